Source: an optimization exercise on an open RTL-to-GDS flow (aim: a short achievable clock period and few clock cycles). Production flows keep margins and buffers that such runs may drop. Where RTL was checked, it was by simulation tests only, not by an equivalence proof against the original. Runs are listed by start time; runs that overlapped did not see each other's results, and the first one shown may already differ from the original design. Some runs may be left out. An edit can pass the tests and still lose a function that they never use. Function not checked in runs 2 to 4: the RTL went through the layout flow alone. No activity file was given, so power comes from the tool's default toggle rates.

--- config.mk ---
export PLATFORM = sky130hd
export DESIGN_NAME = cpu
export DESIGN_NICKNAME = cpu
export VERILOG_FILES = /design/flow/design.v
export SDC_FILE = /design/flow/constraint.sdc
export NUM_CORES = 8
export LEC_CHECK = 0
export CAP_MARGIN = 20
export CORE_MARGIN = 2
export CORE_UTILIZATION = 40
export SETUP_SLACK_MARGIN = 2
export SLEW_MARGIN = 20
--- constraint.sdc ---
create_clock -name core_clock -period 10.5 [get_ports {clk}]
set_input_delay 2.1000 -clock core_clock [delete_from_list [all_inputs] [get_ports {clk}]]
set_output_delay 2.1000 -clock core_clock [all_outputs]
set_load 0.01 [all_outputs]
--- design.v ---
module unit_adder(
    input logic a, b, cin, 
    output logic g, p, s, cout
); 
assign g = a & b;     
assign p = a ^ b;     
assign s = p ^ cin;   
assign cout = g | (p & cin); 
endmodule 
module gp_block(
    input logic g_l, g_h, p_l, p_h, cin,  
    output logic g_hl, p_hl,  
    output logic cin_h, cin_l  
);
assign g_hl = g_h | (g_l & p_h); 
assign p_hl = p_h & p_l; 
assign cin_h = g_l  | (p_l & (cin_l)); 
assign cin_l = cin; 
endmodule
module cla(
    input logic[31:0] A, B, 
    input logic Cin, 
    output logic[31:0] S
);
logic[1:0] gp_1[31:0];  
logic[1:0] gp_2[15:0];  
logic[1:0] gp_3[7:0];
logic[1:0] gp_4[3:0];
logic[1:0] gp_5[1:0]; 
logic cin_1 [31:0];  
logic cin_2 [15:0];  
logic cin_3 [8:0];
logic cin_4 [3:0];
logic cin_5 [1:0];  
genvar k; 
generate 
    for(k = 0; k < 32; k += 1) begin
        unit_adder L1(.a(A[k]), .b(B[k]), .cin(cin_1[k]), .s(S[k]), .g(gp_1[k][1]), .p(gp_1[k][0])); 
    end
endgenerate
generate 
    for(k = 0; k < 16; k += 1) begin
        gp_block L2(.g_l(gp_1[k*2][1]), .g_h(gp_1[k*2 + 1][1]), .p_l(gp_1[k*2][0]), .p_h(gp_1[k*2 + 1][0]), .cin(cin_2[k]), 
                    .cin_l(cin_1[k * 2]), .cin_h(cin_1[k*2 + 1]),
                    .g_hl(gp_2[k][1]), .p_hl(gp_2[k][0])); 
    end
endgenerate 
generate 
    for(k = 0; k < 8; k += 1) begin
        gp_block L3(.g_l(gp_2[k*2][1]), .g_h(gp_2[k*2 + 1][1]), .p_l(gp_2[k*2][0]), .p_h(gp_2[k*2 + 1][0]), .cin(cin_3[k]), 
                    .cin_l(cin_2[k * 2]), .cin_h(cin_2[k*2 + 1]),
                    .g_hl(gp_3[k][1]), .p_hl(gp_3[k][0])); 
    end
endgenerate 
generate 
    for(k = 0; k < 4; k += 1) begin
        gp_block L4(.g_l(gp_3[k*2][1]), .g_h(gp_3[k*2 + 1][1]), .p_l(gp_3[k*2][0]), .p_h(gp_3[k*2 + 1][0]), .cin(cin_4[k]), 
                    .cin_l(cin_3[k * 2]), .cin_h(cin_3[k*2 + 1]),
                    .g_hl(gp_4[k][1]), .p_hl(gp_4[k][0])); 
    end
endgenerate 
generate 
    for(k = 0; k < 2; k += 1) begin
        gp_block L5(.g_l(gp_4[k*2][1]), .g_h(gp_4[k*2 + 1][1]), .p_l(gp_4[k*2][0]), .p_h(gp_4[k*2 + 1][0]), .cin(cin_5[k]), 
                    .cin_l(cin_4[k * 2]), .cin_h(cin_4[k*2 + 1]),
                    .g_hl(gp_5[k][1]), .p_hl(gp_5[k][0])); 
    end
endgenerate 
gp_block L6(.g_l(gp_5[0][1]), .g_h(gp_5[1][1]), .p_l(gp_5[0][0]), .p_h(gp_5[1][0]),
            .cin(Cin), .cin_l(cin_5[0]), .cin_h(cin_5[1])); 
endmodule
module arith(
    input logic[31:0] A, B, 
    input logic AFN,
    output logic[31:0] S,
    output logic z, v, n   
);
logic[31:0] B_in;  
assign B_in = B ^ {32{AFN}}; 
cla ADDER(.A(A), .B(B_in), .Cin(AFN), .S(S)); 
assign z = (S == 32'd0) ? 1'b1 : 1'b0; 
assign n = S[31] == 1'b1 ? 1'b1 : 1'b0; 
assign v = (A[31] & B_in[31] & ~S[31]) | (~A[31] & ~B_in[31] & S[31]);
endmodule 
module bool_func(
    input logic [31:0] A, B,     
    input logic [3:0] BFN,
    output logic[31:0] Y
);
always_comb begin
    for(integer i = 0; i < 32; i += 1) 
        Y[i] = BFN[{B[i], A[i]}]; 
end
endmodule
module cmp (
    input logic z, v, n, 
    input logic[1:0] CFN,
    output logic[31:0] Y
);
assign Y = CFN == 2'b01 ? {{31{1'b0}}, z} : 
           (CFN == 2'b10 ? {{31{1'b0}}, n ^ v} : 
            {{31{1'b0}}, z | (n ^ v) }
           ); 
endmodule 
module shifter(
    input logic[31:0] A, 
    input logic[4:0] B,
    input logic [1:0] SFN,
    output logic[31:0] Y
); 
logic[31:0] A_0, A_1, A_2, A_3, A_4;  
logic [31:0] A_in;  
logic extend_bit; 
assign extend_bit = SFN[1] ? A[31] : 1'b0; 
always_comb begin: A_IN_LOGIC
    if(~SFN[0])
        A_in = A; 
    else begin
        for(integer i = 0; i < 32; i += 1) begin
            A_in[i] = A[31 - i]; 
        end
    end
end
assign A_0 = B[0] ? {A_in[30:0], extend_bit} : A_in; 
assign A_1 = B[1] ? {A_0[29:0], {2{extend_bit}}} : A_0; 
assign A_2 = B[2] ? {A_1[27:0], {4{extend_bit}}} : A_1; 
assign A_3 = B[3] ? {A_2[23:0], {8{extend_bit}}} : A_2; 
assign A_4 = B[4] ? {A_3[15:0], {16{extend_bit}}} : A_3; 
always_comb begin: Y_LOGIC
    if(~SFN[0])
        Y = A_4; 
    else begin
        for(integer i = 0; i < 32; i += 1) begin
            Y[i] = A_4[31 - i]; 
        end
    end
end 
endmodule 
module alu (
    input logic [31:0] A, B,
    input logic[5:0] FN,
    output logic[31:0] Y
);
logic[31:0] shift_o, bool_o, arith_o, cmp_o;  
logic n, z, v; 
logic[31:0] sub_outputs[3:0]; 
arith ARTH (.A(A), .B(B), .AFN(FN[0]), .z(z), .v(v), .n(n), .S(arith_o)); 
shifter SHIFT(.A(A), .B(B[4:0]), .SFN(FN[1:0]), .Y(shift_o)); 
bool_func BOOL(.A(A), .B(B), .BFN(FN[3:0]), .Y(bool_o));
cmp CMP(.CFN(FN[2:1]), .Y(cmp_o), .z(z), .v(v), .n(n)); 
always_comb begin
    Y = 32'd0; 
    case(FN[5:4])
        2'b11: Y = shift_o; 
        2'b10: Y = bool_o; 
        2'b01: Y = arith_o;
        2'b00: Y = cmp_o; 
    endcase 
end
endmodule
module le_reg(
    input logic clk, n_rst, 
    input logic[31:0] load_data, 
    input logic load_en, 
    output logic[31:0] data_out
);
always_ff @(posedge clk, negedge n_rst) begin
    if(~n_rst)
        data_out <= 'b0; 
    else if (load_en) 
        data_out <= load_data; 
end 
endmodule 
module register_file(
    input logic clk, n_rst,
    input logic[4:0] RA1, RA2, WA,
    input logic[31:0] WD,
    input logic WE,
    output logic[31:0] RD1, RD2
);
logic[31:0] WA_dec; 
logic[31:0] reg_outputs[31:0]; 
genvar i; 
generate 
    for(i = 0; i < 31; i += 1)
        le_reg REGX(.clk(clk), .n_rst(n_rst), .load_en(WE & WA_dec[i]), .load_data(WD), .data_out(reg_outputs[i])); 
endgenerate 
always_comb begin: READING_REGISTERS
    RD1 = 'b0; 
    RD2 = 'b0; 
    if(RA1 != 5'd31)
        RD1 = reg_outputs[RA1]; 
    if(RA2 != 5'd31)
        RD2 = reg_outputs[RA2]; 
end
always_comb begin: WA_DECODER_LOGIC
    WA_dec = 'b0; 
    WA_dec[WA] = 1'b1; 
end
endmodule 
module control (
    input logic[5:0] op_code,
    input logic Z, 
    input logic RESET, IRQ, 
    output logic[5:0] ALUFN,
    output logic ASEL, BSEL,
    output logic MOE, MWR, 
    output logic[2:0] PCSEL, 
    output logic RA2SEL,
    output logic WASEL,
    output logic[1:0] WDSEL,
    output logic WERF
);
enum logic[5:0] {CMPEQ = 6'b000011, CMPLT = 6'b000101, CMPLE = 6'b000111,
                 ADD = 6'b010000, SUB = 6'b010001, SHL = 6'b110000,
                 SHR = 6'b110001, SRA = 6'b110011, AFN = 6'b101010, 
                 AND = 6'b101000, OR = 6'b101110, XOR = 6'b100110, XNOR = 6'b101001} ALU_OP; 
always_comb begin
    if(RESET) begin
        ASEL = 1'b0;
        BSEL = 1'b0;
        MOE = 1'b0; 
        MWR = 1'b0; 
        PCSEL = 3'b00; 
        RA2SEL = 1'b0; 
        WASEL = 1'b0; 
        WDSEL = 2'b00;
        WERF = 1'b0; 
        ALUFN = AFN; 
    end
    else if(IRQ) begin
        ASEL = 1'b0;
        BSEL = 1'b0;
        MOE = 1'b0; 
        MWR = 1'b0; 
        PCSEL = 3'b100; 
        RA2SEL = 1'b0; 
        WASEL = 1'b1; 
        WDSEL = 2'b00;
        WERF = 1'b1; 
        ALUFN = AFN; 
    end 
    else begin
        case(op_code)
            6'h0: begin
                ASEL = 1'b0;
                BSEL = 1'b0;
                MOE = 1'b0; 
                MWR = 1'b0; 
                PCSEL = 3'b00; 
                RA2SEL = 1'b0; 
                WASEL = 1'b0; 
                WDSEL = 2'b00;
                WERF = 1'b0; 
                ALUFN = AFN; 
            end 
            6'h20: begin
                ASEL = 1'b0;
                BSEL = 1'b0;
                MOE = 1'b0; 
                MWR = 1'b0; 
                PCSEL = 3'b00; 
                RA2SEL = 1'b0; 
                WASEL = 1'b0; 
                WDSEL = 2'b01;
                WERF = 1'b1; 
                ALUFN = ADD; 
            end
            6'h21: begin
                ASEL = 1'b0;
                BSEL = 1'b0;
                MOE = 1'b0; 
                MWR = 1'b0; 
                PCSEL = 3'b00; 
                RA2SEL = 1'b0; 
                WASEL = 1'b0; 
                WDSEL = 2'b01;
                WERF = 1'b1; 
                ALUFN = SUB; 
            end
            6'h28: begin
                ASEL = 1'b0;
                BSEL = 1'b0;
                MOE = 1'b0; 
                MWR = 1'b0; 
                PCSEL = 3'b00; 
                RA2SEL = 1'b0; 
                WASEL = 1'b0; 
                WDSEL = 2'b01;
                WERF = 1'b1; 
                ALUFN = AND; 
            end
            6'h24: begin
                ASEL = 1'b0;
                BSEL = 1'b0;
                MOE = 1'b0; 
                MWR = 1'b0; 
                PCSEL = 3'b00; 
                RA2SEL = 1'b0; 
                WASEL = 1'b0; 
                WDSEL = 2'b01;
                WERF = 1'b1; 
                ALUFN = CMPEQ; 
            end
            6'h26: begin
                ASEL = 1'b0;
                BSEL = 1'b0;
                MOE = 1'b0; 
                MWR = 1'b0; 
                PCSEL = 3'b00; 
                RA2SEL = 1'b0; 
                WASEL = 1'b0; 
                WDSEL = 2'b01;
                WERF = 1'b1; 
                ALUFN = CMPLE; 
            end
            6'h25: begin
                ASEL = 1'b0;
                BSEL = 1'b0;
                MOE = 1'b0; 
                MWR = 1'b0; 
                PCSEL = 3'b00; 
                RA2SEL = 1'b0; 
                WASEL = 1'b0; 
                WDSEL = 2'b01;
                WERF = 1'b1; 
                ALUFN = CMPLT; 
            end
            6'h29: begin
                ASEL = 1'b0;
                BSEL = 1'b0;
                MOE = 1'b0; 
                MWR = 1'b0; 
                PCSEL = 3'b00; 
                RA2SEL = 1'b0; 
                WASEL = 1'b0; 
                WDSEL = 2'b01;
                WERF = 1'b1; 
                ALUFN = OR; 
            end
            6'h2C: begin
                ASEL = 1'b0;
                BSEL = 1'b0;
                MOE = 1'b0; 
                MWR = 1'b0; 
                PCSEL = 3'b00; 
                RA2SEL = 1'b0; 
                WASEL = 1'b0; 
                WDSEL = 2'b01;
                WERF = 1'b1; 
                ALUFN = SHL; 
            end
            6'h2D: begin
                ASEL = 1'b0;
                BSEL = 1'b0;
                MOE = 1'b0; 
                MWR = 1'b0; 
                PCSEL = 3'b00; 
                RA2SEL = 1'b0; 
                WASEL = 1'b0; 
                WDSEL = 2'b01;
                WERF = 1'b1; 
                ALUFN = SHR; 
            end
            6'h2E: begin
                ASEL = 1'b0;
                BSEL = 1'b0;
                MOE = 1'b0; 
                MWR = 1'b0; 
                PCSEL = 3'b00; 
                RA2SEL = 1'b0; 
                WASEL = 1'b0; 
                WDSEL = 2'b01;
                WERF = 1'b1; 
                ALUFN = SRA; 
            end
            6'h2A: begin
                ASEL = 1'b0;
                BSEL = 1'b0;
                MOE = 1'b0; 
                MWR = 1'b0; 
                PCSEL = 3'b00; 
                RA2SEL = 1'b0; 
                WASEL = 1'b0; 
                WDSEL = 2'b01;
                WERF = 1'b1; 
                ALUFN = XOR; 
            end
            6'h2B: begin
                ASEL = 1'b0;
                BSEL = 1'b0;
                MOE = 1'b0; 
                MWR = 1'b0; 
                PCSEL = 3'b00; 
                RA2SEL = 1'b0; 
                WASEL = 1'b0; 
                WDSEL = 2'b01;
                WERF = 1'b1; 
                ALUFN = XNOR; 
            end
            6'h30: begin
                ASEL = 1'b0;
                BSEL = 1'b1;
                MOE = 1'b0; 
                MWR = 1'b0; 
                PCSEL = 3'b00; 
                RA2SEL = 1'b0; 
                WASEL = 1'b0; 
                WDSEL = 2'b01;
                WERF = 1'b1; 
                ALUFN = ADD; 
            end
            6'h31: begin
                ASEL = 1'b0;
                BSEL = 1'b1;
                MOE = 1'b0; 
                MWR = 1'b0; 
                PCSEL = 3'b00; 
                RA2SEL = 1'b0; 
                WASEL = 1'b0; 
                WDSEL = 2'b01;
                WERF = 1'b1; 
                ALUFN = SUB; 
            end
            6'h38: begin
                ASEL = 1'b0;
                BSEL = 1'b1;
                MOE = 1'b0; 
                MWR = 1'b0; 
                PCSEL = 3'b00; 
                RA2SEL = 1'b0; 
                WASEL = 1'b0; 
                WDSEL = 2'b01;
                WERF = 1'b1; 
                ALUFN = AND; 
            end
            6'h34: begin
                ASEL = 1'b0;
                BSEL = 1'b1;
                MOE = 1'b0; 
                MWR = 1'b0; 
                PCSEL = 3'b00; 
                RA2SEL = 1'b0; 
                WASEL = 1'b0; 
                WDSEL = 2'b01;
                WERF = 1'b1; 
                ALUFN = CMPEQ; 
            end
            6'h36: begin
            ASEL = 1'b0;
                BSEL = 1'b1;
                MOE = 1'b0; 
                MWR = 1'b0; 
                PCSEL = 3'b00; 
                RA2SEL = 1'b0; 
                WASEL = 1'b0; 
                WDSEL = 2'b01;
                WERF = 1'b1; 
                ALUFN = CMPLE; 
            end
            6'h35: begin
                ASEL = 1'b0;
                BSEL = 1'b1;
                MOE = 1'b0; 
                MWR = 1'b0; 
                PCSEL = 3'b00; 
                RA2SEL = 1'b0; 
                WASEL = 1'b0; 
                WDSEL = 2'b01;
                WERF = 1'b1; 
                ALUFN = CMPLT; 
            end
            6'h39: begin
                ASEL = 1'b0;
                BSEL = 1'b1;
                MOE = 1'b0; 
                MWR = 1'b0; 
                PCSEL = 3'b00; 
                RA2SEL = 1'b0; 
                WASEL = 1'b0; 
                WDSEL = 2'b01;
                WERF = 1'b1; 
                ALUFN = OR; 
            end
            6'h3C: begin
                ASEL = 1'b0;
                BSEL = 1'b1;
                MOE = 1'b0; 
                MWR = 1'b0; 
                PCSEL = 3'b00; 
                RA2SEL = 1'b0; 
                WASEL = 1'b0; 
                WDSEL = 2'b01;
                WERF = 1'b1; 
                ALUFN = SHL; 
            end
            6'h3D: begin
                ASEL = 1'b0;
                BSEL = 1'b1;
                MOE = 1'b0; 
                MWR = 1'b0; 
                PCSEL = 3'b00; 
                RA2SEL = 1'b0; 
                WASEL = 1'b0; 
                WDSEL = 2'b01;
                WERF = 1'b1; 
                ALUFN = SHR; 
            end
            6'h3E: begin
                ASEL = 1'b0;
                BSEL = 1'b1;
                MOE = 1'b0; 
                MWR = 1'b0; 
                PCSEL = 3'b00; 
                RA2SEL = 1'b0; 
                WASEL = 1'b0; 
                WDSEL = 2'b01;
                WERF = 1'b1; 
                ALUFN = SRA; 
            end
            6'h3A: begin
                ASEL = 1'b0;
                BSEL = 1'b1;
                MOE = 1'b0; 
                MWR = 1'b0; 
                PCSEL = 3'b00; 
                RA2SEL = 1'b0; 
                WASEL = 1'b0; 
                WDSEL = 2'b01;
                WERF = 1'b1; 
                ALUFN = XOR; 
            end
            6'h3B: begin
                ASEL = 1'b0;
                BSEL = 1'b1;
                MOE = 1'b0; 
                MWR = 1'b0; 
                PCSEL = 3'b00; 
                RA2SEL = 1'b0; 
                WASEL = 1'b0; 
                WDSEL = 2'b01;
                WERF = 1'b1; 
                ALUFN = XNOR; 
            end
            6'h18: begin
                ASEL = 1'b0;
                BSEL = 1'b1;
                MOE = 1'b1; 
                MWR = 1'b0; 
                PCSEL = 3'b00; 
                RA2SEL = 1'b0; 
                WASEL = 1'b0; 
                WDSEL = 2'b10;
                WERF = 1'b1; 
                ALUFN = ADD; 
            end
            6'h19: begin
                ASEL = 1'b0;
                BSEL = 1'b1;
                MOE = 1'b0; 
                MWR = 1'b1; 
                PCSEL = 3'b00; 
                RA2SEL = 1'b1; 
                WASEL = 1'b0; 
                WDSEL = 2'b00;
                WERF = 1'b0; 
                ALUFN = ADD; 
            end
            6'h1F: begin
                ASEL = 1'b1;
                BSEL = 1'b0;
                MOE = 1'b1; 
                MWR = 1'b0; 
                PCSEL = 3'b00; 
                RA2SEL = 1'b0; 
                WASEL = 1'b0; 
                WDSEL = 2'b10;
                WERF = 1'b1; 
                ALUFN = AFN; 
            end
            6'h1B: begin
                ASEL = 1'b0;
                BSEL = 1'b0;
                MOE = 1'b0; 
                MWR = 1'b0; 
                PCSEL = 3'b10; 
                RA2SEL = 1'b0; 
                WASEL = 1'b0; 
                WDSEL = 2'b00;
                WERF = 1'b1; 
                ALUFN = AFN; 
            end
            6'h1C: begin
                ASEL = 1'b0;
                BSEL = 1'b0;
                MOE = 1'b0; 
                MWR = 1'b0; 
                PCSEL = Z ? 3'b01: 3'b00; 
                RA2SEL = 1'b0; 
                WASEL = 1'b0; 
                WDSEL = 2'b00;
                WERF = 1'b1; 
                ALUFN = AFN; 
            end 
            6'h1D: begin
                ASEL = 1'b0;
                BSEL = 1'b0;
                MOE = 1'b0; 
                MWR = 1'b0; 
                PCSEL = Z ? 3'b0 : 3'b1; 
                RA2SEL = 1'b0; 
                WASEL = 1'b0; 
                WDSEL = 2'b00;
                WERF = 1'b1; 
                ALUFN = XNOR; 
            end
            default: begin
                ASEL = 1'b0;
                BSEL = 1'b0;
                MOE = 1'b0; 
                MWR = 1'b0; 
                PCSEL = 3'b11; 
                RA2SEL = 1'b0; 
                WASEL = 1'b1; 
                WDSEL = 2'b00;
                WERF = 1'b1; 
                ALUFN = AFN; 
            end 
        endcase 
    end
end 
endmodule
module IF(
    input logic clk, n_rst,
    input logic bt, jt, irq, stall, reset, RF_exp, 
    input logic[31:0] rd1, 
    input logic[31:0] id, 
    input logic[31:0] pc_offset,
    output logic[31:0] pc,
    output logic[31:0] id_RF, pc_RF
);
localparam BNE_XP = 32'h77df0000;
localparam NOP = 32'h83fff800; 
localparam Reset = 32'h80000000;  
localparam Illop = 32'h80000004;   
localparam XAdr  = 32'h80000008;  
logic[31:0] next_pc;
logic[31:0] next_id_RF;  
logic[31:0] pc_incr;
assign pc_incr = pc + 32'd4;
always_ff @(posedge clk, negedge n_rst) begin: REG_LOGIC_WITH_STALLS
    if(~n_rst) begin
        pc <= 'b0; 
        id_RF <= NOP; 
        pc_RF <= 'b0; 
    end
    else begin
        pc <= stall ? pc : next_pc;
        id_RF <= stall ? id_RF : next_id_RF; 
        pc_RF <= stall ? pc_RF : {pc[31], pc_incr[30:0]}; 
    end
end
always_comb begin: NEXT_PC_LOGIC
    next_pc = {pc[31], pc_incr[30:0]};  
    if(reset)
        next_pc = Reset; 
    else if(RF_exp)
        next_pc = Illop; 
    else if(jt) begin
        next_pc = {pc[31] & rd1[31], rd1[30:0]}; 
    end
    else if(bt) 
        next_pc = {pc[31], pc_offset[30:0]}; 
    else if(irq && ~pc[31])  
        next_pc = XAdr; 
end 
always_comb begin: ID_RF_LOGIC
    next_id_RF = id; 
    if(bt || jt || RF_exp) begin
        next_id_RF = NOP; 
    end
    else if(irq && ~pc[31]) begin  
        next_id_RF = BNE_XP; 
    end
end
endmodule 
module RF(
    input clk, n_rst, 
    input logic[31:0] pc_RF, id_RF, 
    input logic[31:0] y, 
    input logic[31:0] pc_MEM, id_MEM, y_MEM,
    input logic[31:0] pc_WB, id_WB, wd,
    input logic[31:0] rd1, rd2, 
    output logic[31:0] pc_ALU, id_ALU, 
    output logic stall, 
    output logic[31:0] a_ALU, b_ALU, d_ALU, 
    output logic[4:0] ra1, ra2,
    output logic bt, jt, RF_exp, 
    output logic[31:0] pc_offset,
    output logic[31:0] jt_addr
);
localparam BNE_XP = 32'h77df0000;
localparam NOP = 32'h83fff800; 
logic[31:0] next_id_ALU, next_a_ALU, next_b_ALU; 
logic[31:0] rd1_bypass, rd2_bypass; 
logic z, ASEL, BSEL, RA2SEL; 
logic[2:0] PCSEL; 
logic[5:0] op_code; 
logic[4:0] Ra, Rb, Rc; 
logic[15:0] C; 
logic[31:0] SXT_C ;  
control CRTL(
    .op_code (op_code),
    .Z(z),
    .RESET(1'b0),
    .IRQ(1'b0), 
    .ASEL(ASEL), .BSEL(BSEL), 
    .RA2SEL(RA2SEL), 
    .PCSEL(PCSEL)
);
assign Ra = id_RF[20:16];
assign op_code = id_RF[31:26];
assign Rb = id_RF[15:11];
assign Rc = id_RF[25:21]; 
assign C = id_RF[15:0]; 
assign SXT_C = {{16{C[15]}}, C}; 
assign z = ~(|rd1_bypass); 
assign jt_addr = rd1_bypass; 
assign pc_offset = pc_RF + (SXT_C << 2); 
assign jt = op_code == 6'h1B ? 1'b1 : 1'b0; 
assign bt = (op_code == 6'h1c && z) || (op_code == 6'h1d && ~z) ? 1'b1 : 1'b0; 
assign next_a_ALU = ASEL ? pc_offset : rd1_bypass; 
assign next_b_ALU = BSEL ? SXT_C : rd2_bypass; 
assign ra1 = Ra; 
assign ra2 = RA2SEL ? Rc : Rb; 
assign RF_exp = (PCSEL == 3'b011) ? 1'b1 : 1'b0; 
logic wr_ALU, wr_MEM, wr_WB; 
assign wr_ALU = id_ALU[31:26] != 6'h19 && id_ALU[31:26] != 6'h00; 
assign wr_MEM = id_MEM[31:26] != 6'h19 && id_MEM[31:26] != 6'h00; 
assign wr_WB = id_WB[31:26] != 6'h19 && id_WB[31:26] != 6'h00; 
always_ff @(posedge clk, negedge n_rst) begin: REG_LOGIC
    if(~n_rst) begin
        pc_ALU <= 'b0; 
        id_ALU <= NOP; 
        a_ALU <= 'b0; 
        b_ALU <= 'b0; 
        d_ALU <= 'b0; 
    end
    else begin
        pc_ALU <= pc_RF; 
        id_ALU <= next_id_ALU; 
        a_ALU <= next_a_ALU; 
        b_ALU <= next_b_ALU; 
        d_ALU <= rd2_bypass; 
    end 
end
always_comb begin: STALL_LOGIC 
    rd1_bypass = rd1; 
    rd2_bypass = rd2; 
    stall = 1'b0; 
    if(op_code != 6'd0) begin
        if(Ra == id_ALU[25:21] && Ra != 5'd31 && wr_ALU) begin
            if(id_ALU[31:26] == 6'h18 || id_ALU[31:26] == 6'h1f) begin
                stall = 1'b1; 
            end  
            else if(id_ALU[31:26] != 6'h19) begin  
                if(id_ALU[31:26] == 6'h1c || id_ALU[31:26] == 6'h1d || id_ALU[31:26] == 6'h1b)
                    rd1_bypass = pc_ALU; 
                else begin  
                    rd1_bypass = y; 
                end
            end
        end  
        else if(Ra == id_MEM[25:21] && Ra != 5'd31 && wr_MEM) begin 
            if(id_MEM[31:26] == 6'h18 || id_MEM[31:26] == 6'h1f) begin
                stall = 1'b1; 
            end  
            else if(id_MEM[31:26] != 6'h19) begin  
                if(id_MEM[31:26] == 6'h1c || id_MEM[31:26] == 6'h1d || id_MEM[31:26] == 6'h1b)
                    rd1_bypass = pc_MEM; 
                else begin  
                    rd1_bypass = y_MEM; 
                end
            end
        end  
        else if(Ra == id_WB[25:21] && Ra != 5'd31 && wr_WB) begin 
            if(id_WB[31:26] != 6'h19) begin  
                if(id_WB[31:26] == 6'h1c || id_WB[31:26] == 6'h1d || id_WB[31:26] == 6'h1b)
                    rd1_bypass = pc_WB; 
                else begin  
                    rd1_bypass = wd; 
                end
            end
        end
        if(op_code[5:4] == 2'b10) begin
            if(Rb == id_ALU[25:21] && Rb != 5'd31 && wr_ALU) begin
                if(id_ALU[31:26] == 6'h18 || id_ALU[31:26] == 6'h1f) begin
                    stall = 1'b1; 
                end  
                else if(id_ALU[31:26] != 6'h19) begin  
                    if(id_ALU[31:26] == 6'h1c || id_ALU[31:26] == 6'h1d || id_ALU[31:26] == 6'h1b)
                        rd2_bypass = pc_ALU; 
                    else begin  
                        rd2_bypass = y; 
                    end
                end
            end  
            else if(Rb == id_MEM[25:21] && Rb != 5'd31 && wr_MEM) begin 
                if(id_MEM[31:26] == 6'h18 || id_MEM[31:26] == 6'h1f) begin
                    stall = 1'b1; 
                end  
                else if(id_MEM[31:26] != 6'h19) begin  
                    if(id_MEM[31:26] == 6'h1c || id_MEM[31:26] == 6'h1d || id_MEM[31:26] == 6'h1b)
                        rd2_bypass = pc_MEM; 
                    else begin  
                        rd2_bypass = y_MEM; 
                    end
                end
            end  
            else if(Rb == id_WB[25:21] && Rb != 5'd31 && wr_WB) begin 
                if(id_WB[31:26] != 6'h19) begin  
                    if(id_WB[31:26] == 6'h1c || id_WB[31:26] == 6'h1d || id_WB[31:26] == 6'h1b)
                        rd2_bypass = pc_WB; 
                    else begin  
                        rd2_bypass = wd; 
                    end
                end
            end
        end
        if(op_code == 6'h19) begin
            if(Rc == id_ALU[25:21] && Rc != 5'd31 && wr_ALU) begin
                if(id_ALU[31:26] == 6'h18 || id_ALU[31:26] == 6'h1f) begin
                    stall = 1'b1; 
                end  
                else if(id_ALU[31:26] != 6'h19) begin  
                    if(id_ALU[31:26] == 6'h1c || id_ALU[31:26] == 6'h1d || id_ALU[31:26] == 6'h1b)
                        rd2_bypass = pc_ALU; 
                    else begin  
                        rd2_bypass = y; 
                    end
                end
            end  
            else if(Rc == id_MEM[25:21] && Rc != 5'd31 && wr_MEM) begin 
                if(id_MEM[31:26] == 6'h18 || id_MEM[31:26] == 6'h1f) begin
                    stall = 1'b1; 
                end  
                else if(id_MEM[31:26] != 6'h19) begin  
                    if(id_MEM[31:26] == 6'h1c || id_MEM[31:26] == 6'h1d || id_MEM[31:26] == 6'h1b)
                        rd2_bypass = pc_MEM; 
                    else begin  
                        rd2_bypass = y_MEM; 
                    end
                end
            end  
            else if(Rc == id_WB[25:21] && Rc != 5'd31 && wr_WB) begin 
                if(id_WB[31:26] != 6'h19) begin  
                    if(id_WB[31:26] == 6'h1c || id_WB[31:26] == 6'h1d || id_WB[31:26] == 6'h1b)
                        rd2_bypass = pc_WB; 
                    else begin  
                        rd2_bypass = wd; 
                    end
                end
            end
        end 
    end 
end
always_comb begin: ID_ALU_LOGIC
    next_id_ALU = id_RF; 
    if(stall)
        next_id_ALU = NOP; 
    else if(RF_exp)
        next_id_ALU = BNE_XP; 
end
endmodule
module ALU(
    input logic clk, n_rst, 
    input logic[31:0] id_ALU, pc_ALU, a_ALU, b_ALU, d_ALU,
    output logic[31:0] y, y_MEM, pc_MEM, id_MEM, d_MEM
); 
localparam NOP = 32'h83fff800; 
logic[5:0] ALUFN; 
always_ff @(posedge clk, negedge n_rst) begin
    if(~n_rst) begin
        pc_MEM <= 'b0; 
        id_MEM <= NOP; 
        y_MEM <= 'b0; 
        d_MEM <= 'b0; 
    end
    else begin
        y_MEM <= y; 
        pc_MEM <= pc_ALU; 
        id_MEM <= id_ALU; 
        d_MEM <= d_ALU; 
    end
end 
alu alu(
    .A(a_ALU),
    .B(b_ALU),
    .FN(ALUFN), 
    .Y(y)
); 
control CTRL(
    .op_code(id_ALU[31:26]),
    .Z(1'b0), 
    .RESET(1'b0),
    .IRQ(1'b0),
    .ALUFN(ALUFN)
); 
endmodule 
module MEM (
    input logic clk, n_rst, 
    input logic[31:0] pc_MEM, id_MEM, y_MEM, 
    output logic[31:0] pc_WB, id_WB, y_WB,
    output logic MWR
); 
localparam NOP = 32'h83fff800; 
always_ff @(posedge clk, negedge n_rst) begin
    if(~n_rst) begin
        pc_WB <= 'b0; 
        id_WB <= NOP; 
        y_WB <= 'b0; 
    end
    else begin
        pc_WB <= pc_MEM; 
        id_WB <= id_MEM; 
        y_WB <= y_MEM; 
    end
end
control CTRL(
    .op_code(id_MEM[31:26]), 
    .Z(1'b0), 
    .RESET(1'b0),
    .IRQ(1'b0),
    .MWR(MWR)
); 
endmodule 
module WB(
    input logic clk, n_rst, 
    input logic[31:0] pc_WB, id_WB, y_WB, MRD, 
    output logic[4:0] wa, 
    output logic[31:0] wd, 
    output logic WERF 
);
assign wa = id_WB[25:21]; 
logic[1:0] WDSEL; 
control CTRL(
    .op_code(id_WB[31:26]), 
    .Z(1'b0), 
    .RESET(1'b0),
    .IRQ(1'b0),
    .WERF(WERF), 
    .WDSEL(WDSEL)
);
always_comb begin
    case(WDSEL)
    2'b00: wd = pc_WB; 
    2'b01: wd = y_WB; 
    2'b10: wd = MRD; 
    default: wd = 'b0; 
    endcase
end
endmodule 
module cpu (
    input logic clk, n_rst,
    input logic RESET, IRQ,
    input logic[31:0] ID,  
    input logic[31:0] MRD,  
    output logic[31:0] IA,  
    output logic[31:0] MWD,  
    output logic[31:0] MA,
    output logic MWR, MOE
);
logic bt, jt, stall, RF_exp; 
logic[31:0] rd1, rd2; 
logic[31:0] pc_offset; 
logic[31:0] jt_addr;  
logic[31:0] id_RF, pc_RF; 
logic[31:0] y, pc_MEM, id_MEM, y_MEM, pc_WB, id_WB, wd, y_WB; 
logic[31:0] pc_ALU, id_ALU, a_ALU, b_ALU, d_ALU, d_MEM; 
logic[4:0] ra1, ra2, wa;
logic WERF; 
assign MOE = 1'b1; 
assign MA = y_MEM; 
assign MWD = d_MEM; 
IF INSTRUCTION_FETCH(
    .clk(clk), .n_rst(n_rst),
    .bt(bt), .jt(jt), .irq(IRQ), .stall(stall), .reset(RESET), .RF_exp(RF_exp), 
    .rd1(jt_addr), 
    .id(ID), 
    .pc_offset(pc_offset),
    .pc(IA),
    .id_RF(id_RF), .pc_RF(pc_RF)
);
RF REGISTER_FILE_STAGE(.*);
ALU ALU(.*); 
MEM MEMORY_STAGE(.*);
WB WRITE_BACK(.*);
register_file REG_FILE(
    .clk(clk), .n_rst(n_rst),
    .RA1(ra1), .RA2(ra2), .WA(wa),
    .WD(wd),
    .WE(WERF),
    .RD1(rd1), .RD2(rd2)
);
endmodule 
--- run.sh ---
#!/bin/bash
# synth_recipe.tcl (not shown) runs the flow's synth.tcl, then flattens the netlist and writes it again
# the make line also repeats each setting of config.mk as NAME=value (left out here)
make -C /OpenROAD-flow-scripts/flow DESIGN_CONFIG=/design/flow/config.mk WORK_HOME=/design/flow/orfs CLKGATE_MAP_FILE= SYNTH_SCRIPT=/design/flow/synth_recipe.tcl finish
==> results of run 1 <==
==> metrics by stage <==
stage	util [%]	instances
6_report	46.67	11674
5_1_grt	46.59	11610
4_1_cts	46.43	11594
3_5_place_dp	43.41	11286
3_3_place_gp	43.38	11284
2_1_floorplan	-	8970
==> sequential cells by signal (all words and copies together), names as in the netlist <==
signal                          count
ALU.d_MEM                          32
ALU.id_MEM                         11
ALU.pc_MEM                         32
ALU.y_MEM                          32
INSTRUCTION_FETCH.id_RF            32
INSTRUCTION_FETCH.pc               32
INSTRUCTION_FETCH.pc_RF            32
MEMORY_STAGE.id_WB                 11
MEMORY_STAGE.pc_WB                 32
MEMORY_STAGE.y_WB                  32
REGISTER_FILE_STAGE.a_ALU          32
REGISTER_FILE_STAGE.b_ALU          32
REGISTER_FILE_STAGE.d_ALU          32
REGISTER_FILE_STAGE.id_ALU         11
REGISTER_FILE_STAGE.pc_ALU         32
REG_FILE.genblk1.REGX.data_out    992
==> worst max-delay path: cells and delay by family (launching register included) <==
kind	cells	cell delay, ns
buf+inv	2	0.34
xor+xnor	2	0.38
mux	1	0.40
fa+ha+maj	2	0.68
flops	1	0.44
compound gates	22	4.58
simple gates	12	2.18
==> cell type report <==
class / instances / area [sq um]
Fill cell: 18638 / 103800
Antenna cell: 73 / 182.7
Timing Repair Buffer: 587 / 5114
Multi-Input combinational cell: 6707 / 41190
Clock buffer: 229 / 4653
Clock inverter: 68 / 963.4
Inverter: 59 / 221.5
Tap cell: 2542 / 3181
Sequential cell: 1409 / 35310
==> logic make-up (layout without fill, tap and decap cells) <==
group	after synthesis	after routing	synth area share, %
compound gates	3436	3436	28.54
simple gates	2870	2870	16.10
flops	1409	1409	45.15
buf+inv	854	943	4.316
mux	171	171	2.778
xor+xnor	148	148	1.658
fa+ha+maj	81	81	1.450
other cells	1	74	0.004796
==> layer usage <==
metal | track usage [%] | routed length, um | up-vias
met3 | 27.23 | 85320 | 2536
met4 | 33.15 | 44730 | 52
li1 | - | - | 33228
met5 | 4.371 | 1339 | -
met2 | 61.69 | 184200 | 8633
met1 | 61.67 | 183500 | 42460
==> worst min path at each step <==
stage                                                  startpoint                               end  slack, ns
after floorplan            REGISTER_FILE_STAGE.d_ALU[0]$_DFF_PN0_            ALU.d_MEM[0]$_DFF_PN0_       0.33
after global placement    REGISTER_FILE_STAGE.d_ALU[13]$_DFF_PN0_           ALU.d_MEM[13]$_DFF_PN0_       0.33
after detailed placement  REGISTER_FILE_STAGE.d_ALU[12]$_DFF_PN0_           ALU.d_MEM[12]$_DFF_PN0_       0.33
after CTS                 REGISTER_FILE_STAGE.d_ALU[18]$_DFF_PN0_           ALU.d_MEM[18]$_DFF_PN0_       0.35
after global routing      REGISTER_FILE_STAGE.d_ALU[18]$_DFF_PN0_           ALU.d_MEM[18]$_DFF_PN0_       0.35
final                                    ALU.pc_MEM[17]$_DFF_PN0_  MEMORY_STAGE.pc_WB[17]$_DFF_PN0_       0.35
==> cells in the final DEF (no fill, tap or decap), types with 35 or more instances in the layout <==
| master | instances |
|---|---|
| a211oi_1 | 76 |
| a21o_1 | 39 |
| a21oi_1 | 791 |
| a221oi_1 | 128 |
| a222oi_1 | 85 |
| a22o_1 | 161 |
| a22oi_1 | 602 |
| a31oi_1 | 58 |
| and2_1 | 38 |
| and3_1 | 51 |
| buf_4 | 394 |
| clkbuf_16 | 160 |
| clkbuf_8 | 39 |
| clkdlybuf4s50_1 | 163 |
| dfrtp_1 | 1369 |
| diode_2 | 73 |
| ha_1 | 65 |
| inv_1 | 58 |
| mux2_2 | 41 |
| mux2i_1 | 91 |
| nand2_1 | 1129 |
| nand2b_1 | 35 |
| nand3_1 | 141 |
| nand4_1 | 143 |
| nor2_1 | 878 |
| nor2_4 | 54 |
| nor2b_1 | 35 |
| nor3_1 | 128 |
| nor4_1 | 41 |
| o211ai_1 | 51 |
| o21ai_0 | 884 |
| o22ai_1 | 81 |
| or3_1 | 40 |
| xnor2_1 | 80 |
| xor2_1 | 64 |
==> repair_timing <==
| item | in CTS | in global routing |
|---|---|---|
| resized for setup | 39 | 30 |
| cloned | 2 | 0 |
| pin swaps | 17 | 13 |
| hold buffers | 0 | 0 |
| setup endpoints to repair | 65 | 65 |
| buffers inserted | 9 | 3 |
==> flow_metrics.py, run 1 <==
metrics = {
    "clock_tree": {
        "clock_path_buffers": 3,
        "cts_tree": "yes",
        "ctsRootBufferMaster": "clkbuf_16",
        "cts.htree.levels": 4,
        "cts_made_buffers": 159,
        "path_clk_slew_ns": 0.06,
        "clock_latency_ns": 0.89,
        "clock-sinks": 1409,
    },
    "floorplanning": {
        "coreArea_sq_um": 194600,
        "die_h_um": 446.1,
        "ioPinCount": 166,
        "start_util_pct": 40.18,
        "die_w_um": 446.1,
        "rows": 162,
        "die_area_sq_um": 199000,
    },
    "detailed_routing": {
        "drc_errors": 0,
        "wl_per_cell_um": 42.76,
        "vias_per_cell": 7.445,
        "antenna_left": 0,
        "drt_iter0_markers": 17619,
        "first_pass_iters": 12,
        "wirelength_mm": 499.1,
        "route.vias.total": 86909,
    },
    "critical_path": {
        "r2r_setup_slack_ns": 1.36,
        "reg2reg_depth": 41,
        "crit_type": "reg2reg",
        "r2r-end": "INSTRUCTION_FETCH.pc[10]$_DFFE_PN0N_",
        "end_kind": "register",
        "start_kind": "register",
        "cp_slowest_cell": "or4b_4",
        "crit_path_max_fanout": 11,
        "crit_start": "REGISTER_FILE_STAGE.id_ALU[27]$_DFF_PN0_",
        "cp_data_required_time_ns": 11.23,
        "crit_arrival_ns": 9.87,
        "cpPeakStageDelay_ns": 0.46,
        "crit_path_end": "INSTRUCTION_FETCH.pc[10]$_DFFE_PN0N_",
        "reg2reg_from": "REGISTER_FILE_STAGE.id_ALU[27]$_DFF_PN0_",
    },
    "job": {
        "cap_viol_max_count": 0,
    },
    "global_routing": {
        "grt_antenna_before_repair": 56,
        "grt_use_total_pct": 48.79,
        "grt_pass1_wl_mm": 670.6,
        "overflow": 0,
        "grt_max_degree": 158,
        "grt_pass1_vias": 78670,
    },
    "logic_synthesis": {
        "syn_area_sq_um": 78190,
        "synth_area_leader_cell": "dfrtp_1",
        "avgSynthCellArea_sq_um": 8.717,
        "yosysMostFrequentCell": "dfrtp_1",
        "synthArstFlopShare_pct": 100.0,
        "synth_cell_types": 112,
        "synth_warnings": 55,
        "yosysSeqAreaShare_pct": 45.15,
        "synthCells": 8970,
        "synth_top_area_share_pct": 44.00,
        "ys_ff_latch": 1409,
        "ys.flop_type": "dfrtp_1",
        "ys_top_cells_by_area": "dfrtp_1 44%, a22oi_1 5.8%, o21ai_0 5.7%, nand2_1 5.5%, a21oi_1 5.4%",
        "synth_common_cells": "1375 x dfrtp_1, 1142 x nand2_1, 941 x nor2_1",
        "synth_edf_count": 0,
    },
    "placement": {
        "place.gp.congestion": 1.051,
        "dpl-instance-area_sq_um": 84470,
        "pre_cts_ws_ns": 0.5941,
        "io_buffers": 164,
        "hpwl_mm": 334.7,
    },
    "timing": {
        "setup_viol": 0,
        "finalMaxSlewViolations": 0,
        "fin_crit_ns": 9.140,
        "final_hold_viol_count": 0,
        "finalCritPeriodShare_pct": 87.05,
        "max_slew_margin_pct": 4.251,
        "worstMarginPinSlew_ns": 1.431,
        "fin_ws_ns": 1.360,
        "timing.hold.ws_ns": 0.3460,
        "timing.setup.tns_ns": 0,
        "max_freq_mhz": 109.4,
        "rsz0062_at_grt": "yes",
        "finalClockSkew_ns": 0.08760,
    },
    "layout": {
        "nNetsFinal": 9072,
        "stdcell_area_sq_um": 90820,
        "drive_gt1_share_pct": 12.09,
        "area_delta_synth_final_pct": 16.15,
    },
    "outcome": {
        "outcome": "finished clean",
    },
    "worst_hold_path": {
        "hold_path.class": "reg2reg",
        "hold_depth": 0,
    },
}
Testbench counts, summed over its fixed seeds: cycles 91,595.
Power of run 1 is not shown: the default activity estimate is doubtful for this run.
==> inputs of run 2 (changes only) <==
==> design.v (replaced) <==
module cpu (
    input  logic        clk, n_rst,
    input  logic        RESET, IRQ,
    input  logic [31:0] ID,
    input  logic [31:0] MRD,
    output logic [31:0] IA,
    output logic [31:0] MWD,
    output logic [31:0] MA,
    output logic        MWR, MOE
);
assign MOE = 1'b1;
localparam int NB = 8;              
logic [31:0] pc_F;
logic [NB-1:0] btb_v;
logic [31:0]   btb_tag [NB];
logic [31:0]   btb_tgt [NB];
logic [1:0]    btb_cnt [NB];
logic [2:0]    btb_rr;
logic        valid_D;
logic [31:0] ir_D, pc_D, pc4_D, ptgt_D;
logic        ptk_D;
logic        valid_E;
logic [31:0] a_E, b_E, sd_E, pc_E, pc4_E, tgt_E, ptgt_E;
logic        ptk_E, tgtok_E;
logic [4:0]  rc_E;
logic        we_E, ld_E, st_E, beq_E, bne_E, jmp_E, ctl_E, ill_E;
logic        r_add_E, r_cmp_E, r_bool_E, r_sh_E, r_link_E;
logic        sub_E;
logic [1:0]  cfn_E;      
logic [1:0]  sfn_E;      
logic [1:0]  bfn_E;      
logic        fa_y_E, fa_l_E, fb_y_E, fb_l_E, fs_y_E, fs_l_E;
logic        we_M, ldf_M;
logic [4:0]  rc_M;
logic [31:0] y_M, sd_M;
logic        mwr_M;
logic        bupd_M, btk_M;
logic [31:0] bpc_M, btgt_M;
logic        we_W, ldf_W;
logic [4:0]  rc_W;
logic [31:0] y_W;
logic        we_X, ldf_X;
logic [4:0]  rc_X;
logic [31:0] y_X, ld_X;
logic [31:0] rf [31];
logic [30:0] rv;
logic irq_r, reset_r;
logic [NB-1:0] hit_M;
assign IA  = pc_F;
assign MA  = y_M;
assign MWD = sd_M;
assign MWR = mwr_M;
logic [31:0] a, b, sd;
assign a  = fa_y_E ? y_M : (fa_l_E ? ld_X : a_E);
assign b  = fb_y_E ? y_M : (fb_l_E ? ld_X : b_E);
assign sd = fs_y_E ? y_M : (fs_l_E ? ld_X : sd_E);
logic [31:0] sum, shl, shr, bres, shres, res;
logic        eq, lt, cmpb;
assign sum = a + (b ^ {32{sub_E}}) + {31'b0, sub_E};
assign eq  = (a == b);
assign lt  = (a[31] != b[31]) ? a[31] : (a[30:0] < b[30:0]);
always_comb begin
    case (cfn_E)
        2'b00:   cmpb = eq;
        2'b01:   cmpb = lt;
        default: cmpb = lt | eq;
    endcase
end
assign shl  = a << b[4:0];
logic [63:0] shr64;
assign shr64 = {{32{sfn_E[1] & a[31]}}, a} >> b[4:0];
assign shr  = shr64[31:0];
always_comb begin
    case (sfn_E)
        2'b00:   shres = shl;
        default: shres = shr;
    endcase
end
always_comb begin
    case (bfn_E)
        2'b00:   bres = a & b;
        2'b01:   bres = a | b;
        2'b10:   bres = a ^ b;
        default: bres = ~(a ^ b);
    endcase
end
logic irq_sel, irq_take, trap, exec_E;
assign irq_sel  = irq_r & ~pc4_E[31];
assign irq_take = valid_E & irq_sel & ~reset_r;
assign trap     = valid_E & ill_E & ~irq_sel & ~reset_r;
assign exec_E   = valid_E & ~irq_sel & ~reset_r & ~ill_E;
assign res = ({32{r_add_E  & ~irq_sel}} & sum)
           | ({32{r_cmp_E  & ~irq_sel}} & {31'b0, cmpb})
           | ({32{r_bool_E & ~irq_sel}} & bres)
           | ({32{r_sh_E   & ~irq_sel}} & shres)
           | ({32{r_link_E |  irq_sel}} & pc4_E);
logic        az, br_tk, jmp_ok, mis, redirect;
logic [31:0] jtgt, ctgt, rtgt;
assign az     = (a == 32'b0);
assign br_tk  = (beq_E & az) | (bne_E & ~az);
assign jtgt   = {pc4_E[31] & a[31], a[30:0]};
assign jmp_ok = (jtgt == ptgt_E);
always_comb begin
    if (ptk_E)
        mis = jmp_E ? ~jmp_ok : ~(br_tk & tgtok_E);
    else
        mis = jmp_E | br_tk;
end
assign ctgt = jmp_E ? jtgt : (br_tk ? tgt_E : pc4_E);
assign redirect = reset_r | irq_take | trap | (exec_E & mis);
always_comb begin
    if (reset_r)       rtgt = 32'h8000_0000;
    else if (irq_take) rtgt = 32'h8000_0008;
    else if (trap)     rtgt = 32'h8000_0004;
    else               rtgt = ctgt;
end
logic [5:0]  op;
logic [4:0]  rc, ra, rb, r2;
logic [31:0] sxt;
logic        is_alu, is_aluc, is_ld, is_st, is_jmp, is_beq, is_bne, is_ldr, is_nop, legal;
logic        use_a, use_2, use_lit, writes;
logic [4:0]  dst;
logic        we_d;
logic [3:0]  fn;
logic        alu_fn_ok;
assign op  = ir_D[31:26];
assign rc  = ir_D[25:21];
assign ra  = ir_D[20:16];
assign rb  = ir_D[15:11];
assign sxt = {{16{ir_D[15]}}, ir_D[15:0]};
assign fn  = op[3:0];
always_comb begin
    case (fn)
        4'h0, 4'h1, 4'h4, 4'h5, 4'h6, 4'h8, 4'h9, 4'hA, 4'hB, 4'hC, 4'hD, 4'hE: alu_fn_ok = 1'b1;
        default: alu_fn_ok = 1'b0;
    endcase
end
assign is_alu  = op[5] & alu_fn_ok;
assign is_aluc = is_alu & op[4];
assign is_ld   = (op == 6'h18);
assign is_st   = (op == 6'h19);
assign is_jmp  = (op == 6'h1B);
assign is_beq  = (op == 6'h1C);
assign is_bne  = (op == 6'h1D);
assign is_ldr  = (op == 6'h1F);
assign is_nop  = (op == 6'h00);
assign legal   = is_alu | is_ld | is_st | is_jmp | is_beq | is_bne | is_ldr | is_nop;
assign use_a   = is_alu | is_ld | is_st | is_jmp | is_beq | is_bne;
assign use_2   = (is_alu & ~op[4]) | is_st;
assign r2      = is_st ? rc : rb;
assign use_lit = is_aluc | is_ld | is_st;
assign writes  = is_alu | is_ld | is_ldr | is_jmp | is_beq | is_bne | ~legal;
assign dst     = legal ? rc : 5'd30;
assign we_d    = writes & (dst != 5'd31);
logic mE_a, mM_a, mW_a, mX_a, mE_2, mM_2, mW_2, mX_2;
assign mE_a = valid_E & we_E & (rc_E == ra);
assign mM_a = we_M & (rc_M == ra);
assign mW_a = we_W & (rc_W == ra);
assign mX_a = we_X & (rc_X == ra);
assign mE_2 = valid_E & we_E & (rc_E == r2);
assign mM_2 = we_M & (rc_M == r2);
assign mW_2 = we_W & (rc_W == r2);
assign mX_2 = we_X & (rc_X == r2);
logic stall;
assign stall = valid_D & (
      (use_a & ((mE_a & ld_E) | (~mE_a & mM_a & ldf_M)))
    | (use_2 & ((mE_2 & ld_E) | (~mE_2 & mM_2 & ldf_M))));
logic [31:0] rfa, rf2, va, v2, vb;
logic        rva, rv2;
assign rfa = (ra == 5'd31) ? 32'b0 : rf[ra];
assign rf2 = (r2 == 5'd31) ? 32'b0 : rf[r2];
assign rva = (ra != 5'd31) & rv[ra];
assign rv2 = (r2 != 5'd31) & rv[r2];
logic sM_a, sW_a, sXl_a, sXy_a, sR_a, sM_2, sW_2, sXl_2, sXy_2, sR_2;
assign sM_a  = use_a & ~mE_a & mM_a;
assign sW_a  = use_a & ~mE_a & ~mM_a & mW_a & ~ldf_W;
assign sXl_a = use_a & ~mE_a & ~mM_a & ~mW_a & mX_a & ldf_X;
assign sXy_a = use_a & ~mE_a & ~mM_a & ~mW_a & mX_a & ~ldf_X;
assign sR_a  = use_a & ~mE_a & ~mM_a & ~mW_a & ~mX_a & rva;
assign sM_2  = use_2 & ~mE_2 & mM_2;
assign sW_2  = use_2 & ~mE_2 & ~mM_2 & mW_2 & ~ldf_W;
assign sXl_2 = use_2 & ~mE_2 & ~mM_2 & ~mW_2 & mX_2 & ldf_X;
assign sXy_2 = use_2 & ~mE_2 & ~mM_2 & ~mW_2 & mX_2 & ~ldf_X;
assign sR_2  = use_2 & ~mE_2 & ~mM_2 & ~mW_2 & ~mX_2 & rv2;
assign va = ({32{sM_a}} & y_M) | ({32{sW_a}} & y_W) | ({32{sXl_a}} & ld_X)
          | ({32{sXy_a}} & y_X) | ({32{sR_a}} & rfa);
assign v2 = ({32{sM_2}} & y_M) | ({32{sW_2}} & y_W) | ({32{sXl_2}} & ld_X)
          | ({32{sXy_2}} & y_X) | ({32{sR_2}} & rf2);
logic [31:0] tsum, tgt_d;
assign tsum  = pc4_D + {sxt[29:0], 2'b00};
assign tgt_d = {pc4_D[31], tsum[30:0]};
assign vb    = is_ldr ? tsum : (use_lit ? sxt : v2);
logic [31:0] pc4_F, ptgt_F, npc;
logic        ptk_F;
logic [NB-1:0] hit_F;
assign pc4_F = {pc_F[31], pc_F[30:0] + 31'd4};
always_comb begin
    ptk_F  = 1'b0;
    ptgt_F = 32'b0;
    for (int i = 0; i < NB; i++) begin
        hit_F[i] = btb_v[i] & (btb_tag[i] == pc_F) & btb_cnt[i][1];
        ptk_F  = ptk_F | hit_F[i];
        ptgt_F = ptgt_F | ({32{hit_F[i]}} & btb_tgt[i]);
    end
end
always_comb begin
    if (redirect)   npc = rtgt;
    else if (stall) npc = pc_F;
    else if (ptk_F) npc = ptgt_F;
    else            npc = pc4_F;
end
always_ff @(posedge clk, negedge n_rst) begin
    if (~n_rst) begin
        pc_F    <= 32'b0;
        valid_D <= 1'b0;
        valid_E <= 1'b0;
        we_M    <= 1'b0;
        mwr_M   <= 1'b0;
        bupd_M  <= 1'b0;
        we_W    <= 1'b0;
        we_X    <= 1'b0;
        irq_r   <= 1'b0;
        reset_r <= 1'b0;
        rv      <= 31'b0;
        btb_v   <= '0;
        btb_rr  <= 3'b0;
    end else begin
        pc_F    <= npc;
        valid_D <= redirect ? 1'b0 : (stall ? valid_D : 1'b1);
        valid_E <= valid_D & ~stall & ~redirect;
        we_M    <= valid_E & ~reset_r & (irq_sel | we_E);
        mwr_M   <= exec_E & st_E;
        bupd_M  <= exec_E & ctl_E;
        we_W    <= we_M;
        we_X    <= we_W;
        irq_r   <= IRQ;
        reset_r <= RESET;
        if (we_X) rv[rc_X] <= 1'b1;
        if (bupd_M & ~(|hit_M) & btk_M) begin
            btb_v[btb_rr] <= 1'b1;
            btb_rr        <= btb_rr + 3'd1;
        end
    end
end
always_comb
    for (int i = 0; i < NB; i++) hit_M[i] = btb_v[i] & (btb_tag[i] == bpc_M);
always_ff @(posedge clk) begin
    for (int i = 0; i < NB; i++) begin
        if (bupd_M & hit_M[i]) begin
            if (btk_M) begin
                btb_tgt[i] <= btgt_M;
                if (btb_cnt[i] != 2'b11) btb_cnt[i] <= btb_cnt[i] + 2'd1;
            end else begin
                if (btb_cnt[i] != 2'b00) btb_cnt[i] <= btb_cnt[i] - 2'd1;
            end
        end else if (bupd_M & ~(|hit_M) & btk_M & (btb_rr == 3'(i))) begin
            btb_tag[i] <= bpc_M;
            btb_tgt[i] <= btgt_M;
            btb_cnt[i] <= 2'b10;
        end
    end
end
always_ff @(posedge clk) begin
    if (~stall) begin
        ir_D   <= ID;
        pc_D   <= pc_F;
        pc4_D  <= pc4_F;
        ptk_D  <= ptk_F;
        ptgt_D <= ptgt_F;
    end
    a_E     <= va;
    b_E     <= vb;
    sd_E    <= v2;
    pc_E    <= pc_D;
    pc4_E   <= pc4_D;
    tgt_E   <= tgt_d;
    ptgt_E  <= ptgt_D;
    ptk_E   <= ptk_D;
    tgtok_E <= (ptgt_D == tgt_d);
    rc_E    <= dst;
    we_E    <= we_d;
    ld_E    <= is_ld | is_ldr;
    st_E    <= is_st;
    beq_E   <= is_beq;
    bne_E   <= is_bne;
    jmp_E   <= is_jmp;
    ctl_E   <= is_beq | is_bne | is_jmp;
    ill_E   <= ~legal;
    r_add_E  <= (is_alu & (fn[3:1] == 3'b000)) | is_ld | is_st | is_ldr;
    r_cmp_E  <= is_alu & (fn[3:2] == 2'b01);
    r_bool_E <= is_alu & (fn[3:2] == 2'b10);
    r_sh_E   <= is_alu & (fn[3:2] == 2'b11);
    r_link_E <= is_jmp | is_beq | is_bne | ~legal;
    sub_E   <= is_alu & (fn[3:1] == 3'b000) & fn[0];
    cfn_E   <= (fn[1:0] == 2'b00) ? 2'b00 : ((fn[1:0] == 2'b01) ? 2'b01 : 2'b10);
    sfn_E   <= fn[1:0];
    bfn_E   <= fn[1:0];
    fa_y_E  <= use_a & mE_a;
    fa_l_E  <= use_a & ~mE_a & ~mM_a & mW_a & ldf_W;
    fb_y_E  <= use_2 & ~is_st & mE_2;
    fb_l_E  <= use_2 & ~is_st & ~mE_2 & ~mM_2 & mW_2 & ldf_W;
    fs_y_E  <= use_2 & is_st & mE_2;
    fs_l_E  <= use_2 & is_st & ~mE_2 & ~mM_2 & mW_2 & ldf_W;
    rc_M   <= irq_sel ? 5'd30 : rc_E;
    ldf_M  <= ld_E & ~irq_sel;
    y_M    <= res;
    sd_M   <= sd;
    btk_M  <= br_tk | jmp_E;
    bpc_M  <= pc_E;
    btgt_M <= ctgt;
    rc_W  <= rc_M;
    ldf_W <= ldf_M;
    y_W   <= y_M;
    rc_X  <= rc_W;
    ldf_X <= ldf_W;
    y_X   <= y_W;
    ld_X  <= MRD;
    if (we_X) rf[rc_X] <= ldf_X ? ld_X : y_X;
end
endmodule
--- a/config.mk
+++ b/config.mk
@@ -8,5 +8,5 @@
 export CAP_MARGIN = 20
 export CORE_MARGIN = 2
 export CORE_UTILIZATION = 40
-export SETUP_SLACK_MARGIN = 2
+export SETUP_SLACK_MARGIN = 5
 export SLEW_MARGIN = 20
==> flow_metrics.py, run 2 <==
metrics = {
    "pwr": {
        "clockPowerShare_pct": 42.0,
        "p_seq_share_pct": 48.5,
        "p_int_mw": 15.12,
        "p_total_mw": 20.26,
        "power.switching_mw": 5.143,
        "p_sw_share_pct": 25.38,
        "power.density_nw_per_um2": 165.8,
        "combinationalPowerShare_pct": 9.5,
        "p_leak_nw": 44.19,
        "max-vdd-ir-drop_uv": 165.3,
    },
    "layout": {
        "final_common_cell": "edfxtp_1",
        "regMostFlops": "rf",
        "largest_reg_flops": 992,
        "nNetsFinal": 9087,
        "largestRegisters": "rf: 992 flops, btb_tag: 256 flops, btb_tgt: 256 flops",
        "final_core_util_pct": 45.52,
        "drive_gt1_share_pct": 12.84,
        "layout_common_cells": "1646 x edfxtp_1, 1132 x nand2_1, 545 x xnor2_1",
        "area_delta_synth_final_pct": 12.93,
    },
    "timing": {
        "final_hold_viol_count": 0,
        "timing.setup.tns_ns": 0,
        "finalMaxSlewViolations": 0,
        "fin_ws_ns": 5.189,
        "timing.hold.ws_ns": 0.2628,
        "worstMarginPinSlew_ns": 1.321,
        "finalClockSkew_ns": 0.1155,
        "finalCritPeriodShare_pct": 50.59,
        "fin_crit_ns": 5.311,
        "max_slew_margin_pct": 11.28,
        "max_freq_mhz": 188.3,
        "setup_viol": 0,
        "rsz0062_at_grt": "no",
    },
    "clock_tree": {
        "cts_hold_buf": 0,
        "cts_tree": "yes",
        "clock-sinks": 2227,
        "clock_latency_ns": 0.94,
        "ctsRootBufferMaster": "clkbuf_16",
        "cts.htree.levels": 4,
        "cts_made_buffers": 235,
        "clock_path_buffers": 4,
        "path_clk_slew_ns": 0.06,
    },
    "detailed_routing": {
        "wl_met2_mm": 184.4,
        "met3_length_mm": 45.12,
        "drc_errors": 0,
        "route.vias.total": 80783,
        "antenna_left": 0,
        "drt_iter0_markers": 12155,
        "vias_per_cell": 6.398,
        "highest_layer": "met5",
        "wl_per_cell_um": 33.43,
        "m1WireLength_mm": 167.1,
        "first_pass_iters": 10,
        "wirelength_mm": 422.1,
    },
    "placement": {
        "pre_cts_ws_ns": 4.468,
        "hpwl_mm": 276.1,
        "place.gp.congestion": 1.014,
        "io_buffers": 164,
    },
    "floorplanning": {
        "start_util_pct": 40.31,
        "die_w_um": 524.1,
        "ioPinCount": 166,
        "rows": 190,
        "die_h_um": 524.1,
        "die_area_sq_um": 274600,
        "coreArea_sq_um": 268400,
    },
    "global_routing": {
        "grt_max_degree": 150,
        "grt_pass1_wl_mm": 586.1,
        "overflow": 0,
        "grt_use_total_pct": 29.86,
        "grt_pass1_vias": 77409,
        "grt_antenna_before_repair": 29,
    },
    "logic_synthesis": {
        "ys_top_cells_by_area": "edfxtp_1 46%, dfxtp_1 9.2%, mux4_2 6.2%, xnor2_1 4.4%, nand2_1 3.9%",
        "avgSynthCellArea_sq_um": 12.26,
        "ys.flop_type": "edfxtp_1",
        "synth_top_area_share_pct": 45.69,
        "syn_area_sq_um": 108200,
        "synth_area_leader_cell": "edfxtp_1",
        "synth_cell_types": 108,
        "ys_ff_latch": 2227,
        "synthArstFlopShare_pct": 3.727,
        "synthCells": 8824,
        "yosysSeqAreaShare_pct": 56.82,
        "synth_warnings": 4,
        "synth_common_cells": "1646 x edfxtp_1, 1138 x nand2_1, 545 x xnor2_1",
        "synth_edf_count": 1646,
        "yosysMostFrequentCell": "edfxtp_1",
    },
    "worst_hold_path": {
        "hold_path.class": "reg2reg",
    },
    "critical_path": {
        "end_kind": "register",
        "crit_arrival_ns": 6.09,
        "path_common_cell": "buf_4",
        "crit_chain": "buf_4, mux2_1, mux2i_2, nand4_1, nor4_1, nand2_1, mux2i_4, buf_4, mux2i_1, o21ai_0, a22o_1",
        "crit_path_max_fanout": 32,
        "start_kind": "register",
        "cp_slowest_cell": "o21ai_0",
        "cp_data_required_time_ns": 11.28,
        "crit_type": "reg2reg",
        "cpPeakStageDelay_ns": 0.95,
    },
    "outcome": {
        "outcome": "finished clean",
    },
    "job": {
        "cap_viol_max_count": 0,
    },
}
[run 2: cell types whose count changed after synthesis, sizes merged, moves of 263 or more]
| cell | before | now |
|---|---|---|
| mux2i | 97 | 360 |
| nor2 | 943 | 296 |
| edfxtp | 0 | 1646 |
| dfrtp | 1375 | 83 |
| dfxtp | 0 | 498 |
| mux4 | 32 | 300 |
| xnor2 | 84 | 545 |
| o21ai | 916 | 387 |
| a21oi | 841 | 188 |
| clkbuf | 664 | 401 |
| a22oi | 605 | 87 |
[run 2: timing repair]
action                     4_1_cts  5_1_grt
setup endpoints to repair       89       92
hold endpoints to repair         0        0
buffers inserted                 0        1
pin swaps                        0        0
resized for setup                8        8
[run 2: final timing paths]
path / startpoint / end / slack [ns] / cells past startpoint
worst max-delay path: fa_l_E$_DFF_P_ / pc_F[24]$_DFFE_PN0P_ / 5.19 / 11
worst max register to register: fa_l_E$_DFF_P_ / pc_F[24]$_DFFE_PN0P_ / 5.19 / 11
worst min-delay path: pc_D[15]$_DFFE_PN_ / pc_E[15]$_DFF_P_ / 0.26 / 0
max in group asynchronous: n_rst / rv[21]$_DFFE_PN0P_ / 8.36 / 2
min in group asynchronous: n_rst / btb_v[3]$_DFFE_PN0P_ / 1.02 / 1
worst min register to register: pc_D[15]$_DFFE_PN_ / pc_E[15]$_DFF_P_ / 0.26 / 0
[run 2: kinds of logic after synthesis]
kind of cell | Yosys count | share of synthesized area [%]
compound gates | 1675 | 10.91
xor+xnor | 739 | 6.021
fa+ha+maj | 171 | 1.992
buf+inv | 825 | 3.086
flops | 2227 | 56.82
mux | 733 | 10.43
other cells | 1 | 0.003466
simple gates | 2453 | 10.74
[run 2: critical path, delay by kind of cell (launching register included)]
kind                   cells  cell delay [ns]
AOI/OAI and AO/OA          2             1.23
buffers and inverters      2             1.04
DFF                        1             0.31
muxes                      4             1.65
and+or+nand+nor            3             0.90
[run 2: area by class of cell]
class	count	area, sq um
Antenna cell	26	65.06
Clock buffer	322	6550
Clock inverter	115	1260
Fill cell	24142	146200
Inverter	189	735.7
Multi-Input combinational cell	5772	43950
Sequential cell	2227	61510
Tap cell	3552	4444
Timing Repair Buffer	423	3665
[run 2: per-layer routing]
layer  GRT usage [%]  vias up
met5               0        -
met4           15.93       14
met3           5.937      949
met2           44.72     5341
met1           40.87    40876
li1                -    33603
[run 2: metrics by stage]
step                cells  area, sq um
floorplan            8824       108200
global placement    12162       114200
detailed placement  12162       114200
CTS                 12599       122100
global route        12619       122200
finish              12626       122200
[run 2: power by group through the flow]
stage / logic, mW / clock network, mW / registers [mW]
floorplan: 1.16 / 0 / 9.87
global placement: 1.86 / 0 / 10.0
detailed placement: 1.87 / 0 / 10.0
CTS: 1.88 / 8.58 / 9.82
global route: 2.01 / 8.93 / 9.83
finish: 1.92 / 8.51 / 9.83
==> inputs of run 3 (changes only) <==
--- a/design.v
+++ b/design.v
@@ -16,12 +16,9 @@
 logic [31:0]   btb_tgt [NB];
 logic [1:0]    btb_cnt [NB];
 logic [2:0]    btb_rr;
-logic        valid_D;
-logic [31:0] ir_D, pc_D, pc4_D, ptgt_D;
-logic        ptk_D;
 logic        valid_E;
 logic [31:0] a_E, b_E, sd_E, pc_E, pc4_E, tgt_E, ptgt_E;
-logic        ptk_E, tgtok_E;
+logic        ptk_E;
 logic [4:0]  rc_E;
 logic        we_E, ld_E, st_E, beq_E, bne_E, jmp_E, ctl_E, ill_E;
 logic        r_add_E, r_cmp_E, r_bool_E, r_sh_E, r_link_E;
@@ -39,9 +36,6 @@
 logic        we_W, ldf_W;
 logic [4:0]  rc_W;
 logic [31:0] y_W;
-logic        we_X, ldf_X;
-logic [4:0]  rc_X;
-logic [31:0] y_X, ld_X;
 logic [31:0] rf [31];
 logic [30:0] rv;
 logic irq_r, reset_r;
@@ -51,9 +45,9 @@
 assign MWD = sd_M;
 assign MWR = mwr_M;
 logic [31:0] a, b, sd;
-assign a  = fa_y_E ? y_M : (fa_l_E ? ld_X : a_E);
-assign b  = fb_y_E ? y_M : (fb_l_E ? ld_X : b_E);
-assign sd = fs_y_E ? y_M : (fs_l_E ? ld_X : sd_E);
+assign a  = fa_y_E ? y_M : (fa_l_E ? MRD : a_E);
+assign b  = fb_y_E ? y_M : (fb_l_E ? MRD : b_E);
+assign sd = fs_y_E ? y_M : (fs_l_E ? MRD : sd_E);
 logic [31:0] sum, shl, shr, bres, shres, res;
 logic        eq, lt, cmpb;
 assign sum = a + (b ^ {32{sub_E}}) + {31'b0, sub_E};
@@ -66,16 +60,11 @@
         default: cmpb = lt | eq;
     endcase
 end
-assign shl  = a << b[4:0];
 logic [63:0] shr64;
+assign shl   = a << b[4:0];
 assign shr64 = {{32{sfn_E[1] & a[31]}}, a} >> b[4:0];
-assign shr  = shr64[31:0];
-always_comb begin
-    case (sfn_E)
-        2'b00:   shres = shl;
-        default: shres = shr;
-    endcase
-end
+assign shr   = shr64[31:0];
+assign shres = (sfn_E == 2'b00) ? shl : shr;
 always_comb begin
     case (bfn_E)
         2'b00:   bres = a & b;
@@ -94,15 +83,14 @@
            | ({32{r_bool_E & ~irq_sel}} & bres)
            | ({32{r_sh_E   & ~irq_sel}} & shres)
            | ({32{r_link_E |  irq_sel}} & pc4_E);
-logic        az, br_tk, jmp_ok, mis, redirect;
+logic        az, br_tk, mis, redirect;
 logic [31:0] jtgt, ctgt, rtgt;
 assign az     = (a == 32'b0);
 assign br_tk  = (beq_E & az) | (bne_E & ~az);
 assign jtgt   = {pc4_E[31] & a[31], a[30:0]};
-assign jmp_ok = (jtgt == ptgt_E);
 always_comb begin
     if (ptk_E)
-        mis = jmp_E ? ~jmp_ok : ~(br_tk & tgtok_E);
+        mis = jmp_E ? (jtgt != ptgt_E) : ~(br_tk & (tgt_E == ptgt_E));
     else
         mis = jmp_E | br_tk;
 end
@@ -123,11 +111,11 @@
 logic        we_d;
 logic [3:0]  fn;
 logic        alu_fn_ok;
-assign op  = ir_D[31:26];
-assign rc  = ir_D[25:21];
-assign ra  = ir_D[20:16];
-assign rb  = ir_D[15:11];
-assign sxt = {{16{ir_D[15]}}, ir_D[15:0]};
+assign op  = ID[31:26];
+assign rc  = ID[25:21];
+assign ra  = ID[20:16];
+assign rb  = ID[15:11];
+assign sxt = {{16{ID[15]}}, ID[15:0]};
 assign fn  = op[3:0];
 always_comb begin
     case (fn)
@@ -152,48 +140,39 @@
 assign writes  = is_alu | is_ld | is_ldr | is_jmp | is_beq | is_bne | ~legal;
 assign dst     = legal ? rc : 5'd30;
 assign we_d    = writes & (dst != 5'd31);
-logic mE_a, mM_a, mW_a, mX_a, mE_2, mM_2, mW_2, mX_2;
+logic mE_a, mM_a, mW_a, mE_2, mM_2, mW_2;
 assign mE_a = valid_E & we_E & (rc_E == ra);
 assign mM_a = we_M & (rc_M == ra);
 assign mW_a = we_W & (rc_W == ra);
-assign mX_a = we_X & (rc_X == ra);
 assign mE_2 = valid_E & we_E & (rc_E == r2);
 assign mM_2 = we_M & (rc_M == r2);
 assign mW_2 = we_W & (rc_W == r2);
-assign mX_2 = we_X & (rc_X == r2);
 logic stall;
-assign stall = valid_D & (
-      (use_a & ((mE_a & ld_E) | (~mE_a & mM_a & ldf_M)))
-    | (use_2 & ((mE_2 & ld_E) | (~mE_2 & mM_2 & ldf_M))));
-logic [31:0] rfa, rf2, va, v2, vb;
+assign stall = ld_E & ((use_a & mE_a) | (use_2 & mE_2));
+logic [31:0] rfa, rf2, va, v2, vb, wd_W;
 logic        rva, rv2;
-assign rfa = (ra == 5'd31) ? 32'b0 : rf[ra];
-assign rf2 = (r2 == 5'd31) ? 32'b0 : rf[r2];
-assign rva = (ra != 5'd31) & rv[ra];
-assign rv2 = (r2 != 5'd31) & rv[r2];
-logic sM_a, sW_a, sXl_a, sXy_a, sR_a, sM_2, sW_2, sXl_2, sXy_2, sR_2;
-assign sM_a  = use_a & ~mE_a & mM_a;
-assign sW_a  = use_a & ~mE_a & ~mM_a & mW_a & ~ldf_W;
-assign sXl_a = use_a & ~mE_a & ~mM_a & ~mW_a & mX_a & ldf_X;
-assign sXy_a = use_a & ~mE_a & ~mM_a & ~mW_a & mX_a & ~ldf_X;
-assign sR_a  = use_a & ~mE_a & ~mM_a & ~mW_a & ~mX_a & rva;
-assign sM_2  = use_2 & ~mE_2 & mM_2;
-assign sW_2  = use_2 & ~mE_2 & ~mM_2 & mW_2 & ~ldf_W;
-assign sXl_2 = use_2 & ~mE_2 & ~mM_2 & ~mW_2 & mX_2 & ldf_X;
-assign sXy_2 = use_2 & ~mE_2 & ~mM_2 & ~mW_2 & mX_2 & ~ldf_X;
-assign sR_2  = use_2 & ~mE_2 & ~mM_2 & ~mW_2 & ~mX_2 & rv2;
-assign va = ({32{sM_a}} & y_M) | ({32{sW_a}} & y_W) | ({32{sXl_a}} & ld_X)
-          | ({32{sXy_a}} & y_X) | ({32{sR_a}} & rfa);
-assign v2 = ({32{sM_2}} & y_M) | ({32{sW_2}} & y_W) | ({32{sXl_2}} & ld_X)
-          | ({32{sXy_2}} & y_X) | ({32{sR_2}} & rf2);
-logic [31:0] tsum, tgt_d;
-assign tsum  = pc4_D + {sxt[29:0], 2'b00};
-assign tgt_d = {pc4_D[31], tsum[30:0]};
+assign rfa  = (ra == 5'd31) ? 32'b0 : rf[ra];
+assign rf2  = (r2 == 5'd31) ? 32'b0 : rf[r2];
+assign rva  = (ra != 5'd31) & rv[ra];
+assign rv2  = (r2 != 5'd31) & rv[r2];
+assign wd_W = ldf_W ? MRD : y_W;
+logic sM_a, sW_a, sR_a, sM_2, sW_2, sR_2;
+assign sM_a = use_a & ~mE_a & mM_a & ~ldf_M;
+assign sW_a = use_a & ~mE_a & ~mM_a & mW_a;
+assign sR_a = use_a & ~mE_a & ~mM_a & ~mW_a & rva;
+assign sM_2 = use_2 & ~mE_2 & mM_2 & ~ldf_M;
+assign sW_2 = use_2 & ~mE_2 & ~mM_2 & mW_2;
+assign sR_2 = use_2 & ~mE_2 & ~mM_2 & ~mW_2 & rv2;
+assign va = ({32{sM_a}} & y_M) | ({32{sW_a}} & wd_W) | ({32{sR_a}} & rfa);
+assign v2 = ({32{sM_2}} & y_M) | ({32{sW_2}} & wd_W) | ({32{sR_2}} & rf2);
+logic [31:0] pc4_F, tsum, tgt_d;
+assign pc4_F = {pc_F[31], pc_F[30:0] + 31'd4};
+assign tsum  = pc4_F + {sxt[29:0], 2'b00};
+assign tgt_d = {pc4_F[31], tsum[30:0]};
 assign vb    = is_ldr ? tsum : (use_lit ? sxt : v2);
-logic [31:0] pc4_F, ptgt_F, npc;
+logic [31:0] ptgt_F, npc;
 logic        ptk_F;
 logic [NB-1:0] hit_F;
-assign pc4_F = {pc_F[31], pc_F[30:0] + 31'd4};
 always_comb begin
     ptk_F  = 1'b0;
     ptgt_F = 32'b0;
@@ -212,13 +191,11 @@
 always_ff @(posedge clk, negedge n_rst) begin
     if (~n_rst) begin
         pc_F    <= 32'b0;
-        valid_D <= 1'b0;
         valid_E <= 1'b0;
         we_M    <= 1'b0;
         mwr_M   <= 1'b0;
         bupd_M  <= 1'b0;
         we_W    <= 1'b0;
-        we_X    <= 1'b0;
         irq_r   <= 1'b0;
         reset_r <= 1'b0;
         rv      <= 31'b0;
@@ -226,16 +203,14 @@
         btb_rr  <= 3'b0;
     end else begin
         pc_F    <= npc;
-        valid_D <= redirect ? 1'b0 : (stall ? valid_D : 1'b1);
-        valid_E <= valid_D & ~stall & ~redirect;
+        valid_E <= ~stall & ~redirect;
         we_M    <= valid_E & ~reset_r & (irq_sel | we_E);
         mwr_M   <= exec_E & st_E;
         bupd_M  <= exec_E & ctl_E;
         we_W    <= we_M;
-        we_X    <= we_W;
         irq_r   <= IRQ;
         reset_r <= RESET;
-        if (we_X) rv[rc_X] <= 1'b1;
+        if (we_W) rv[rc_W] <= 1'b1;
         if (bupd_M & ~(|hit_M) & btk_M) begin
             btb_v[btb_rr] <= 1'b1;
             btb_rr        <= btb_rr + 3'd1;
@@ -261,22 +236,14 @@
     end
 end
 always_ff @(posedge clk) begin
-    if (~stall) begin
-        ir_D   <= ID;
-        pc_D   <= pc_F;
-        pc4_D  <= pc4_F;
-        ptk_D  <= ptk_F;
-        ptgt_D <= ptgt_F;
-    end
     a_E     <= va;
     b_E     <= vb;
     sd_E    <= v2;
-    pc_E    <= pc_D;
-    pc4_E   <= pc4_D;
+    pc_E    <= pc_F;
+    pc4_E   <= pc4_F;
     tgt_E   <= tgt_d;
-    ptgt_E  <= ptgt_D;
-    ptk_E   <= ptk_D;
-    tgtok_E <= (ptgt_D == tgt_d);
+    ptgt_E  <= ptgt_F;
+    ptk_E   <= ptk_F;
     rc_E    <= dst;
     we_E    <= we_d;
     ld_E    <= is_ld | is_ldr;
@@ -296,11 +263,11 @@
     sfn_E   <= fn[1:0];
     bfn_E   <= fn[1:0];
     fa_y_E  <= use_a & mE_a;
-    fa_l_E  <= use_a & ~mE_a & ~mM_a & mW_a & ldf_W;
+    fa_l_E  <= use_a & ~mE_a & mM_a & ldf_M;
     fb_y_E  <= use_2 & ~is_st & mE_2;
-    fb_l_E  <= use_2 & ~is_st & ~mE_2 & ~mM_2 & mW_2 & ldf_W;
+    fb_l_E  <= use_2 & ~is_st & ~mE_2 & mM_2 & ldf_M;
     fs_y_E  <= use_2 & is_st & mE_2;
-    fs_l_E  <= use_2 & is_st & ~mE_2 & ~mM_2 & mW_2 & ldf_W;
+    fs_l_E  <= use_2 & is_st & ~mE_2 & mM_2 & ldf_M;
     rc_M   <= irq_sel ? 5'd30 : rc_E;
     ldf_M  <= ld_E & ~irq_sel;
     y_M    <= res;
@@ -311,10 +278,6 @@
     rc_W  <= rc_M;
     ldf_W <= ldf_M;
     y_W   <= y_M;
-    rc_X  <= rc_W;
-    ldf_X <= ldf_W;
-    y_X   <= y_W;
-    ld_X  <= MRD;
-    if (we_X) rf[rc_X] <= ldf_X ? ld_X : y_X;
+    if (we_W) rf[rc_W] <= wd_W;
 end
 endmodule
==> flow/run.sh (new file) <==
#!/bin/bash
set -euo pipefail
MARGIN=7.5
bash standard.sh synth > log_1_synth.txt 2>&1
bash standard.sh SETUP_SLACK_MARGIN=$MARGIN finish > log_2_layout.txt 2>&1
==> standard.sh (new file) <==
#!/bin/bash
# synth_recipe.tcl (not shown) runs the flow's synth.tcl, then flattens the netlist and writes it again
# the make line also repeats each setting of config.mk as NAME=value (left out here)
make -C /OpenROAD-flow-scripts/flow DESIGN_CONFIG=/design/flow/config.mk WORK_HOME=/design/flow/orfs CLKGATE_MAP_FILE= SYNTH_SCRIPT=/design/flow/synth_recipe.tcl "${@:-finish}"
removed: run.sh
==> flow_metrics.py, run 3 <==
metrics = {
    "pwr": {
        "clockPowerShare_pct": 38.9,
        "combinationalPowerShare_pct": 16.3,
        "power.density_nw_per_um2": 148.2,
        "power.switching_mw": 5.553,
        "max-vdd-ir-drop_uv": 189.4,
        "p_leak_nw": 50.47,
        "p_seq_share_pct": 44.8,
        "p_int_mw": 14.46,
        "p_sw_share_pct": 27.74,
    },
    "clock_tree": {
        "cts_hold_buf": 0,
        "ctsRootBufferMaster": "clkbuf_16",
        "cts.htree.levels": 4,
        "clock_path_buffers": 3,
        "clock_latency_ns": 0.91,
        "path_clk_slew_ns": 0.06,
        "clock-sinks": 2022,
        "cts_made_buffers": 214,
        "cts_tree": "yes",
    },
    "logic_synthesis": {
        "yosysMostFrequentCell": "edfxtp_1",
        "synth_top_area_share_pct": 45.07,
        "ys.flop_type": "edfxtp_1",
        "ys_ff_latch": 2022,
        "synth.area.mux_share_pct": 13.20,
        "synth-xor-area-share_pct": 6.339,
        "synth_cell_types": 105,
        "yosysSeqAreaShare_pct": 55.39,
        "synth_compound_area_share_pct": 10.75,
        "avgSynthCellArea_sq_um": 12.56,
        "yosys.area_share.simple_pct": 8.896,
        "ys_top_cells_by_area": "edfxtp_1 45%, dfxtp_1 8.3%, mux4_2 7.5%, mux2i_1 4.6%, xnor2_1 3.8%",
        "synth_warnings": 4,
        "synthCells": 8064,
        "synth_top_family_by_area": "multiplexers",
        "synthAdderAreaFrac_pct": 2.127,
        "synthArstFlopShare_pct": 4.006,
        "synth_edf_count": 1520,
        "syn_area_sq_um": 101300,
        "synth_common_cells": "1520 x edfxtp_1, 807 x nand2_1, 461 x mux2i_1",
        "synth_area_leader_cell": "edfxtp_1",
    },
    "floorplanning": {
        "coreArea_sq_um": 251600,
        "die_area_sq_um": 257200,
        "die_w_um": 507.2,
        "start_util_pct": 40.25,
        "ioPinCount": 166,
        "die_h_um": 507.2,
        "rows": 184,
    },
    "layout": {
        "layout_common_cells": "1520 x edfxtp_1, 784 x nand2_1, 715 x buf_4",
        "largestRegisters": "rf: 992 flops, btb_tag: 256 flops, btb_tgt: 256 flops",
        "nNetsFinal": 9371,
        "largest_reg_flops": 992,
        "final_common_cell": "edfxtp_1",
        "area_delta_synth_final_pct": 33.37,
        "regMostFlops": "rf",
        "drive_gt1_share_pct": 34.86,
    },
    "timing": {
        "finalClockSkew_ns": 0.07899,
        "finalMaxSlewViolations": 0,
        "fin_ws_ns": 5.857,
        "setup_viol": 0,
        "max_slew_margin_pct": 20.49,
        "timing.hold.ws_ns": 0.2755,
        "max_freq_mhz": 215.4,
        "final_hold_viol_count": 0,
        "worstMarginPinSlew_ns": 1.191,
        "finalCritPeriodShare_pct": 44.22,
        "timing.setup.tns_ns": 0,
        "fin_crit_ns": 4.643,
        "rsz0062_at_grt": "yes",
    },
    "placement": {
        "hpwl_mm": 259.9,
        "io_buffers": 164,
        "pre_cts_ws_ns": 2.659,
        "place.gp.congestion": 1.001,
    },
    "detailed_routing": {
        "drt_iter0_markers": 12886,
        "antenna_left": 0,
        "first_pass_iters": 7,
        "drc_errors": 0,
        "wirelength_mm": 479.6,
        "vias_per_cell": 6.564,
        "wl_per_cell_um": 37.79,
        "route.vias.total": 83300,
    },
    "critical_path": {
        "crit_type": "in2reg",
        "reg2reg_depth": 16,
        "r2r_setup_slack_ns": 6.03,
        "crit_arrival_ns": 5.30,
        "start_kind": "input pin",
        "end_kind": "register",
        "crit_path_max_fanout": 4,
        "cp_data_required_time_ns": 11.15,
    },
    "global_routing": {
        "grt_use_total_pct": 35.44,
        "grt_max_degree": 73,
        "grt_pass1_wl_mm": 638.6,
        "grt_pass1_vias": 79067,
        "overflow": 0,
        "grt_antenna_before_repair": 27,
    },
    "worst_hold_path": {
        "hold_depth": 0,
        "hold_path.class": "reg2reg",
    },
    "job": {
        "cap_viol_max_count": 0,
    },
    "outcome": {
        "outcome": "finished clean",
    },
}
run 3: cell count changes in the layout (fill, tap and decap cells not counted), moves of 143 or more:
cell | previous run | this run
buf_4 | 251 | 715
nand2_1 | 1132 | 784
buf_6 | 3 | 245
buf_12 | 5 | 197
clkdlybuf4s50_1 | 163 | 4
xnor2_1 | 545 | 391
o21ai_0 | 342 | 192
dfxtp_1 | 482 | 339
run 3: final timing paths:
kind,from,endpoint
setup / recovery,MRD[0],y_M[10]$_DFF_P_
hold / removal,pc_E[16]$_DFF_P_,bpc_M[16]$_DFF_P_
setup reg to reg,fb_l_E$_DFF_P_,y_M[10]$_DFF_P_
hold reg to reg,pc_E[16]$_DFF_P_,bpc_M[16]$_DFF_P_
max in group asynchronous,n_rst,pc_F[30]$_DFFE_PN0P_
min in group asynchronous,n_rst,irq_r$_DFF_PN0_
run 3: through the flow:
step                      util (%)  power (mW)  instances  instance area [sq um]
after floorplan                  -       10.41       8064                 103500
after detailed placement     42.92       11.31      11227                 108000
after global routing         53.67       20.38      12677                 135000
after global placement       42.92       11.29      11227                 108000
after CTS                    51.38       19.66      12343                 129300
final                        53.68       20.02      12690                 135100
run 3: power groups by stage:
stage | Sequential (mW) | Combinational (mW) | Clock [mW]
after floorplan | 9.04 | 1.37 | 0
after global placement | 9.14 | 2.16 | 0
after detailed placement | 9.14 | 2.17 | 0
after CTS | 8.95 | 2.91 | 7.80
after global routing | 8.96 | 3.32 | 8.09
final | 8.97 | 3.26 | 7.79
run 3: what timing repair did:
item | 4_1_cts | 5_1_grt
setup endpoints to repair | 1486 | 981
cloned | 102 | 41
setup buffers | 608 | 284
gates resized for setup | 2138 | 546
pin swaps | 267 | 287
run 3: cells by family (layout without fill, tap and decap cells):
group / Yosys count / count (layout)
multiplexers: 892 / 892
flip-flops: 2022 / 2022
XOR/XNOR: 733 / 733
adder cells (fa/ha/maj): 171 / 171
buffers and inverters: 789 / 2019
AND/OR/NAND/NOR: 1914 / 1941
AO/OA/AOI/OAI: 1542 / 1543
other: 1 / 21
run 3: worst max-delay path, stage by stage:
cell and delay (ns):
buf_8 0.10, mux2_4 0.35, o21ai_4 0.24, nor2_4 0.05, a21o_1 0.18, fa_2 0.38, a21oi_4 0.18, nor3_2 0.06
o21ai_2 0.12, buf_6 0.15, buf_6 0.10, nand2_4 0.06, xor2_1 0.17, a222oi_1 0.75, o21ai_1 0.29
run 3: area by class of cell:
class,count,area (sq um)
repair inverters,5,37.54
clock buffers,285,5918
fillers,20294,116600
clock inverters,121,1240
diodes,20,50.05
inverters,198,895.9
well taps,3348,4189
repair buffers,1410,17100
multi-input cells,5281,49330
flip-flops and latches,2022,56310
run 3: per-layer routing:
| metal | vias up | wire length (um) | track usage, % | share of wire (%) |
|---|---|---|---|---|
| met5 | - | 89 | 0 | 0.019 |
| met4 | 10 | 50050 | 29.60 | 10 |
| met3 | 1991 | 58280 | 9.308 | 12 |
| met2 | 6755 | 210200 | 53.77 | 44 |
| met1 | 41476 | 161000 | 42.25 | 34 |
| li1 | 33068 | - | - | - |
==> inputs of run 4 (changes only) <==
--- a/design.v
+++ b/design.v
@@ -36,6 +36,9 @@
 logic        we_W, ldf_W;
 logic [4:0]  rc_W;
 logic [31:0] y_W;
+logic        we_X, ldf_X;
+logic [4:0]  rc_X;
+logic [31:0] y_X, ld_X;
 logic [31:0] rf [31];
 logic [30:0] rv;
 logic irq_r, reset_r;
@@ -45,9 +48,9 @@
 assign MWD = sd_M;
 assign MWR = mwr_M;
 logic [31:0] a, b, sd;
-assign a  = fa_y_E ? y_M : (fa_l_E ? MRD : a_E);
-assign b  = fb_y_E ? y_M : (fb_l_E ? MRD : b_E);
-assign sd = fs_y_E ? y_M : (fs_l_E ? MRD : sd_E);
+assign a  = fa_y_E ? y_M : (fa_l_E ? ld_X : a_E);
+assign b  = fb_y_E ? y_M : (fb_l_E ? ld_X : b_E);
+assign sd = fs_y_E ? y_M : (fs_l_E ? ld_X : sd_E);
 logic [31:0] sum, shl, shr, bres, shres, res;
 logic        eq, lt, cmpb;
 assign sum = a + (b ^ {32{sub_E}}) + {31'b0, sub_E};
@@ -140,31 +143,36 @@
 assign writes  = is_alu | is_ld | is_ldr | is_jmp | is_beq | is_bne | ~legal;
 assign dst     = legal ? rc : 5'd30;
 assign we_d    = writes & (dst != 5'd31);
-logic mE_a, mM_a, mW_a, mE_2, mM_2, mW_2;
+logic mE_a, mM_a, mW_a, mX_a, mE_2, mM_2, mW_2, mX_2;
 assign mE_a = valid_E & we_E & (rc_E == ra);
 assign mM_a = we_M & (rc_M == ra);
 assign mW_a = we_W & (rc_W == ra);
+assign mX_a = we_X & (rc_X == ra);
 assign mE_2 = valid_E & we_E & (rc_E == r2);
 assign mM_2 = we_M & (rc_M == r2);
 assign mW_2 = we_W & (rc_W == r2);
+assign mX_2 = we_X & (rc_X == r2);
 logic stall;
-assign stall = ld_E & ((use_a & mE_a) | (use_2 & mE_2));
-logic [31:0] rfa, rf2, va, v2, vb, wd_W;
+assign stall = (use_a & ((mE_a & ld_E) | (~mE_a & mM_a & ldf_M)))
+             | (use_2 & ((mE_2 & ld_E) | (~mE_2 & mM_2 & ldf_M)));
+logic [31:0] rfa, rf2, va, v2, vb, wd_X;
 logic        rva, rv2;
 assign rfa  = (ra == 5'd31) ? 32'b0 : rf[ra];
 assign rf2  = (r2 == 5'd31) ? 32'b0 : rf[r2];
 assign rva  = (ra != 5'd31) & rv[ra];
 assign rv2  = (r2 != 5'd31) & rv[r2];
-assign wd_W = ldf_W ? MRD : y_W;
-logic sM_a, sW_a, sR_a, sM_2, sW_2, sR_2;
-assign sM_a = use_a & ~mE_a & mM_a & ~ldf_M;
-assign sW_a = use_a & ~mE_a & ~mM_a & mW_a;
-assign sR_a = use_a & ~mE_a & ~mM_a & ~mW_a & rva;
-assign sM_2 = use_2 & ~mE_2 & mM_2 & ~ldf_M;
-assign sW_2 = use_2 & ~mE_2 & ~mM_2 & mW_2;
-assign sR_2 = use_2 & ~mE_2 & ~mM_2 & ~mW_2 & rv2;
-assign va = ({32{sM_a}} & y_M) | ({32{sW_a}} & wd_W) | ({32{sR_a}} & rfa);
-assign v2 = ({32{sM_2}} & y_M) | ({32{sW_2}} & wd_W) | ({32{sR_2}} & rf2);
+assign wd_X = ldf_X ? ld_X : y_X;
+logic sM_a, sW_a, sX_a, sR_a, sM_2, sW_2, sX_2, sR_2;
+assign sM_a = use_a & ~mE_a & mM_a;
+assign sW_a = use_a & ~mE_a & ~mM_a & mW_a & ~ldf_W;
+assign sX_a = use_a & ~mE_a & ~mM_a & ~mW_a & mX_a;
+assign sR_a = use_a & ~mE_a & ~mM_a & ~mW_a & ~mX_a & rva;
+assign sM_2 = use_2 & ~mE_2 & mM_2;
+assign sW_2 = use_2 & ~mE_2 & ~mM_2 & mW_2 & ~ldf_W;
+assign sX_2 = use_2 & ~mE_2 & ~mM_2 & ~mW_2 & mX_2;
+assign sR_2 = use_2 & ~mE_2 & ~mM_2 & ~mW_2 & ~mX_2 & rv2;
+assign va = ({32{sM_a}} & y_M) | ({32{sW_a}} & y_W) | ({32{sX_a}} & wd_X) | ({32{sR_a}} & rfa);
+assign v2 = ({32{sM_2}} & y_M) | ({32{sW_2}} & y_W) | ({32{sX_2}} & wd_X) | ({32{sR_2}} & rf2);
 logic [31:0] pc4_F, tsum, tgt_d;
 assign pc4_F = {pc_F[31], pc_F[30:0] + 31'd4};
 assign tsum  = pc4_F + {sxt[29:0], 2'b00};
@@ -196,6 +204,7 @@
         mwr_M   <= 1'b0;
         bupd_M  <= 1'b0;
         we_W    <= 1'b0;
+        we_X    <= 1'b0;
         irq_r   <= 1'b0;
         reset_r <= 1'b0;
         rv      <= 31'b0;
@@ -208,9 +217,10 @@
         mwr_M   <= exec_E & st_E;
         bupd_M  <= exec_E & ctl_E;
         we_W    <= we_M;
+        we_X    <= we_W;
         irq_r   <= IRQ;
         reset_r <= RESET;
-        if (we_W) rv[rc_W] <= 1'b1;
+        if (we_X) rv[rc_X] <= 1'b1;
         if (bupd_M & ~(|hit_M) & btk_M) begin
             btb_v[btb_rr] <= 1'b1;
             btb_rr        <= btb_rr + 3'd1;
@@ -263,11 +273,11 @@
     sfn_E   <= fn[1:0];
     bfn_E   <= fn[1:0];
     fa_y_E  <= use_a & mE_a;
-    fa_l_E  <= use_a & ~mE_a & mM_a & ldf_M;
+    fa_l_E  <= use_a & ~mE_a & ~mM_a & mW_a & ldf_W;
     fb_y_E  <= use_2 & ~is_st & mE_2;
-    fb_l_E  <= use_2 & ~is_st & ~mE_2 & mM_2 & ldf_M;
+    fb_l_E  <= use_2 & ~is_st & ~mE_2 & ~mM_2 & mW_2 & ldf_W;
     fs_y_E  <= use_2 & is_st & mE_2;
-    fs_l_E  <= use_2 & is_st & ~mE_2 & mM_2 & ldf_M;
+    fs_l_E  <= use_2 & is_st & ~mE_2 & ~mM_2 & mW_2 & ldf_W;
     rc_M   <= irq_sel ? 5'd30 : rc_E;
     ldf_M  <= ld_E & ~irq_sel;
     y_M    <= res;
@@ -278,6 +288,10 @@
     rc_W  <= rc_M;
     ldf_W <= ldf_M;
     y_W   <= y_M;
-    if (we_W) rf[rc_W] <= wd_W;
+    rc_X  <= rc_W;
+    ldf_X <= ldf_W;
+    y_X   <= y_W;
+    ld_X  <= MRD;
+    if (we_X) rf[rc_X] <= wd_X;
 end
 endmodule
==> flow_metrics.py, run 4 <==
metrics = {
    "clock_tree": {
        "clock-sinks": 2093,
        "cts_tree": "yes",
        "cts.htree.levels": 4,
        "path_clk_slew_ns": 0.06,
        "clock_latency_ns": 0.93,
        "ctsRootBufferMaster": "clkbuf_16",
        "clock_path_buffers": 3,
        "cts_hold_buf": 0,
        "cts_made_buffers": 217,
    },
    "global_routing": {
        "grt_use_total_pct": 34.37,
        "grt_pass1_vias": 78490,
        "met2_usage_pct": 51.97,
        "overflow": 0,
        "met3_usage_pct": 9.454,
        "grt_pass1_wl_mm": 625.4,
        "use_met1_pct": 41.55,
        "grt-busiest-layer": "met2",
        "grt_max_degree": 75,
        "grt_antenna_before_repair": 48,
    },
    "timing": {
        "timing.setup.tns_ns": 0,
        "setup_viol": 0,
        "finalClockSkew_ns": 0.09601,
        "finalMaxSlewViolations": 0,
        "max_freq_mhz": 218.9,
        "worstMarginPinSlew_ns": 1.265,
        "final_hold_viol_count": 0,
        "finalCritPeriodShare_pct": 43.51,
        "fin_ws_ns": 5.932,
        "max_slew_margin_pct": 14.80,
        "fin_crit_ns": 4.568,
        "rsz0062_at_grt": "yes",
    },
    "placement": {
        "hpwl_mm": 248.5,
        "dpl-instance-area_sq_um": 108900,
        "io_buffers": 164,
        "place.gp.congestion": 0.9687,
        "pre_cts_ws_ns": 2.925,
    },
    "critical_path": {
        "r2r_setup_slack_ns": 6.15,
        "start_kind": "input pin",
        "crit_type": "in2reg",
        "crit_path_max_fanout": 8,
        "cp_data_required_time_ns": 11.21,
        "reg2reg_depth": 19,
        "crit_arrival_ns": 5.28,
        "end_kind": "register",
    },
    "pwr": {
        "p_leak_nw": 50.75,
        "p_int_mw": 14.70,
        "max-vdd-ir-drop_uv": 193.1,
        "p_total_mw": 20.25,
        "p_seq_share_pct": 45.6,
        "clockPowerShare_pct": 39.3,
        "p_sw_share_pct": 27.40,
        "combinationalPowerShare_pct": 15.1,
        "power.density_nw_per_um2": 150.0,
        "power.switching_mw": 5.549,
    },
    "logic_synthesis": {
        "synth.area.mux_share_pct": 11.81,
        "synth_edf_count": 1520,
        "synth-xor-area-share_pct": 6.443,
        "synth_area_leader_cell": "edfxtp_1",
        "synth_common_cells": "1520 x edfxtp_1, 900 x nand2_1, 491 x dfxtp_1",
        "ys_top_cells_by_area": "edfxtp_1 45%, dfxtp_1 9.6%, mux4_2 6.9%, mux2i_1 3.5%, nand2_1 3.3%",
        "synthAdderAreaFrac_pct": 2.108,
        "yosysMostFrequentCell": "edfxtp_1",
        "synth_compound_area_share_pct": 10.31,
        "yosys.area_share.simple_pct": 10.00,
        "synthCells": 8240,
        "yosysSeqAreaShare_pct": 56.27,
        "synth_top_family_by_area": "multiplexers",
        "syn_area_sq_um": 102200,
        "synthArstFlopShare_pct": 3.918,
        "synth_top_area_share_pct": 44.65,
        "avgSynthCellArea_sq_um": 12.41,
        "ys.flop_type": "edfxtp_1",
        "ys_ff_latch": 2093,
        "synth_cell_types": 97,
        "synth_warnings": 4,
    },
    "detailed_routing": {
        "drc_errors": 0,
        "wirelength_mm": 475.8,
        "vias_per_cell": 6.583,
        "wl_per_cell_um": 37.08,
        "route.vias.total": 84462,
        "antenna_left": 0,
        "drt_iter0_markers": 14372,
        "first_pass_iters": 9,
    },
    "layout": {
        "final_common_cell": "edfxtp_1",
        "regMostFlops": "rf",
        "drive_gt1_share_pct": 32.83,
        "layout_common_cells": "1520 x edfxtp_1, 879 x nand2_1, 656 x buf_4",
        "stdcell_area_sq_um": 135000,
        "largestRegisters": "rf: 992 flops, btb_tag: 256 flops, btb_tgt: 256 flops",
        "area_delta_synth_final_pct": 32.10,
        "nNetsFinal": 9464,
        "largest_reg_flops": 992,
        "nFillCells": 20620,
    },
    "floorplanning": {
        "die_w_um": 509.5,
        "start_util_pct": 40.22,
        "rows": 185,
        "ioPinCount": 166,
        "coreArea_sq_um": 254200,
        "die_h_um": 509.5,
        "die_area_sq_um": 259600,
    },
    "worst_hold_path": {
        "hold_path.class": "reg2reg",
        "hold_depth": 0,
    },
    "outcome": {
        "outcome": "finished clean",
    },
    "job": {
        "cap_viol_max_count": 0,
    },
}
[run 4: cell count changes after synthesis, sizes merged, moves of 56 or more]
cell | previous run | this run
nand2 | 810 | 901
a31oi | 86 | 23
xor2 | 294 | 384
xnor2 | 439 | 368
clkbuf | 315 | 397
mux2i | 475 | 361
dfxtp | 421 | 491
buf | 276 | 208
a222oi | 18 | 74
a311oi | 78 | 186
[run 4: final timing paths]
kind | startpoint | endpoint
max reg2reg | pc_F[5]$_DFFE_PN0P_ | b_E[26]$_DFF_P_
max | ID[28] | b_E[4]$_DFF_P_
min in group asynchronous | n_rst | we_W$_DFF_PN0_
min | y_W[1]$_DFF_P_ | y_X[1]$_DFF_P_
min reg2reg | y_W[1]$_DFF_P_ | y_X[1]$_DFF_P_
max in group asynchronous | n_rst | pc_F[1]$_DFFE_PN0P_
[run 4: logic make-up after synthesis]
| kind of cell | after synthesis |
|---|---|
| AOI/OAI and AO/OA | 1501 |
| xor gates and xnor gates | 752 |
| adders and majority gates | 171 |
| buffers and inverters | 781 |
| DFF | 2093 |
| muxes | 798 |
| other | 1 |
| and+or+nand+nor | 2143 |
[run 4: routing by layer]
layer / up-vias / part of all wire [%]
met5: - / 0.040
met4: 23 / 10
met3: 1917 / 13
met2: 7002 / 44
met1: 42028 / 33
li1: 33492 / -
[run 4: repair_timing]
item	in CTS	in global routing
setup buffers	581	247
cloned	114	41
setup endpoints to repair	1044	906
endpoints found under the hold margin	0	0
resized for setup	1816	570
pin swaps	195	219
[run 4: worst max-delay path: stages]
cell and delay, ns:
buf_12 0.11, nand4bb_4 0.35, o21ai_4 0.25, buf_12 0.17
a21oi_2 0.06, nand4b_1 0.23, or4_4 0.61, and4_4 0.21
and2_4 0.19, buf_6 0.15, buf_16 0.15, a222oi_1 0.31
nor2b_2 0.28, a21oi_2 0.07
[run 4: stage by stage]
| step | hold slack [ns] | utilization, % | instances |
|---|---|---|---|
| after CTS | 0.3141 | 50.83 | 12489 |
| after global placement | 0.3101 | 42.83 | 11388 |
| after floorplan | 0.3095 | - | 8240 |
| after detailed placement | 0.3120 | 42.83 | 11388 |
| final | 0.3184 | 53.13 | 12830 |
| after global routing | 0.3234 | 53.12 | 12815 |
[run 4: area by class of cell]
| type | count | area (sq um) | area share [%] |
|---|---|---|---|
| Clock buffer | 294 | 5988 | 4.435 |
| Sequential cell | 2093 | 57780 | 42.79 |
| Timing Repair Buffer | 1349 | 16940 | 12.54 |
| Tap cell | 3366 | 4212 | 3.119 |
| Antenna cell | 52 | 130.1 | 0.09636 |
| Multi-Input combinational cell | 5379 | 47850 | 35.43 |
| Clock inverter | 112 | 1285 | 0.9516 |
| Timing Repair inverter | 9 | 68.82 | 0.05096 |
| Inverter | 176 | 784.5 | 0.5810 |
[run 4: power groups by stage]
stage          clock network (mW)  registers [mW]  logic (mW)
2_1_floorplan                   0            9.33        1.37
3_3_place_gp                    0            9.41        2.10
3_5_place_dp                    0            9.42        2.12
4_1_cts                      7.96            9.22        2.69
5_1_grt                      8.29            9.24        3.12
6_report                     7.96            9.23        3.05
==> inputs of run 5 (changes only) <==
==> design.v (replaced) <==
module cpu (
    input  logic        clk, n_rst,
    input  logic        RESET, IRQ,
    input  logic [31:0] ID,
    input  logic [31:0] MRD,
    output logic [31:0] IA,
    output logic [31:0] MWD,
    output logic [31:0] MA,
    output logic        MWR, MOE
);
assign MOE = 1'b1;
localparam int NB = 8;              
localparam int BW = 19;
logic [31:0] ia_F, pcn_F;
logic [NB-1:0] btb_v;
logic [BW-1:0] btb_tag [NB];
logic [BW-1:0] btb_tgt [NB];
logic [1:0]    btb_cnt [NB];
logic [2:0]    btb_rr;
logic        valid_E;
logic [31:0] a_E, b_E, c_E, pc4_E, ptgt_E;
logic [BW-1:0] pc_E;
logic [15:0] lit_E;
logic        ptk_E;
logic [4:0]  rc_E;
logic        we_E, ld_E, st_E, beq_E, bne_E, jmp_E, ctl_E, ill_E;
logic        r_add_E, r_cmp_E, r_bool_E, r_sh_E, r_link_E;
logic        sub_E;
logic [1:0]  cfn_E;      
logic [1:0]  sfn_E;      
logic [1:0]  bfn_E;      
logic        fa_m_E, fc_m_E;  
logic        we_M, ldf_M;
logic [4:0]  rc_M;
logic [31:0] y_M, ma_M, sd_M;
logic        mwr_M;
logic        bupd_M, btk_M;
logic [BW-1:0] bpc_M;
logic [31:0] btgt_M;
logic        we_W, ldf_W;
logic [4:0]  rc_W;
logic [31:0] y_W;
logic        we_X, ldf_X;
logic [4:0]  rc_X;
logic [31:0] y_X, ld_X;
logic [31:0] rf [31];
logic [30:0] rv;
logic irq_r, reset_r;
logic [NB-1:0] hit_M;
logic [31:0] pc_F;
assign pc_F = ~pcn_F;
assign IA  = ia_F;
assign MA  = ma_M;
assign MWD = sd_M;
assign MWR = mwr_M;
logic [31:0] a, b, sd;
assign a  = a_E;
assign b  = b_E;
assign sd = fc_m_E ? MRD : c_E;
logic [31:0] sum, dif, shl, shr, bres, shres, res, res_e;
logic        eq, lt, cmpb;
add32 ADD (.a(a), .b(b),  .ci(1'b0), .s(sum));
add32 SUB (.a(a), .b(~b), .ci(1'b1), .s(dif));
assign eq  = (a == b);
assign lt  = (a[31] != b[31]) ? a[31] : (a[30:0] < b[30:0]);
always_comb begin
    case (cfn_E)
        2'b00:   cmpb = eq;
        2'b01:   cmpb = lt;
        default: cmpb = lt | eq;
    endcase
end
logic [63:0] shr64;
assign shl   = a << b[4:0];
assign shr64 = {{32{sfn_E[1] & a[31]}}, a} >> b[4:0];
assign shr   = shr64[31:0];
assign shres = (sfn_E == 2'b00) ? shl : shr;
always_comb begin
    case (bfn_E)
        2'b00:   bres = a & b;
        2'b01:   bres = a | b;
        2'b10:   bres = a ^ b;
        default: bres = ~(a ^ b);
    endcase
end
logic irq_sel, irq_take, trap, exec_E;
assign irq_sel  = irq_r & ~pc4_E[31];
assign irq_take = valid_E & irq_sel & ~reset_r;
assign trap     = valid_E & ill_E & ~irq_sel & ~reset_r;
assign exec_E   = valid_E & ~irq_sel & ~reset_r & ~ill_E;
assign res_e = ({32{r_cmp_E  & ~irq_sel}} & {31'b0, cmpb})
             | ({32{r_bool_E & ~irq_sel}} & bres)
             | ({32{r_sh_E   & ~irq_sel}} & shres)
             | ({32{r_link_E |  irq_sel}} & pc4_E);
sel2x32 RES (.d0(sum), .d1(dif), .s0(r_add_E & ~sub_E & ~irq_sel), .s1(r_add_E & sub_E & ~irq_sel),
             .rest(res_e), .y(res));
logic [31:0] off, tsum, tgt, kin;
logic [30:0] kgen;
logic        tgtok;
assign off  = {{14{lit_E[15]}}, lit_E, 2'b00};
assign tsum = pc4_E + off;
assign tgt  = {pc4_E[31], tsum[30:0]};
assign kin  = pc4_E ^ off ^ ptgt_E;
assign kgen = (pc4_E[30:0] & off[30:0]) | (kin[30:0] & (pc4_E[30:0] ^ off[30:0]));
assign tgtok = ptk_E & ~kin[0] & (kin[30:1] == kgen[29:0]) & (ptgt_E[31] == pc4_E[31]);
logic        az, br_tk, jok, mis_z, mis_nz, red_z, red_nz, redirect;
logic [31:0] jtgt, ctgt, ctgt_z, ctgt_nz, rtgt_z, rtgt_nz;
logic zmrd, za;
zero32 ZM (.x(MRD), .z(zmrd));
zero32 ZA (.x(a), .z(za));
assign az     = fa_m_E ? zmrd : za;
assign br_tk  = (beq_E & az) | (bne_E & ~az);
assign jtgt   = {pc4_E[31] & a[31], a[30:0]};
assign jok    = ptk_E & (jtgt == ptgt_E);
assign mis_z  = jmp_E ? ~jok : (ptk_E ? ~(beq_E & tgtok) : beq_E);
assign mis_nz = jmp_E ? ~jok : (ptk_E ? ~(bne_E & tgtok) : bne_E);
assign red_z  = reset_r | irq_take | trap | (exec_E & mis_z);
assign red_nz = reset_r | irq_take | trap | (exec_E & mis_nz);
assign redirect = az ? red_z : red_nz;
assign ctgt_z  = jmp_E ? jtgt : (beq_E ? tgt : pc4_E);
assign ctgt_nz = jmp_E ? jtgt : (bne_E ? tgt : pc4_E);
assign ctgt    = az ? ctgt_z : ctgt_nz;
always_comb begin
    if (reset_r)       begin rtgt_z = 32'h8000_0000; rtgt_nz = 32'h8000_0000; end
    else if (irq_take) begin rtgt_z = 32'h8000_0008; rtgt_nz = 32'h8000_0008; end
    else if (trap)     begin rtgt_z = 32'h8000_0004; rtgt_nz = 32'h8000_0004; end
    else               begin rtgt_z = ctgt_z;        rtgt_nz = ctgt_nz;       end
end
logic [5:0]  op;
logic [4:0]  rc, ra, rb;
logic [31:0] sxt;
logic        is_alu, is_aluc, is_alur, is_ld, is_st, is_jmp, is_beq, is_bne, is_ldr, is_nop;
logic        legal, ctl_d, br_d, use_a, use_b, use_c, use_lit, writes;
logic [4:0]  dst;
logic        we_d;
logic [3:0]  fn;
logic        alu_fn_ok;
assign op  = ID[31:26];
assign rc  = ID[25:21];
assign ra  = ID[20:16];
assign rb  = ID[15:11];
assign sxt = {{16{ID[15]}}, ID[15:0]};
assign fn  = op[3:0];
always_comb begin
    case (fn)
        4'h0, 4'h1, 4'h4, 4'h5, 4'h6, 4'h8, 4'h9, 4'hA, 4'hB, 4'hC, 4'hD, 4'hE: alu_fn_ok = 1'b1;
        default: alu_fn_ok = 1'b0;
    endcase
end
assign is_alu  = op[5] & alu_fn_ok;
assign is_aluc = is_alu & op[4];
assign is_alur = is_alu & ~op[4];
assign is_ld   = (op == 6'h18);
assign is_st   = (op == 6'h19);
assign is_jmp  = (op == 6'h1B);
assign is_beq  = (op == 6'h1C);
assign is_bne  = (op == 6'h1D);
assign is_ldr  = (op == 6'h1F);
assign is_nop  = (op == 6'h00);
assign legal   = is_alu | is_ld | is_st | is_jmp | is_beq | is_bne | is_ldr | is_nop;
assign ctl_d   = is_jmp | is_beq | is_bne;
assign br_d    = is_beq | is_bne;
assign use_a   = is_alu | is_ld | is_st | ctl_d;      
assign use_b   = is_alur;                             
assign use_c   = is_st;                               
assign use_lit = is_aluc | is_ld | is_st;
assign writes  = is_alu | is_ld | is_ldr | ctl_d | ~legal;
assign dst     = legal ? rc : 5'd30;
assign we_d    = writes & (dst != 5'd31);
logic mE_a, mM_a, mW_a, mX_a, mE_b, mM_b, mW_b, mX_b, mE_c, mM_c, mW_c, mX_c;
assign mE_a = valid_E & we_E & (rc_E == ra);
assign mM_a = we_M & (rc_M == ra);
assign mW_a = we_W & (rc_W == ra);
assign mX_a = we_X & (rc_X == ra);
assign mE_b = valid_E & we_E & (rc_E == rb);
assign mM_b = we_M & (rc_M == rb);
assign mW_b = we_W & (rc_W == rb);
assign mX_b = we_X & (rc_X == rb);
assign mE_c = valid_E & we_E & (rc_E == rc);
assign mM_c = we_M & (rc_M == rc);
assign mW_c = we_W & (rc_W == rc);
assign mX_c = we_X & (rc_X == rc);
logic stall;
assign stall = (use_a & ((mE_a & ld_E) | (~br_d & ~mE_a & mM_a & ldf_M)))
             | (use_b & ((mE_b & ld_E) | (~mE_b & mM_b & ldf_M)))
             | (use_c & mE_c & ld_E);
logic [30:0] da, d2;
logic [31:0] rfa, rf2, rfb, rfc;
always_comb begin
    rfa = 32'b0;
    rf2 = 32'b0;
    for (int i = 0; i < 31; i++) begin
        da[i] = (ra == 5'(i)) & rv[i];
        d2[i] = (((rb == 5'(i)) & op[5]) | ((rc == 5'(i)) & ~op[5])) & rv[i];
        rfa = rfa | ({32{da[i]}} & rf[i]);
        rf2 = rf2 | ({32{d2[i]}} & rf[i]);
    end
end
assign rfb = rf2;
assign rfc = rf2;
logic [31:0] wd_X, va, vb, vc, pc4_F;
assign wd_X  = ldf_X ? ld_X : y_X;
assign pc4_F = {pc_F[31], pc_F[30:0] + 31'd4};
logic sE_a, sL_a, sM_a, sW_a, sX_a, sR_a;
logic sE_b, sL_b, sM_b, sW_b, sX_b, sR_b;
logic sE_c, sL_c, sM_c, sW_c, sX_c, sR_c;
assign sE_a = use_a & mE_a;
assign sM_a = use_a & ~mE_a & mM_a;
assign sL_a = use_a & ~mE_a & ~mM_a & mW_a & ldf_W;
assign sW_a = use_a & ~mE_a & ~mM_a & mW_a & ~ldf_W;
assign sX_a = use_a & ~mE_a & ~mM_a & ~mW_a & mX_a;
assign sR_a = use_a & ~mE_a & ~mM_a & ~mW_a & ~mX_a;
assign sE_b = use_b & mE_b;
assign sM_b = use_b & ~mE_b & mM_b;
assign sL_b = use_b & ~mE_b & ~mM_b & mW_b & ldf_W;
assign sW_b = use_b & ~mE_b & ~mM_b & mW_b & ~ldf_W;
assign sX_b = use_b & ~mE_b & ~mM_b & ~mW_b & mX_b;
assign sR_b = use_b & ~mE_b & ~mM_b & ~mW_b & ~mX_b;
assign sE_c = use_c & mE_c;
assign sM_c = use_c & ~mE_c & mM_c;
assign sL_c = use_c & ~mE_c & ~mM_c & mW_c & ldf_W;
assign sW_c = use_c & ~mE_c & ~mM_c & mW_c & ~ldf_W;
assign sX_c = use_c & ~mE_c & ~mM_c & ~mW_c & mX_c;
assign sR_c = use_c & ~mE_c & ~mM_c & ~mW_c & ~mX_c;
logic [31:0] ea_, eb_, ec_;
assign ea_ = ({32{sL_a}} & MRD) | ({32{sM_a}} & y_M) | ({32{sW_a}} & y_W)
           | ({32{sX_a}} & wd_X) | ({32{is_ldr}} & pc4_F);
assign eb_ = ({32{sL_b}} & MRD) | ({32{sM_b}} & y_M) | ({32{sW_b}} & y_W)
           | ({32{sX_b}} & wd_X) | ({32{use_lit}} & sxt) | ({32{is_ldr}} & {sxt[29:0], 2'b00});
assign ec_ = ({32{sL_c}} & MRD) | ({32{sM_c}} & y_M) | ({32{sW_c}} & y_W)
           | ({32{sX_c}} & wd_X);
sel2x32 OPA (.d0(res), .d1(rfa), .s0(sE_a), .s1(sR_a), .rest(ea_), .y(va));
sel2x32 OPB (.d0(res), .d1(rfb), .s0(sE_b), .s1(sR_b), .rest(eb_), .y(vb));
sel2x32 OPC (.d0(res), .d1(rfc), .s0(sE_c), .s1(sR_c), .rest(ec_), .y(vc));
logic [31:0] ptgt_F, seq, nz_n, nnz_n, nz_s, nnz_s, npc;
logic        ptk_F;
logic [NB-1:0] hit_F;
always_comb begin
    ptk_F  = 1'b0;
    ptgt_F = 32'b0;
    for (int i = 0; i < NB; i++) begin
        hit_F[i] = btb_v[i] & (btb_tag[i] == {pc_F[31], pc_F[17:0]}) & btb_cnt[i][1];
        ptk_F  = ptk_F | hit_F[i];
        ptgt_F = ptgt_F | ({32{hit_F[i]}} & {btb_tgt[i][18], pc_F[30:18], btb_tgt[i][17:0]});
    end
end
assign seq   = ptk_F ? ptgt_F : pc4_F;
assign nz_n  = red_z  ? rtgt_z  : seq;
assign nnz_n = red_nz ? rtgt_nz : seq;
assign nz_s  = red_z  ? rtgt_z  : pc_F;
assign nnz_s = red_nz ? rtgt_nz : pc_F;
mux4x32 NPC (.d0(nnz_n), .d1(nz_n), .d2(nnz_s), .d3(nz_s), .s0(az), .s1(stall), .y(npc));
always_ff @(posedge clk, negedge n_rst) begin
    if (~n_rst) begin
        ia_F    <= 32'b0;
        pcn_F   <= 32'hFFFF_FFFF;
        valid_E <= 1'b0;
        we_M    <= 1'b0;
        mwr_M   <= 1'b0;
        bupd_M  <= 1'b0;
        we_W    <= 1'b0;
        we_X    <= 1'b0;
        irq_r   <= 1'b0;
        reset_r <= 1'b0;
        rv      <= 31'b0;
        btb_v   <= '0;
        btb_rr  <= 3'b0;
    end else begin
        ia_F    <= npc;
        pcn_F   <= ~npc;
        valid_E <= ~stall & ~redirect;
        we_M    <= valid_E & ~reset_r & (irq_sel | we_E);
        mwr_M   <= exec_E & st_E;
        bupd_M  <= exec_E & ctl_E;
        we_W    <= we_M;
        we_X    <= we_W;
        irq_r   <= IRQ;
        reset_r <= RESET;
        if (we_X) rv[rc_X] <= 1'b1;
        if (bupd_M & ~(|hit_M) & btk_M) begin
            btb_v[btb_rr] <= 1'b1;
            btb_rr        <= btb_rr + 3'd1;
        end
    end
end
always_comb
    for (int i = 0; i < NB; i++) hit_M[i] = btb_v[i] & (btb_tag[i] == bpc_M);
always_ff @(posedge clk) begin
    for (int i = 0; i < NB; i++) begin
        if (bupd_M & hit_M[i]) begin
            if (btk_M) begin
                btb_tgt[i] <= {btgt_M[31], btgt_M[17:0]};
                if (btb_cnt[i] != 2'b11) btb_cnt[i] <= btb_cnt[i] + 2'd1;
            end else begin
                if (btb_cnt[i] != 2'b00) btb_cnt[i] <= btb_cnt[i] - 2'd1;
            end
        end else if (bupd_M & ~(|hit_M) & btk_M & (btb_rr == 3'(i))) begin
            btb_tag[i] <= bpc_M;
            btb_tgt[i] <= {btgt_M[31], btgt_M[17:0]};
            btb_cnt[i] <= 2'b10;
        end
    end
end
always_ff @(posedge clk) begin
    a_E     <= va;
    b_E     <= vb;
    c_E     <= vc;
    lit_E   <= ID[15:0];
    pc_E    <= {pc_F[31], pc_F[17:0]};
    pc4_E   <= pc4_F;
    ptgt_E  <= ptgt_F;
    ptk_E   <= ptk_F;
    rc_E    <= dst;
    we_E    <= we_d;
    ld_E    <= is_ld | is_ldr;
    st_E    <= is_st;
    beq_E   <= is_beq;
    bne_E   <= is_bne;
    jmp_E   <= is_jmp;
    ctl_E   <= ctl_d;
    ill_E   <= ~legal;
    r_add_E  <= (is_alu & (fn[3:1] == 3'b000)) | is_ld | is_st | is_ldr;
    r_cmp_E  <= is_alu & (fn[3:2] == 2'b01);
    r_bool_E <= is_alu & (fn[3:2] == 2'b10);
    r_sh_E   <= is_alu & (fn[3:2] == 2'b11);
    r_link_E <= ctl_d | ~legal;
    sub_E   <= is_alu & (fn[3:1] == 3'b000) & fn[0];
    cfn_E   <= (fn[1:0] == 2'b00) ? 2'b00 : ((fn[1:0] == 2'b01) ? 2'b01 : 2'b10);
    sfn_E   <= fn[1:0];
    bfn_E   <= fn[1:0];
    fa_m_E  <= use_a & br_d & ~mE_a & mM_a & ldf_M;
    fc_m_E  <= use_c & ~mE_c & mM_c & ldf_M;
    rc_M   <= irq_sel ? 5'd30 : rc_E;
    ldf_M  <= ld_E & ~irq_sel;
    y_M    <= res;
    ma_M   <= sum;
    sd_M   <= sd;
    btk_M  <= br_tk | jmp_E;
    bpc_M  <= pc_E;
    btgt_M <= ctgt;
    rc_W  <= rc_M;
    ldf_W <= ldf_M;
    y_W   <= y_M;
    rc_X  <= rc_W;
    ldf_X <= ldf_W;
    y_X   <= y_W;
    ld_X  <= MRD;
    if (we_X) rf[rc_X] <= wd_X;
end
endmodule
module zero32 (input logic [31:0] x, output logic z);
assign z = ~(|x);
endmodule
module mux4x32 (input logic [31:0] d0, d1, d2, d3, input logic s0, s1, output logic [31:0] y);
assign y = s1 ? (s0 ? d3 : d2) : (s0 ? d1 : d0);
endmodule
module sel2x32 (input logic [31:0] d0, d1, rest, input logic s0, s1, output logic [31:0] y);
assign y = ({32{s0}} & d0) | ({32{s1}} & d1) | rest;
endmodule
module add32 (input logic [31:0] a, b, input logic ci, output logic [31:0] s);
logic [32:0] s33;
assign s33 = {a, ci} + {b, ci};
assign s   = s33[32:1];
endmodule
--- a/config.mk
+++ b/config.mk
@@ -8,5 +8,8 @@
 export CAP_MARGIN = 20
 export CORE_MARGIN = 2
 export CORE_UTILIZATION = 40
+export PLACE_DENSITY = 0.45
 export SETUP_SLACK_MARGIN = 5
 export SLEW_MARGIN = 20
+export SYNTH_HIERARCHICAL = 1
+export SYNTH_MINIMUM_KEEP_SIZE = 0
==> flow_metrics.py, run 5 <==
metrics = {
    "outcome": {
        "outcome": "finished clean",
    },
    "pwr": {
        "power.density_nw_per_um2": 162.8,
        "p_total_mw": 19.91,
        "combinationalPowerShare_pct": 19.1,
        "p_seq_share_pct": 43.2,
        "clockPowerShare_pct": 37.8,
        "max-vdd-ir-drop_uv": 151.3,
        "p_int_mw": 14.01,
        "p_leak_nw": 45.07,
        "p_sw_share_pct": 29.64,
        "power.switching_mw": 5.901,
    },
    "logic_synthesis": {
        "synth_area_leader_cell": "edfxtp_1",
        "synth_common_cells": "1312 x edfxtp_1, 467 x a22oi_1, 467 x dfxtp_1",
        "synthArstFlopShare_pct": 6.022,
        "yosysSeqAreaShare_pct": 55.51,
        "ys_ff_latch": 1893,
        "ys_top_cells_by_area": "edfxtp_1 42%, dfxtp_1 10%, a22oi_1 3.8%, xor2_1 3.7%, ha_1 2.7%",
        "synthCells": 7627,
        "synth_cell_types": 102,
        "avgSynthCellArea_sq_um": 12.20,
        "synth_warnings": 10,
        "yosysMostFrequentCell": "edfxtp_1",
        "syn_area_sq_um": 93020,
        "synth_top_area_share_pct": 42.35,
        "synth_edf_count": 1312,
        "ys.flop_type": "edfxtp_1",
    },
    "global_routing": {
        "overflow": 0,
        "grt_pass1_wl_mm": 714.4,
        "grt_use_total_pct": 44.72,
        "grt_pass1_vias": 77536,
        "grt_antenna_before_repair": 52,
        "grt_max_degree": 62,
    },
    "floorplanning": {
        "die_w_um": 486.2,
        "ioPinCount": 166,
        "start_util_pct": 40.12,
        "die_h_um": 486.2,
        "coreArea_sq_um": 231900,
        "die_area_sq_um": 236400,
        "rows": 177,
    },
    "detailed_routing": {
        "vias_per_cell": 7.209,
        "wl_per_cell_um": 47.43,
        "wl_met2_mm": 232.0,
        "drc_errors": 0,
        "highest_layer": "met5",
        "wirelength_mm": 551.8,
        "antenna_left": 0,
        "drt_iter0_markers": 15718,
        "m1WireLength_mm": 188.1,
        "met3_length_mm": 72.28,
        "route.vias.total": 83866,
        "first_pass_iters": 11,
    },
    "critical_path": {
        "start_kind": "input pin",
        "crit_path_max_fanout": 5,
        "cp_slowest_cell": "or4_4",
        "crit_arrival_ns": 4.71,
        "cp_num_buf_inv": 7,
        "cpPeakStageDelay_ns": 0.60,
        "critPathTopFamily": "buffers and inverters",
        "cp_data_required_time_ns": 11.29,
        "end_kind": "register",
        "path_common_cell": "buf_16",
        "crit_type": "in2reg",
        "crit_chain": "buf_12, buf_16, buf_6, nand2b_4, buf_6, o32ai_4, and2_4, buf_12, buf_16, buf_16, a221o_1, or4_4, a221o_1",
    },
    "placement": {
        "place.gp.congestion": 0.9856,
        "pre_cts_ws_ns": 3.987,
        "io_buffers": 164,
        "hpwl_mm": 294.4,
        "dpl-instance-area_sq_um": 99230,
    },
    "layout": {
        "drive_gt1_share_pct": 31.49,
        "regMostFlops": "rf",
        "largest_reg_flops": 992,
        "layout_common_cells": "1312 x edfxtp_1, 455 x buf_4, 430 x a22oi_1",
        "nFillCells": 19624,
        "nNetsFinal": 8675,
        "final_common_cell": "edfxtp_1",
        "area_delta_synth_final_pct": 31.44,
        "largestRegisters": "rf: 992 flops, btb_tag: 152 flops, btb_tgt: 152 flops",
        "stdcell_area_sq_um": 122300,
    },
    "clock_tree": {
        "cts_tree": "yes",
        "clock_latency_ns": 0.91,
        "clock-sinks": 1893,
        "ctsRootBufferMaster": "clkbuf_16",
        "path_clk_slew_ns": 0.07,
        "clock_path_buffers": 3,
        "cts_made_buffers": 201,
        "cts.htree.levels": 4,
    },
    "timing": {
        "max_freq_mhz": 254.9,
        "fin_crit_ns": 3.923,
        "max_slew_margin_pct": 18.13,
        "final_hold_viol_count": 0,
        "worstMarginPinSlew_ns": 1.223,
        "timing.setup.tns_ns": 0,
        "setup_viol": 0,
        "finalCritPeriodShare_pct": 37.36,
        "rsz0062_at_grt": "yes",
        "finalMaxSlewViolations": 0,
        "finalClockSkew_ns": 0.09595,
        "fin_ws_ns": 6.577,
    },
    "job": {
        "cap_viol_max_count": 0,
    },
    "worst_hold_path": {
        "hold_path.class": "reg2reg",
    },
}
run 5: changes by cell type in the layout (fill, tap and decap cells not counted), moves of 161 or more:
cell,change
mux4_2,-217
a221oi_2,+161
buf_4,-201
edfxtp_1,-208
nand2_1,-634
a22o_1,+244
a22oi_1,+359
mux2i_1,-191
run 5: worst register-to-register path, delay by kind of cell (launching register included):
family,cells,cell delay (ns)
AOI/OAI and AO/OA,2,0.48
buffers and inverters,2,1.00
DFF,1,0.88
muxes,1,0.47
and+or+nand+nor,2,0.83
run 5: area by class of cell:
cell class	instances	area [sq um]	area share [%]
clock buffers	264	5574	4.559
clock inverters	117	1331	1.089
repair inverters	1	8.758	0.007163
diodes	39	97.59	0.07982
well taps	3043	3807	3.114
inverters	249	1044	0.8534
multi-input cells	4884	43040	35.20
flip-flops and latches	1893	51850	42.41
repair buffers	1143	15510	12.69
run 5: layer usage:
metal,up-vias,track usage [%]
li1,31742,-
met1,41779,52.61
met2,7726,65.66
met3,2579,15.64
met4,40,36.99
met5,-,0.4287
run 5: metrics by stage:
step           instances  hold slack [ns]  util [%]
4_1_cts            11408           0.3112     50.92
3_3_place_gp       10468           0.3126     42.78
3_5_place_dp       10470           0.3138     42.79
5_1_grt            11609           0.3142     52.71
2_1_floorplan       7630           0.3096         -
6_report           11633           0.3207     52.73
run 5: per-module statistics from Yosys, one instance, submodules excluded:
| module | area (sq um) | times used |
|---|---|---|
| add32 | 1735 | 2 |
| zero32 | 72.57 | 2 |
| mux4x32 | 814.5 | 1 |
| cpu | 87030 | 1 |
| sel2x32 | 389.1 | 4 |
run 5: path summary, 6_finish.rpt:
path / startpoint / end / slack, ns / depth (start not counted)
worst max register to register: beq_E$_DFF_P_ / ia_F[20]$_DFF_PN0_ / 6.64 / 7
worst min register to register: pc_E[3]$_DFF_P_ / bpc_M[3]$_DFF_P_ / 0.32 / 0
max in group asynchronous: n_rst / ia_F[17]$_DFF_PN0_ / 7.77 / 2
worst max-delay path: ID[11] / c_E[27]$_DFF_P_ / 6.58 / 13
worst min-delay path: pc_E[3]$_DFF_P_ / bpc_M[3]$_DFF_P_ / 0.32 / 0
min in group asynchronous: n_rst / btb_v[5]$_DFFE_PN0P_ / 1.17 / 1
run 5: what timing repair did:
| item | in CTS | in global routing |
|---|---|---|
| setup endpoints to repair | 1068 | 780 |
| hold buffers | 0 | 0 |
| setup buffers | 455 | 170 |
| resized for setup | 1856 | 501 |
| pin swaps | 292 | 289 |
| cloned | 102 | 14 |
run 5: kinds of logic after synthesis:
logic type,count (synthesis),synth area share (%)
muxes,270,4.308
adders and majority gates,234,3.398
and+or+nand+nor,1573,8.806
xor gates and xnor gates,599,5.648
buffers and inverters,855,3.944
AOI/OAI and AO/OA,2201,18.37
other,2,0.008074
DFF,1893,55.51
run 5: power groups by stage:
stage	clock network, mW	registers [mW]	logic [mW]
final	7.52	8.59	3.79
after global routing	7.82	8.60	3.87
after CTS	7.53	8.59	3.36
after detailed placement	0	8.75	2.63
after global placement	0	8.75	2.63
after floorplan	0	8.57	1.65
Testbench counts for the RTL of run 5, summed over its fixed seeds: cycles 80,568.
==> inputs of run 6 (changes only) <==
--- a/config.mk
+++ b/config.mk
@@ -5,11 +5,11 @@
 export SDC_FILE = /design/flow/constraint.sdc
 export NUM_CORES = 8
 export LEC_CHECK = 0
-export CAP_MARGIN = 20
+export CAP_MARGIN = 50
 export CORE_MARGIN = 2
 export CORE_UTILIZATION = 40
 export PLACE_DENSITY = 0.45
 export SETUP_SLACK_MARGIN = 5
-export SLEW_MARGIN = 20
+export SLEW_MARGIN = 50
 export SYNTH_HIERARCHICAL = 1
 export SYNTH_MINIMUM_KEEP_SIZE = 0
==> flow_metrics.py, run 6 <==
metrics = {
    "outcome": {
        "outcome": "finished clean",
    },
    "clock_tree": {
        "clock-sinks": 1893,
        "clock_path_buffers": 3,
        "cts.htree.levels": 4,
        "cts_made_buffers": 206,
        "cts_tree": "yes",
        "ctsRootBufferMaster": "clkbuf_16",
        "path_clk_slew_ns": 0.07,
        "clock_latency_ns": 0.92,
        "cts_hold_buf": 0,
    },
    "logic_synthesis": {
        "yosysMostFrequentCell": "edfxtp_1",
        "ys_top_cells_by_area": "edfxtp_1 42%, dfxtp_1 10%, a22oi_1 3.8%, xor2_1 3.7%, ha_1 2.7%",
        "synth_top_area_share_pct": 42.35,
        "ys_ff_latch": 1893,
        "yosysSeqAreaShare_pct": 55.51,
        "syn_area_sq_um": 93020,
        "synthArstFlopShare_pct": 6.022,
        "synth_area_leader_cell": "edfxtp_1",
        "avgSynthCellArea_sq_um": 12.20,
        "synth_edf_count": 1312,
        "ys.flop_type": "edfxtp_1",
        "synth_cell_types": 102,
        "synth_warnings": 10,
        "synth_common_cells": "1312 x edfxtp_1, 467 x a22oi_1, 467 x dfxtp_1",
        "synthCells": 7627,
    },
    "global_routing": {
        "met3_usage_pct": 16.23,
        "grt_pass1_wl_mm": 724.4,
        "met2_usage_pct": 67.04,
        "use_met1_pct": 53.38,
        "grt_use_total_pct": 45.49,
        "grt-busiest-layer": "met2",
        "grt_antenna_before_repair": 68,
        "grt_pass1_vias": 78112,
        "grt_max_degree": 62,
        "overflow": 0,
    },
    "timing": {
        "worstMarginPinSlew_ns": 0.8672,
        "fin_crit_ns": 3.920,
        "finalClockSkew_ns": 0.05548,
        "rsz0062_at_grt": "yes",
        "finalCritPeriodShare_pct": 37.33,
        "timing.setup.tns_ns": 0,
        "max_slew_margin_pct": 41.77,
        "setup_viol": 0,
        "final_hold_viol_count": 0,
        "finalMaxSlewViolations": 0,
        "max_freq_mhz": 255.1,
    },
    "placement": {
        "place_inst": 10491,
        "place.gp.congestion": 0.9856,
        "hpwl_mm": 297.7,
        "io_buffers": 164,
    },
    "detailed_routing": {
        "antenna_left": 0,
        "route.vias.total": 84620,
        "wl_per_cell_um": 47.85,
        "first_pass_iters": 14,
        "wirelength_mm": 559.2,
        "drt_iter0_markers": 15495,
        "drc_errors": 0,
        "vias_per_cell": 7.240,
    },
    "critical_path": {
        "end_kind": "register",
        "path_common_cell": "buf_12",
        "crit_start": "ID[11]",
        "crit_path_max_fanout": 9,
        "crit_chain": "buf_8, buf_12, buf_8, nand4_1, o22ai_1, and2_4, buf_12, buf_12, a222oi_1, nand3_1, or4_4, a221o_1",
        "reg2reg_from": "b_E[0]$_DFF_P_",
        "reg2reg_depth": 9,
        "crit_arrival_ns": 4.70,
        "crit_type": "in2reg",
        "cp_slowest_cell": "or4_4",
        "start_kind": "input pin",
        "cpPeakStageDelay_ns": 0.63,
        "cp_data_required_time_ns": 11.28,
    },
    "pwr": {
        "combinationalPowerShare_pct": 19.3,
        "p_sw_share_pct": 29.46,
        "power.switching_mw": 5.943,
        "power.density_nw_per_um2": 163.7,
        "p_leak_nw": 45.45,
        "p_seq_share_pct": 42.6,
        "max-vdd-ir-drop_uv": 159.0,
        "p_int_mw": 14.23,
        "clockPowerShare_pct": 38.1,
    },
    "floorplanning": {
        "die_area_sq_um": 236400,
        "rows": 177,
        "coreArea_sq_um": 231900,
        "die_h_um": 486.2,
        "die_w_um": 486.2,
        "ioPinCount": 166,
        "start_util_pct": 40.12,
    },
    "layout": {
        "nNetsFinal": 8698,
        "final_common_cell": "edfxtp_1",
        "drive_gt1_share_pct": 32.73,
        "area_delta_synth_final_pct": 32.51,
        "layout_common_cells": "1312 x edfxtp_1, 445 x buf_4, 428 x a22oi_1",
        "regMostFlops": "rf",
        "largest_reg_flops": 992,
        "largestRegisters": "rf: 992 flops, btb_tag: 152 flops, btb_tgt: 152 flops",
        "fin_cells": 11688,
    },
    "worst_hold_path": {
        "worstHoldStart": "pc_E[11]$_DFF_P_",
        "hold_path.class": "reg2reg",
        "hold_depth": 0,
    },
    "job": {
        "cap_viol_max_count": 0,
    },
}
run 6: changes by cell type in the layout (fill, tap and decap cells not counted), moves of 17 or more:
cell | previous run | this run
buf_12 | 225 | 187
dfxtp_1 | 384 | 367
inv_2 | 30 | 54
buf_8 | 30 | 58
nor2_1 | 304 | 285
buf_6 | 215 | 234
diode_2 | 39 | 67
buf_16 | 99 | 118
run 6: area by class of cell:
| type | count | area (sq um) |
|---|---|---|
| clock buffer | 275 | 5725 |
| antenna | 67 | 167.7 |
| timing repair buffer | 1158 | 15870 |
| inverter | 249 | 1025 |
| multi-input combinational | 4887 | 43480 |
| tap | 3043 | 3807 |
| fill | 19449 | 108600 |
| sequential | 1893 | 51870 |
| clock inverter | 115 | 1306 |
| timing repair inverter | 1 | 8.758 |
run 6: through the flow:
step	hold slack, ns	instance area [sq um]	utilization, %	setup slack, ns	power (mW)
after floorplan	0.3096	95330	-	6.228	10.22
after global placement	0.3126	99190	42.78	4.053	11.38
after detailed placement	0.3132	99970	43.11	4.436	11.39
after CTS	0.3247	119600	51.57	6.711	19.66
after global routing	0.3328	123200	53.12	6.635	20.55
final	0.3280	123300	53.16	6.581	20.17
run 6: power by group through the flow:
stage          Combinational [mW]  Sequential (mW)  Clock [mW]
6_report                     3.89             8.60        7.69
5_1_grt                      3.97             8.60        7.98
4_1_cts                      3.40             8.58        7.68
3_5_place_dp                 2.65             8.74           0
3_3_place_gp                 2.63             8.75           0
2_1_floorplan                1.65             8.57           0
run 6: cell families (layout without fill, tap and decap cells):
group                      Yosys count  count (layout)  synth area share, %
AOI/OAI and AO/OA                 2201            2201                18.37
xor gates and xnor gates           599             599                5.648
adders and majority gates          234             234                3.398
buffers and inverters              855            1798                3.944
DFF                               1893            1893                55.51
muxes                              270             270                4.308
other                                2              72             0.008074
and+or+nand+nor                   1573            1578                8.806
run 6: what timing repair did:
action	in CTS	in global routing
resized for setup	1906	455
endpoints found under the setup margin	726	631
buffers inserted	467	137
cloned	115	16
pin swaps	340	252
run 6: routing by layer:
metal,share of wire (%),up-vias,routed length (um)
li1,-,31834,-
met5,0.068,-,378
met4,11,32,60100
met2,42,8035,235300
met1,34,41985,190300
met3,13,2734,73140
run 6: final timing paths:
| path | to | slack, ns |
|---|---|---|
| max in group asynchronous | ia_F[17]$_DFF_PN0_ | 8.19 |
| min in group asynchronous | ia_F[6]$_DFF_PN0_ | 1.18 |
| setup / recovery | c_E[24]$_DFF_P_ | 6.58 |
| hold / removal | bpc_M[11]$_DFF_P_ | 0.33 |
| hold reg to reg | bpc_M[11]$_DFF_P_ | 0.33 |
| setup reg to reg | c_E[26]$_DFF_P_ | 6.77 |
run 6: Yosys stat by module (local to each module, per instance):
| module | copies in the design | flops+latches | cells | cell area, sq um |
|---|---|---|---|---|
| add32 | 2 | 0 | 241 | 1735 |
| sel2x32 | 4 | 0 | 38 | 389.1 |
| cpu | 1 | 1893 | 6932 | 87030 |
| zero32 | 2 | 0 | 11 | 72.57 |
| mux4x32 | 1 | 0 | 39 | 814.5 |
run 6: critical path: cells and delay by family:
kind	cells	cell delay, ns
and+or+nand+nor	4	1.17
buffers and inverters	5	0.71
AOI/OAI and AO/OA	3	0.68
==> inputs of run 7 (changes only) <==
--- a/design.v
+++ b/design.v
@@ -29,7 +29,8 @@
 logic [1:0]  cfn_E;      
 logic [1:0]  sfn_E;      
 logic [1:0]  bfn_E;      
-logic        fa_m_E, fc_m_E;  
+logic        fa_m_E, fb_m_E, fc_m_E;  
+logic        cm_E;                     
 logic        we_M, ldf_M;
 logic [4:0]  rc_M;
 logic [31:0] y_M, ma_M, sd_M;
@@ -92,8 +93,23 @@
              | ({32{r_bool_E & ~irq_sel}} & bres)
              | ({32{r_sh_E   & ~irq_sel}} & shres)
              | ({32{r_link_E |  irq_sel}} & pc4_E);
+logic [31:0] res_n;
 sel2x32 RES (.d0(sum), .d1(dif), .s0(r_add_E & ~sub_E & ~irq_sel), .s1(r_add_E & sub_E & ~irq_sel),
-             .rest(res_e), .y(res));
+             .rest(res_e), .y(res_n));
+logic [31:0] am, bm;
+logic        eqm, ltm, cmpbm;
+assign am  = fa_m_E ? MRD : a_E;
+assign bm  = fb_m_E ? MRD : b_E;
+assign eqm = (am == bm);
+assign ltm = (am[31] != bm[31]) ? am[31] : (am[30:0] < bm[30:0]);
+always_comb begin
+    case (cfn_E)
+        2'b00:   cmpbm = eqm;
+        2'b01:   cmpbm = ltm;
+        default: cmpbm = ltm | eqm;
+    endcase
+end
+assign res = {res_n[31:1], (cm_E & ~irq_sel) ? cmpbm : res_n[0]};
 logic [31:0] off, tsum, tgt, kin;
 logic [30:0] kgen;
 logic        tgtok;
@@ -160,6 +176,8 @@
 assign legal   = is_alu | is_ld | is_st | is_jmp | is_beq | is_bne | is_ldr | is_nop;
 assign ctl_d   = is_jmp | is_beq | is_bne;
 assign br_d    = is_beq | is_bne;
+logic is_cmp;
+assign is_cmp  = is_alu & (fn[3:2] == 2'b01);
 assign use_a   = is_alu | is_ld | is_st | ctl_d;      
 assign use_b   = is_alur;                             
 assign use_c   = is_st;                               
@@ -181,8 +199,8 @@
 assign mW_c = we_W & (rc_W == rc);
 assign mX_c = we_X & (rc_X == rc);
 logic stall;
-assign stall = (use_a & ((mE_a & ld_E) | (~br_d & ~mE_a & mM_a & ldf_M)))
-             | (use_b & ((mE_b & ld_E) | (~mE_b & mM_b & ldf_M)))
+assign stall = (use_a & ((mE_a & ld_E) | (~br_d & ~is_cmp & ~mE_a & mM_a & ldf_M)))
+             | (use_b & ((mE_b & ld_E) | (~is_cmp & ~mE_b & mM_b & ldf_M)))
              | (use_c & mE_c & ld_E);
 logic [30:0] da, d2;
 logic [31:0] rfa, rf2, rfb, rfc;
@@ -328,7 +346,9 @@
     cfn_E   <= (fn[1:0] == 2'b00) ? 2'b00 : ((fn[1:0] == 2'b01) ? 2'b01 : 2'b10);
     sfn_E   <= fn[1:0];
     bfn_E   <= fn[1:0];
-    fa_m_E  <= use_a & br_d & ~mE_a & mM_a & ldf_M;
+    fa_m_E  <= use_a & (br_d | is_cmp) & ~mE_a & mM_a & ldf_M;
+    fb_m_E  <= use_b & is_cmp & ~mE_b & mM_b & ldf_M;
+    cm_E    <= is_cmp & ((use_a & ~mE_a & mM_a & ldf_M) | (use_b & ~mE_b & mM_b & ldf_M));
     fc_m_E  <= use_c & ~mE_c & mM_c & ldf_M;
     rc_M   <= irq_sel ? 5'd30 : rc_E;
     ldf_M  <= ld_E & ~irq_sel;
--- a/config.mk
+++ b/config.mk
@@ -5,11 +5,11 @@
 export SDC_FILE = /design/flow/constraint.sdc
 export NUM_CORES = 8
 export LEC_CHECK = 0
-export CAP_MARGIN = 50
+export CAP_MARGIN = 20
 export CORE_MARGIN = 2
 export CORE_UTILIZATION = 40
 export PLACE_DENSITY = 0.45
 export SETUP_SLACK_MARGIN = 5
-export SLEW_MARGIN = 50
+export SLEW_MARGIN = 20
 export SYNTH_HIERARCHICAL = 1
 export SYNTH_MINIMUM_KEEP_SIZE = 0
==> flow_metrics.py, run 7 <==
metrics = {
    "critical_path": {
        "crit_path_max_fanout": 8,
        "reg2reg_from": "lit_E[14]$_DFF_P_",
        "crit_start": "ID[31]",
        "crit_arrival_ns": 4.83,
        "reg2reg_depth": 10,
        "start_kind": "input pin",
        "cp_data_required_time_ns": 11.28,
        "r2r_setup_slack_ns": 6.69,
        "crit_type": "in2reg",
        "r2r-end": "ia_F[23]$_DFF_PN0_",
        "end_kind": "register",
    },
    "worst_hold_path": {
        "worstHoldStart": "pc_E[6]$_DFF_P_",
        "hold_end": "bpc_M[6]$_DFF_P_",
        "hold_path.class": "reg2reg",
        "hold_depth": 0,
    },
    "detailed_routing": {
        "wirelength_mm": 588.1,
        "first_pass_iters": 13,
        "vias_per_cell": 7.256,
        "antenna_left": 0,
        "drc_errors": 0,
        "route.vias.total": 88550,
        "drt_iter0_markers": 16629,
        "wl_per_cell_um": 48.20,
    },
    "pwr": {
        "max-vdd-ir-drop_uv": 152.1,
        "power.density_nw_per_um2": 161.4,
        "p_sw_share_pct": 29.54,
        "p_int_mw": 14.42,
        "p_leak_nw": 46.92,
        "power.switching_mw": 6.047,
        "p_seq_share_pct": 41.9,
        "combinationalPowerShare_pct": 20.1,
        "clockPowerShare_pct": 38.0,
    },
    "global_routing": {
        "grt_pass1_wl_mm": 757.7,
        "overflow": 0,
        "grt_max_degree": 67,
        "grt_pass1_vias": 80282,
        "grt_antenna_before_repair": 74,
        "grt_use_total_pct": 47.37,
    },
    "logic_synthesis": {
        "ys_top_cells_by_area": "edfxtp_1 42%, dfxtp_1 10%, a22oi_1 4.6%, ha_1 3.1%, xor2_1 2.9%",
        "synth_top_area_share_pct": 41.80,
        "synth_cell_types": 96,
        "ys_ff_latch": 1895,
        "synthCells": 7884,
        "synthArstFlopShare_pct": 6.016,
        "avgSynthCellArea_sq_um": 11.96,
        "synth_edf_count": 1312,
        "yosysSeqAreaShare_pct": 54.82,
        "syn_area_sq_um": 94260,
        "synth_common_cells": "1312 x edfxtp_1, 577 x a22oi_1, 469 x dfxtp_1",
        "synth_area_leader_cell": "edfxtp_1",
        "synth_warnings": 10,
        "ys.flop_type": "edfxtp_1",
        "yosysMostFrequentCell": "edfxtp_1",
    },
    "floorplanning": {
        "die_h_um": 489.4,
        "start_util_pct": 40.16,
        "die_w_um": 489.4,
        "rows": 178,
        "coreArea_sq_um": 234700,
        "ioPinCount": 166,
        "die_area_sq_um": 239600,
    },
    "layout": {
        "largestRegisters": "rf: 992 flops, btb_tag: 152 flops, btb_tgt: 152 flops",
        "layout_common_cells": "1312 x edfxtp_1, 602 x buf_4, 478 x a22oi_1",
        "stdcell_area_sq_um": 126800,
        "drive_gt1_share_pct": 33.31,
        "final_common_cell": "edfxtp_1",
        "nNetsFinal": 9137,
        "largest_reg_flops": 992,
        "regMostFlops": "rf",
        "area_delta_synth_final_pct": 34.56,
    },
    "placement": {
        "dpl-instance-area_sq_um": 100900,
        "io_buffers": 164,
        "place.gp.congestion": 0.9777,
        "hpwl_mm": 309.4,
    },
    "clock_tree": {
        "clock-sinks": 1895,
        "cts_made_buffers": 206,
        "clock_path_buffers": 3,
        "ctsRootBufferMaster": "clkbuf_16",
        "cts_hold_buf": 0,
        "path_clk_slew_ns": 0.06,
        "cts_tree": "yes",
        "clock_latency_ns": 0.91,
        "cts.htree.levels": 4,
    },
    "timing": {
        "finalClockSkew_ns": 0.05232,
        "timing.setup.tns_ns": 0,
        "max_slew_margin_pct": 17.63,
        "rsz0062_at_grt": "yes",
        "max_freq_mhz": 246.6,
        "fin_crit_ns": 4.055,
        "finalMaxSlewViolations": 0,
        "finalCritPeriodShare_pct": 38.62,
        "worstMarginPinSlew_ns": 1.228,
        "setup_viol": 0,
        "timing.hold.ws_ns": 0.3241,
        "final_hold_viol_count": 0,
    },
    "job": {
        "cap_viol_max_count": 0,
    },
    "outcome": {
        "outcome": "finished clean",
    },
}
[run 7: kinds of logic (layout without fill, tap and decap cells)]
family | Yosys count | in the layout | share of synthesized area, %
compound gates | 2247 | 2247 | 18.30
xor+xnor | 601 | 601 | 5.584
buf+inv | 868 | 1963 | 3.835
fa+ha+maj | 265 | 265 | 3.764
simple gates | 1713 | 1715 | 9.185
flops | 1895 | 1895 | 54.82
mux | 293 | 293 | 4.494
other cells | 2 | 74 | 0.007967
[run 7: power groups by stage]
| stage | Clock [mW] | Combinational, mW | Sequential [mW] |
|---|---|---|---|
| finish | 7.78 | 4.11 | 8.58 |
| detailed placement | 0 | 2.71 | 8.75 |
| global route | 8.06 | 4.18 | 8.59 |
| CTS | 7.76 | 3.74 | 8.56 |
| global placement | 0 | 2.71 | 8.75 |
| floorplan | 0 | 1.67 | 8.58 |
[run 7: worst max-delay path by stage]
stage,to,cells past startpoint
final,b_E[3]$_DFF_P_,15
after global routing,b_E[3]$_DFF_P_,15
after CTS,b_E[13]$_DFF_P_,14
after detailed placement,c_E[30]$_DFF_P_,11
after global placement,c_E[22]$_DFF_P_,10
after floorplan,ia_F[12]$_DFF_PN0_,9
[run 7: critical path, stage by stage]
cell,delay [ns]
buf_6,0.10
buf_12,0.13
buf_6,0.11
nand3b_1,0.13
buf_4,0.14
or2_4,0.16
o22ai_4,0.07
and2_4,0.19
buf_12,0.15
buf_16,0.18
a22o_1,0.21
a221oi_2,0.21
nand4_1,0.15
or3_4,0.42
a221o_1,0.33
[run 7: cell type report]
class / instances / area [sq um]
Fill cell: 19897 / 107900
Sequential cell: 1895 / 51980
Multi-Input combinational cell: 5126 / 45020
Timing Repair Buffer: 1328 / 17540
Clock buffer: 270 / 5647
Tap cell: 3150 / 3941
Clock inverter: 118 / 1465
Inverter: 247 / 1075
Antenna cell: 69 / 172.7
[run 7: stage by stage]
| step | util, % | std cells | power, mW | worst slack, ns |
|---|---|---|---|---|
| after floorplan | - | 7887 | 10.25 | 6.237 |
| after global placement | 42.99 | 10820 | 11.46 | 4.267 |
| after detailed placement | 43.00 | 10821 | 11.45 | 4.185 |
| after CTS | 52.41 | 11921 | 20.07 | 6.635 |
| after global routing | 53.98 | 12154 | 20.83 | 6.459 |
| final | 54.03 | 12203 | 20.47 | 6.445 |
[run 7: layer usage]
layer | vias up | track usage, % | share of wire, %
met5 | - | 1.167 | 0.17
met4 | 50 | 36.62 | 9.9
met3 | 2814 | 20.29 | 14
met2 | 8503 | 67.90 | 41
met1 | 44225 | 55.66 | 34
li1 | 32958 | - | -
[run 7: repair_timing]
| action | 4_1_cts | 5_1_grt |
|---|---|---|
| buffers inserted | 593 | 198 |
| endpoints found under the setup margin | 1156 | 777 |
| pin swaps | 428 | 288 |
| gates cloned | 119 | 15 |
| resized for setup | 2180 | 366 |
[run 7: modules after synthesis (local to each module, per instance)]
| module | flops+latches | cells inside |
|---|---|---|
| add32 | 0 | 253 |
| cpu | 1895 | 7165 |
| mux4x32 | 0 | 39 |
| sel2x32 | 0 | 38 |
| zero32 | 0 | 11 |
Testbench counts for the RTL of run 7, summed over its fixed seeds: cycles 78,291.
==> inputs of run 8 (changes only) <==
--- a/design.v
+++ b/design.v
@@ -10,7 +10,7 @@
 );
 assign MOE = 1'b1;
 localparam int NB = 8;              
-localparam int BW = 19;
+localparam int BW = 32;
 logic [31:0] ia_F, pcn_F;
 logic [NB-1:0] btb_v;
 logic [BW-1:0] btb_tag [NB];
@@ -48,15 +48,32 @@
 logic [30:0] rv;
 logic irq_r, reset_r;
 logic [NB-1:0] hit_M;
+localparam int NP = 4;
+logic [NP-1:0] pt_v;
+logic [10:0]   pt_tag [NP];
+logic [31:0]   pt_last [NP];
+logic [31:0]   pt_pred [NP];
+logic [1:0]    pt_cnf [NP];
+logic [1:0]    pt_rr;
+logic          early_E, ldo_E, early_M, pupd_M;
+logic [31:0]   pa_M;               
+logic [10:0]   ppc_M;
 logic [31:0] pc_F;
 assign pc_F = ~pcn_F;
+logic [31:0] pcb_F;
 assign IA  = ia_F;
 assign MA  = ma_M;
 assign MWD = sd_M;
 assign MWR = mwr_M;
+logic eok, lflM, vE;
+assign eok  = early_M & (pa_M == y_M);
+assign lflM = early_M & ~eok;
+assign vE   = valid_E & ~lflM;
 logic [31:0] a, b, sd;
 assign a  = a_E;
 assign b  = b_E;
+logic [31:0] wd_X;
+assign wd_X  = ldf_X ? ld_X : y_X;
 assign sd = fc_m_E ? MRD : c_E;
 logic [31:0] sum, dif, shl, shr, bres, shres, res, res_e;
 logic        eq, lt, cmpb;
@@ -86,9 +103,9 @@
 end
 logic irq_sel, irq_take, trap, exec_E;
 assign irq_sel  = irq_r & ~pc4_E[31];
-assign irq_take = valid_E & irq_sel & ~reset_r;
-assign trap     = valid_E & ill_E & ~irq_sel & ~reset_r;
-assign exec_E   = valid_E & ~irq_sel & ~reset_r & ~ill_E;
+assign irq_take = vE & irq_sel & ~reset_r;
+assign trap     = vE & ill_E & ~irq_sel & ~reset_r;
+assign exec_E   = vE & ~irq_sel & ~reset_r & ~ill_E;
 assign res_e = ({32{r_cmp_E  & ~irq_sel}} & {31'b0, cmpb})
              | ({32{r_bool_E & ~irq_sel}} & bres)
              | ({32{r_sh_E   & ~irq_sel}} & shres)
@@ -110,15 +127,10 @@
     endcase
 end
 assign res = {res_n[31:1], (cm_E & ~irq_sel) ? cmpbm : res_n[0]};
-logic [31:0] off, tsum, tgt, kin;
-logic [30:0] kgen;
-logic        tgtok;
+logic [31:0] off, tsum, tgt;
 assign off  = {{14{lit_E[15]}}, lit_E, 2'b00};
 assign tsum = pc4_E + off;
 assign tgt  = {pc4_E[31], tsum[30:0]};
-assign kin  = pc4_E ^ off ^ ptgt_E;
-assign kgen = (pc4_E[30:0] & off[30:0]) | (kin[30:0] & (pc4_E[30:0] ^ off[30:0]));
-assign tgtok = ptk_E & ~kin[0] & (kin[30:1] == kgen[29:0]) & (ptgt_E[31] == pc4_E[31]);
 logic        az, br_tk, jok, mis_z, mis_nz, red_z, red_nz, redirect;
 logic [31:0] jtgt, ctgt, ctgt_z, ctgt_nz, rtgt_z, rtgt_nz;
 logic zmrd, za;
@@ -128,10 +140,10 @@
 assign br_tk  = (beq_E & az) | (bne_E & ~az);
 assign jtgt   = {pc4_E[31] & a[31], a[30:0]};
 assign jok    = ptk_E & (jtgt == ptgt_E);
-assign mis_z  = jmp_E ? ~jok : (ptk_E ? ~(beq_E & tgtok) : beq_E);
-assign mis_nz = jmp_E ? ~jok : (ptk_E ? ~(bne_E & tgtok) : bne_E);
-assign red_z  = reset_r | irq_take | trap | (exec_E & mis_z);
-assign red_nz = reset_r | irq_take | trap | (exec_E & mis_nz);
+assign mis_z  = jmp_E ? ~jok : (ptk_E ? ~beq_E : beq_E);
+assign mis_nz = jmp_E ? ~jok : (ptk_E ? ~bne_E : bne_E);
+assign red_z  = reset_r | lflM | irq_take | trap | (exec_E & mis_z);
+assign red_nz = reset_r | lflM | irq_take | trap | (exec_E & mis_nz);
 assign redirect = az ? red_z : red_nz;
 assign ctgt_z  = jmp_E ? jtgt : (beq_E ? tgt : pc4_E);
 assign ctgt_nz = jmp_E ? jtgt : (bne_E ? tgt : pc4_E);
@@ -140,6 +152,7 @@
     if (reset_r)       begin rtgt_z = 32'h8000_0000; rtgt_nz = 32'h8000_0000; end
     else if (irq_take) begin rtgt_z = 32'h8000_0008; rtgt_nz = 32'h8000_0008; end
     else if (trap)     begin rtgt_z = 32'h8000_0004; rtgt_nz = 32'h8000_0004; end
+    else if (lflM)     begin rtgt_z = bpc_M;         rtgt_nz = bpc_M;         end
     else               begin rtgt_z = ctgt_z;        rtgt_nz = ctgt_nz;       end
 end
 logic [5:0]  op;
@@ -176,8 +189,10 @@
 assign legal   = is_alu | is_ld | is_st | is_jmp | is_beq | is_bne | is_ldr | is_nop;
 assign ctl_d   = is_jmp | is_beq | is_bne;
 assign br_d    = is_beq | is_bne;
-logic is_cmp;
+logic is_cmp, mrd_a, mrd_b;
 assign is_cmp  = is_alu & (fn[3:2] == 2'b01);
+assign mrd_a   = br_d | is_cmp;
+assign mrd_b   = is_cmp;
 assign use_a   = is_alu | is_ld | is_st | ctl_d;      
 assign use_b   = is_alur;                             
 assign use_c   = is_st;                               
@@ -199,9 +214,9 @@
 assign mW_c = we_W & (rc_W == rc);
 assign mX_c = we_X & (rc_X == rc);
 logic stall;
-assign stall = (use_a & ((mE_a & ld_E) | (~br_d & ~is_cmp & ~mE_a & mM_a & ldf_M)))
-             | (use_b & ((mE_b & ld_E) | (~is_cmp & ~mE_b & mM_b & ldf_M)))
-             | (use_c & mE_c & ld_E);
+assign stall = (use_a & ((mE_a & ld_E & ~(mrd_a & early_E)) | (~mrd_a & ~mE_a & mM_a & ldf_M & ~eok)))
+             | (use_b & ((mE_b & ld_E & ~(mrd_b & early_E)) | (~mrd_b & ~mE_b & mM_b & ldf_M & ~eok)))
+             | (use_c & mE_c & ld_E & ~early_E);
 logic [30:0] da, d2;
 logic [31:0] rfa, rf2, rfb, rfc;
 always_comb begin
@@ -216,27 +231,26 @@
 end
 assign rfb = rf2;
 assign rfc = rf2;
-logic [31:0] wd_X, va, vb, vc, pc4_F;
-assign wd_X  = ldf_X ? ld_X : y_X;
+logic [31:0] va, vb, vc, pc4_F;
 assign pc4_F = {pc_F[31], pc_F[30:0] + 31'd4};
 logic sE_a, sL_a, sM_a, sW_a, sX_a, sR_a;
 logic sE_b, sL_b, sM_b, sW_b, sX_b, sR_b;
 logic sE_c, sL_c, sM_c, sW_c, sX_c, sR_c;
 assign sE_a = use_a & mE_a;
-assign sM_a = use_a & ~mE_a & mM_a;
-assign sL_a = use_a & ~mE_a & ~mM_a & mW_a & ldf_W;
+assign sM_a = use_a & ~mE_a & mM_a & ~ldf_M;
+assign sL_a = use_a & ~mE_a & ((mM_a & ldf_M & eok) | (~mM_a & mW_a & ldf_W));
 assign sW_a = use_a & ~mE_a & ~mM_a & mW_a & ~ldf_W;
 assign sX_a = use_a & ~mE_a & ~mM_a & ~mW_a & mX_a;
 assign sR_a = use_a & ~mE_a & ~mM_a & ~mW_a & ~mX_a;
 assign sE_b = use_b & mE_b;
-assign sM_b = use_b & ~mE_b & mM_b;
-assign sL_b = use_b & ~mE_b & ~mM_b & mW_b & ldf_W;
+assign sM_b = use_b & ~mE_b & mM_b & ~ldf_M;
+assign sL_b = use_b & ~mE_b & ((mM_b & ldf_M & eok) | (~mM_b & mW_b & ldf_W));
 assign sW_b = use_b & ~mE_b & ~mM_b & mW_b & ~ldf_W;
 assign sX_b = use_b & ~mE_b & ~mM_b & ~mW_b & mX_b;
 assign sR_b = use_b & ~mE_b & ~mM_b & ~mW_b & ~mX_b;
 assign sE_c = use_c & mE_c;
-assign sM_c = use_c & ~mE_c & mM_c;
-assign sL_c = use_c & ~mE_c & ~mM_c & mW_c & ldf_W;
+assign sM_c = use_c & ~mE_c & mM_c & ~ldf_M;
+assign sL_c = use_c & ~mE_c & ((mM_c & ldf_M & eok) | (~mM_c & mW_c & ldf_W));
 assign sW_c = use_c & ~mE_c & ~mM_c & mW_c & ~ldf_W;
 assign sX_c = use_c & ~mE_c & ~mM_c & ~mW_c & mX_c;
 assign sR_c = use_c & ~mE_c & ~mM_c & ~mW_c & ~mX_c;
@@ -257,9 +271,9 @@
     ptk_F  = 1'b0;
     ptgt_F = 32'b0;
     for (int i = 0; i < NB; i++) begin
-        hit_F[i] = btb_v[i] & (btb_tag[i] == {pc_F[31], pc_F[17:0]}) & btb_cnt[i][1];
+        hit_F[i] = btb_v[i] & (btb_tag[i] == pcb_F) & btb_cnt[i][1];
         ptk_F  = ptk_F | hit_F[i];
-        ptgt_F = ptgt_F | ({32{hit_F[i]}} & {btb_tgt[i][18], pc_F[30:18], btb_tgt[i][17:0]});
+        ptgt_F = ptgt_F | ({32{hit_F[i]}} & btb_tgt[i]);
     end
 end
 assign seq   = ptk_F ? ptgt_F : pc4_F;
@@ -268,14 +282,55 @@
 assign nz_s  = red_z  ? rtgt_z  : pc_F;
 assign nnz_s = red_nz ? rtgt_nz : pc_F;
 mux4x32 NPC (.d0(nnz_n), .d1(nz_n), .d2(nnz_s), .d3(nz_s), .s0(az), .s1(stall), .y(npc));
+logic [NP-1:0] phit_F;
+logic [31:0]   ppred_F;
+logic          pcnf_F, memE, early_d;
+always_comb begin
+    pcnf_F  = 1'b0;
+    ppred_F = 32'b0;
+    for (int i = 0; i < NP; i++) begin
+        phit_F[i] = pt_v[i] & (pt_tag[i] == {pc_F[31], pc_F[11:2]});
+        pcnf_F  = pcnf_F | (phit_F[i] & pt_cnf[i][1]);
+        ppred_F = ppred_F | ({32{phit_F[i]}} & pt_pred[i]);
+    end
+end
+assign memE    = valid_E & (st_E | (ld_E & ~early_E));
+assign early_d = is_ld & pcnf_F & ~memE;
+logic [NP-1:0] phit_M;
+logic [31:0]   ppred_n [NP];
+always_comb
+    for (int i = 0; i < NP; i++) begin
+        phit_M[i]  = pt_v[i] & (pt_tag[i] == ppc_M);
+        ppred_n[i] = {y_M[30:0], 1'b0} - pt_last[i];
+    end
+always_ff @(posedge clk) begin
+    for (int i = 0; i < NP; i++) begin
+        if (pupd_M & phit_M[i]) begin
+            pt_cnf[i]  <= (y_M != pt_pred[i]) ? 2'b00 :
+                          ((pt_cnf[i] == 2'b11) ? 2'b11 : pt_cnf[i] + 2'd1);
+            pt_last[i] <= y_M;
+            pt_pred[i] <= ppred_n[i];
+        end else if (pupd_M & ~(|phit_M) & (pt_rr == 2'(i))) begin
+            pt_tag[i]  <= ppc_M;
+            pt_cnf[i]  <= 2'b00;
+            pt_last[i] <= y_M;
+            pt_pred[i] <= y_M;
+        end
+    end
+end
 always_ff @(posedge clk, negedge n_rst) begin
     if (~n_rst) begin
         ia_F    <= 32'b0;
         pcn_F   <= 32'hFFFF_FFFF;
+        pcb_F   <= 32'hFFFF_FFFF;
         valid_E <= 1'b0;
         we_M    <= 1'b0;
         mwr_M   <= 1'b0;
         bupd_M  <= 1'b0;
+        pupd_M  <= 1'b0;
+        early_M <= 1'b0;
+        pt_v    <= '0;
+        pt_rr   <= 2'b0;
         we_W    <= 1'b0;
         we_X    <= 1'b0;
         irq_r   <= 1'b0;
@@ -286,11 +341,18 @@
     end else begin
         ia_F    <= npc;
         pcn_F   <= ~npc;
+        pcb_F   <= npc;
         valid_E <= ~stall & ~redirect;
-        we_M    <= valid_E & ~reset_r & (irq_sel | we_E);
+        we_M    <= vE & ~reset_r & (irq_sel | we_E);
+        pupd_M  <= vE & ~reset_r & ~irq_sel & ldo_E;
+        early_M <= vE & ~reset_r & ~irq_sel & early_E;
+        if (pupd_M & ~(|phit_M)) begin
+            pt_v[pt_rr] <= 1'b1;
+            pt_rr       <= pt_rr + 2'd1;
+        end
         mwr_M   <= exec_E & st_E;
         bupd_M  <= exec_E & ctl_E;
-        we_W    <= we_M;
+        we_W    <= we_M & ~lflM;
         we_X    <= we_W;
         irq_r   <= IRQ;
         reset_r <= RESET;
@@ -307,14 +369,14 @@
     for (int i = 0; i < NB; i++) begin
         if (bupd_M & hit_M[i]) begin
             if (btk_M) begin
-                btb_tgt[i] <= {btgt_M[31], btgt_M[17:0]};
+                btb_tgt[i] <= btgt_M;
                 if (btb_cnt[i] != 2'b11) btb_cnt[i] <= btb_cnt[i] + 2'd1;
             end else begin
                 if (btb_cnt[i] != 2'b00) btb_cnt[i] <= btb_cnt[i] - 2'd1;
             end
         end else if (bupd_M & ~(|hit_M) & btk_M & (btb_rr == 3'(i))) begin
             btb_tag[i] <= bpc_M;
-            btb_tgt[i] <= {btgt_M[31], btgt_M[17:0]};
+            btb_tgt[i] <= btgt_M;
             btb_cnt[i] <= 2'b10;
         end
     end
@@ -324,13 +386,15 @@
     b_E     <= vb;
     c_E     <= vc;
     lit_E   <= ID[15:0];
-    pc_E    <= {pc_F[31], pc_F[17:0]};
+    pc_E    <= pc_F;
     pc4_E   <= pc4_F;
     ptgt_E  <= ptgt_F;
     ptk_E   <= ptk_F;
     rc_E    <= dst;
     we_E    <= we_d;
     ld_E    <= is_ld | is_ldr;
+    ldo_E   <= is_ld;
+    early_E <= early_d;
     st_E    <= is_st;
     beq_E   <= is_beq;
     bne_E   <= is_bne;
@@ -346,21 +410,24 @@
     cfn_E   <= (fn[1:0] == 2'b00) ? 2'b00 : ((fn[1:0] == 2'b01) ? 2'b01 : 2'b10);
     sfn_E   <= fn[1:0];
     bfn_E   <= fn[1:0];
-    fa_m_E  <= use_a & (br_d | is_cmp) & ~mE_a & mM_a & ldf_M;
-    fb_m_E  <= use_b & is_cmp & ~mE_b & mM_b & ldf_M;
-    cm_E    <= is_cmp & ((use_a & ~mE_a & mM_a & ldf_M) | (use_b & ~mE_b & mM_b & ldf_M));
-    fc_m_E  <= use_c & ~mE_c & mM_c & ldf_M;
+    fa_m_E  <= use_a & mrd_a & ((mE_a & ld_E & early_E) | (~mE_a & mM_a & ldf_M & ~eok));
+    fb_m_E  <= use_b & mrd_b & ((mE_b & ld_E & early_E) | (~mE_b & mM_b & ldf_M & ~eok));
+    fc_m_E  <= use_c & ((mE_c & ld_E & early_E) | (~mE_c & mM_c & ldf_M & ~eok));
+    cm_E    <= is_cmp & ((use_a & ((mE_a & ld_E & early_E) | (~mE_a & mM_a & ldf_M & ~eok)))
+                       | (use_b & ((mE_b & ld_E & early_E) | (~mE_b & mM_b & ldf_M & ~eok))));
     rc_M   <= irq_sel ? 5'd30 : rc_E;
     ldf_M  <= ld_E & ~irq_sel;
     y_M    <= res;
-    ma_M   <= sum;
+    ma_M   <= early_d ? ppred_F : sum;
+    ppc_M  <= {pc_E[31], pc_E[11:2]};
+    pa_M   <= ma_M;
     sd_M   <= sd;
     btk_M  <= br_tk | jmp_E;
     bpc_M  <= pc_E;
     btgt_M <= ctgt;
     rc_W  <= rc_M;
-    ldf_W <= ldf_M;
-    y_W   <= y_M;
+    ldf_W <= ldf_M & ~eok;               
+    y_W   <= eok ? MRD : y_M;
     rc_X  <= rc_W;
     ldf_X <= ldf_W;
     y_X   <= y_W;
==> flow_metrics.py, run 8 <==
metrics = {
    "outcome": {
        "outcome": "finished clean",
    },
    "critical_path": {
        "crit_type": "in2reg",
        "end_kind": "register",
        "start_kind": "input pin",
        "path_common_cell": "buf_6",
        "crit_path_max_fanout": 7,
        "cpPeakStageDelay_ns": 0.67,
        "cp_num_buf_inv": 4,
        "cp_slowest_cell": "or4_4",
        "critPathTopFamily": "simple AND/OR/NAND/NOR gates",
        "crit_arrival_ns": 4.81,
        "crit_chain": "buf_6, buf_12, nand4_1, o22ai_2, and2_4, buf_16, buf_6, a22oi_1, nand3_1, or4_4, a221o_1",
        "cp_data_required_time_ns": 11.32,
    },
    "pwr": {
        "power.density_nw_per_um2": 178.0,
        "max-vdd-ir-drop_uv": 130.1,
        "p_total_mw": 30.87,
        "p_leak_nw": 65.51,
    },
    "detailed_routing": {
        "m1WireLength_mm": 265.7,
        "vias_per_cell": 6.993,
        "wirelength_mm": 772.6,
        "highest_layer": "met5",
        "antenna_left": 0,
        "wl_per_cell_um": 45.97,
        "drc_errors": 0,
        "wl_met2_mm": 322.6,
        "drt_iter0_markers": 21056,
        "first_pass_iters": 11,
        "route.vias.total": 117549,
        "met3_length_mm": 96.21,
    },
    "floorplanning": {
        "start_util_pct": 40.14,
        "die_h_um": 568.7,
        "coreArea_sq_um": 317800,
        "ioPinCount": 166,
        "die_w_um": 568.7,
        "die_area_sq_um": 323400,
        "rows": 207,
    },
    "logic_synthesis": {
        "ys.flop_type": "edfxtp_1",
        "synthCells": 10899,
        "synth_warnings": 15,
        "syn_area_sq_um": 127600,
        "synth_top_area_share_pct": 43.03,
        "synth_common_cells": "1828 x edfxtp_1, 686 x a22oi_1, 639 x nand2_1",
        "synthArstFlopShare_pct": 6.101,
        "ys_ff_latch": 2524,
        "synth_cell_types": 111,
        "synth_area_leader_cell": "edfxtp_1",
        "synth_edf_count": 1828,
        "avgSynthCellArea_sq_um": 11.70,
        "yosysMostFrequentCell": "edfxtp_1",
        "ys_top_cells_by_area": "edfxtp_1 43%, dfxtp_1 8.5%, xnor2_1 4.2%, a22oi_1 4.0%, ha_1 3.5%",
        "yosysSeqAreaShare_pct": 54.62,
    },
    "layout": {
        "nNetsFinal": 12744,
        "area_delta_synth_final_pct": 35.97,
        "nFillCells": 26493,
        "drive_gt1_share_pct": 32.79,
        "multi_input_area_sq_um": 61790,
        "largest_reg_flops": 992,
        "regMostFlops": "rf",
        "fin_cells": 16809,
        "final_common_cell": "edfxtp_1",
        "largestRegisters": "rf: 992 flops, btb_tag: 256 flops, btb_tgt: 256 flops",
        "layout_common_cells": "1828 x edfxtp_1, 870 x buf_4, 588 x a22oi_1",
        "regArea_sq_um": 70230,
    },
    "timing": {
        "setup_viol": 0,
        "finalCritPeriodShare_pct": 38.04,
        "max_slew_margin_pct": 11.61,
        "max_freq_mhz": 250.4,
        "finalMaxSlewViolations": 0,
        "worstMarginPinSlew_ns": 1.312,
        "rsz0062_at_grt": "yes",
        "timing.setup.tns_ns": 0,
        "final_hold_viol_count": 0,
        "finalClockSkew_ns": 0.1082,
        "fin_crit_ns": 3.994,
    },
    "clock_tree": {
        "clock_latency_ns": 1.02,
        "cts_tree": "yes",
        "ctsRootBufferMaster": "clkbuf_16",
        "clock-sinks": 2524,
        "cts.htree.levels": 5,
        "clock_path_buffers": 4,
        "cts_hold_buf": 0,
        "cts_made_buffers": 294,
        "path_clk_slew_ns": 0.07,
    },
    "global_routing": {
        "grt_pass1_vias": 107875,
        "grt_use_total_pct": 45.31,
        "grt_pass1_wl_mm": 990.7,
        "grt_max_degree": 95,
        "grt_antenna_before_repair": 81,
        "overflow": 0,
    },
    "placement": {
        "place_inst": 14804,
        "hpwl_mm": 422.6,
        "io_buffers": 164,
        "place.gp.congestion": 1.043,
    },
    "worst_hold_path": {
        "hold_path.class": "reg2reg",
    },
    "job": {
        "cap_viol_max_count": 0,
    },
}
[run 8: worst register-to-register path, delay by kind of cell (launching register included)]
family	cells	cell delay [ns]
buffers and inverters	2	0.36
muxes	1	0.49
and+or+nand+nor	4	0.63
DFF	1	0.84
xor gates and xnor gates	1	0.20
AOI/OAI and AO/OA	4	1.31
[run 8: routing by layer]
layer,vias to the layer above,track usage (%)
li1,45167,-
met1,58400,52.92
met2,10450,66.13
met3,3506,15.81
met4,26,39.32
met5,-,0.6842
[run 8: power breakdown]
group	internal (mW)	switching [mW]
Sequential	11.5	0.756
Clock	6.02	4.57
Combinational	3.26	4.80
Total	20.7	10.1
[run 8: through the flow]
step	utilization, %	cell area, sq um	hold slack [ns]	worst slack (ns)
3_5_place_dp	42.66	135600	0.3120	4.236
6_report	54.58	173400	0.3084	6.506
2_1_floorplan	-	130500	0.3095	6.179
5_1_grt	54.53	173300	0.3107	6.555
3_3_place_gp	42.63	135500	0.3102	4.287
4_1_cts	52.34	166300	0.3106	6.686
[run 8: worst paths after layout]
kind	slack, ns	cells after the start	to	startpoint
worst max-delay path	6.51	11	c_E[29]$_DFF_P_	ID[13]
worst min-delay path	0.31	0	bpc_M[12]$_DFF_P_	pc_E[12]$_DFF_P_
worst max register to register	6.54	12	ia_F[13]$_DFF_PN0_	pcb_F[30]$_DFF_PN1_
worst min register to register	0.31	0	bpc_M[12]$_DFF_P_	pc_E[12]$_DFF_P_
max in group asynchronous	7.93	2	ia_F[3]$_DFF_PN0_	n_rst
min in group asynchronous	1.27	1	rv[21]$_DFFE_PN0P_	n_rst
[run 8: timing repair]
item / 4_1_cts / 5_1_grt
resized for setup: 2849 / 671
gates cloned: 163 / 39
setup buffers: 827 / 363
endpoints found under the hold margin: 0 / 0
setup endpoints to repair: 1671 / 1266
pin swaps: 519 / 457
[run 8: final cells by class]
class	count	area share [%]
multi-input cells	7211	35.63
clock buffers	379	4.653
diodes	76	0.1096
flip-flops and latches	2524	40.49
repair buffers	1855	14.10
clock inverters	158	0.9327
repair inverters	11	0.07647
inverters	415	0.9977
well taps	4180	3.015
[run 8: cell families (layout without fill, tap and decap cells)]
kind of cell,Yosys count,in the layout,share of synthesized area [%]
other,2,81,0.005887
and+or+nand+nor,2430,2442,9.578
muxes,327,330,3.456
adders and majority gates,364,364,3.611
xor gates and xnor gates,1104,1104,7.580
DFF,2524,2524,54.62
AOI/OAI and AO/OA,2966,2966,17.32
buffers and inverters,1182,2818,3.823
[run 8: modules after synthesis, one instance, submodules excluded]
module | cells inside | copies in the design | cell area, sq um
add32 | 241 | 2 | 1735
cpu | 10204 | 1 | 121600
mux4x32 | 39 | 1 | 814.5
sel2x32 | 38 | 4 | 389.1
zero32 | 11 | 2 | 72.57
Testbench counts for the RTL of run 8, summed over its fixed seeds: cycles 76,525.
==> inputs of run 9 (changes only) <==
==> flow/run.sh (replaced) <==
#!/bin/bash
set -euo pipefail
MARGIN=7.5
bash standard.sh synth > log_1_synth.txt 2>&1
bash standard.sh SETUP_SLACK_MARGIN=$MARGIN POST_GLOBAL_ROUTE_TCL=$PWD/flow/post_grt.tcl finish > log_2_layout.txt 2>&1
==> flow/post_grt.tcl (new file) <==
# Extra setup repair after global routing, with global-route parasitics, stepping the margin
# up so that paths short of each target are worked on, not only the worst one.
foreach m {6.4 6.6 6.8 7.0} {
  estimate_parasitics -global_routing
  repair_timing -setup -setup_margin $m -repair_tns 100 -verbose
  global_route -start_incremental
  detailed_placement
  global_route -end_incremental
}
estimate_parasitics -global_routing
report_worst_slack
write_guides $::env(RESULTS_DIR)/route.guide
==> flow_metrics.py, run 9 <==
metrics = {
    "outcome": {
        "outcome": "finished clean",
    },
    "critical_path": {
        "cp_data_required_time_ns": 11.32,
        "reg2reg_depth": 12,
        "crit_path_max_fanout": 5,
        "crit_type": "in2reg",
        "end_kind": "register",
        "crit_arrival_ns": 4.81,
        "start_kind": "input pin",
    },
    "timing": {
        "fin_ws_ns": 6.504,
        "max_slew_margin_pct": 9.161,
        "finalClockSkew_ns": 0.1140,
        "max_freq_mhz": 250.2,
        "setup_viol": 0,
        "timing.setup.tns_ns": 0,
        "worstMarginPinSlew_ns": 1.356,
        "fin_crit_ns": 3.996,
        "final_hold_viol_count": 0,
        "finalMaxSlewViolations": 0,
        "finalCritPeriodShare_pct": 38.06,
    },
    "layout": {
        "largest_reg_flops": 992,
        "drive_gt1_share_pct": 33.79,
        "layout_common_cells": "1828 x edfxtp_1, 912 x buf_4, 576 x nand2_1",
        "final_common_cell": "edfxtp_1",
        "nFillCells": 26355,
        "nNetsFinal": 12820,
        "area_delta_synth_final_pct": 37.04,
        "regMostFlops": "rf",
        "largestRegisters": "rf: 992 flops, btb_tag: 256 flops, btb_tgt: 256 flops",
    },
    "logic_synthesis": {
        "synth_common_cells": "1828 x edfxtp_1, 686 x a22oi_1, 639 x nand2_1",
        "ys_top_cells_by_area": "edfxtp_1 43%, dfxtp_1 8.5%, xnor2_1 4.2%, a22oi_1 4.0%, ha_1 3.5%",
        "ys.flop_type": "edfxtp_1",
        "synth_area_leader_cell": "edfxtp_1",
        "yosysMostFrequentCell": "edfxtp_1",
        "yosysSeqAreaShare_pct": 54.62,
        "synth_warnings": 15,
        "avgSynthCellArea_sq_um": 11.70,
        "synth_top_area_share_pct": 43.03,
        "ys_ff_latch": 2524,
        "synth_edf_count": 1828,
        "syn_area_sq_um": 127600,
        "synthCells": 10899,
        "synthArstFlopShare_pct": 6.101,
        "synth_cell_types": 111,
    },
    "global_routing": {
        "grt_max_degree": 95,
        "overflow": 0,
        "grt_pass1_wl_mm": 990.7,
        "grt_use_total_pct": 45.31,
        "grt_antenna_before_repair": 81,
        "grt_pass1_vias": 107875,
    },
    "floorplanning": {
        "coreArea_sq_um": 317800,
        "die_h_um": 568.7,
        "rows": 207,
        "start_util_pct": 40.14,
        "ioPinCount": 166,
        "die_area_sq_um": 323400,
        "die_w_um": 568.7,
    },
    "clock_tree": {
        "path_clk_slew_ns": 0.07,
        "cts_hold_buf": 0,
        "clock_path_buffers": 4,
        "clock-sinks": 2524,
        "cts_setup_buffers": 827,
        "clock_latency_ns": 1.02,
        "cts_made_buffers": 294,
        "ctsRootBufferMaster": "clkbuf_16",
        "cts.htree.levels": 5,
        "ctsResizeCount": 2849,
        "cts_tree": "yes",
    },
    "detailed_routing": {
        "route.vias.total": 117947,
        "drc_errors": 0,
        "vias_per_cell": 6.983,
        "antenna_left": 0,
        "first_pass_iters": 13,
        "wl_per_cell_um": 45.93,
        "drt_iter0_markers": 21261,
        "wirelength_mm": 775.8,
    },
    "pwr": {
        "max-vdd-ir-drop_uv": 130.1,
        "p_total_mw": 30.96,
        "p_leak_nw": 66.10,
        "power.density_nw_per_um2": 177.1,
    },
    "placement": {
        "pre_cts_ws_ns": 4.236,
        "place.gp.congestion": 1.043,
        "io_buffers": 164,
        "hpwl_mm": 422.6,
    },
    "job": {
        "cap_viol_max_count": 0,
    },
    "worst_hold_path": {
        "hold_depth": 0,
        "hold_path.class": "reg2reg",
    },
}
[run 9: cell counts after synthesis]
Identical to the previous run, type by type.
[run 9: logic make-up (layout without fill, tap and decap cells)]
family	after synthesis	in the layout	synth area share, %
AOI/OAI and AO/OA	2966	2966	17.32
xor gates and xnor gates	1104	1104	7.580
adders and majority gates	364	364	3.611
buffers and inverters	1182	2894	3.823
DFF	2524	2524	54.62
muxes	327	330	3.456
other	2	86	0.005887
and+or+nand+nor	2430	2442	9.578
[run 9: layer usage]
metal | wire length (um) | vias up | track usage [%] | share of wire (%)
met5 | 542 | - | 0.6842 | 0.070
met2 | 322400 | 10487 | 66.13 | 42
met1 | 266300 | 58486 | 52.92 | 34
met3 | 96520 | 3624 | 15.81 | 12
li1 | - | 45322 | - | -
met4 | 89990 | 28 | 39.32 | 12
[run 9: area by class of cell]
type                       instances  area (sq um)  share of cell area (%)
sequential                      2524         70230                   40.17
antenna                           81         202.7                  0.1159
tap                             4180          5230                   2.992
inverter                         415          1730                  0.9898
multi-input combinational       7211         62180                   35.57
clock buffer                     379          8070                   4.616
clock inverter                   158          1618                  0.9254
timing repair buffer            1931         25430                   14.55
timing repair inverter            11         132.6                 0.07586
[run 9: final timing paths]
path / end / start / slack (ns)
setup / recovery: c_E[29]$_DFF_P_ / ID[14] / 6.50
max in group asynchronous: ia_F[3]$_DFF_PN0_ / n_rst / 7.93
hold / removal: bpc_M[12]$_DFF_P_ / pc_E[12]$_DFF_P_ / 0.31
hold reg to reg: bpc_M[12]$_DFF_P_ / pc_E[12]$_DFF_P_ / 0.31
setup reg to reg: ia_F[7]$_DFF_PN0_ / pcb_F[30]$_DFF_PN1_ / 6.64
min in group asynchronous: rv[14]$_DFFE_PN0P_ / n_rst / 1.27
[run 9: report_power, final]
group	leakage, nW	switching, mW	internal (mW)
Clock	4.75	4.56	6.02
Sequential	23.3	0.757	11.5
Combinational	38.0	4.84	3.32
[run 9: per-stage QoR]
step	instances	hold slack (ns)	utilization, %	instance area (sq um)
CTS	16331	0.3106	52.34	166300
floorplan	10902	0.3095	-	130500
global placement	14800	0.3102	42.63	135500
finish	16890	0.3115	55.01	174800
detailed placement	14804	0.3120	42.66	135600
[run 9: critical path: stages]
cell     delay (ns)
buf_12         0.12
buf_16         0.12
nand4_1        0.21
o22ai_2        0.11
and2_4         0.20
buf_16         0.18
buf_6          0.15
a22oi_1        0.42
nand3_1        0.14
or4_4          0.68
a221o_1        0.34
[run 9: Yosys stat by module (local to each module, per instance)]
module	cell area [sq um]	times used	cells inside
add32	1735	2	241
zero32	72.57	2	11
sel2x32	389.1	4	38
cpu	121600	1	10204
mux4x32	814.5	1	39
==> inputs of run 10 (changes only) <==
--- a/design.v
+++ b/design.v
@@ -54,6 +54,11 @@
 logic [31:0]   pt_last [NP];
 logic [31:0]   pt_pred [NP];
 logic [1:0]    pt_cnf [NP];
+logic [31:0]   pt_pdat [NP];
+logic [1:0]    pt_pcnf [NP];
+logic [15:0]   lit_M, lit_W, lit_X;
+logic          pupd_W, pupd_X;
+logic [NP-1:0] pidx_W, pidx_X;
 logic [1:0]    pt_rr;
 logic          early_E, ldo_E, early_M, pupd_M;
 logic [31:0]   pa_M;               
@@ -290,8 +295,8 @@
     ppred_F = 32'b0;
     for (int i = 0; i < NP; i++) begin
         phit_F[i] = pt_v[i] & (pt_tag[i] == {pc_F[31], pc_F[11:2]});
-        pcnf_F  = pcnf_F | (phit_F[i] & pt_cnf[i][1]);
-        ppred_F = ppred_F | ({32{phit_F[i]}} & pt_pred[i]);
+        pcnf_F  = pcnf_F | (phit_F[i] & (pt_cnf[i][1] | pt_pcnf[i][1]));
+        ppred_F = ppred_F | ({32{phit_F[i]}} & (pt_pcnf[i][1] ? pt_pdat[i] : pt_pred[i]));
     end
 end
 assign memE    = valid_E & (st_E | (ld_E & ~early_E));
@@ -308,16 +313,33 @@
         if (pupd_M & phit_M[i]) begin
             pt_cnf[i]  <= (y_M != pt_pred[i]) ? 2'b00 :
                           ((pt_cnf[i] == 2'b11) ? 2'b11 : pt_cnf[i] + 2'd1);
+            pt_pcnf[i] <= (y_M != pt_pdat[i]) ? 2'b00 :
+                          ((pt_pcnf[i] == 2'b11) ? 2'b11 : pt_pcnf[i] + 2'd1);
             pt_last[i] <= y_M;
             pt_pred[i] <= ppred_n[i];
         end else if (pupd_M & ~(|phit_M) & (pt_rr == 2'(i))) begin
             pt_tag[i]  <= ppc_M;
             pt_cnf[i]  <= 2'b00;
+            pt_pcnf[i] <= 2'b00;
             pt_last[i] <= y_M;
             pt_pred[i] <= y_M;
         end
     end
 end
+logic [NP-1:0] pidx_M;
+logic [31:0]   pdat_n;
+always_comb begin
+    pidx_M = phit_M;
+    if (~(|phit_M))
+        for (int i = 0; i < NP; i++) pidx_M[i] = (pt_rr == 2'(i));
+end
+assign pdat_n = wd_X + {{16{lit_X[15]}}, lit_X};
+always_ff @(posedge clk)
+    for (int i = 0; i < NP; i++)
+        if (pupd_X & pidx_X[i])
+            pt_pdat[i] <= pdat_n;
+        else if (pupd_M & ~(|phit_M) & (pt_rr == 2'(i)))
+            pt_pdat[i] <= ~y_M;         
 always_ff @(posedge clk, negedge n_rst) begin
     if (~n_rst) begin
         ia_F    <= 32'b0;
@@ -328,6 +350,8 @@
         mwr_M   <= 1'b0;
         bupd_M  <= 1'b0;
         pupd_M  <= 1'b0;
+        pupd_W  <= 1'b0;
+        pupd_X  <= 1'b0;
         early_M <= 1'b0;
         pt_v    <= '0;
         pt_rr   <= 2'b0;
@@ -346,6 +370,8 @@
         we_M    <= vE & ~reset_r & (irq_sel | we_E);
         pupd_M  <= vE & ~reset_r & ~irq_sel & ldo_E;
         early_M <= vE & ~reset_r & ~irq_sel & early_E;
+        pupd_W  <= pupd_M & ~lflM;
+        pupd_X  <= pupd_W;
         if (pupd_M & ~(|phit_M)) begin
             pt_v[pt_rr] <= 1'b1;
             pt_rr       <= pt_rr + 2'd1;
@@ -421,6 +447,11 @@
     ma_M   <= early_d ? ppred_F : sum;
     ppc_M  <= {pc_E[31], pc_E[11:2]};
     pa_M   <= ma_M;
+    lit_M  <= lit_E;
+    lit_W  <= lit_M;
+    pidx_W <= pidx_M;
+    lit_X  <= lit_W;
+    pidx_X <= pidx_W;
     sd_M   <= sd;
     btk_M  <= br_tk | jmp_E;
     bpc_M  <= pc_E;
==> flow/run.sh (replaced) <==
#!/bin/bash
set -euo pipefail
MARGIN=7.5
bash standard.sh synth > log_1_synth.txt 2>&1
bash standard.sh SETUP_SLACK_MARGIN=$MARGIN finish > log_2_layout.txt 2>&1
removed: flow/post_grt.tcl
==> flow_metrics.py, run 10 <==
metrics = {
    "pwr": {
        "power.density_nw_per_um2": 186.7,
        "max-vdd-ir-drop_uv": 150.1,
        "clockPowerShare_pct": 32.9,
        "combinationalPowerShare_pct": 29.1,
        "p_seq_share_pct": 38.0,
        "power.switching_mw": 12.33,
        "p_leak_nw": 71.98,
        "p_int_mw": 23.41,
        "p_sw_share_pct": 34.50,
    },
    "floorplanning": {
        "die_h_um": 590.9,
        "rows": 215,
        "coreArea_sq_um": 343000,
        "start_util_pct": 40.18,
        "ioPinCount": 166,
        "die_w_um": 590.9,
        "die_area_sq_um": 349200,
    },
    "placement": {
        "place.gp.congestion": 0.9949,
        "io_buffers": 164,
        "pre_cts_ws_ns": 3.710,
        "hpwl_mm": 465.6,
    },
    "logic_synthesis": {
        "synthCells": 11909,
        "yosys.area_share.simple_pct": 9.714,
        "yosysSeqAreaShare_pct": 54.38,
        "syn_area_sq_um": 137800,
        "synth-xor-area-share_pct": 8.037,
        "synth_edf_count": 1964,
        "avgSynthCellArea_sq_um": 11.57,
        "synth_compound_area_share_pct": 16.18,
        "synth_top_area_share_pct": 42.80,
        "ys_ff_latch": 2718,
        "synth_area_leader_cell": "edfxtp_1",
        "ys_top_cells_by_area": "edfxtp_1 43%, dfxtp_1 8.7%, xnor2_1 5.0%, ha_1 3.5%, xor2_1 3.0%",
        "synth_common_cells": "1964 x edfxtp_1, 798 x nand2_1, 792 x xnor2_1",
        "yosysMostFrequentCell": "edfxtp_1",
        "ys.flop_type": "edfxtp_1",
        "synth_top_family_by_area": "compound AO/OA/AOI/OAI gates",
        "synth_warnings": 17,
        "synth_cell_types": 99,
        "synthAdderAreaFrac_pct": 3.621,
        "synth.area.mux_share_pct": 4.428,
        "synthArstFlopShare_pct": 5.740,
    },
    "timing": {
        "finalCritPeriodShare_pct": 38.35,
        "final_hold_viol_count": 0,
        "finalClockSkew_ns": 0.09309,
        "setup_viol": 0,
        "rsz0062_at_grt": "yes",
        "max_slew_margin_pct": 9.565,
        "timing.setup.tns_ns": 0,
        "finalMaxSlewViolations": 0,
        "fin_crit_ns": 4.027,
        "worstMarginPinSlew_ns": 1.347,
        "fin_ws_ns": 6.473,
        "max_freq_mhz": 248.3,
    },
    "detailed_routing": {
        "route.vias.total": 130300,
        "drc_errors": 0,
        "vias_per_cell": 7.055,
        "first_pass_iters": 13,
        "drt_iter0_markers": 24416,
        "antenna_left": 0,
        "wl_per_cell_um": 46.99,
        "wirelength_mm": 867.9,
    },
    "critical_path": {
        "crit_chain": "buf_16, mux4_2, mux4_2, a21oi_4, o22ai_4, a221oi_4, o211ai_1, a221o_1, a21oi_2, buf_4, buf_4, buf_4, buf_4, o21ai_4, a221o_1",
        "path_common_cell": "buf_4",
        "end_kind": "register",
        "critPathTopFamily": "compound AO/OA/AOI/OAI gates",
        "crit_type": "reg2reg",
        "crit_arrival_ns": 4.94,
        "crit_path_max_fanout": 5,
        "cpPeakStageDelay_ns": 0.53,
        "start_kind": "register",
        "cp_data_required_time_ns": 11.41,
        "cp_num_buf_inv": 5,
        "cp_slowest_cell": "mux4_2",
    },
    "global_routing": {
        "grt_pass1_wl_mm": 1119,
        "grt_max_degree": 77,
        "grt_use_total_pct": 47.90,
        "overflow": 0,
        "grt_antenna_before_repair": 115,
        "grt_pass1_vias": 118707,
    },
    "job": {
        "cap_viol_max_count": 0,
    },
    "layout": {
        "layout_common_cells": "1964 x edfxtp_1, 917 x buf_4, 725 x xnor2_1",
        "largestRegisters": "rf: 992 flops, btb_tag: 256 flops, btb_tgt: 256 flops",
        "drive_gt1_share_pct": 34.62,
        "area_delta_synth_final_pct": 38.88,
        "final_core_util_pct": 55.80,
        "final_common_cell": "edfxtp_1",
        "largest_reg_flops": 992,
        "regMostFlops": "rf",
        "nNetsFinal": 14013,
    },
    "outcome": {
        "outcome": "finished clean",
    },
    "clock_tree": {
        "cts_tree": "yes",
        "clock_path_buffers": 4,
        "clock-sinks": 2718,
        "cts.htree.levels": 5,
        "path_clk_slew_ns": 0.07,
        "clock_latency_ns": 1.06,
        "ctsRootBufferMaster": "clkbuf_16",
        "cts_made_buffers": 317,
    },
    "worst_hold_path": {
        "hold_path.class": "reg2reg",
    },
}
==> run 10: final cells by class <==
| type | instances | area (sq um) |
|---|---|---|
| Timing Repair inverter | 10 | 87.58 |
| Fill cell | 28341 | 151600 |
| Inverter | 410 | 1775 |
| Multi-Input combinational cell | 7996 | 69110 |
| Sequential cell | 2718 | 75570 |
| Antenna cell | 104 | 260.3 |
| Tap cell | 4557 | 5702 |
| Timing Repair Buffer | 2098 | 28040 |
| Clock buffer | 399 | 8807 |
| Clock inverter | 178 | 2028 |
==> run 10: cells by family after synthesis <==
group / after synthesis
compound gates: 3054
simple gates: 2730
flops: 2718
xor+xnor: 1263
buf+inv: 1235
mux: 513
fa+ha+maj: 394
other cells: 2
==> run 10: Yosys stat by module (local to each module, per instance) <==
module   copies in the design  cell area (sq um)
cpu                         1             131800
mux4x32                     1              814.5
sel2x32                     4              389.1
zero32                      2              72.57
add32                       2               1735
==> run 10: path summary, 6_finish.rpt <==
| kind | to | slack, ns | from | cells past startpoint |
|---|---|---|---|---|
| max | b_E[0]$_DFF_P_ | 6.47 | b_E[0]$_DFF_P_ | 15 |
| min in group asynchronous | rv[16]$_DFFE_PN0P_ | 1.12 | n_rst | 1 |
| max in group asynchronous | pcb_F[2]$_DFF_PN1_ | 7.69 | n_rst | 3 |
| min reg2reg | lit_X[1]$_DFF_P_ | 0.32 | lit_W[1]$_DFF_P_ | 0 |
| max reg2reg | b_E[0]$_DFF_P_ | 6.47 | b_E[0]$_DFF_P_ | 15 |
| min | lit_X[1]$_DFF_P_ | 0.32 | lit_W[1]$_DFF_P_ | 0 |
==> run 10: stage by stage <==
stage / std cells / power (mW) / hold WS (ns) / area (sq um)
floorplan: 11912 / 17.23 / 0.3089 / 141600
global placement: 16163 / 20.51 / 0.3091 / 147000
detailed placement: 16171 / 20.55 / 0.3118 / 147200
CTS: 18118 / 34.68 / 0.3160 / 185900
global route: 18381 / 36.27 / 0.3244 / 191200
finish: 18470 / 35.74 / 0.3157 / 191400
==> run 10: power groups by stage <==
stage               clock network, mW  registers, mW  logic (mW)
finish                           11.7           13.6        10.4
detailed placement                  0           13.8        6.78
global route                     12.1           13.5        10.6
floorplan                           0           13.0        4.26
global placement                    0           13.8        6.75
CTS                              11.7           13.5        9.47
==> run 10: repair_timing <==
item,CTS,global route
hold buffers,0,0
buffers inserted,1151,232
cloned,219,14
pin swaps,764,449
resized for setup,3461,636
endpoints found under the setup margin,2200,1671
==> run 10: per-layer routing <==
metal,wire [um],track usage [%],vias up
li1,-,-,49185
met1,309200,58.38,65071
met2,344100,66.18,12131
met3,126900,20.84,3859
met4,87100,36.89,54
met5,543,0.3382,-
Testbench counts for the RTL of run 10, summed over its fixed seeds: cycles 75,428.
==> inputs of run 11 (changes only) <==
--- a/design.v
+++ b/design.v
@@ -21,6 +21,7 @@
 logic [31:0] a_E, b_E, c_E, pc4_E, ptgt_E;
 logic [BW-1:0] pc_E;
 logic [15:0] lit_E;
+logic [31:0] tgt_E;
 logic        ptk_E;
 logic [4:0]  rc_E;
 logic        we_E, ld_E, st_E, beq_E, bne_E, jmp_E, ctl_E, ill_E;
@@ -65,7 +66,7 @@
 logic [10:0]   ppc_M;
 logic [31:0] pc_F;
 assign pc_F = ~pcn_F;
-logic [31:0] pcb_F;
+logic [31:0] pcb_F, pcbn_F;
 assign IA  = ia_F;
 assign MA  = ma_M;
 assign MWD = sd_M;
@@ -131,12 +132,12 @@
         default: cmpbm = ltm | eqm;
     endcase
 end
-assign res = {res_n[31:1], (cm_E & ~irq_sel) ? cmpbm : res_n[0]};
-logic [31:0] off, tsum, tgt;
-assign off  = {{14{lit_E[15]}}, lit_E, 2'b00};
-assign tsum = pc4_E + off;
-assign tgt  = {pc4_E[31], tsum[30:0]};
-logic        az, br_tk, jok, mis_z, mis_nz, red_z, red_nz, redirect;
+logic cmsel;
+assign cmsel = cm_E & ~irq_sel;
+assign res   = {res_n[31:1], cmsel ? cmpbm : res_n[0]};
+logic [31:0] tgt;
+assign tgt  = tgt_E;
+logic        az, br_tk, jok, tgtok, mis_z, mis_nz, red_z, red_nz, redirect;
 logic [31:0] jtgt, ctgt, ctgt_z, ctgt_nz, rtgt_z, rtgt_nz;
 logic zmrd, za;
 zero32 ZM (.x(MRD), .z(zmrd));
@@ -145,8 +146,9 @@
 assign br_tk  = (beq_E & az) | (bne_E & ~az);
 assign jtgt   = {pc4_E[31] & a[31], a[30:0]};
 assign jok    = ptk_E & (jtgt == ptgt_E);
-assign mis_z  = jmp_E ? ~jok : (ptk_E ? ~beq_E : beq_E);
-assign mis_nz = jmp_E ? ~jok : (ptk_E ? ~bne_E : bne_E);
+assign tgtok  = (tgt_E == ptgt_E);
+assign mis_z  = jmp_E ? ~jok : (ptk_E ? ~(beq_E & tgtok) : beq_E);
+assign mis_nz = jmp_E ? ~jok : (ptk_E ? ~(bne_E & tgtok) : bne_E);
 assign red_z  = reset_r | lflM | irq_take | trap | (exec_E & mis_z);
 assign red_nz = reset_r | lflM | irq_take | trap | (exec_E & mis_nz);
 assign redirect = az ? red_z : red_nz;
@@ -266,9 +268,20 @@
            | ({32{sX_b}} & wd_X) | ({32{use_lit}} & sxt) | ({32{is_ldr}} & {sxt[29:0], 2'b00});
 assign ec_ = ({32{sL_c}} & MRD) | ({32{sM_c}} & y_M) | ({32{sW_c}} & y_W)
            | ({32{sX_c}} & wd_X);
-sel2x32 OPA (.d0(res), .d1(rfa), .s0(sE_a), .s1(sR_a), .rest(ea_), .y(va));
-sel2x32 OPB (.d0(res), .d1(rfb), .s0(sE_b), .s1(sR_b), .rest(eb_), .y(vb));
-sel2x32 OPC (.d0(res), .d1(rfc), .s0(sE_c), .s1(sR_c), .rest(ec_), .y(vc));
+logic va0, vb0, vc0;
+logic [31:0] va_n, vb_n, vc_n;
+sel2x32 OPA (.d0(res_n), .d1(rfa), .s0(sE_a), .s1(sR_a), .rest(ea_), .y(va_n));
+sel2x32 OPB (.d0(res_n), .d1(rfb), .s0(sE_b), .s1(sR_b), .rest(eb_), .y(vb_n));
+sel2x32 OPC (.d0(res_n), .d1(rfc), .s0(sE_c), .s1(sR_c), .rest(ec_), .y(vc_n));
+sel3x1 OPA0 (.d0(res_n[0]), .d1(cmpbm), .d2(rfa[0]), .s0(sE_a & ~cmsel), .s1(sE_a & cmsel),
+             .s2(sR_a), .rest(ea_[0]), .y(va0));
+sel3x1 OPB0 (.d0(res_n[0]), .d1(cmpbm), .d2(rfb[0]), .s0(sE_b & ~cmsel), .s1(sE_b & cmsel),
+             .s2(sR_b), .rest(eb_[0]), .y(vb0));
+sel3x1 OPC0 (.d0(res_n[0]), .d1(cmpbm), .d2(rfc[0]), .s0(sE_c & ~cmsel), .s1(sE_c & cmsel),
+             .s2(sR_c), .rest(ec_[0]), .y(vc0));
+assign va = {va_n[31:1], va0};
+assign vb = {vb_n[31:1], vb0};
+assign vc = {vc_n[31:1], vc0};
 logic [31:0] ptgt_F, seq, nz_n, nnz_n, nz_s, nnz_s, npc;
 logic        ptk_F;
 logic [NB-1:0] hit_F;
@@ -276,7 +289,7 @@
     ptk_F  = 1'b0;
     ptgt_F = 32'b0;
     for (int i = 0; i < NB; i++) begin
-        hit_F[i] = btb_v[i] & (btb_tag[i] == pcb_F) & btb_cnt[i][1];
+        hit_F[i] = btb_v[i] & (btb_tag[i] == ((i < NB/2) ? pcb_F : ~pcbn_F)) & btb_cnt[i][1];
         ptk_F  = ptk_F | hit_F[i];
         ptgt_F = ptgt_F | ({32{hit_F[i]}} & btb_tgt[i]);
     end
@@ -287,6 +300,8 @@
 assign nz_s  = red_z  ? rtgt_z  : pc_F;
 assign nnz_s = red_nz ? rtgt_nz : pc_F;
 mux4x32 NPC (.d0(nnz_n), .d1(nz_n), .d2(nnz_s), .d3(nz_s), .s0(az), .s1(stall), .y(npc));
+logic [29:0] tadd;
+assign tadd = {pc_F[30:2], 1'b1} + {sxt[28:0], 1'b1};
 logic [NP-1:0] phit_F;
 logic [31:0]   ppred_F;
 logic          pcnf_F, memE, early_d;
@@ -333,7 +348,10 @@
     if (~(|phit_M))
         for (int i = 0; i < NP; i++) pidx_M[i] = (pt_rr == 2'(i));
 end
-assign pdat_n = wd_X + {{16{lit_X[15]}}, lit_X};
+logic [31:0] pdat_l, pdat_y;
+assign pdat_l = ld_X + {{16{lit_X[15]}}, lit_X};
+assign pdat_y = y_X + {{16{lit_X[15]}}, lit_X};
+assign pdat_n = ldf_X ? pdat_l : pdat_y;
 always_ff @(posedge clk)
     for (int i = 0; i < NP; i++)
         if (pupd_X & pidx_X[i])
@@ -345,6 +363,7 @@
         ia_F    <= 32'b0;
         pcn_F   <= 32'hFFFF_FFFF;
         pcb_F   <= 32'hFFFF_FFFF;
+        pcbn_F  <= 32'h0000_0000;
         valid_E <= 1'b0;
         we_M    <= 1'b0;
         mwr_M   <= 1'b0;
@@ -366,6 +385,7 @@
         ia_F    <= npc;
         pcn_F   <= ~npc;
         pcb_F   <= npc;
+        pcbn_F  <= ~npc;
         valid_E <= ~stall & ~redirect;
         we_M    <= vE & ~reset_r & (irq_sel | we_E);
         pupd_M  <= vE & ~reset_r & ~irq_sel & ldo_E;
@@ -412,6 +432,7 @@
     b_E     <= vb;
     c_E     <= vc;
     lit_E   <= ID[15:0];
+    tgt_E   <= {pc_F[31], tadd[29:1], pc_F[1:0]};
     pc_E    <= pc_F;
     pc4_E   <= pc4_F;
     ptgt_E  <= ptgt_F;
@@ -475,6 +496,9 @@
 module sel2x32 (input logic [31:0] d0, d1, rest, input logic s0, s1, output logic [31:0] y);
 assign y = ({32{s0}} & d0) | ({32{s1}} & d1) | rest;
 endmodule
+module sel3x1 (input logic d0, d1, d2, rest, input logic s0, s1, s2, output logic y);
+assign y = (s0 & d0) | (s1 & d1) | (s2 & d2) | rest;
+endmodule
 module add32 (input logic [31:0] a, b, input logic ci, output logic [31:0] s);
 logic [32:0] s33;
 assign s33 = {a, ci} + {b, ci};
==> flow_metrics.py, run 11 <==
metrics = {
    "floorplanning": {
        "die_h_um": 598.1,
        "die_w_um": 598.1,
        "coreArea_sq_um": 351900,
        "rows": 218,
        "start_util_pct": 40.13,
        "die_area_sq_um": 357700,
        "ioPinCount": 166,
    },
    "logic_synthesis": {
        "synthCells": 12002,
        "syn_area_sq_um": 141200,
        "avgSynthCellArea_sq_um": 11.76,
        "synth_warnings": 17,
    },
    "layout": {
        "final_common_cell": "edfxtp_1",
        "layout_common_cells": "1964 x edfxtp_1, 870 x buf_4, 826 x xnor2_1",
        "area_delta_synth_final_pct": 35.93,
        "stdcell_area_sq_um": 191900,
        "drive_gt1_share_pct": 34.08,
        "largest_reg_flops": 992,
        "nNetsFinal": 13964,
        "regMostFlops": "rf",
        "nFillCells": 29337,
        "largestRegisters": "rf: 992 flops, btb_tag: 256 flops, btb_tgt: 256 flops",
    },
    "clock_tree": {
        "path_clk_slew_ns": 0.06,
        "ctsRootBufferMaster": "clkbuf_16",
        "cts.htree.levels": 5,
        "clock-sinks": 2779,
        "cts_made_buffers": 317,
        "cts_hold_buf": 0,
        "clock_path_buffers": 4,
        "clock_latency_ns": 1.07,
        "cts_tree": "yes",
    },
    "worst_hold_path": {
        "hold_path.class": "reg2reg",
    },
    "critical_path": {
        "crit_chain": "buf_4, xor2_2, nor4_2, nand2_1, nor4_4, buf_12, a22o_1, a221o_1, or3_4, a21o_1, o21a_1, mux4_2, inv_2",
        "start_kind": "register",
        "crit_type": "reg2reg",
        "cpPeakStageDelay_ns": 0.75,
        "critPathTopFamily": "compound AO/OA/AOI/OAI gates",
        "crit_path_max_fanout": 33,
        "end_kind": "register",
        "crit_arrival_ns": 4.88,
        "cp_data_required_time_ns": 11.37,
        "cp_num_buf_inv": 3,
        "cp_slowest_cell": "dfstp_4",
    },
    "pwr": {
        "p_seq_share_pct": 36.5,
        "p_int_mw": 26.05,
        "power.switching_mw": 15.96,
        "combinationalPowerShare_pct": 35.9,
        "max-vdd-ir-drop_uv": 174.5,
        "power.density_nw_per_um2": 218.9,
        "p_leak_nw": 70.55,
        "p_sw_share_pct": 37.98,
        "clockPowerShare_pct": 27.6,
    },
    "global_routing": {
        "grt_antenna_before_repair": 127,
        "grt_pass1_vias": 117381,
        "met2_usage_pct": 60.39,
        "overflow": 0,
        "grt_use_total_pct": 45.22,
        "grt_max_degree": 109,
        "use_met1_pct": 58.56,
        "grt_pass1_wl_mm": 1086,
        "met3_usage_pct": 20.35,
        "grt-busiest-layer": "met2",
    },
    "detailed_routing": {
        "vias_per_cell": 7.022,
        "first_pass_iters": 17,
        "drt_iter0_markers": 24843,
        "antenna_left": 0,
        "route.vias.total": 129949,
        "drc_errors": 0,
        "wl_per_cell_um": 45.96,
        "wirelength_mm": 850.6,
    },
    "placement": {
        "place.gp.congestion": 1.024,
        "dpl-instance-area_sq_um": 149900,
        "hpwl_mm": 478.1,
        "io_buffers": 164,
        "pre_cts_ws_ns": 3.815,
    },
    "timing": {
        "max_slew_margin_pct": 14.88,
        "fin_ws_ns": 6.493,
        "max_freq_mhz": 249.6,
        "worstMarginPinSlew_ns": 1.277,
        "finalCritPeriodShare_pct": 38.16,
        "timing.setup.tns_ns": 0,
        "setup_viol": 0,
        "rsz0062_at_grt": "yes",
        "finalMaxSlewViolations": 0,
        "fin_crit_ns": 4.007,
        "finalClockSkew_ns": 0.1342,
        "final_hold_viol_count": 0,
    },
    "outcome": {
        "outcome": "finished clean",
    },
    "job": {
        "cap_viol_max_count": 0,
    },
}
-- run 11: area by class of cell --
class                   count  area, sq um  share of cell area, %
diodes                    126        315.3                 0.1643
inverters                 415         1730                 0.9016
clock buffers             412         8673                  4.519
clock inverters           165         1823                 0.9499
repair buffers           1949        25270                  13.17
repair inverters            9        65.06                0.03390
flip-flops and latches   2779        76810                  40.02
multi-input cells        8031        71440                  37.23
well taps                4620         5781                  3.012
-- run 11: power groups by stage --
stage          Combinational (mW)  Clock (mW)  Sequential [mW]
2_1_floorplan                6.47           0             14.3
3_3_place_gp                 10.6           0             15.3
3_5_place_dp                 10.6           0             15.3
4_1_cts                      13.7        11.6             15.2
5_1_grt                      15.4        12.0             15.3
6_report                     15.1        11.6             15.3
-- run 11: worst reg2reg max path: stages, from the launching register on --
cell and delay (ns):
dfstp_4 0.75, buf_4 0.20, xor2_2 0.18, nor4_2 0.09, nand2_1 0.14, nor4_4 0.07
buf_12 0.17, a22o_1 0.44, a221o_1 0.27, or3_4 0.47, a21o_1 0.23, o21a_1 0.18
mux4_2 0.59, inv_2 0.12
-- run 11: metal layers --
metal | part of all wire [%] | vias to the layer above
met4 | 8.7 | 62
met2 | 38 | 11946
met5 | 0.15 | -
met3 | 15 | 3351
li1 | - | 49305
met1 | 37 | 65285
-- run 11: metrics by stage --
stage	utilization [%]	hold slack [ns]	power (mW)	instances
6_report	54.54	0.2910	42.01	18506
5_1_grt	54.49	0.3083	42.74	18430
4_1_cts	52.38	0.3195	40.42	18010
3_5_place_dp	42.62	0.3118	25.95	16315
3_3_place_gp	42.59	0.3099	25.87	16313
2_1_floorplan	-	0.3089	20.78	12005
-- run 11: timing repair --
item                        CTS  global route
resized for setup          3170           826
buffers inserted            958           342
pin swaps                   632           585
gates cloned                160            27
setup endpoints to repair  1942          1685
-- run 11: final timing paths --
kind / from / slack, ns / end / depth (start not counted)
setup / recovery: pcb_F[12]$_DFF_PN1_ / 6.49 / pcbn_F[15]$_DFF_PN0_ / 13
hold / removal: y_W[6]$_DFF_P_ / 0.29 / y_X[6]$_DFF_P_ / 0
setup reg to reg: pcb_F[12]$_DFF_PN1_ / 6.49 / pcbn_F[15]$_DFF_PN0_ / 13
hold reg to reg: y_W[6]$_DFF_P_ / 0.29 / y_X[6]$_DFF_P_ / 0
max in group asynchronous: n_rst / 7.98 / irq_r$_DFF_PN0_ / 2
min in group asynchronous: n_rst / 1.15 / btb_v[1]$_DFFE_PN0P_ / 1
Testbench counts for the RTL of run 11, summed over its fixed seeds: cycles 75,428.

==> afterwards: timing with drivers on the ports <==
No port has a modelled driver above. Below, the same layouts with a new extraction and two added sets of constraints.
Step 1 sets driving cells, clkbuf_16 on the clock port and buf_2 on the other inputs (assumed; they add their load-dependent delay and slew).
Step 2, shift: input delay + t, output delay - t, t = (earliest + latest rising clock arrival at the registers) / 2. This alone moves slack from input paths to output paths.
a / b / c = ideal ports / drivers / drivers and shift; a / b = the first two.
run | t (ns) | setup slack, ns | worst setup path at the end | worst data-port slew with drivers (ns) | cell pins on the clock port's net
run 1 | 0.945 | 1.360 / 1.360 / 1.360 | register to register | 0.11 | 1
run 2 | 0.970 | 5.189 / 5.189 / 5.189 | register to register | 0.22 | 1
run 3 | 0.989 | 5.857 / 5.822 / 4.832 | input to register | 0.40 | 1
run 4 | 0.973 | 5.932 / 5.786 / 4.813 | input to register | 0.40 | 1
run 5 | 0.971 | 6.577 / 6.538 / 5.567 | input to register | 0.25 | 1
run 6 | 0.995 | 6.580 / 6.607 / 5.612 | input to register | 0.20 | 1
run 7 | 0.988 | 6.445 / 6.512 / 5.524 | input to register | 0.20 | 1
run 8 | 1.078 | 6.506 / 6.541 / 5.487 | input to register | 0.26 | 1
run 9 | 1.079 | 6.504 / 6.545 / 5.466 | input to register | 0.26 | 1
run 10 | 1.107 | 6.473 / 6.473 / 5.446 | input to register | 0.25 | 1
run 11 | 1.113 | 6.493 / 6.493 / 5.470 | input to register | 0.26 | 1
After both steps setup and hold are still met in every run listed. For run 4, which loses most, drivers alone change the setup slack by -0.146 ns; drivers and shift together by -1.119 ns.
